What follows belongs to an exercise in optimizing a design on an open flow for small area; a production flow would make more cautious choices.
At most, simulation tests tie the RTL to the original design; equivalence was not proved.
Order is by start time. A run may have started before the one above it ended, and the first run may already hold edits.
Some runs may be left out. An edit can pass the tests and still lose a function that they never use.
Only the layout flow was run in runs 4, 5, 7 and 8; the RTL was not checked for function there.
The clock cells of runs 10 to 15 come from the design's own scripts or RTL, not from TritonCTS.
No driver is modelled on the clock port, so clock power and skew are understated where the tree is cut down; a real chip needs a root buffer or a tree.
Power is estimated from default activity; no workload was simulated.

--- design.v ---
module shift_reg (
  input        clk, rst_n,
  input  [7:0] pixel_i,
  output [7:0] pixel00, pixel01, pixel02,
  output [7:0] pixel10, pixel11, pixel12,
  output [7:0] pixel20, pixel21, pixel22
);
  reg  [7:0] pixel[0:8];
  genvar j;
  generate for (j = 1; j < 9; j = j + 1) begin : gen_shift
    always @(posedge clk or negedge rst_n) begin
      if (!rst_n)
        pixel[j-1] <= 0;
      else
        pixel[j-1] <= pixel[j];
    end
  end endgenerate
  always @(posedge clk or negedge rst_n) begin
    if (!rst_n)
      pixel[8] <= 0;
    else
      pixel[8] <= pixel_i;
  end
  assign pixel00 = pixel[8];
  assign pixel01 = pixel[7];
  assign pixel02 = pixel[6];
  assign pixel10 = pixel[5];
  assign pixel11 = pixel[4];
  assign pixel12 = pixel[3];
  assign pixel20 = pixel[2];
  assign pixel21 = pixel[1];
  assign pixel22 = pixel[0];
endmodule
module filter_median_3x3 #(
  parameter PixelBit = 8
) (
  input  clk, rst_n,
  input  [PixelBit-1:0] pixel00, pixel01, pixel02,
  input  [PixelBit-1:0] pixel10, pixel11, pixel12,
  input  [PixelBit-1:0] pixel20, pixel21, pixel22,
  output [PixelBit-1:0] median
);
  wire [PixelBit-1:0] max0, max1, max2;
  wire [PixelBit-1:0] med0, med1, med2;
  wire [PixelBit-1:0] min0, min1, min2;
  wire [PixelBit-1:0] min_max, med_med, max_min;
  sort3 #(.Bit(PixelBit))
    u0_sort3 (
      .clk(clk), .rst_n(rst_n),
      .data_x(pixel00), .data_y(pixel01), .data_z(pixel02),
      .max(max0), .med(med0), .min(min0)
    ),
    u1_sort3 (
      .clk(clk), .rst_n(rst_n),
      .data_x(pixel10), .data_y(pixel11), .data_z(pixel12),
      .max(max1), .med(med1), .min(min1)
    ),
    u2_sort3 (
      .clk(clk), .rst_n(rst_n),
      .data_x(pixel20), .data_y(pixel21), .data_z(pixel22),
      .max(max2), .med(med2), .min(min2)
    ),
    u3_min_max (
      .clk(clk), .rst_n(rst_n),
      .data_x(max0), .data_y(max1), .data_z(max2),
      .max(), .med(), .min(min_max)
    ),
    u4_med_med (
      .clk(clk), .rst_n(rst_n),
      .data_x(med0), .data_y(med1), .data_z(med2),
      .max(), .med(med_med), .min()
    ),
    u5_max_min (
      .clk(clk), .rst_n(rst_n),
      .data_x(min0), .data_y(min1), .data_z(min2),
      .max(max_min), .med(), .min()
    ),
    u6_median (
      .clk(clk), .rst_n(rst_n),
      .data_x(min_max), .data_y(med_med), .data_z(max_min),
      .max(), .med(median), .min()
    );
endmodule
module sort3 #(
  parameter Bit = 8
) (
  input  clk, rst_n,
  input  [Bit-1:0] data_x,
  input  [Bit-1:0] data_y,
  input  [Bit-1:0] data_z,
  output reg [Bit-1:0] max,
  output reg [Bit-1:0] med,
  output reg [Bit-1:0] min
);
  wire greater_xy;
  wire greater_yz;
  wire greater_zx;
  assign greater_xy = data_x >= data_y;
  assign greater_yz = data_y >= data_z;
  assign greater_zx = data_z >= data_x;
  always @(posedge clk or negedge rst_n) begin
    if (!rst_n) begin
      max <= 0; med <= 0; min <= 0;
    end else begin
      casez ({greater_xy,greater_yz,greater_zx})
        3'b11?: begin
          max <= data_x; med <= data_y; min <= data_z;
        end
        3'b011: begin
          max <= data_y; med <= data_z; min <= data_x;
        end
        3'b101: begin
          max <= data_z; med <= data_x; min <= data_y;
        end
        3'b001: begin
          max <= data_z; med <= data_y; min <= data_x;
        end
        3'b100: begin
          max <= data_x; med <= data_z; min <= data_y;
        end
        3'b010: begin
          max <= data_y; med <= data_x; min <= data_z;
        end
        default: begin
          max <= data_x; med <= data_y; min <= data_z;
        end
      endcase
    end
  end
endmodule
module filter_median_top (
  input        clk, rst_n,
  input  [7:0] pixel,
  output [7:0] median
);
  wire [7:0] pixel00, pixel01, pixel02;
  wire [7:0] pixel10, pixel11, pixel12;
  wire [7:0] pixel20, pixel21, pixel22;
  shift_reg	u_shift_reg (
    .rst_n ( rst_n ),
    .clk ( clk ),
    .pixel_i ( pixel ),
    .pixel00(pixel00), .pixel01(pixel01), .pixel02(pixel02),
    .pixel10(pixel10), .pixel11(pixel11), .pixel12(pixel12),
    .pixel20(pixel20), .pixel21(pixel21), .pixel22(pixel22)
  );
  filter_median_3x3 #(.PixelBit(8))
    u_filter (.clk(clk), .rst_n(rst_n),
      .pixel00(pixel00), .pixel01(pixel01), .pixel02(pixel02),
      .pixel10(pixel10), .pixel11(pixel11), .pixel12(pixel12),
      .pixel20(pixel20), .pixel21(pixel21), .pixel22(pixel22),
      .median(median)
    );
endmodule
--- run.sh ---
#!/bin/bash
# synth_recipe.tcl (not shown) runs the flow's synth.tcl, then flattens the netlist and writes it again
# the make line also repeats each setting of config.mk as NAME=value (left out here)
make -C /OpenROAD-flow-scripts/flow DESIGN_CONFIG=/design/flow/config.mk WORK_HOME=/design/flow/orfs CLKGATE_MAP_FILE= SYNTH_SCRIPT=/design/flow/synth_recipe.tcl finish
--- config.mk ---
export PLATFORM = sky130hd
export DESIGN_NAME = filter_median_top
export DESIGN_NICKNAME = filter_median_top
export VERILOG_FILES = /design/flow/design.v
export SDC_FILE = /design/flow/constraint.sdc
export NUM_CORES = 4
export LEC_CHECK = 0
export CAP_MARGIN = 20
export CORE_MARGIN = 2
export CORE_UTILIZATION = 40
export SLEW_MARGIN = 20
--- constraint.sdc ---
create_clock -name core_clock -period 6.7 [get_ports {clk}]
set_input_delay 1.3400 -clock core_clock [delete_from_list [all_inputs] [get_ports {clk}]]
set_output_delay 1.3400 -clock core_clock [all_outputs]
set_load 0.01 [all_outputs]
==> flow_metrics.env, run 1 <==
export IMPL_clock_sinks=176
export IMPL_rows=58
export IMPL_cts_setup_buffers=0
export IMPL_whs_path_depth=0
export IMPL_synthesis_nets=1195
export IMPL_final_min_clock_period_ns=3.13
export IMPL_io_pins=18
export IMPL_syn2layout_area_growth_pct=11.4
export IMPL_diodes=0
export IMPL_worstPathArrival_ns=3.48
export IMPL_regToRegSetupSlack_ns=3.57
export IMPL_r2r_end="u_filter.u2_sort3.med[7]"
export IMPL_insertion_delay_ns=0.43
export IMPL_netlist_area_leader_share=0.424
export IMPL_dp_hpwl_um=19700
export IMPL_die_y_um=165
export IMPL_drtIter0Drc=615
export IMPL_holdPathEnd="u_shift_reg.pixel[0][4]"
export IMPL_worstPathMaxFanout=12
export IMPL_fin_nets=1223
export IMPL_top_register="u_shift_reg.pixel"
export IMPL_die_width_um=165
export IMPL_drive_above_1_share=0.0699
export IMPL_power_density_nw_per_um2=363
export IMPL_hp_start="u_shift_reg.pixel[1][4]"
export IMPL_setup_viol=0
export IMPL_syn_inst=1017
export IMPL_grt_first_pass_wirelength_um=40900
export IMPL_cts_inserted_buffers=17
export IMPL_synth_distinct_cells=47
export IMPL_postCtsHoldBufs=0
export IMPL_synth_area_um2=10400
export IMPL_firstDrtPassIters=5
export IMPL_required_ns=7.05
export IMPL_reg2reg_from="u_shift_reg.pixel[1][2]"
export IMPL_gr_usage_all_layers=0.198
export IMPL_cts_tree="done"
export IMPL_cts_reportedPaths_clkPinSlew_ns=0.07
export IMPL_num_vias=7627
export IMPL_p_leak_nw=5.94
export IMPL_endpoint_kind="flop"
export IMPL_root_buffer="clkbuf_16"
export IMPL_slew_viol_final=0
export IMPL_reg2reg_depth=10
export IMPL_fmax_ghz=0.319
export IMPL_overflow=0
export IMPL_largest_register_ffs=72
export IMPL_cts_buffer_depth=2
export IMPL_design_core_area_um2=25300
export IMPL_synth_warnings=3
export IMPL_cap_violations=0
export IMPL_hold_worst_slack_ns=0.409
export IMPL_avgSynthCellArea_um2=10.2
export IMPL_drc=0
export IMPL_ys_seq_elements=176
export IMPL_relSlewSlack=0.357
export IMPL_startpoint_type="flop"
export IMPL_outcome="no timing/DRC/antenna violations"
export IMPL_min_path_type="flop to flop"
export IMPL_worstSetupPathType="flop to flop"
export IMPL_netlist_top_cell_by_area="dfrtp_1"
export IMPL_cts_resized=0
export IMPL_skew_ns=0.0131
export IMPL_start_util=0.410
export IMPL_place_congestion=0.954
export IMPL_avgRoutedWirePerCell_um=18.3
export IMPL_port_buffers=17
export IMPL_tns_ns=0
export IMPL_htree_levels=4
export IMPL_worst_pin_slew_ns=0.938
export IMPL_antenna_found_initial=1
export IMPL_synthTopCellsByArea="dfrtp_1 (42%), ha_1 (20%), inv_1 (6.1%), a21o_1 (3.5%), nor2_1 (3.0%)"
export IMPL_period_share=0.468
export IMPL_ant_nets=0
export IMPL_ir_worst_vdd_uv=167
export IMPL_grt_max_degree=96
export IMPL_rsz0062_at_grt="no"
export IMPL_floorplan_die_area_um2=27300
export IMPL_drt_total_wl_um=25300
export IMPL_detail_route_vias_per_cell=5.49
export IMPL_grt_pass1_vias=7559
export IMPL_synth_edf_count=0
export IMPL_synth_main_ff_cell="dfrtp_1"
export IMPL_ys_seq_area_frac=0.424
export IMPL_hold_viol=0
export IMPL_async_reset_ff_frac=1.00
-- layout by cell type (no fill, tap or decap), types with 8 or more instances in the layout --
master and count:
a21oi_1 43, nand2_1 18, nor2_1 82, o21ai_0 15
a31oi_1 23, dfrtp_1 176, a21o_1 48, clkbuf_16 17
nor2b_1 11, o22ai_1 40, nor3_1 18, clkdlybuf4s50_1 16
nand3_1 25, a221oi_1 35, o221a_2 16, and3_1 8
a22o_1 9, nand2b_1 32, ha_1 168, o221a_1 8
inv_1 168
-- worst max-delay path, stage by stage (launching register included) --
cell and delay [ns]:
dfrtp_1 0.40, inv_1 0.15, ha_1 0.27, a21o_1 0.17, a31oi_1 0.24, o21ai_0 0.32
buf_4 0.27, nor2_1 0.57, nor2_1 0.28, a22o_1 0.25, a21oi_1 0.12
-- synth_stat cells (4+ instances only) --
master,number
nand2_1,18
a31oi_1,23
clkbuf_1,8
a221oi_1,35
inv_1,168
a21o_1,48
o22ai_1,40
buf_2,5
ha_1,168
a21oi_1,43
a22o_1,9
o221a_1,8
o21ai_0,15
nand2b_1,32
a2111o_1,5
and3_1,8
nand3_1,25
nor2_1,82
o221a_2,16
mux2_2,4
nor2b_1,11
dfrtp_1,176
nand3b_1,4
nor3_1,18
o21ai_1,5
-- area by class of cell --
cell class | instances | area (um^2)
fillers | 2326 | 13800
multi-input cells | 658 | 5290
flip-flops and latches | 176 | 4400
inverters | 169 | 634
clock buffers | 17 | 425
well taps | 330 | 413
repair buffers | 23 | 216
clock inverters | 15 | 188
-- per-layer routing --
metal,vias up,track usage,share of wire
li1,3707,-,-
met2,194,0.327,0.47
met1,3686,0.268,0.46
met5,-,0,0
met3,40,0.0327,0.042
met4,0,0.0577,0.022
-- report_power, final --
part           internal (mW)  total (mW)  switching [mW]
clock                  0.540        1.03           0.485
combinational          0.787        1.66           0.878
sequential              1.28        1.51           0.225
total                   2.61        4.19            1.59
-- cells by family after synthesis --
logic type | Yosys count | share of synthesized area
xor+xnor | 3 | 0.00325
flops | 176 | 0.424
compound gates | 271 | 0.198
simple gates | 209 | 0.0976
fa+ha+maj | 168 | 0.202
buf+inv | 183 | 0.0668
mux | 7 | 0.00723
-- per-stage QoR --
step	util	instances	setup WS, ns	total power, mW	instance area (um^2)
finish	0.457	1388	3.57	4.19	11600
global route	0.457	1388	3.33	4.53	11600
CTS	0.456	1385	3.64	4.21	11500
detailed placement	0.432	1353	3.66	3.18	10900
global placement	0.432	1353	3.66	3.14	10900
floorplan	-	1017	4.27	2.68	10400
-- worst max-delay path by stage --
stage / start / to / slack, ns
after global routing: u_shift_reg.pixel[1][7] / u_filter.u2_sort3.med[5] / 3.33
after detailed placement: u_shift_reg.pixel[1][6] / u_filter.u2_sort3.med[2] / 3.66
after CTS: u_shift_reg.pixel[1][6] / u_filter.u2_sort3.med[7] / 3.64
after global placement: u_shift_reg.pixel[1][5] / u_filter.u2_sort3.med[7] / 3.66
final: u_shift_reg.pixel[1][2] / u_filter.u2_sort3.med[7] / 3.57
after floorplan: u_shift_reg.pixel[4][0] / u_filter.u1_sort3.med[0] / 4.27
==> inputs of run 2 (changes only) <==
==> design.v (replaced) <==
module median_delay (
  input            clk, rst_n,
  input      [7:0] d,
  output reg [7:0] q
);
  reg [7:0] d1, d2;
  always @(posedge clk or negedge rst_n) begin
    if (!rst_n) begin
      d1 <= 8'd0; d2 <= 8'd0; q <= 8'd0;
    end else begin
      d1 <= d; d2 <= d1; q <= d2;
    end
  end
endmodule
module median_select (
  input  [7:0] w0, w1, w2, w3, w4, w5, w6, w7, w8,
  input  [3:0] r0, r1, r2, r3, r4, r5, r6, r7, r8,
  output [7:0] med
);
  assign med = ({8{r0 == 4'd4}} & w0) | ({8{r1 == 4'd4}} & w1) |
               ({8{r2 == 4'd4}} & w2) | ({8{r3 == 4'd4}} & w3) |
               ({8{r4 == 4'd4}} & w4) | ({8{r5 == 4'd4}} & w5) |
               ({8{r6 == 4'd4}} & w6) | ({8{r7 == 4'd4}} & w7) |
               ({8{r8 == 4'd4}} & w8);
endmodule
module filter_median_top (
  input        clk, rst_n,
  input  [7:0] pixel,
  output [7:0] median
);
  reg  [7:0] w [0:8];
  reg  [3:0] r [0:8];
  wire [7:0] ge;
  wire [7:0] med_sel;
  wire [7:0] npix = ~pixel;
  genvar i;
  generate for (i = 0; i < 8; i = i + 1) begin : g_cmp
    wire [8:0] c;
    assign c[0] = 1'b0;
    genvar b;
    for (b = 0; b < 8; b = b + 1) begin : g_bit
      assign c[b+1] = (w[i][b] & npix[b]) | (w[i][b] & c[b]) | (npix[b] & c[b]);
    end
    assign ge[i] = ~c[8];
  end endgenerate
  wire [3:0] r_new = ge[0] + ge[1] + ge[2] + ge[3] + ge[4] + ge[5] + ge[6] + ge[7];
  generate for (i = 0; i < 8; i = i + 1) begin : g_upd
    wire       up   = ~ge[i];
    wire       down = r[8] < r[i];
    wire [3:0] r_upd = r[i] + {{3{down & ~up}}, up ^ down};
    always @(posedge clk or negedge rst_n) begin
      if (!rst_n) begin
        w[i+1] <= 8'd0;
        r[i+1] <= 4'd7 - i;
      end else begin
        w[i+1] <= w[i];
        r[i+1] <= r_upd;
      end
    end
  end endgenerate
  always @(posedge clk or negedge rst_n) begin
    if (!rst_n) begin
      w[0] <= 8'd0;
      r[0] <= 4'd8;
    end else begin
      w[0] <= pixel;
      r[0] <= r_new;
    end
  end
  median_select u_sel (
    .w0(w[0]), .w1(w[1]), .w2(w[2]), .w3(w[3]), .w4(w[4]),
    .w5(w[5]), .w6(w[6]), .w7(w[7]), .w8(w[8]),
    .r0(r[0]), .r1(r[1]), .r2(r[2]), .r3(r[3]), .r4(r[4]),
    .r5(r[5]), .r6(r[6]), .r7(r[7]), .r8(r[8]),
    .med(med_sel)
  );
  median_delay u_dly (.clk(clk), .rst_n(rst_n), .d(med_sel), .q(median));
endmodule
--- a/config.mk
+++ b/config.mk
@@ -7,2 +7,3 @@
 export LEC_CHECK = 0
+export ABC_AREA = 1
 export CAP_MARGIN = 20
==> run 2 against run 1 <==
- still clean
- clock skew decreased by 0.0069 ns
- worst hold slack got worse by 0.065 ns
- die area decreased by 34%
- combinational power decreased by 7%
- critical path type is now input pin to flop
- highest routed layer unchanged
==> flow_metrics.env, run 2 <==
export IMPL_rsz0062_at_grt="no"
export IMPL_grt_first_pass_wirelength_um=22500
export IMPL_p_total_mw=3.69
export IMPL_port_buffers=17
export IMPL_worstPathMaxFanout=10
export IMPL_clock_sinks=132
export IMPL_grt_pass1_vias=4708
export IMPL_synth_common_cells="inv_1 (206), dfrtp_1 (119), nand2_1 (117)"
export IMPL_endpoint_kind="flop"
export IMPL_yosysMostFrequentCell="inv_1"
export IMPL_r2r_end="r[0][1]"
export IMPL_postCtsHoldBufs=0
export IMPL_final_min_clock_period_ns=4.80
export IMPL_synthTopCellsByArea="dfrtp_1 (44%), inv_1 (11%), ha_1 (11%), nand2_1 (6.5%), o22ai_1 (5.2%)"
export IMPL_async_reset_ff_frac=1.00
export IMPL_cts_buffer_depth=2
export IMPL_overflow=0
export IMPL_antenna_found_initial=0
export IMPL_power_density_nw_per_um2=475
export IMPL_reg2reg_from="w[0][2]"
export IMPL_layout_commonest_cell="inv_1"
export IMPL_outcome="no timing/DRC/antenna violations"
export IMPL_netlist_top_cell_by_area="dfrtp_1"
export IMPL_avgSynthCellArea_um2=9.08
export IMPL_cts_reportedPaths_clkPinSlew_ns=0.06
export IMPL_nFillCells=1575
export IMPL_cts_setup_buffers=0
export IMPL_netlist_area_leader_share=0.440
export IMPL_synth_warnings=6
export IMPL_cts_resized=0
export IMPL_top_register="w"
export IMPL_die_y_um=134
export IMPL_slew_viol_final=0
export IMPL_root_buffer="clkbuf_16"
export IMPL_htree_levels=4
export IMPL_rows=47
export IMPL_ant_nets=0
export IMPL_drive_above_1_share=0.0659
export IMPL_cts_tree="done"
export IMPL_synthesis_nets=827
export IMPL_final_cell_mix="inv_1 (206), dfrtp_1 (119), nand2_1 (117)"
export IMPL_drtIter0Drc=236
export IMPL_place_area_um2=7170
export IMPL_die_width_um=134
export IMPL_diodes=0
export IMPL_synth_edf_count=0
export IMPL_firstDrtPassIters=4
export IMPL_startpoint_type="input pin"
export IMPL_num_vias=4637
export IMPL_regToRegSetupSlack_ns=3.31
export IMPL_holdPathEnd="u_dly.d2[0]"
export IMPL_reg_top3="w (72), r (36)"
export IMPL_min_path_type="flop to flop"
export IMPL_fin_nets=857
export IMPL_required_ns=7.01
export IMPL_hold_viol=0
export IMPL_insertion_delay_ns=0.42
export IMPL_synth_distinct_cells=22
export IMPL_whs_path_depth=0
export IMPL_ys_seq_elements=132
export IMPL_final_util=0.469
export IMPL_hp_start="u_dly.d1[0]"
export IMPL_worstSetupPathType="input pin to flop"
export IMPL_start_util=0.408
export IMPL_period_share=0.717
export IMPL_fmax_ghz=0.208
export IMPL_skew_ns=0.00624
export IMPL_cts_inserted_buffers=17
export IMPL_relSlewSlack=0.434
export IMPL_worst_pin_slew_ns=0.849
export IMPL_syn_inst=746
export IMPL_synth_main_ff_cell="dfrtp_1"
export IMPL_detail_route_vias_per_cell=4.60
export IMPL_drc=0
export IMPL_grt_max_degree=98
export IMPL_ir_worst_vdd_uv=198
export IMPL_synth_area_um2=6770
export IMPL_multi_input_area_um2=2620
export IMPL_io_pins=18
export IMPL_cap_violations=0
export IMPL_avgRoutedWirePerCell_um=13.0
export IMPL_reg2reg_depth=18
export IMPL_dp_hpwl_um=9590
export IMPL_tns_ns=0
export IMPL_worstPathArrival_ns=5.12
export IMPL_setup_viol=0
export IMPL_p_leak_nw=4.19
export IMPL_floorplan_die_area_um2=18000
export IMPL_design_core_area_um2=16600
export IMPL_ys_seq_area_frac=0.490
export IMPL_largest_register_ffs=72
export IMPL_gr_usage_all_layers=0.162
export IMPL_final_area_um2=7780
export IMPL_drt_total_wl_um=13100
export IMPL_syn2layout_area_growth_pct=14.9
export IMPL_place_congestion=0.793
export IMPL_regArea_um2=3320
[run 2: cells by family after synthesis]
family	share of synthesized area
AO/OA/AOI/OAI	0.0935
XOR/XNOR	0.0323
adder cells (fa/ha/maj)	0.144
buffers and inverters	0.122
flip-flops	0.490
AND/OR/NAND/NOR	0.117
[run 2: power breakdown]
part	switching [mW]	total, mW	internal (mW)
sequential	0.147	1.21	1.06
combinational	0.835	1.54	0.705
clock	0.357	0.946	0.589
total	1.34	3.69	2.35
[run 2: how the worst max path moves through the flow]
| stage | endpoint | start | slack [ns] | depth (start not counted) |
|---|---|---|---|---|
| after global routing | r[0][1] | pixel[4] | 1.69 | 16 |
| after floorplan | r[0][2] | pixel[4] | 2.41 | 16 |
| after detailed placement | r[0][2] | pixel[4] | 1.44 | 16 |
| after CTS | r[0][2] | pixel[4] | 1.90 | 16 |
| after global placement | r[0][2] | pixel[2] | 1.58 | 18 |
| final | r[0][1] | pixel[4] | 1.90 | 16 |
[run 2: per-layer routing]
| layer | vias to the layer above | share of wire | global-route usage |
|---|---|---|---|
| met5 | - | 0 | 0 |
| met4 | 0 | 0.0091 | 0.0620 |
| met3 | 9 | 0.034 | 0.0355 |
| met2 | 60 | 0.46 | 0.252 |
| met1 | 2191 | 0.50 | 0.222 |
| li1 | 2377 | - | - |
[run 2: metrics by stage]
step / instances / hold WS, ns / setup slack, ns
after global routing: 1009 / 0.347 / 1.69
after CTS: 1009 / 0.346 / 1.90
after global placement: 977 / 0.333 / 1.58
final: 1009 / 0.344 / 1.90
after detailed placement: 977 / 0.335 / 1.44
after floorplan: 746 / 0.331 / 2.41
[run 2: layout make-up]
type                       count  share of cell area
multi-input combinational    400               0.337
timing repair buffer          18              0.0230
inverter                     207              0.0999
tap                          220              0.0354
clock buffer                  18              0.0552
sequential                   132               0.427
clock inverter                14              0.0228
[run 2: worst max-delay path, stage by stage]
cell             delay (ns)
clkdlybuf4s50_1        0.71
inv_1                  0.24
o22ai_1                0.20
inv_1                  0.06
nand2_1                0.06
nand2_1                0.05
nand2_1                0.07
a21oi_1                0.09
fa_1                   0.54
inv_1                  0.05
fa_1                   0.45
fa_1                   0.50
ha_1                   0.17
inv_1                  0.06
fa_1                   0.48
inv_1                  0.04
==> inputs of run 3 (changes only) <==
==> design.v (replaced) <==
module filter_median_top (
  input        clk, rst_n,
  input  [7:0] pixel,
  output [7:0] median
);
  reg  [7:0] s [0:9];
  reg  [3:0] s10;           
  reg  [8:0] hi, lo;        
  reg  [3:0] mtop;          
  reg  [7:0] med_q;
  integer k;
  always @(posedge clk or negedge rst_n) begin
    if (!rst_n) begin
      for (k = 0; k < 10; k = k + 1) s[k] <= 8'd0;
      s10 <= 4'd0;
    end else begin
      s[0] <= pixel;
      for (k = 1; k < 10; k = k + 1) s[k] <= s[k-1];
      s10 <= s[9][3:0];
    end
  end
  wire [8:0] hiA [0:4];
  wire [8:0] loA [0:4];
  wire [3:0] mA;
  assign hiA[0] = 9'd0;
  assign loA[0] = 9'd0;
  genvar b, i;
  generate for (b = 0; b < 4; b = b + 1) begin : g_a
    wire [8:0] e;
    for (i = 0; i < 9; i = i + 1) begin : g_e
      assign e[i] = hiA[b][i] | (s[i+1][7-b] & ~loA[b][i]);
    end
    assign mA[3-b] = maj9(e);
    assign hiA[b+1] = hiA[b] | (e & {9{~mA[3-b]}});
    assign loA[b+1] = loA[b] | (~e & {9{mA[3-b]}});
  end endgenerate
  always @(posedge clk or negedge rst_n) begin
    if (!rst_n) begin
      hi <= 9'd0; lo <= 9'd0; mtop <= 4'd0;
    end else begin
      hi <= hiA[4]; lo <= loA[4]; mtop <= mA;
    end
  end
  wire [3:0] low [0:8];
  generate for (i = 0; i < 8; i = i + 1) begin : g_low
    assign low[i] = s[i+2][3:0];
  end endgenerate
  assign low[8] = s10;
  wire [8:0] hiB [0:4];
  wire [8:0] loB [0:4];
  wire [3:0] mB;
  assign hiB[0] = hi;
  assign loB[0] = lo;
  generate for (b = 0; b < 4; b = b + 1) begin : g_b
    wire [8:0] e;
    for (i = 0; i < 9; i = i + 1) begin : g_e
      assign e[i] = hiB[b][i] | (low[i][3-b] & ~loB[b][i]);
    end
    assign mB[3-b] = maj9(e);
    assign hiB[b+1] = hiB[b] | (e & {9{~mB[3-b]}});
    assign loB[b+1] = loB[b] | (~e & {9{mB[3-b]}});
  end endgenerate
  always @(posedge clk or negedge rst_n) begin
    if (!rst_n) med_q <= 8'd0;
    else        med_q <= {mtop, mB};
  end
  assign median = med_q;
  function maj9(input [8:0] v);
    reg [3:0] n;
    begin
      n = v[0] + v[1] + v[2] + v[3] + v[4] + v[5] + v[6] + v[7] + v[8];
      maj9 = n >= 4'd5;
    end
  endfunction
endmodule
--- a/config.mk
+++ b/config.mk
@@ -7,3 +7,2 @@
 export LEC_CHECK = 0
-export ABC_AREA = 1
 export CAP_MARGIN = 20
==> run 3 against run 2 <==
- now fails the layout checks on setup timing
- fmax shrank 66%
- final cell count shrank 2.0%
- flip-flop and latch count shrank 18
- worst hold slack gained 0.0014 ns
- setup slack lost 9.3 ns
- die area shrank 7.9%
- first-iteration DRC count grew 15%
- critical path depth grew 50
- non-clock buffer count grew 203
- clock-buffer cell count grew 4
- critical endpoint is now lo[5]
- highest routed layer unchanged
==> flow_metrics.env, run 3 <==
export IMPL_outcome="complete, but fails checks"
export IMPL_violations="setup timing"
export IMPL_endpoint_kind="flop"
export IMPL_setup_ws_ns=-7.44
export IMPL_worstSetupPathType="flop to flop"
export IMPL_cts_tree="done"
export IMPL_worst_pin_slew_ns=0.896
export IMPL_skew_ns=0.00735
export IMPL_cts_inserted_buffers=17
export IMPL_fin_nets=854
export IMPL_start_util=0.409
export IMPL_slew_viol_final=0
export IMPL_fmax_ghz=0.0707
export IMPL_period_share=2.11
export IMPL_port_buffers=17
export IMPL_cpPeakStageDelay_ns=0.55
export IMPL_largest_register_ffs=80
export IMPL_clock_sinks=114
export IMPL_final_cell_mix="buf_4 (185), dfrtp_1 (114), inv_1 (47)"
export IMPL_crit_path_frequent_cell="buf_4"
export IMPL_place_congestion=0.814
export IMPL_synth_distinct_cells=50
export IMPL_async_reset_ff_frac=1.00
export IMPL_synth_common_cells="dfrtp_1 (114), inv_1 (70), a21oi_1 (66)"
export IMPL_synthTopCellsByArea="dfrtp_1 (46%), fa_1 (13%), a21oi_1 (5.3%), maj3_1 (4.5%), inv_1 (4.2%)"
export IMPL_gr_usage_all_layers=0.215
export IMPL_hold_viol=0
export IMPL_drive_above_1_share=0.423
export IMPL_insertion_delay_ns=0.43
export IMPL_netlist_top_cell_by_area="dfrtp_1"
export IMPL_synth_warnings=2
export IMPL_num_vias=5187
export IMPL_avgRoutedWirePerCell_um=16.6
export IMPL_overflow=0
export IMPL_ant_nets=0
export IMPL_min_path_type="flop to flop"
export IMPL_layout_commonest_cell="buf_4"
export IMPL_worstPathMaxFanout=7
export IMPL_synth_area_um2=6220
export IMPL_htree_levels=4
export IMPL_diodes=0
export IMPL_grt_max_degree=71
export IMPL_dp_hpwl_um=10800
export IMPL_cap_violations=0
export IMPL_syn2layout_area_growth_pct=46.2
export IMPL_firstDrtPassIters=4
export IMPL_grt_pass1_vias=5584
export IMPL_top_register="s"
export IMPL_cts_buffer_depth=2
export IMPL_synthesis_nets=634
export IMPL_cts_reportedPaths_clkPinSlew_ns=0.05
export IMPL_required_ns=7.01
export IMPL_relSlewSlack=0.403
export IMPL_io_pins=18
export IMPL_worstPathArrival_ns=14.45
export IMPL_ys_seq_elements=114
export IMPL_hold_worst_slack_ns=0.346
export IMPL_floorplan_die_area_um2=16600
export IMPL_final_min_clock_period_ns=14.14
export IMPL_antenna_found_initial=0
export IMPL_grt_first_pass_wirelength_um=27200
export IMPL_die_width_um=129
export IMPL_postCtsHoldBufs=0
export IMPL_design_core_area_um2=15200
export IMPL_drc=0
export IMPL_drt_total_wl_um=16400
export IMPL_avgSynthCellArea_um2=10.9
export IMPL_netlist_area_leader_share=0.459
export IMPL_synth_main_ff_cell="dfrtp_1"
export IMPL_reg_top3="s (80), hi (9), lo (9)"
export IMPL_setup_viol=24
export IMPL_crit_path_top_delay_cell="fa_1"
export IMPL_ys_seq_area_frac=0.459
export IMPL_detail_route_vias_per_cell=5.24
export IMPL_drtIter0Drc=271
export IMPL_synth_edf_count=0
export IMPL_yosysMostFrequentCell="dfrtp_1"
export IMPL_rows=45
export IMPL_die_y_um=129
export IMPL_rsz0062_at_grt="yes"
export IMPL_startpoint_type="flop"
export IMPL_syn_inst=568
export IMPL_root_buffer="clkbuf_16"
## run 3: changes by cell type in the layout (fill, tap and decap cells not counted), sizes merged, moves of 43 or more
cell,delta
o22ai,-45
inv,-141
nor2,-43
nand2,-93
a21oi,+48
ha,-43
buf,+203
## run 3: kinds of logic after synthesis
family | count (synthesis) | share of synthesized area
flops | 114 | 0.459
buf+inv | 90 | 0.0622
simple gates | 74 | 0.0594
compound gates | 206 | 0.214
fa+ha+maj | 84 | 0.206
## run 3: area by class of cell
class	instances	area [um^2]
fillers	1228	6110
well taps	188	235
clock buffers	22	464
flip-flops and latches	114	2850
clock inverters	10	156
multi-input cells	364	3310
repair buffers	221	1800
inverters	70	270
## run 3: worst paths after layout
path | start | to | slack (ns) | cells after the start
hold reg to reg | mtop[0] | med_q[4] | 0.35 | 0
setup reg to reg | s[4][7] | lo[5] | -7.44 | 66
hold / removal | mtop[0] | med_q[4] | 0.35 | 0
setup / recovery | s[4][7] | lo[5] | -7.44 | 66
max in group asynchronous | rst_n | hi[7] | 4.56 | 2
min in group asynchronous | rst_n | s[2][6] | 1.02 | 1
## run 3: timing repair
item,4_1_cts,5_1_grt
endpoints found under the setup margin,24,24
buffers inserted,58,9
pin swaps,22,34
resized for setup,59,40
cloned,3,1
## run 3: critical path, delay by kind of cell (launching register included)
family / cells / cell delay (ns)
fa+ha+maj: 16 / 7.16
compound gates: 8 / 1.43
buf+inv: 37 / 4.30
simple gates: 5 / 0.71
flops: 1 / 0.39
## run 3: metal layers
layer	wire, um	GRT usage	up-vias
li1	-	-	2451
met1	7110	0.277	2595
met2	8250	0.356	104
met3	586	0.0403	37
met4	478	0.0953	0
met5	0	0	-
## run 3: through the flow
| step | setup slack [ns] | TNS (ns) | area [um^2] | cells | utilization |
|---|---|---|---|---|---|
| 3_5_place_dp | -7.40 | -156.45 | 7800 | 901 | 0.513 |
| 4_1_cts | -7.29 | -154.31 | 9080 | 994 | 0.598 |
| 3_3_place_gp | -6.97 | -147.26 | 7800 | 901 | 0.513 |
| 5_1_grt | -8.01 | -169.35 | 9090 | 989 | 0.598 |
| 6_report | -7.44 | -156.41 | 9090 | 989 | 0.598 |
| 2_1_floorplan | -7.27 | -151.95 | 6460 | 568 | - |
Power of run 3 is not shown: default switching activity piles up to over one toggle a cycle in this logic, so the estimate is an artifact.
==> inputs of run 4 (changes only) <==
==> design.v (replaced) <==
module filter_median_top (
  input        clk, rst_n,
  input  [7:0] pixel,
  output [7:0] median
);
  reg  [7:0] s0;
  reg  [7:0] s1;
  reg  [7:0] s2;
  reg  [7:0] s3;
  reg  [7:0] s4;
  reg  [7:0] s5;
  reg  [7:0] s6;
  reg  [7:0] s7;
  reg  [7:0] s8;
  reg  [5:0] s9;
  reg  [2:0] s10;
  reg  [3:0] n;             
  always @(posedge clk) begin
    s0 <= pixel[7:0];
    s1 <= s0[7:0];
    s2 <= s1[7:0];
    s3 <= s2[7:0];
    s4 <= s3[7:0];
    s5 <= s4[7:0];
    s6 <= s5[7:0];
    s7 <= s6[7:0];
    s8 <= s7[7:0];
    s9 <= s8[5:0];
    s10 <= s9[2:0];
  end
  always @(posedge clk or negedge rst_n) begin
    if (!rst_n)         n <= 4'd0;
    else if (n != 4'd9) n <= n + 4'd1;
  end
  function [18:0] level(input [8:0] x, input [8:0] hi, input [8:0] lo);
    reg [8:0] e;
    reg       m;
    begin
      e = hi | (x & ~lo);
      m = maj9(e);
      level = {m, hi | (e & {9{~m}}), lo | (~e & {9{m}})};
    end
  endfunction
  function maj9(input [8:0] v);
    reg s1, c1, s2, c2, s3, c3, s4, c4, s5, c5;
    begin
      {c1, s1} = fa(v[0], v[1], v[2]);
      {c2, s2} = fa(v[3], v[4], v[5]);
      {c3, s3} = fa(v[6], v[7], v[8]);
      {c4, s4} = fa(s1, s2, s3);
      {c5, s5} = fa(c1, c2, c3);
      maj9 = (c5 & (s4 | s5 | c4)) | (s4 & s5 & c4);
    end
  endfunction
  function [1:0] fa(input a, input b, input c);
    fa = {(a & b) | (a & c) | (b & c), a ^ b ^ c};
  endfunction
  wire [8:0] valid = {n > 4'd8, n > 4'd7, n > 4'd6, n > 4'd5, n > 4'd4,
                      n > 4'd3, n > 4'd2, n > 4'd1, n > 4'd0};
  wire [8:0] hi0_0 = 9'd0;
  wire [8:0] lo0_0 = ~valid;
  wire [8:0] x0_0 = {s8[7], s7[7], s6[7], s5[7], s4[7], s3[7], s2[7], s1[7], s0[7]};
  wire       m7;
  wire [8:0] hi0_1, lo0_1;
  assign {m7, hi0_1, lo0_1} = level(x0_0, hi0_0, lo0_0);
  wire [8:0] x0_1 = {s8[6], s7[6], s6[6], s5[6], s4[6], s3[6], s2[6], s1[6], s0[6]};
  wire       m6;
  wire [8:0] hi0_2, lo0_2;
  assign {m6, hi0_2, lo0_2} = level(x0_1, hi0_1, lo0_1);
  reg  [8:0] hi_q1, lo_q1;
  reg  [7:6] m_q1;
  always @(posedge clk) begin
    hi_q1 <= hi0_2;
    lo_q1 <= lo0_2;
    m_q1 <= {m7, m6};
  end
  wire [8:0] hi1_0 = hi_q1;
  wire [8:0] lo1_0 = lo_q1;
  wire [8:0] x1_0 = {s9[5], s8[5], s7[5], s6[5], s5[5], s4[5], s3[5], s2[5], s1[5]};
  wire       m5;
  wire [8:0] hi1_1, lo1_1;
  assign {m5, hi1_1, lo1_1} = level(x1_0, hi1_0, lo1_0);
  wire [8:0] x1_1 = {s9[4], s8[4], s7[4], s6[4], s5[4], s4[4], s3[4], s2[4], s1[4]};
  wire       m4;
  wire [8:0] hi1_2, lo1_2;
  assign {m4, hi1_2, lo1_2} = level(x1_1, hi1_1, lo1_1);
  wire [8:0] x1_2 = {s9[3], s8[3], s7[3], s6[3], s5[3], s4[3], s3[3], s2[3], s1[3]};
  wire       m3;
  wire [8:0] hi1_3, lo1_3;
  assign {m3, hi1_3, lo1_3} = level(x1_2, hi1_2, lo1_2);
  reg  [8:0] hi_q2, lo_q2;
  reg  [7:3] m_q2;
  always @(posedge clk) begin
    hi_q2 <= hi1_3;
    lo_q2 <= lo1_3;
    m_q2 <= {m_q1, m5, m4, m3};
  end
  wire [8:0] hi2_0 = hi_q2;
  wire [8:0] lo2_0 = lo_q2;
  wire [8:0] x2_0 = {s10[2], s9[2], s8[2], s7[2], s6[2], s5[2], s4[2], s3[2], s2[2]};
  wire       m2;
  wire [8:0] hi2_1, lo2_1;
  assign {m2, hi2_1, lo2_1} = level(x2_0, hi2_0, lo2_0);
  wire [8:0] x2_1 = {s10[1], s9[1], s8[1], s7[1], s6[1], s5[1], s4[1], s3[1], s2[1]};
  wire       m1;
  wire [8:0] hi2_2, lo2_2;
  assign {m1, hi2_2, lo2_2} = level(x2_1, hi2_1, lo2_1);
  wire [8:0] x2_2 = {s10[0], s9[0], s8[0], s7[0], s6[0], s5[0], s4[0], s3[0], s2[0]};
  wire       m0;
  wire [8:0] hi2_3, lo2_3;
  assign {m0, hi2_3, lo2_3} = level(x2_2, hi2_2, lo2_2);
  reg  [7:0] med_q;
  always @(posedge clk or negedge rst_n) begin
    if (!rst_n) med_q <= 8'd0;
    else        med_q <= (n < 4'd4) ? 8'd0 : {m_q2, m2, m1, m0};
  end
  assign median = med_q;
endmodule
--- a/config.mk
+++ b/config.mk
@@ -7,2 +7,3 @@
 export LEC_CHECK = 0
+export ABC_AREA = 1
 export CAP_MARGIN = 20
==> run 4 against run 3 <==
- the run now finishes clean
- critical path depth fell by 34
- synthesized cell count grew 33%
- core utilization fell by 11 points
- clock skew down 0.0016 ns
- fmax up 120%
- via count is 13% lower
- setup slack improved by 7.8 ns
- critical path type unchanged
- highest routed layer unchanged
==> flow_metrics.env, run 4 <==
export IMPL_cts_inserted_buffers=17
export IMPL_hold_viol=0
export IMPL_htree_levels=4
export IMPL_dp_hpwl_um=9560
export IMPL_ant_nets=0
export IMPL_synth_distinct_cells=43
export IMPL_antenna_found_initial=0
export IMPL_worstPathArrival_ns=6.63
export IMPL_final_min_clock_period_ns=6.33
export IMPL_setup_viol=0
export IMPL_cts_reportedPaths_clkPinSlew_ns=0.06
export IMPL_synth_main_ff_cell="dfxtp_1"
export IMPL_met3_usage=0.0386
export IMPL_die_width_um=131
export IMPL_io_pins=18
export IMPL_syn2layout_area_growth_pct=19.7
export IMPL_avgRoutedWirePerCell_um=11.9
export IMPL_use_met2=0.255
export IMPL_synth_common_cells="nand2_1 (164), inv_1 (156), dfxtp_1 (124)"
export IMPL_fin_nets=855
export IMPL_die_y_um=131
export IMPL_final_cell_mix="nand2_1 (163), inv_1 (156), dfxtp_1 (123)"
export IMPL_busiest_layer="met2"
export IMPL_period_share=0.944
export IMPL_min_path_type="flop to flop"
export IMPL_skew_ns=0.00570
export IMPL_grtUsageMet1=0.187
export IMPL_final_area_um2=7750
export IMPL_synth_top_family_by_area="simple AND/OR/NAND/NOR gates"
export IMPL_drc=0
export IMPL_path_delay_family="adder cells"
export IMPL_firstDrtPassIters=5
export IMPL_start_util=0.408
export IMPL_place_area_um2=6940
export IMPL_slew_viol_final=0
export IMPL_synth_warnings=1
export IMPL_yosysMostFrequentCell="nand2_1"
export IMPL_ys_seq_elements=136
export IMPL_async_reset_ff_frac=0.0882
export IMPL_setup_ws_ns=0.373
export IMPL_rows=46
export IMPL_worst_pin_slew_ns=0.589
export IMPL_synth_xor_area_share=0.00270
export IMPL_layout_commonest_cell="nand2_1"
export IMPL_grt_pass1_vias=4474
export IMPL_root_buffer="clkbuf_16"
export IMPL_design_core_area_um2=15900
export IMPL_netlist_area_leader_share=0.383
export IMPL_syn_inst=753
export IMPL_port_buffers=17
export IMPL_relSlewSlack=0.606
export IMPL_grt_max_degree=20
export IMPL_fmax_ghz=0.158
export IMPL_required_ns=7.01
export IMPL_synthSimpleGateAreaFrac=0.236
export IMPL_synthTopCellsByArea="dfxtp_1 (38%), fa_1 (12%), nand2_1 (9.5%), inv_1 (9.0%), dfrtp_1 (4.6%)"
export IMPL_place_congestion=0.838
export IMPL_muxShareOfSynthArea=0
export IMPL_final_util=0.488
export IMPL_floorplan_die_area_um2=17200
export IMPL_grt_first_pass_wirelength_um=21000
export IMPL_place_ws_ns=-0.0637
export IMPL_outcome="no timing/DRC/antenna violations"
export IMPL_synth_compound_area_frac=0.0946
export IMPL_synthesis_nets=807
export IMPL_synthAdderAreaFrac=0.131
export IMPL_startpoint_type="flop"
export IMPL_tns_ns=0
export IMPL_cpPeakStageDelay_ns=0.58
export IMPL_insertion_delay_ns=0.42
export IMPL_worstSetupPathType="flop to flop"
export IMPL_gr_usage_all_layers=0.152
export IMPL_detail_route_vias_per_cell=4.37
export IMPL_cp_num_buf_inv=8
export IMPL_ys_seq_area_frac=0.430
export IMPL_avgSynthCellArea_um2=8.60
export IMPL_endpoint_kind="flop"
export IMPL_netlist_top_cell_by_area="dfxtp_1"
export IMPL_cap_violations=0
export IMPL_cts_buffer_depth=2
export IMPL_crit_path_top_delay_cell="fa_1"
export IMPL_drt_total_wl_um=12200
export IMPL_drtIter0Drc=149
export IMPL_clock_sinks=136
export IMPL_synth_edf_count=0
export IMPL_overflow=0
export IMPL_crit_path_frequent_cell="fa_1"
export IMPL_drive_above_1_share=0.178
export IMPL_worstPathMaxFanout=16
export IMPL_cts_tree="done"
export IMPL_diodes=0
export IMPL_synth_area_um2=6480
export IMPL_num_vias=4502
## run 4: cell count changes after synthesis, sizes merged, moves of 12 or more
cell	previous run	this run
ha	16	4
inv	70	161
a21oi	67	38
a21o	18	6
o21ai	40	25
maj3	28	0
dfxtp	0	124
nor2	9	53
nand3	4	48
dfrtp	114	12
nand2	26	186
nand4	0	19
## run 4: cell type report
cell class              instances  area [um^2]
flip-flops and latches        136         2780
clock inverters                11          218
well taps                     216          270
repair buffers                 39          335
inverters                     162          608
multi-input cells             445         3070
clock buffers                  21          470
fillers                      1513         8130
## run 4: timing repair
action | in CTS | in global routing
cloned | 0 | 0
setup endpoints to repair | 9 | 19
buffers inserted | 0 | 9
hold buffers | 0 | 0
resized for setup | 1 | 14
pin swaps | 0 | 5
## run 4: stage by stage
stage,hold WS (ns),std cells
finish,0.326,1030
global route,0.329,1030
global placement,0.311,989
CTS,0.327,1021
detailed placement,0.312,989
floorplan,0.310,753
## run 4: worst paths after layout
| kind | slack (ns) | start | depth (start not counted) | endpoint |
|---|---|---|---|---|
| max | 0.37 | lo_q1[2] | 32 | lo_q2[8] |
| min | 0.33 | s0[5] | 0 | s1[5] |
| max reg2reg | 0.37 | lo_q1[2] | 32 | lo_q2[8] |
| min reg2reg | 0.33 | s0[5] | 0 | s1[5] |
| max in group asynchronous | 5.02 | rst_n | 1 | med_q[0] |
| min in group asynchronous | 1.29 | rst_n | 1 | n[3] |
## run 4: worst register-to-register path, delay by kind of cell, from the launching register on
family / cells / cell delay, ns
adders and majority gates: 6 / 2.99
and+or+nand+nor: 16 / 1.67
buffers and inverters: 8 / 0.85
DFF: 1 / 0.38
AOI/OAI and AO/OA: 2 / 0.36
## run 4: layer usage
layer  vias up  part of all wire
li1       2401                 -
met1      2028              0.47
met2        56              0.48
met3        17             0.029
met5         -                 0
met4         0             0.019
## run 4: cells by family (layout without fill, tap and decap cells)
logic type,after synthesis,in the layout
compound gates,83,83
xor+xnor,2,2
fa+ha+maj,44,44
buf+inv,172,233
flops,136,136
simple gates,316,316
Power of run 4 is left out for the same reason.
==> inputs of run 5 (changes only) <==
--- a/design.v
+++ b/design.v
@@ -44,17 +44,14 @@
   function maj9(input [8:0] v);
-    reg s1, c1, s2, c2, s3, c3, s4, c4, s5, c5;
+    reg [2:0] mx, md, mn;
     begin
-      {c1, s1} = fa(v[0], v[1], v[2]);
-      {c2, s2} = fa(v[3], v[4], v[5]);
-      {c3, s3} = fa(v[6], v[7], v[8]);
-      {c4, s4} = fa(s1, s2, s3);
-      {c5, s5} = fa(c1, c2, c3);
-      maj9 = (c5 & (s4 | s5 | c4)) | (s4 & s5 & c4);
+      mx = {v[8] | v[7] | v[6], v[5] | v[4] | v[3], v[2] | v[1] | v[0]};
+      md = {maj3(v[8], v[7], v[6]), maj3(v[5], v[4], v[3]), maj3(v[2], v[1], v[0])};
+      mn = {v[8] & v[7] & v[6], v[5] & v[4] & v[3], v[2] & v[1] & v[0]};
+      maj9 = maj3(&mx, maj3(md[2], md[1], md[0]), |mn);
     end
   endfunction
-  function [1:0] fa(input a, input b, input c);
-    fa = {(a & b) | (a & c) | (b & c), a ^ b ^ c};
+  function maj3(input a, input b, input c);
+    maj3 = (a & b) | (a & c) | (b & c);
   endfunction
-  wire [8:0] valid = {n > 4'd8, n > 4'd7, n > 4'd6, n > 4'd5, n > 4'd4,
-                      n > 4'd3, n > 4'd2, n > 4'd1, n > 4'd0};
+  wire [8:0] valid = {n > 4'd8, n > 4'd7, n > 4'd6, n > 4'd5, n > 4'd4, n > 4'd3, n > 4'd2, n > 4'd1, n > 4'd0};
   wire [8:0] hi0_0 = 9'd0;
==> flow/run.sh (new file) <==
#!/bin/bash
# Layout flow: the standard ORFS flow, except that synthesis maps the
# logic with an area-oriented ABC script (abc_area_map.script) instead of
# ORFS's, which buffers and upsizes for speed. Register inference, naming,
# flattening and everything after synthesis are unchanged.
set -euo pipefail
HERE=$(pwd)
# synth.tcl with ABC's script replaced, right after the preamble sets it
sed "s|^source \$::env(SCRIPTS_DIR)/synth_preamble.tcl\$|&\nset abc_args [lreplace \$abc_args 1 1 $HERE/flow/abc_area_map.script]|" \
  "$FLOW_HOME/scripts/synth.tcl" > "$HERE/synth_area_map.tcl"
grep -q abc_area_map.script "$HERE/synth_area_map.tcl"
# The standard flow's synthesis script, sourcing that synth.tcl
sed "s|\$::env(SCRIPTS_DIR)/synth.tcl|$HERE/synth_area_map.tcl|" synth_recipe.tcl > "$HERE/synth_top.tcl"
grep -q synth_area_map.tcl "$HERE/synth_top.tcl"
bash standard.sh SYNTH_SCRIPT="$HERE/synth_top.tcl" finish > "$HERE/flow_make.log" 2>&1
==> flow/abc_area_map.script (new file) <==
strash
dch
amap
topo
stime -c
==> standard.sh (new file) <==
#!/bin/bash
# synth_recipe.tcl (not shown) runs the flow's synth.tcl, then flattens the netlist and writes it again
# the make line also repeats each setting of config.mk as NAME=value (left out here)
make -C /OpenROAD-flow-scripts/flow DESIGN_CONFIG=/design/flow/config.mk WORK_HOME=/design/flow/orfs CLKGATE_MAP_FILE= SYNTH_SCRIPT=/design/flow/synth_recipe.tcl "${@:-finish}"
--- a/config.mk
+++ b/config.mk
@@ -7,3 +7,2 @@
 export LEC_CHECK = 0
-export ABC_AREA = 1
 export CAP_MARGIN = 20
removed: run.sh
==> run 5 against run 4 <==
- still clean on timing, DRC and antenna
- fmax increased by 6.1%
- register-to-register slack improved by 0.36 ns
- non-clock buffer count decreased by 17
- global-route usage increased by 2.1 points
==> flow_metrics.env, run 5 <==
export IMPL_min_path_type="flop to flop"
export IMPL_grt_first_pass_wirelength_um=17600
export IMPL_root_buffer="clkbuf_16"
export IMPL_cts_tree="done"
export IMPL_rows=40
export IMPL_fmax_ghz=0.168
export IMPL_die_y_um=116
export IMPL_worstPathArrival_ns=6.24
export IMPL_io_pins=18
export IMPL_regArea_um2=2780
export IMPL_synth_warnings=1
export IMPL_skew_ns=0.00596
export IMPL_synth_edf_count=0
export IMPL_place_congestion=0.811
export IMPL_cpPeakStageDelay_ns=0.69
export IMPL_async_reset_ff_frac=0.0882
export IMPL_synth_common_cells="dfxtp_1 (124), nand2_1 (74), o21ai_0 (69)"
export IMPL_period_share=0.890
export IMPL_ys_seq_area_frac=0.554
export IMPL_ant_nets=0
export IMPL_nFillCells=1145
export IMPL_drive_above_1_share=0.0577
export IMPL_floorplan_die_area_um2=13500
export IMPL_insertion_delay_ns=0.41
export IMPL_die_width_um=116
export IMPL_avgSynthCellArea_um2=8.80
export IMPL_dp_hpwl_um=8060
export IMPL_slew_viol_final=0
export IMPL_ys_seq_elements=136
export IMPL_clock_sinks=136
export IMPL_endpoint_kind="flop"
export IMPL_antenna_found_initial=0
export IMPL_firstDrtPassIters=6
export IMPL_worstPathMaxFanout=19
export IMPL_worst_pin_slew_ns=0.755
export IMPL_layout_commonest_cell="dfxtp_1"
export IMPL_cp_num_buf_inv=5
export IMPL_synth_area_um2=5020
export IMPL_startpoint_type="flop"
export IMPL_cts_buffer_depth=2
export IMPL_final_cell_mix="dfxtp_1 (124), nand2_1 (74), o21ai_0 (67)"
export IMPL_crit_path_frequent_cell="o21ai_0"
export IMPL_syn_inst=570
export IMPL_required_ns=6.98
export IMPL_drt_total_wl_um=10700
export IMPL_synthesis_nets=584
export IMPL_synth_main_ff_cell="dfxtp_1"
export IMPL_tns_ns=0
export IMPL_syn2layout_area_growth_pct=19.0
export IMPL_crit_path_top_delay_cell="clkinv_1"
export IMPL_design_core_area_um2=12100
export IMPL_cts_inserted_buffers=17
export IMPL_diodes=0
export IMPL_drtIter0Drc=262
export IMPL_relSlewSlack=0.491
export IMPL_netlist_area_leader_share=0.495
export IMPL_hold_viol=0
export IMPL_drc=0
export IMPL_avgRoutedWirePerCell_um=13.5
export IMPL_synthTopCellsByArea="dfxtp_1 (49%), o21ai_0 (6.9%), dfrtp_1 (6.0%), nand2_1 (5.5%), a21oi_1 (5.1%)"
export IMPL_synth_distinct_cells=24
export IMPL_final_min_clock_period_ns=5.96
export IMPL_path_cells="clkinv_1 -> ha_1 -> clkinv_1 -> o21ai_0 -> clkinv_1 -> o21ai_0 -> nor2b_1 -> nor2_1 -> o21ai_0 -> o221a_1 -> a21oi_1 -> nor2_1 -> o21ai_1 -> clkinv_1 -> o21ai_0 -> a22oi_1 -> nor2_1 -> o21ai_0 -> a221oi_1 -> nor2_1 -> nor2_1 -> o21ai_0 -> clkinv_1 -> o22ai_1"
export IMPL_gr_usage_all_layers=0.172
export IMPL_start_util=0.414
export IMPL_port_buffers=17
export IMPL_overflow=0
export IMPL_fin_nets=625
export IMPL_cap_violations=0
export IMPL_netlist_top_cell_by_area="dfxtp_1"
export IMPL_setup_viol=0
export IMPL_detail_route_vias_per_cell=5.06
export IMPL_yosysMostFrequentCell="dfxtp_1"
export IMPL_cts_reportedPaths_clkPinSlew_ns=0.06
export IMPL_rsz0062_at_grt="no"
export IMPL_path_delay_family="compound AO/OA/AOI/OAI gates"
export IMPL_grt_pass1_vias=3668
export IMPL_htree_levels=4
export IMPL_outcome="no timing/DRC/antenna violations"
export IMPL_multi_input_area_um2=2000
export IMPL_worstSetupPathType="flop to flop"
export IMPL_grt_max_degree=20
export IMPL_num_vias=4004
## run 5: cell count changes after synthesis, sizes merged, moves of 11 or more
cell    delta
inv      -161
nand2    -112
o22ai     +15
o21a      +19
a31oi     +11
fa        -40
nand4     -19
nand3     -47
clkinv    +62
o21ai     +44
a21oi     +13
## run 5: repair_timing
item / 4_1_cts / 5_1_grt
hold buffers: 0 / 0
endpoints found under the setup margin: 0 / 1
buffers inserted: 0 / 0
resized for setup: 0 / 1
## run 5: path summary, 6_finish.rpt
check                           start        to  slack [ns]  depth (start not counted)
worst max register to register   n[0]  hi_q1[7]        0.74                         24
worst min-delay path            s1[1]     s2[1]        0.32                          0
worst min register to register  s1[1]     s2[1]        0.32                          0
max in group asynchronous       rst_n  med_q[3]        5.06                          1
min in group asynchronous       rst_n      n[2]        1.28                          1
worst max-delay path             n[0]  hi_q1[7]        0.74                         24
## run 5: per-layer routing
layer,share of wire,routed length [um],GRT usage
met5,0,0,0
met4,0.0076,82,0.0571
met2,0.42,4460,0.242
met1,0.53,5650,0.249
met3,0.049,528,0.0565
## run 5: final cells by class
cell class | count | area share
multi-input combinational | 371 | 0.335
clock inverter | 12 | 0.0132
sequential | 136 | 0.466
inverter | 63 | 0.0396
tap | 168 | 0.0352
clock buffer | 20 | 0.0765
timing repair buffer | 22 | 0.0348
## run 5: logic make-up (layout without fill, tap and decap cells)
group,Yosys count,in the layout,share of synthesized area
compound gates,225,225,0.278
simple gates,142,142,0.110
flops,136,136,0.554
buf+inv,63,117,0.0471
fa+ha+maj,4,4,0.00997
## run 5: stage by stage
stage	utilization	cells	hold slack, ns	setup WS [ns]	cell area (um^2)
finish	0.493	792	0.324	0.736	5970
global route	0.493	792	0.330	0.143	5970
CTS	0.493	792	0.326	0.441	5970
detailed placement	0.449	760	0.312	0.501	5440
global placement	0.449	760	0.310	0.657	5440
floorplan	-	570	0.310	0.976	5020
## run 5: worst reg2reg max path, cell delays in order, from the launching register on
cell and delay [ns]:
dfrtp_1 0.41, clkinv_1 0.13, ha_1 0.27, clkinv_1 0.12, o21ai_0 0.29, clkinv_1 0.14, o21ai_0 0.13, nor2b_1 0.14
nor2_1 0.16, o21ai_0 0.13, o221a_1 0.24, a21oi_1 0.18, nor2_1 0.07, o21ai_1 0.56, clkinv_1 0.69, o21ai_0 0.44
a22oi_1 0.19, nor2_1 0.20, o21ai_0 0.15, a221oi_1 0.28, nor2_1 0.09, nor2_1 0.08, o21ai_0 0.25, clkinv_1 0.35
o22ai_1 0.14
Power of run 5 is not shown: the default activity estimate is doubtful for this run.
==> inputs of run 6 (changes only) <==
==> design.v (replaced) <==
module filter_median_top (
  input        clk, rst_n,
  input  [7:0] pixel,
  output [7:0] median
);
  reg  [7:0] s0;
  reg  [7:0] s1;
  reg  [7:0] s2;
  reg  [7:0] s3;
  reg  [7:0] s4;
  reg  [7:0] s5;
  reg  [7:0] s6;
  reg  [7:0] s7;
  reg  [7:0] s8;
  reg  [7:0] s9;
  reg  [3:0] s10;
  reg  [3:0] n;             
  always @(posedge clk) begin
    s0 <= pixel[7:0];
    s1 <= s0[7:0];
    s2 <= s1[7:0];
    s3 <= s2[7:0];
    s4 <= s3[7:0];
    s5 <= s4[7:0];
    s6 <= s5[7:0];
    s7 <= s6[7:0];
    s8 <= s7[7:0];
    s9 <= s8[7:0];
    s10 <= s9[3:0];
  end
  always @(posedge clk or negedge rst_n) begin
    if (!rst_n)         n <= 4'd0;
    else if (n != 4'd10) n <= n + 4'd1;
  end
  function [18:0] level(input [8:0] x, input [8:0] hi, input [8:0] lo);
    reg [8:0] e;
    reg       m;
    begin
      e = hi | (x & ~lo);
      m = maj9(e);
      level = {m, hi | (e & {9{~m}}), lo | (~e & {9{m}})};
    end
  endfunction
  function maj9(input [8:0] v);
    reg [2:0] mx, md, mn;
    begin
      mx = {v[8] | v[7] | v[6], v[5] | v[4] | v[3], v[2] | v[1] | v[0]};
      md = {maj3(v[8], v[7], v[6]), maj3(v[5], v[4], v[3]), maj3(v[2], v[1], v[0])};
      mn = {v[8] & v[7] & v[6], v[5] & v[4] & v[3], v[2] & v[1] & v[0]};
      maj9 = maj3(&mx, maj3(md[2], md[1], md[0]), |mn);
    end
  endfunction
  function maj3(input a, input b, input c);
    maj3 = (a & b) | (a & c) | (b & c);
  endfunction
  wire [8:0] valid = {n > 4'd9, n > 4'd8, n > 4'd7, n > 4'd6, n > 4'd5, n > 4'd4, n > 4'd3, n > 4'd2, n > 4'd1};
  wire [8:0] hi0_0 = 9'd0;
  wire [8:0] lo0_0 = ~valid;
  wire [8:0] x0_0 = {s9[7], s8[7], s7[7], s6[7], s5[7], s4[7], s3[7], s2[7], s1[7]};
  wire       m7;
  wire [8:0] hi0_1, lo0_1;
  assign {m7, hi0_1, lo0_1} = level(x0_0, hi0_0, lo0_0);
  wire [8:0] x0_1 = {s9[6], s8[6], s7[6], s6[6], s5[6], s4[6], s3[6], s2[6], s1[6]};
  wire       m6;
  wire [8:0] hi0_2, lo0_2;
  assign {m6, hi0_2, lo0_2} = level(x0_1, hi0_1, lo0_1);
  wire [8:0] x0_2 = {s9[5], s8[5], s7[5], s6[5], s5[5], s4[5], s3[5], s2[5], s1[5]};
  wire       m5;
  wire [8:0] hi0_3, lo0_3;
  assign {m5, hi0_3, lo0_3} = level(x0_2, hi0_2, lo0_2);
  wire [8:0] x0_3 = {s9[4], s8[4], s7[4], s6[4], s5[4], s4[4], s3[4], s2[4], s1[4]};
  wire       m4;
  wire [8:0] hi0_4, lo0_4;
  assign {m4, hi0_4, lo0_4} = level(x0_3, hi0_3, lo0_3);
  reg  [8:0] hi_q1, lo_q1;
  reg  [7:4] m_q1;
  always @(posedge clk) begin
    hi_q1 <= hi0_4;
    lo_q1 <= lo0_4;
    m_q1 <= {m7, m6, m5, m4};
  end
  wire [8:0] hi1_0 = hi_q1;
  wire [8:0] lo1_0 = lo_q1;
  wire [8:0] x1_0 = {s10[3], s9[3], s8[3], s7[3], s6[3], s5[3], s4[3], s3[3], s2[3]};
  wire       m3;
  wire [8:0] hi1_1, lo1_1;
  assign {m3, hi1_1, lo1_1} = level(x1_0, hi1_0, lo1_0);
  wire [8:0] x1_1 = {s10[2], s9[2], s8[2], s7[2], s6[2], s5[2], s4[2], s3[2], s2[2]};
  wire       m2;
  wire [8:0] hi1_2, lo1_2;
  assign {m2, hi1_2, lo1_2} = level(x1_1, hi1_1, lo1_1);
  wire [8:0] x1_2 = {s10[1], s9[1], s8[1], s7[1], s6[1], s5[1], s4[1], s3[1], s2[1]};
  wire       m1;
  wire [8:0] hi1_3, lo1_3;
  assign {m1, hi1_3, lo1_3} = level(x1_2, hi1_2, lo1_2);
  wire [8:0] x1_3 = {s10[0], s9[0], s8[0], s7[0], s6[0], s5[0], s4[0], s3[0], s2[0]};
  wire       m0;
  wire [8:0] hi1_4, lo1_4;
  assign {m0, hi1_4, lo1_4} = level(x1_3, hi1_3, lo1_3);
  reg  [7:0] med_q;
  always @(posedge clk or negedge rst_n) begin
    if (!rst_n) med_q <= 8'd0;
    else        med_q <= (n < 4'd4) ? 8'd0 : {m_q1, m3, m2, m1, m0};
  end
  assign median = med_q;
endmodule
==> run.sh (new file) <==
#!/bin/bash
# synth_recipe.tcl (not shown) runs the flow's synth.tcl, then flattens the netlist and writes it again
# the make line also repeats each setting of config.mk as NAME=value (left out here)
make -C /OpenROAD-flow-scripts/flow DESIGN_CONFIG=/design/flow/config.mk WORK_HOME=/design/flow/orfs CLKGATE_MAP_FILE= SYNTH_SCRIPT=/design/flow/synth_recipe.tcl finish
--- a/config.mk
+++ b/config.mk
@@ -7,2 +7,3 @@
 export LEC_CHECK = 0
+export ABC_AREA = 1
 export CAP_MARGIN = 20
removed: flow/run.sh
removed: flow/abc_area_map.script
removed: standard.sh
==> run 6 against run 5 <==
- still clean on timing, DRC and antenna
- worst hold slack improved by 0.0022 ns
- clock skew rose by 0.00056 ns
- routed wire length rose by 24%
- sequential share of layout area fell by 11 points
- critical path type unchanged
==> flow_metrics.env, run 6 <==
export IMPL_outcome="no timing/DRC/antenna violations"
export IMPL_final_cell_mix="nand2_1 (340), inv_1 (148), nand3_1 (137)"
export IMPL_drt_total_wl_um=13300
export IMPL_synthesis_nets=902
export IMPL_relSlewSlack=0.638
export IMPL_diodes=0
export IMPL_htree_levels=4
export IMPL_crit_path_top_delay_cell="dfrtp_1"
export IMPL_port_buffers=17
export IMPL_required_ns=7.01
export IMPL_cts_resized=0
export IMPL_root_buffer="clkbuf_16"
export IMPL_synth_main_ff_cell="dfxtp_1"
export IMPL_layout_commonest_cell="nand2_1"
export IMPL_netlist_area_leader_share=0.364
export IMPL_clock_sinks=118
export IMPL_grt_first_pass_wirelength_um=22700
export IMPL_skew_ns=0.00652
export IMPL_worstPathArrival_ns=6.06
export IMPL_io_pins=18
export IMPL_die_width_um=125
export IMPL_detail_route_vias_per_cell=4.67
export IMPL_synth_edf_count=0
export IMPL_die_y_um=125
export IMPL_endpoint_kind="flop"
export IMPL_worst_pin_slew_ns=0.541
export IMPL_rsz0062_at_grt="no"
export IMPL_start_util=0.405
export IMPL_drc=0
export IMPL_antenna_found_initial=0
export IMPL_async_reset_ff_frac=0.102
export IMPL_grtUsageMet1=0.241
export IMPL_firstDrtPassIters=5
export IMPL_drtIter0Drc=385
export IMPL_gr_usage_all_layers=0.184
export IMPL_cts_inserted_buffers=17
export IMPL_fin_nets=930
export IMPL_design_core_area_um2=14400
export IMPL_yosysMostFrequentCell="nand2_1"
export IMPL_drive_above_1_share=0.0635
export IMPL_hold_viol=0
export IMPL_synth_common_cells="nand2_1 (340), inv_1 (148), nand3_1 (137)"
export IMPL_reg_top3="hi_q1 (9), lo_q1 (9)"
export IMPL_cap_violations=0
export IMPL_hold_worst_slack_ns=0.326
export IMPL_fmax_ghz=0.174
export IMPL_ys_seq_elements=118
export IMPL_slew_viol_final=0
export IMPL_insertion_delay_ns=0.42
export IMPL_syn_inst=888
export IMPL_cts_reportedPaths_clkPinSlew_ns=0.06
export IMPL_cpPeakStageDelay_ns=0.51
export IMPL_met3_usage=0.0438
export IMPL_floorplan_die_area_um2=15500
export IMPL_synth_distinct_cells=33
export IMPL_avgSynthCellArea_um2=6.56
export IMPL_synth_area_um2=5820
export IMPL_ant_nets=0
export IMPL_ys_seq_area_frac=0.416
export IMPL_synth_warnings=1
export IMPL_rows=44
export IMPL_cts_buffer_depth=2
export IMPL_worstSetupPathType="flop to flop"
export IMPL_netlist_top_cell_by_area="dfxtp_1"
export IMPL_busiest_layer="met2"
export IMPL_postCtsHoldBufs=0
export IMPL_overflow=0
export IMPL_startpoint_type="flop"
export IMPL_tns_ns=0
export IMPL_grt_pass1_vias=4811
export IMPL_period_share=0.858
export IMPL_final_min_clock_period_ns=5.75
export IMPL_setup_viol=0
export IMPL_place_congestion=0.912
export IMPL_crit_path_frequent_cell="nand2_1"
export IMPL_grt_max_degree=21
export IMPL_cts_setup_buffers=0
export IMPL_min_path_type="flop to flop"
export IMPL_avgRoutedWirePerCell_um=12.0
export IMPL_num_vias=5203
export IMPL_syn2layout_area_growth_pct=15.6
export IMPL_worstPathMaxFanout=20
export IMPL_dp_hpwl_um=10600
export IMPL_cts_tree="done"
export IMPL_use_met2=0.289
export IMPL_synthTopCellsByArea="dfxtp_1 (36%), nand2_1 (22%), nand3_1 (12%), inv_1 (9.5%), dfrtp_1 (5.2%)"
==> run 6: layout make-up <==
type / instances / area (um^2)
fill: 1494 / 7640
clock inverter: 14 / 140
timing repair buffer: 18 / 178
inverter: 152 / 571
clock buffer: 18 / 450
sequential: 118 / 2420
tap: 184 / 230
multi-input combinational: 609 / 2740
==> run 6: metrics by stage <==
stage | instance area, um^2 | util | cells | setup slack, ns
floorplan | 5820 | - | 888 | 2.20
global placement | 6140 | 0.427 | 1081 | 0.941
detailed placement | 6140 | 0.427 | 1081 | 1.02
CTS | 6730 | 0.468 | 1113 | 0.988
global route | 6730 | 0.468 | 1113 | 0.355
finish | 6730 | 0.468 | 1113 | 0.948
==> run 6: worst paths after layout <==
| kind | from | to | slack, ns | cells past startpoint |
|---|---|---|---|---|
| hold / removal | s1[2] | s2[2] | 0.33 | 0 |
| min in group asynchronous | rst_n | med_q[7] | 1.27 | 1 |
| setup reg to reg | n[3] | hi_q1[0] | 0.95 | 37 |
| max in group asynchronous | rst_n | med_q[0] | 5.07 | 1 |
| hold reg to reg | s1[2] | s2[2] | 0.33 | 0 |
| setup / recovery | n[3] | hi_q1[0] | 0.95 | 37 |
==> run 6: metal layers <==
layer  vias up  wire, um
li1       2816         -
met1      2255      6560
met2       110      5880
met3        22       626
met4         0       270
met5         -         0
==> run 6: kinds of logic after synthesis <==
logic type | count (synthesis) | synth area share
flip-flops | 118 | 0.416
XOR/XNOR | 3 | 0.00451
AND/OR/NAND/NOR | 538 | 0.397
buffers and inverters | 161 | 0.114
adder cells (fa/ha/maj) | 5 | 0.0103
AO/OA/AOI/OAI | 63 | 0.0591
==> run 6: worst max-delay path, delay by kind of cell, from the launching register on <==
family | cells | cell delay, ns
AND/OR/NAND/NOR | 30 | 4.16
flip-flops | 1 | 0.51
buffers and inverters | 5 | 0.46
AO/OA/AOI/OAI | 2 | 0.50
Power of run 6 is not shown: the default activity estimate is doubtful for this run.
==> inputs of run 7 (changes only) <==
==> design.v: back to that of run 5 <==
==> flow/run.sh (new file) <==
#!/bin/bash
# Layout flow: the standard ORFS flow, except that synthesis maps the
# logic with an area-oriented ABC script (abc_area_map.script) instead of
# ORFS's, which buffers and upsizes for speed. Register inference, naming,
# flattening and everything after synthesis are unchanged.
set -euo pipefail
HERE=$(pwd)
# synth.tcl with ABC's script replaced, right after the preamble sets it
sed "s|^source \$::env(SCRIPTS_DIR)/synth_preamble.tcl\$|&\nset abc_args [lreplace \$abc_args 1 1 $HERE/flow/abc_area_map.script]|" \
  "$FLOW_HOME/scripts/synth.tcl" > "$HERE/synth_area_map.tcl"
grep -q abc_area_map.script "$HERE/synth_area_map.tcl"
# The standard flow's synthesis script, sourcing that synth.tcl
sed "s|\$::env(SCRIPTS_DIR)/synth.tcl|$HERE/synth_area_map.tcl|" synth_recipe.tcl > "$HERE/synth_top.tcl"
grep -q synth_area_map.tcl "$HERE/synth_top.tcl"
bash standard.sh SYNTH_SCRIPT="$HERE/synth_top.tcl" finish > "$HERE/flow_make.log" 2>&1
==> flow/abc_area_map.script (new file) <==
strash
dch
amap
topo
stime -c
==> standard.sh (new file) <==
#!/bin/bash
# synth_recipe.tcl (not shown) runs the flow's synth.tcl, then flattens the netlist and writes it again
# the make line also repeats each setting of config.mk as NAME=value (left out here)
make -C /OpenROAD-flow-scripts/flow DESIGN_CONFIG=/design/flow/config.mk WORK_HOME=/design/flow/orfs CLKGATE_MAP_FILE= SYNTH_SCRIPT=/design/flow/synth_recipe.tcl "${@:-finish}"
--- a/config.mk
+++ b/config.mk
@@ -7,3 +7,2 @@
 export LEC_CHECK = 0
-export ABC_AREA = 1
 export CAP_MARGIN = 20
@@ -11,2 +10,5 @@
 export CORE_UTILIZATION = 40
+export CTS_BUF_LIST = sky130_fd_sc_hd__clkbuf_4 sky130_fd_sc_hd__clkbuf_8
+export CTS_CLUSTER_DIAMETER = 100
+export CTS_CLUSTER_SIZE = 40
 export SLEW_MARGIN = 20
removed: run.sh
==> run 7 against run 6 <==
- register-to-register slack got worse by 0.19 ns
- highest routed layer unchanged
- still clean on timing, DRC and antenna
- core utilization increased by 0.91 points
- final area is 14% lower
- critical path depth down 13
- worst hold slack improved by 0.0017 ns
==> flow_metrics.env, run 7 <==
export IMPL_die_width_um=116
export IMPL_drt_total_wl_um=10600
export IMPL_crit_path_frequent_cell="o21ai_0"
export IMPL_synthSimpleGateAreaFrac=0.110
export IMPL_cap_violations=0
export IMPL_fmax_ghz=0.168
export IMPL_cts_buffer_depth=2
export IMPL_netlist_top_cell_by_area="dfxtp_1"
export IMPL_design_core_area_um2=12100
export IMPL_cts_reportedPaths_clkPinSlew_ns=0.07
export IMPL_reg2reg_from="n[0]"
export IMPL_grt_first_pass_wirelength_um=17400
export IMPL_diodes=0
export IMPL_ys_seq_area_frac=0.554
export IMPL_skew_ns=0.00838
export IMPL_outcome="no timing/DRC/antenna violations"
export IMPL_hp_start="s1[1]"
export IMPL_overflow=0
export IMPL_synthAdderAreaFrac=0.00997
export IMPL_gr_usage_all_layers=0.170
export IMPL_syn2layout_area_growth_pct=15.3
export IMPL_setup_viol=0
export IMPL_root_buffer="clkbuf_8"
export IMPL_worstPathArrival_ns=6.24
export IMPL_port_buffers=17
export IMPL_synth_top_family_by_area="compound AO/OA/AOI/OAI gates"
export IMPL_dp_hpwl_um=8060
export IMPL_htree_levels=4
export IMPL_synth_xor_area_share=0
export IMPL_worst_pin_slew_ns=0.772
export IMPL_path_cells="clkinv_1 -> ha_1 -> clkinv_1 -> o21ai_0 -> clkinv_1 -> o21ai_0 -> nor2b_1 -> nor2_1 -> o21ai_0 -> o221a_1 -> a21oi_1 -> nor2_1 -> o21ai_1 -> clkinv_1 -> o21ai_0 -> a22oi_1 -> nor2_1 -> o21ai_0 -> a221oi_1 -> nor2_1 -> nor2_1 -> o21ai_0 -> clkinv_1 -> o22ai_1"
export IMPL_endpoint_kind="flop"
export IMPL_avgSynthCellArea_um2=8.80
export IMPL_drive_above_1_share=0.0593
export IMPL_hold_viol=0
export IMPL_synth_warnings=1
export IMPL_die_y_um=116
export IMPL_min_path_type="flop to flop"
export IMPL_antenna_found_initial=0
export IMPL_cts_setup_buffers=0
export IMPL_detail_route_vias_per_cell=5.04
export IMPL_ys_seq_elements=136
export IMPL_rows=40
export IMPL_layout_commonest_cell="dfxtp_1"
export IMPL_clock_sinks=136
export IMPL_crit_path_top_delay_cell="clkinv_1"
export IMPL_cts_tree="done"
export IMPL_worstPathMaxFanout=19
export IMPL_ant_nets=0
export IMPL_num_vias=3990
export IMPL_synth_common_cells="dfxtp_1 (124), nand2_1 (74), o21ai_0 (69)"
export IMPL_startpoint="n[0]"
export IMPL_synthesis_nets=584
export IMPL_floorplan_die_area_um2=13500
export IMPL_avgRoutedWirePerCell_um=13.4
export IMPL_final_cell_mix="dfxtp_1 (124), nand2_1 (74), o21ai_0 (67)"
export IMPL_period_share=0.886
export IMPL_path_delay_family="compound AO/OA/AOI/OAI gates"
export IMPL_cpPeakStageDelay_ns=0.65
export IMPL_firstDrtPassIters=6
export IMPL_muxShareOfSynthArea=0
export IMPL_worstSetupPathType="flop to flop"
export IMPL_slew_viol_final=0
export IMPL_yosysMostFrequentCell="dfxtp_1"
export IMPL_grt_pass1_vias=3647
export IMPL_synth_compound_area_frac=0.278
export IMPL_synth_edf_count=0
export IMPL_netlist_area_leader_share=0.495
export IMPL_startpoint_type="flop"
export IMPL_required_ns=7.00
export IMPL_start_util=0.414
export IMPL_cts_inserted_buffers=17
export IMPL_place_congestion=0.811
export IMPL_drtIter0Drc=268
export IMPL_async_reset_ff_frac=0.0882
export IMPL_fin_nets=625
export IMPL_synth_distinct_cells=24
export IMPL_tns_ns=0
export IMPL_io_pins=18
export IMPL_synth_main_ff_cell="dfxtp_1"
export IMPL_drc=0
export IMPL_grt_max_degree=20
export IMPL_syn_inst=570
export IMPL_synth_area_um2=5020
export IMPL_rsz0062_at_grt="no"
export IMPL_final_min_clock_period_ns=5.94
export IMPL_synthTopCellsByArea="dfxtp_1 (49%), o21ai_0 (6.9%), dfrtp_1 (6.0%), nand2_1 (5.5%), a21oi_1 (5.1%)"
export IMPL_insertion_delay_ns=0.43
export IMPL_cp_num_buf_inv=5
export IMPL_relSlewSlack=0.480
## run 7: cell type report
| type | instances | area (um^2) |
|---|---|---|
| tap | 168 | 210 |
| clock buffer | 20 | 269 |
| sequential | 136 | 2780 |
| inverter | 63 | 236 |
| timing repair buffer | 22 | 208 |
| multi-input combinational | 371 | 2000 |
| clock inverter | 12 | 78.8 |
| fill | 1168 | 6330 |
## run 7: path summary, 6_finish.rpt
path	cells past startpoint	end	slack [ns]
worst min-delay path	0	s2[1]	0.33
worst max-delay path	24	hi_q1[7]	0.76
max in group asynchronous	1	med_q[3]	5.09
min in group asynchronous	1	n[2]	1.25
worst max register to register	24	hi_q1[7]	0.76
worst min register to register	0	s2[1]	0.33
## run 7: cell families after synthesis
logic type / Yosys count
AOI/OAI and AO/OA: 225
buffers and inverters: 63
adders and majority gates: 4
DFF: 136
and+or+nand+nor: 142
## run 7: timing repair
item | 4_1_cts | 5_1_grt
endpoints found under the setup margin | 0 | 2
hold buffers | 0 | 0
gates resized for setup | 0 | 1
## run 7: metrics by stage
step	cells	worst slack, ns	hold slack, ns	area, um^2	utilization
after detailed placement	760	0.501	0.312	5440	0.449
final	792	0.763	0.328	5780	0.478
after CTS	792	0.456	0.330	5780	0.478
after global routing	792	0.141	0.336	5780	0.478
after global placement	760	0.657	0.310	5440	0.449
after floorplan	570	0.976	0.310	5020	-
## run 7: worst reg2reg max path, cell delays in order (launching register included)
cell	delay [ns]
dfrtp_1	0.41
clkinv_1	0.13
ha_1	0.27
clkinv_1	0.12
o21ai_0	0.29
clkinv_1	0.14
o21ai_0	0.13
nor2b_1	0.14
nor2_1	0.18
o21ai_0	0.14
o221a_1	0.24
a21oi_1	0.18
nor2_1	0.07
o21ai_1	0.56
clkinv_1	0.65
o21ai_0	0.42
a22oi_1	0.19
nor2_1	0.21
o21ai_0	0.14
a221oi_1	0.28
nor2_1	0.09
nor2_1	0.08
o21ai_0	0.25
clkinv_1	0.34
o22ai_1	0.13
## run 7: per-layer routing
layer | GRT usage | share of wire | vias up
li1 | - | - | 2089
met1 | 0.248 | 0.53 | 1802
met2 | 0.239 | 0.41 | 90
met3 | 0.0565 | 0.049 | 9
met4 | 0.0500 | 0.0098 | 0
met5 | 0 | 0 | -
Power of run 7 is not shown: the default activity estimate is doubtful for this run.
==> inputs of run 8 (changes only) <==
--- a/flow/run.sh
+++ b/flow/run.sh
@@ -1,6 +1,8 @@
 #!/bin/bash
-# Layout flow: the standard ORFS flow, except that synthesis maps the
-# logic with an area-oriented ABC script (abc_area_map.script) instead of
-# ORFS's, which buffers and upsizes for speed. Register inference, naming,
-# flattening and everything after synthesis are unchanged.
+# Layout flow: the standard ORFS flow with these changes:
+#  - synthesis maps the logic with an area-oriented ABC script
+#    (abc_area_map.script) instead of ORFS's, which buffers and upsizes for
+#    speed; register inference, naming and flattening are unchanged;
+#  - the port buffers are the smallest buffer (still one on every port);
+#  - clock tree synthesis without dummy loads and with larger sink clusters.
 set -euo pipefail
@@ -14,2 +16,7 @@
 grep -q synth_area_map.tcl "$HERE/synth_top.tcl"
-bash standard.sh SYNTH_SCRIPT="$HERE/synth_top.tcl" finish > "$HERE/flow_make.log" 2>&1
+CTS="-sink_clustering_enable -repair_clock_nets -dont_use_dummy_load"
+CTS="$CTS -sink_clustering_size ${CTS_SIZE:-30} -sink_clustering_max_diameter ${CTS_DIAM:-100}"
+CTS="$CTS -buf_list {${CTS_BUFS:-sky130_fd_sc_hd__clkbuf_4 sky130_fd_sc_hd__clkbuf_8}}"
+bash standard.sh SYNTH_SCRIPT="$HERE/synth_top.tcl" \
+  BUFFER_PORTS_ARGS="-buffer_cell sky130_fd_sc_hd__buf_1" \
+  CTS_ARGS="$CTS" finish > "$HERE/flow_make.log" 2>&1
--- a/config.mk
+++ b/config.mk
@@ -10,5 +10,2 @@
 export CORE_UTILIZATION = 40
-export CTS_BUF_LIST = sky130_fd_sc_hd__clkbuf_4 sky130_fd_sc_hd__clkbuf_8
-export CTS_CLUSTER_DIAMETER = 100
-export CTS_CLUSTER_SIZE = 40
 export SLEW_MARGIN = 20
==> run 8 against run 7 <==
- sequential share of layout area is 1.9 points higher
- clock-buffer cell count is 3 lower
- routed wire length is 1.7% lower
- via count is 0.85% higher
- setup slack better by 0.0055 ns
- final cell count is 1.9% lower
- critical path depth stayed put
- synthesized cell count stayed put
==> flow_metrics.env, run 8 <==
export IMPL_endpoint_kind="flop"
export IMPL_cts_tree="done"
export IMPL_place_congestion=0.816
export IMPL_ys_seq_area_frac=0.554
export IMPL_reg2reg_from="n[0]"
export IMPL_period_share=0.885
export IMPL_layout_commonest_cell="dfxtp_1"
export IMPL_synth_warnings=1
export IMPL_whs_path_depth=0
export IMPL_insertion_delay_ns=0.43
export IMPL_setup_viol=0
export IMPL_drc=0
export IMPL_gr_usage_all_layers=0.172
export IMPL_synth_edf_count=0
export IMPL_fmax_ghz=0.169
export IMPL_postCtsHoldBufs=0
export IMPL_die_width_um=116
export IMPL_grt_max_degree=20
export IMPL_cts_inserted_buffers=17
export IMPL_tns_ns=0
export IMPL_netlist_area_leader_share=0.495
export IMPL_antenna_found_initial=0
export IMPL_num_vias=4024
export IMPL_rsz0062_at_grt="no"
export IMPL_regToRegSetupSlack_ns=0.77
export IMPL_outcome="no timing/DRC/antenna violations"
export IMPL_dp_hpwl_um=7980
export IMPL_synthesis_nets=584
export IMPL_hold_viol=0
export IMPL_cts_reportedPaths_clkPinSlew_ns=0.06
export IMPL_htree_levels=4
export IMPL_worstPathMaxFanout=19
export IMPL_worst_pin_slew_ns=0.815
export IMPL_slew_viol_final=0
export IMPL_hp_start="s0[3]"
export IMPL_avgSynthCellArea_um2=8.80
export IMPL_final_cell_mix="dfxtp_1 (124), nand2_1 (74), o21ai_0 (68)"
export IMPL_worstSetupPathType="flop to flop"
export IMPL_netlist_top_cell_by_area="dfxtp_1"
export IMPL_drt_total_wl_um=10400
export IMPL_detail_route_vias_per_cell=5.18
export IMPL_required_ns=6.98
export IMPL_firstDrtPassIters=9
export IMPL_async_reset_ff_frac=0.0882
export IMPL_relSlewSlack=0.451
export IMPL_cts_resized=0
export IMPL_rows=40
export IMPL_worstPathArrival_ns=6.22
export IMPL_drive_above_1_share=0.0361
export IMPL_overflow=0
export IMPL_ant_nets=0
export IMPL_holdPathEnd="s1[3]"
export IMPL_clock_sinks=136
export IMPL_root_buffer="clkbuf_8"
export IMPL_grt_pass1_vias=3823
export IMPL_die_y_um=116
export IMPL_avgRoutedWirePerCell_um=13.4
export IMPL_r2r_end="hi_q1[6]"
export IMPL_final_min_clock_period_ns=5.93
export IMPL_start_util=0.414
export IMPL_synthTopCellsByArea="dfxtp_1 (49%), o21ai_0 (6.9%), dfrtp_1 (6.0%), nand2_1 (5.5%), a21oi_1 (5.1%)"
export IMPL_cap_violations=0
export IMPL_synth_main_ff_cell="dfxtp_1"
export IMPL_cts_setup_buffers=0
export IMPL_ys_seq_elements=136
export IMPL_yosysMostFrequentCell="dfxtp_1"
export IMPL_fin_nets=625
export IMPL_min_path_type="flop to flop"
export IMPL_port_buffers=17
export IMPL_drtIter0Drc=282
export IMPL_syn_inst=570
export IMPL_design_core_area_um2=12100
export IMPL_cts_buffer_depth=2
export IMPL_floorplan_die_area_um2=13500
export IMPL_io_pins=18
export IMPL_skew_ns=0.0130
export IMPL_grt_first_pass_wirelength_um=17700
export IMPL_startpoint_type="flop"
export IMPL_synth_area_um2=5020
export IMPL_synth_common_cells="dfxtp_1 (124), nand2_1 (74), o21ai_0 (69)"
export IMPL_reg2reg_depth=24
export IMPL_syn2layout_area_growth_pct=10.9
export IMPL_diodes=0
export IMPL_synth_distinct_cells=24
## run 8: changes by cell type in the layout (fill, tap and decap cells not counted), sizes merged
| cell | previous run | this run |
|---|---|---|
| clkinvlp | 6 | 0 |
| buf | 5 | 22 |
| clkinv | 69 | 63 |
| clkdlybuf4s50 | 17 | 0 |
| clkbuf | 20 | 17 |
## run 8: per-stage QoR
| stage | setup WS, ns | utilization | instances | hold WS, ns | instance area, um^2 |
|---|---|---|---|---|---|
| after detailed placement | 0.521 | 0.440 | 760 | 0.312 | 5330 |
| after floorplan | 0.976 | - | 570 | 0.310 | 5020 |
| after global placement | 0.812 | 0.440 | 760 | 0.310 | 5330 |
| final | 0.768 | 0.459 | 777 | 0.326 | 5560 |
| after global routing | 0.192 | 0.459 | 777 | 0.336 | 5560 |
| after CTS | 0.496 | 0.459 | 777 | 0.326 | 5560 |
## run 8: cell families (layout without fill, tap and decap cells)
| group | after synthesis | in the layout | share of synthesized area |
|---|---|---|---|
| adder cells (fa/ha/maj) | 4 | 4 | 0.00997 |
| flip-flops | 136 | 136 | 0.554 |
| AO/OA/AOI/OAI | 225 | 225 | 0.278 |
| buffers and inverters | 63 | 102 | 0.0471 |
| AND/OR/NAND/NOR | 142 | 142 | 0.110 |
## run 8: per-layer routing
| metal | GRT usage | wire length [um] |
|---|---|---|
| met2 | 0.251 | 4210 |
| met5 | 0 | 0 |
| met1 | 0.234 | 5300 |
| met3 | 0.0596 | 673 |
| met4 | 0.0730 | 216 |
## run 8: critical path: stages (launching register included)
cell	delay, ns
dfrtp_1	0.41
clkinv_1	0.13
ha_1	0.28
clkinv_1	0.12
o21ai_0	0.29
clkinv_1	0.14
o21ai_0	0.12
nor2b_1	0.13
nor2_1	0.17
o21ai_0	0.14
o221a_1	0.25
a21oi_1	0.15
nor2_1	0.06
o21ai_1	0.58
clkinv_1	0.65
o21ai_0	0.44
a22oi_1	0.19
nor2_1	0.20
o21ai_0	0.14
a221oi_1	0.32
nor2_1	0.10
nor2_1	0.10
o21ai_0	0.24
clkinv_1	0.34
o22ai_1	0.10
## run 8: worst max-delay path by stage
stage,startpoint,to,slack (ns),depth (start not counted)
5_1_grt,lo_q1[1],lo_q2[5],0.19,28
3_5_place_dp,n[0],hi_q1[6],0.52,24
3_3_place_gp,n[0],hi_q1[1],0.81,24
2_1_floorplan,lo_q2[4],med_q[0],0.98,23
4_1_cts,n[0],hi_q1[6],0.50,24
6_report,n[0],hi_q1[6],0.77,24
## run 8: area by class of cell
| type | count | area [um^2] |
|---|---|---|
| Sequential cell | 136 | 2780 |
| Clock buffer | 17 | 234 |
| Timing Repair Buffer | 22 | 101 |
| Multi-Input combinational cell | 371 | 2000 |
| Tap cell | 168 | 210 |
| Inverter | 63 | 236 |
| Fill cell | 1253 | 6550 |
Power of run 8 is not shown: the default activity estimate is doubtful for this run.
==> inputs of run 9 (changes only) <==
==> design.v (replaced) <==
module filter_median_top (
  input        clk, rst_n,
  input  [7:0] pixel,
  output [7:0] median
);
  reg  [7:0] s0;
  reg  [7:0] s1;
  reg  [7:0] s2;
  reg  [7:0] s3;
  reg  [7:0] s4;
  reg  [7:0] s5;
  reg  [7:0] s6;
  reg  [7:0] s7;
  reg  [7:0] s8;
  reg  [7:0] s9;
  reg  [3:0] s10;
  reg  [9:0] v;             
  always @(posedge clk) begin
    s0 <= pixel[7:0];
    s1 <= s0[7:0];
    s2 <= s1[7:0];
    s3 <= s2[7:0];
    s4 <= s3[7:0];
    s5 <= s4[7:0];
    s6 <= s5[7:0];
    s7 <= s6[7:0];
    s8 <= s7[7:0];
    s9 <= s8[7:0];
    s10 <= s9[3:0];
  end
  always @(posedge clk or negedge rst_n) begin
    if (!rst_n) v <= 10'd0;
    else        v <= {v[8:0], 1'b1};
  end
  function [18:0] level(input [8:0] x, input [8:0] hi, input [8:0] lo);
    reg [8:0] e;
    reg       m;
    begin
      e = hi | (x & ~lo);
      m = maj9(e);
      level = {m, hi | (e & {9{~m}}), lo | (~e & {9{m}})};
    end
  endfunction
  function maj9(input [8:0] t);
    reg [2:0] mx, md, mn;
    begin
      mx = {t[8] | t[7] | t[6], t[5] | t[4] | t[3], t[2] | t[1] | t[0]};
      md = {maj3(t[8], t[7], t[6]), maj3(t[5], t[4], t[3]), maj3(t[2], t[1], t[0])};
      mn = {t[8] & t[7] & t[6], t[5] & t[4] & t[3], t[2] & t[1] & t[0]};
      maj9 = maj3(&mx, maj3(md[2], md[1], md[0]), |mn);
    end
  endfunction
  function maj3(input a, input b, input c);
    maj3 = (a & b) | (a & c) | (b & c);
  endfunction
  wire [8:0] valid = v[9:1];
  wire [8:0] hi0_0 = 9'd0;
  wire [8:0] lo0_0 = ~valid;
  wire [8:0] x0_0 = {s9[7], s8[7], s7[7], s6[7], s5[7], s4[7], s3[7], s2[7], s1[7]};
  wire       m7;
  wire [8:0] hi0_1, lo0_1;
  assign {m7, hi0_1, lo0_1} = level(x0_0, hi0_0, lo0_0);
  wire [8:0] x0_1 = {s9[6], s8[6], s7[6], s6[6], s5[6], s4[6], s3[6], s2[6], s1[6]};
  wire       m6;
  wire [8:0] hi0_2, lo0_2;
  assign {m6, hi0_2, lo0_2} = level(x0_1, hi0_1, lo0_1);
  wire [8:0] x0_2 = {s9[5], s8[5], s7[5], s6[5], s5[5], s4[5], s3[5], s2[5], s1[5]};
  wire       m5;
  wire [8:0] hi0_3, lo0_3;
  assign {m5, hi0_3, lo0_3} = level(x0_2, hi0_2, lo0_2);
  wire [8:0] x0_3 = {s9[4], s8[4], s7[4], s6[4], s5[4], s4[4], s3[4], s2[4], s1[4]};
  wire       m4;
  wire [8:0] hi0_4, lo0_4;
  assign {m4, hi0_4, lo0_4} = level(x0_3, hi0_3, lo0_3);
  reg  [8:0] hi_q1, lo_q1;
  reg  [7:4] m_q1;
  always @(posedge clk) begin
    hi_q1 <= hi0_4;
    lo_q1 <= lo0_4;
    m_q1 <= {m7, m6, m5, m4};
  end
  wire [8:0] hi1_0 = hi_q1;
  wire [8:0] lo1_0 = lo_q1;
  wire [8:0] x1_0 = {s10[3], s9[3], s8[3], s7[3], s6[3], s5[3], s4[3], s3[3], s2[3]};
  wire       m3;
  wire [8:0] hi1_1, lo1_1;
  assign {m3, hi1_1, lo1_1} = level(x1_0, hi1_0, lo1_0);
  wire [8:0] x1_1 = {s10[2], s9[2], s8[2], s7[2], s6[2], s5[2], s4[2], s3[2], s2[2]};
  wire       m2;
  wire [8:0] hi1_2, lo1_2;
  assign {m2, hi1_2, lo1_2} = level(x1_1, hi1_1, lo1_1);
  wire [8:0] x1_2 = {s10[1], s9[1], s8[1], s7[1], s6[1], s5[1], s4[1], s3[1], s2[1]};
  wire       m1;
  wire [8:0] hi1_3, lo1_3;
  assign {m1, hi1_3, lo1_3} = level(x1_2, hi1_2, lo1_2);
  wire [8:0] x1_3 = {s10[0], s9[0], s8[0], s7[0], s6[0], s5[0], s4[0], s3[0], s2[0]};
  wire       m0;
  wire [8:0] hi1_4, lo1_4;
  assign {m0, hi1_4, lo1_4} = level(x1_3, hi1_3, lo1_3);
  reg  [7:0] med_q;
  always @(posedge clk or negedge rst_n) begin
    if (!rst_n) med_q <= 8'd0;
    else        med_q <= v[3] ? {m_q1, m3, m2, m1, m0} : 8'd0;
  end
  assign median = med_q;
endmodule
==> run 9 against run 8 <==
- die area fell by 7.0%
- flip-flop and latch count decreased by 12
- core utilization up 1.4 points
- critical path type unchanged
==> flow_metrics.env, run 9 <==
export IMPL_setup_viol=0
export IMPL_hold_worst_slack_ns=0.315
export IMPL_cap_violations=0
export IMPL_reg_top3="v (10), hi_q1 (9), lo_q1 (9)"
export IMPL_insertion_delay_ns=0.43
export IMPL_netlist_top_cell_by_area="dfxtp_1"
export IMPL_dp_hpwl_um=7090
export IMPL_avgRoutedWirePerCell_um=12.9
export IMPL_period_share=0.898
export IMPL_layout_commonest_cell="dfxtp_1"
export IMPL_drc=0
export IMPL_clock_sinks=124
export IMPL_syn2layout_area_growth_pct=15.6
export IMPL_synth_common_cells="dfxtp_1 (106), nand2_1 (81), o21ai_0 (73)"
export IMPL_outcome="no timing/DRC/antenna violations"
export IMPL_overflow=0
export IMPL_largest_register_ffs=10
export IMPL_fmax_ghz=0.166
export IMPL_yosysMostFrequentCell="dfxtp_1"
export IMPL_diodes=0
export IMPL_floorplan_die_area_um2=12500
export IMPL_drt_met1_wl_um=4770
export IMPL_regToRegSetupSlack_ns=0.68
export IMPL_cp_num_buf_inv=5
export IMPL_drt_total_wl_um=9370
export IMPL_setup_ws_ns=0.683
export IMPL_ys_seq_elements=124
export IMPL_async_reset_ff_frac=0.145
export IMPL_drtIter0Drc=209
export IMPL_grt_first_pass_wirelength_um=15600
export IMPL_cts_buffer_depth=2
export IMPL_regArea_um2=2570
export IMPL_drive_above_1_share=0.109
export IMPL_fin_nets=598
export IMPL_grt_pass1_vias=3450
export IMPL_die_y_um=112
export IMPL_final_cell_mix="dfxtp_1 (104), nand2_1 (81), nor2_1 (68)"
export IMPL_reg2reg_depth=32
export IMPL_multi_input_area_um2=2010
export IMPL_skew_ns=0.0133
export IMPL_path_depth=32
export IMPL_cts_reportedPaths_clkPinSlew_ns=0.06
export IMPL_synth_edf_count=0
export IMPL_worst_pin_slew_ns=0.549
export IMPL_avgSynthCellArea_um2=8.66
export IMPL_worstPathArrival_ns=6.32
export IMPL_cts_tree="done"
export IMPL_ys_seq_area_frac=0.552
export IMPL_endpoint_kind="flop"
export IMPL_ant_nets=0
export IMPL_path_delay_family="compound AO/OA/AOI/OAI gates"
export IMPL_synthTopCellsByArea="dfxtp_1 (46%), dfrtp_1 (9.7%), o21ai_0 (7.8%), nand2_1 (6.5%), nor2_1 (5.5%)"
export IMPL_startpoint_type="flop"
export IMPL_place_ws_ns=0.270
export IMPL_place_area_um2=5080
export IMPL_root_buffer="clkbuf_8"
export IMPL_htree_levels=4
export IMPL_synth_warnings=1
export IMPL_die_width_um=112
export IMPL_synth_main_ff_cell="dfxtp_1"
export IMPL_design_core_area_um2=11400
export IMPL_place_congestion=0.847
export IMPL_routed_top_layer="met4"
export IMPL_relSlewSlack=0.634
export IMPL_start_util=0.410
export IMPL_rows=39
export IMPL_syn_inst=538
export IMPL_hold_viol=0
export IMPL_wl_met3_um=537
export IMPL_port_buffers=17
export IMPL_io_pins=18
export IMPL_detail_route_vias_per_cell=5.22
export IMPL_synth_distinct_cells=24
export IMPL_min_path_type="flop to flop"
export IMPL_firstDrtPassIters=6
export IMPL_worstPathMaxFanout=19
export IMPL_netlist_area_leader_share=0.456
export IMPL_final_util=0.474
export IMPL_synth_area_um2=4660
export IMPL_wl_met2_um=3910
export IMPL_whs_path_depth=0
export IMPL_worstSetupPathType="flop to flop"
export IMPL_slew_viol_final=0
export IMPL_grt_max_degree=20
export IMPL_crit_path_top_delay_cell="a221oi_1"
export IMPL_required_ns=7.00
export IMPL_final_area_um2=5380
export IMPL_top_register="v"
export IMPL_crit_path_frequent_cell="nor2_1"
export IMPL_cpPeakStageDelay_ns=0.40
export IMPL_gr_usage_all_layers=0.158
export IMPL_synthesis_nets=548
export IMPL_cts_inserted_buffers=17
export IMPL_final_min_clock_period_ns=6.02
export IMPL_nFillCells=1109
export IMPL_antenna_found_initial=0
export IMPL_num_vias=3803
run 9: cell types whose count changed in the layout (fill, tap and decap cells not counted), moves of 11 or more:
cell	delta
a21oi_1	-20
a21oi_2	+11
clkinv_1	-17
dfxtp_1	-20
o21a_1	+12
o21ai_0	-13
o21ai_1	+14
o22ai_1	-13
run 9: per-stage QoR:
step	TNS, ns	std cells
finish	0	729
CTS	0	724
floorplan	-0.117	538
global route	-0.202	729
detailed placement	0	707
global placement	0	707
run 9: worst paths after layout:
check,startpoint,end
setup / recovery,lo_q1[2],med_q[0]
hold / removal,s0[7],s1[7]
setup reg to reg,lo_q1[2],med_q[0]
hold reg to reg,s0[7],s1[7]
max in group asynchronous,rst_n,v[7]
min in group asynchronous,rst_n,v[3]
run 9: what timing repair did:
item | CTS | global route
setup endpoints to repair | 0 | 20
setup buffers | 0 | 4
hold buffers | 0 | 0
gates resized for setup | 0 | 15
run 9: cell families after synthesis:
logic type / share of synthesized area
other: 0.000805
DFF: 0.552
buffers and inverters: 0.0427
AOI/OAI and AO/OA: 0.276
and+or+nand+nor: 0.128
run 9: cell type report:
class	instances	area share
well taps	143	0.0332
repair buffers	30	0.0300
flip-flops and latches	124	0.478
multi-input cells	361	0.374
repair inverters	1	0.000930
inverters	53	0.0400
clock buffers	17	0.0435
run 9: layer usage:
metal	GRT usage	vias up
li1	-	1960
met4	0.0757	0
met3	0.0457	15
met2	0.229	97
met1	0.215	1731
met5	0	-
Power of run 9 is not shown: the default activity estimate is doubtful for this run.
==> inputs of run 10 (changes only) <==
--- a/flow/run.sh
+++ b/flow/run.sh
@@ -6,3 +6,4 @@
 #  - the port buffers are the smallest buffer (still one on every port);
-#  - clock tree synthesis without dummy loads and with larger sink clusters.
+#  - a small balanced clock tree made by hand (cts_manual.tcl) in place of
+#    clock_tree_synthesis.
 set -euo pipefail
@@ -16,7 +17,8 @@
 grep -q synth_area_map.tcl "$HERE/synth_top.tcl"
-CTS="-sink_clustering_enable -repair_clock_nets -dont_use_dummy_load"
-CTS="$CTS -sink_clustering_size ${CTS_SIZE:-30} -sink_clustering_max_diameter ${CTS_DIAM:-100}"
-CTS="$CTS -buf_list {${CTS_BUFS:-sky130_fd_sc_hd__clkbuf_4 sky130_fd_sc_hd__clkbuf_8}}"
+export MANUAL_CTS_LEAF=${MANUAL_CTS_LEAF:-sky130_fd_sc_hd__clkbuf_8}
+export MANUAL_CTS_ROOT=${MANUAL_CTS_ROOT:-sky130_fd_sc_hd__clkbuf_4}
+export MANUAL_CTS_NX=${MANUAL_CTS_NX:-4}
+export MANUAL_CTS_NY=${MANUAL_CTS_NY:-2}
 bash standard.sh SYNTH_SCRIPT="$HERE/synth_top.tcl" \
   BUFFER_PORTS_ARGS="-buffer_cell sky130_fd_sc_hd__buf_1" \
-  CTS_ARGS="$CTS" finish > "$HERE/flow_make.log" 2>&1
+  PRE_CTS_TCL="$HERE/flow/cts_manual.tcl" finish > "$HERE/flow_make.log" 2>&1
==> flow/cts_manual.tcl (new file) <==
# PRE_CTS hook: a hand-made two-level clock tree in place of
# clock_tree_synthesis. The flip-flops are split by position into
# MANUAL_CTS_NX x MANUAL_CTS_NY groups of about equal size (columns by x,
# then each column by y); each group is driven by one clock buffer at its
# centre, and those buffers by one root buffer next to the clock port's pin. clock_tree_synthesis is then
# made to only switch the clock to propagated timing; the rest of cts.tcl
# (legalisation, setup and hold repair) runs as usual.
set ct_db [ord::get_db]
set ct_block [ord::get_db_block]
set ct_leaf_master [$ct_db findMaster $::env(MANUAL_CTS_LEAF)]
set ct_root_master [$ct_db findMaster $::env(MANUAL_CTS_ROOT)]
set ct_clk [$ct_block findNet clk]

set ct_sinks {}
foreach it [$ct_clk getITerms] {
  set inst [$it getInst]
  set loc [$inst getLocation]
  lappend ct_sinks [list $it [lindex $loc 0] [lindex $loc 1]]
}
puts "manual CTS: [llength $ct_sinks] clock sinks"

# split items, sorted by coordinate idx, into n runs of about equal size
proc ct_split { items idx n } {
  set s [lsort -integer -index $idx $items]
  set parts {}
  set len [llength $s]
  for { set k 0 } { $k < $n } { incr k } {
    set a [expr { ($k * $len) / $n }]
    set b [expr { (($k + 1) * $len) / $n - 1 }]
    lappend parts [lrange $s $a $b]
  }
  return $parts
}

set ct_groups {}
foreach col [ct_split $ct_sinks 1 $::env(MANUAL_CTS_NX)] {
  foreach g [ct_split $col 2 $::env(MANUAL_CTS_NY)] {
    lappend ct_groups $g
  }
}

# root buffer next to the clock pin
set ct_bterm [$ct_block findBTerm clk]
set ct_bb [$ct_bterm getBBox]
set ct_px [expr { ([$ct_bb xMin] + [$ct_bb xMax]) / 2 }]
set ct_py [expr { ([$ct_bb yMin] + [$ct_bb yMax]) / 2 }]
set ct_root [odb::dbInst_create $ct_block $ct_root_master clkbuf_root]
set ct_core [$ct_block getCoreArea]
set ct_rx [expr { min(max($ct_px, [$ct_core xMin]), [$ct_core xMax] - 5000) }]
set ct_ry [expr { min(max($ct_py, [$ct_core yMin]), [$ct_core yMax] - 5000) }]
$ct_root setLocation $ct_rx $ct_ry
$ct_root setPlacementStatus PLACED
set ct_rootnet [odb::dbNet_create $ct_block clknet_root]
$ct_rootnet setSigType CLOCK
[$ct_root findITerm A] connect $ct_clk
[$ct_root findITerm X] connect $ct_rootnet

set ct_i 0
foreach g $ct_groups {
  set sx 0
  set sy 0
  foreach s $g {
    set sx [expr { $sx + [lindex $s 1] }]
    set sy [expr { $sy + [lindex $s 2] }]
  }
  set n [llength $g]
  set buf [odb::dbInst_create $ct_block $ct_leaf_master clkbuf_leaf_$ct_i]
  $buf setLocation [expr { $sx / $n }] [expr { $sy / $n }]
  $buf setPlacementStatus PLACED
  set net [odb::dbNet_create $ct_block clknet_leaf_$ct_i]
  $net setSigType CLOCK
  foreach s $g {
    set it [lindex $s 0]
    $it disconnect
    $it connect $net
  }
  [$buf findITerm A] connect $ct_rootnet
  [$buf findITerm X] connect $net
  puts "manual CTS: leaf $ct_i drives $n sinks"
  incr ct_i
}

rename clock_tree_synthesis orig_clock_tree_synthesis
proc clock_tree_synthesis { args } {
  puts "manual CTS: clock tree already built"
  set_propagated_clock [all_clocks]
}
==> run 10 against run 9 <==
- still clean on timing, DRC and antenna
- sequential share of layout area increased by 1.1 points
- setup slack got worse by 0.050 ns
- area after synthesis unchanged
- die area unchanged
- final area decreased by 2.2%
- worst hold slack gained 0.0072 ns
- clock skew is 0.00074 ns higher
- core utilization shrank 1.0 points
- fmax decreased by 0.83%
- global-route usage fell by 1.4 points
- via count down 3.1%
- synthesized cell count did not move
- critical path type unchanged
- highest routed layer unchanged
==> flow_metrics.env, run 10 <==
export IMPL_drtIter0Drc=223
export IMPL_insertion_delay_ns=0.49
export IMPL_period_share=0.906
export IMPL_synth_common_cells="dfxtp_1 (106), nand2_1 (81), o21ai_0 (73)"
export IMPL_setup_viol=0
export IMPL_slew_viol_final=0
export IMPL_diodes=0
export IMPL_hold_viol=0
export IMPL_largest_register_ffs=10
export IMPL_synth_edf_count=0
export IMPL_grt_first_pass_wirelength_um=15500
export IMPL_drive_above_1_share=0.0971
export IMPL_syn2layout_area_growth_pct=13.1
export IMPL_r2r_end="med_q[0]"
export IMPL_syn_inst=538
export IMPL_num_vias=3686
export IMPL_avgSynthCellArea_um2=8.66
export IMPL_min_path_type="flop to flop"
export IMPL_worstPathArrival_ns=6.44
export IMPL_synth_distinct_cells=24
export IMPL_reg_top3="v (10), hi_q1 (9), lo_q1 (9)"
export IMPL_reg2reg_depth=32
export IMPL_ys_seq_elements=124
export IMPL_worst_pin_slew_ns=0.547
export IMPL_layout_commonest_cell="dfxtp_1"
export IMPL_reg2reg_from="lo_q1[1]"
export IMPL_cp_num_buf_inv=5
export IMPL_synth_warnings=1
export IMPL_required_ns=7.07
export IMPL_fmax_ghz=0.165
export IMPL_regToRegSetupSlack_ns=0.63
export IMPL_detail_route_vias_per_cell=5.12
export IMPL_grt_max_degree=20
export IMPL_place_congestion=0.847
export IMPL_skew_ns=0.0140
export IMPL_ant_nets=0
export IMPL_worstPathMaxFanout=19
export IMPL_grt_pass1_vias=3385
export IMPL_die_y_um=112
export IMPL_drt_total_wl_um=9230
export IMPL_ys_seq_area_frac=0.552
export IMPL_outcome="no timing/DRC/antenna violations"
export IMPL_relSlewSlack=0.631
export IMPL_dp_hpwl_um=7090
export IMPL_rows=39
export IMPL_overflow=0
export IMPL_worstSetupPathType="flop to flop"
export IMPL_final_cell_mix="dfxtp_1 (104), nand2_1 (81), nor2_1 (68)"
export IMPL_design_core_area_um2=11400
export IMPL_synth_area_um2=4660
export IMPL_endpoint_kind="flop"
export IMPL_synth_main_ff_cell="dfxtp_1"
export IMPL_crit_path_frequent_cell="nor2_1"
export IMPL_multi_input_area_um2=2020
export IMPL_cts_reportedPaths_clkPinSlew_ns=0.10
export IMPL_holdPathEnd="s1[7]"
export IMPL_place_area_um2=5080
export IMPL_synthTopCellsByArea="dfxtp_1 (46%), dfrtp_1 (9.7%), o21ai_0 (7.8%), nand2_1 (6.5%), nor2_1 (5.5%)"
export IMPL_regArea_um2=2570
export IMPL_cpPeakStageDelay_ns=0.37
export IMPL_dp_cells=707
export IMPL_hp_start="s0[7]"
export IMPL_start_util=0.410
export IMPL_antenna_found_initial=0
export IMPL_fin_nets=589
export IMPL_port_buffers=17
export IMPL_top_register="v"
export IMPL_yosysMostFrequentCell="dfxtp_1"
export IMPL_avgRoutedWirePerCell_um=12.8
export IMPL_die_width_um=112
export IMPL_io_pins=18
export IMPL_firstDrtPassIters=8
export IMPL_gr_usage_all_layers=0.144
export IMPL_drc=0
export IMPL_netlist_top_cell_by_area="dfxtp_1"
export IMPL_netlist_area_leader_share=0.456
export IMPL_crit_path_top_delay_cell="a221oi_1"
export IMPL_whs_path_depth=0
export IMPL_async_reset_ff_frac=0.145
export IMPL_startpoint_type="flop"
export IMPL_tns_ns=0
export IMPL_fin_cells=720
export IMPL_final_area_um2=5270
export IMPL_nFillCells=1121
export IMPL_floorplan_die_area_um2=12500
export IMPL_cap_violations=0
export IMPL_synthesis_nets=548
export IMPL_path_delay_family="compound AO/OA/AOI/OAI gates"
export IMPL_final_min_clock_period_ns=6.07
[run 10: cell counts after synthesis]
Identical to the previous run, type by type.
[run 10: final cells by class]
cell class | instances | area share
multi-input combinational | 361 | 0.384
sequential | 124 | 0.489
buffer | 9 | 0.0223
timing repair inverter | 1 | 0.000950
inverter | 53 | 0.0409
tap | 143 | 0.0340
timing repair buffer | 29 | 0.0292
[run 10: worst max path at each step]
stage | endpoint | cells after the start | startpoint | slack (ns)
5_1_grt | med_q[0] | 30 | lo_q1[1] | -0.03
4_1_cts | med_q[0] | 30 | lo_q1[0] | 0.21
3_3_place_gp | med_q[0] | 31 | lo_q1[0] | 0.37
6_report | med_q[0] | 32 | lo_q1[1] | 0.63
2_1_floorplan | med_q[0] | 29 | lo_q1[4] | -0.12
3_5_place_dp | med_q[0] | 31 | lo_q1[0] | 0.27
[run 10: worst register-to-register path: cells and delay by family, from the launching register on]
| family | cells | cell delay, ns |
|---|---|---|
| compound gates | 19 | 3.82 |
| simple gates | 8 | 0.96 |
| buf+inv | 5 | 0.86 |
| flops | 1 | 0.31 |
[run 10: stage by stage]
step	utilization	worst slack (ns)	hold WS [ns]
3_5_place_dp	0.447	0.270	0.312
6_report	0.463	0.633	0.322
4_1_cts	0.458	0.205	0.329
2_1_floorplan	-	-0.117	0.310
5_1_grt	0.463	-0.0337	0.340
3_3_place_gp	0.447	0.370	0.310
[run 10: repair_timing]
item                       CTS  global route
gates resized for setup      0            20
hold buffers                 0             0
setup endpoints to repair    0            20
buffers inserted             0             3
[run 10: cell families after synthesis]
kind of cell | share of synthesized area
AOI/OAI and AO/OA | 0.276
and+or+nand+nor | 0.128
DFF | 0.552
buffers and inverters | 0.0427
other | 0.000805
[run 10: per-layer routing]
metal	share of wire	up-vias	GRT usage
li1	-	1940	-
met1	0.51	1664	0.214
met2	0.43	74	0.236
met3	0.051	8	0.0103
met4	0.013	0	0.0173
met5	0	-	0
Power of run 10 is not shown: the default activity estimate is doubtful for this run.
==> inputs of run 11 (changes only) <==
--- a/design.v
+++ b/design.v
@@ -16,3 +16,3 @@
   reg  [3:0] s10;
-  reg  [9:0] v;             
+  reg  [3:0] n;             
   always @(posedge clk) begin
@@ -31,4 +31,4 @@
   always @(posedge clk or negedge rst_n) begin
-    if (!rst_n) v <= 10'd0;
-    else        v <= {v[8:0], 1'b1};
+    if (!rst_n)         n <= 4'd0;
+    else if (n != 4'd10) n <= n + 4'd1;
   end
@@ -43,8 +43,8 @@
   endfunction
-  function maj9(input [8:0] t);
+  function maj9(input [8:0] v);
     reg [2:0] mx, md, mn;
     begin
-      mx = {t[8] | t[7] | t[6], t[5] | t[4] | t[3], t[2] | t[1] | t[0]};
-      md = {maj3(t[8], t[7], t[6]), maj3(t[5], t[4], t[3]), maj3(t[2], t[1], t[0])};
-      mn = {t[8] & t[7] & t[6], t[5] & t[4] & t[3], t[2] & t[1] & t[0]};
+      mx = {v[8] | v[7] | v[6], v[5] | v[4] | v[3], v[2] | v[1] | v[0]};
+      md = {maj3(v[8], v[7], v[6]), maj3(v[5], v[4], v[3]), maj3(v[2], v[1], v[0])};
+      mn = {v[8] & v[7] & v[6], v[5] & v[4] & v[3], v[2] & v[1] & v[0]};
       maj9 = maj3(&mx, maj3(md[2], md[1], md[0]), |mn);
@@ -55,3 +55,3 @@
   endfunction
-  wire [8:0] valid = v[9:1];
+  wire [8:0] valid = {n > 4'd9, n > 4'd8, n > 4'd7, n > 4'd6, n > 4'd5, n > 4'd4, n > 4'd3, n > 4'd2, n > 4'd1};
   wire [8:0] hi0_0 = 9'd0;
@@ -102,3 +102,3 @@
     if (!rst_n) med_q <= 8'd0;
-    else        med_q <= v[3] ? {m_q1, m3, m2, m1, m0} : 8'd0;
+    else        med_q <= (n < 4'd4) ? 8'd0 : {m_q1, m3, m2, m1, m0};
   end
==> run 11 against run 10 <==
- now fails the layout checks on setup timing
- highest routed layer unchanged
- critical path depth increased by 7
- fmax is 11% lower
- via count increased by 16%
- critical path type unchanged
==> flow_metrics.env, run 11 <==
export IMPL_overflow=0
export IMPL_synth_xor_area_share=0
export IMPL_drive_above_1_share=0.347
export IMPL_outcome="complete, but fails checks"
export IMPL_cts_reportedPaths_clkPinSlew_ns=0.10
export IMPL_ys_seq_elements=118
export IMPL_synth_distinct_cells=26
export IMPL_fmax_ghz=0.147
export IMPL_synth_top_family_by_area="compound AO/OA/AOI/OAI gates"
export IMPL_period_share=1.02
export IMPL_muxShareOfSynthArea=0
export IMPL_design_core_area_um2=11400
export IMPL_avgSynthCellArea_um2=8.52
export IMPL_postCtsHoldBufs=0
export IMPL_die_width_um=112
export IMPL_grt_max_degree=16
export IMPL_detail_route_vias_per_cell=5.34
export IMPL_worstPathArrival_ns=7.23
export IMPL_min_path_type="flop to flop"
export IMPL_worst_pin_slew_ns=0.663
export IMPL_crit_path_top_delay_cell="dfrtp_2"
export IMPL_final_cell_mix="dfxtp_1 (106), buf_4 (70), nand2_1 (55)"
export IMPL_synthAdderAreaFrac=0.0108
export IMPL_setup_viol=15
export IMPL_yosysMostFrequentCell="dfxtp_1"
export IMPL_grt_pass1_vias=3854
export IMPL_violations="setup timing"
export IMPL_antenna_found_initial=0
export IMPL_slew_viol_final=0
export IMPL_ys_seq_area_frac=0.523
export IMPL_synth_compound_area_frac=0.303
export IMPL_startpoint_type="flop"
export IMPL_place_ws_ns=-0.428
export IMPL_final_min_clock_period_ns=6.81
export IMPL_io_pins=18
export IMPL_num_vias=4261
export IMPL_synth_area_um2=4630
export IMPL_cap_violations=0
export IMPL_netlist_top_cell_by_area="dfxtp_1"
export IMPL_synth_common_cells="dfxtp_1 (106), o21ai_0 (79), nand2_1 (70), nor2_1 (70), clkinv_1 (52)"
export IMPL_grt_first_pass_wirelength_um=18100
export IMPL_tns_ns=-0.925
export IMPL_skew_ns=0.0157
export IMPL_synthesis_nets=558
export IMPL_syn_inst=544
export IMPL_place_congestion=0.976
export IMPL_synth_edf_count=0
export IMPL_async_reset_ff_frac=0.102
export IMPL_rows=39
export IMPL_crit_path_frequent_cell="a222oi_1"
export IMPL_syn2layout_area_growth_pct=39.2
export IMPL_netlist_area_leader_share=0.458
export IMPL_drt_total_wl_um=12500
export IMPL_worstSetupPathType="flop to flop"
export IMPL_die_y_um=112
export IMPL_endpoint_kind="flop"
export IMPL_start_util=0.408
export IMPL_diodes=0
export IMPL_reg_top3="hi_q1 (9), lo_q1 (9)"
export IMPL_drtIter0Drc=262
export IMPL_synthSimpleGateAreaFrac=0.121
export IMPL_insertion_delay_ns=0.49
export IMPL_layout_commonest_cell="dfxtp_1"
export IMPL_rsz0062_at_grt="yes"
export IMPL_synthTopCellsByArea="dfxtp_1 (46%), o21ai_0 (8.5%), dfrtp_1 (6.5%), nand2_1 (5.7%), nor2_1 (5.7%)"
export IMPL_dp_hpwl_um=8040
export IMPL_required_ns=7.12
export IMPL_relSlewSlack=0.558
export IMPL_ant_nets=0
export IMPL_floorplan_die_area_um2=12500
export IMPL_synth_warnings=1
export IMPL_port_buffers=17
export IMPL_avgRoutedWirePerCell_um=15.6
export IMPL_cpPeakStageDelay_ns=0.49
export IMPL_fin_nets=671
export IMPL_setup_ws_ns=-0.109
export IMPL_hold_viol=0
export IMPL_worstPathMaxFanout=7
export IMPL_synth_main_ff_cell="dfxtp_1"
export IMPL_drc=0
export IMPL_gr_usage_all_layers=0.171
export IMPL_firstDrtPassIters=8
==> run 11: changes by cell type in the layout (fill, tap and decap cells not counted), moves of 18 or more <==
cell,change
buf_4,+58
nand2_1,-26
o21ai_2,+20
nor2_1,-18
o21ai_0,-26
==> run 11: timing repair <==
item | CTS | global route
gates resized for setup | 60 | 172
setup endpoints to repair | 19 | 20
pin swaps | 15 | 54
gates cloned | 3 | 1
buffers inserted | 15 | 30
==> run 11: cell type report <==
cell class,count,area [um^2]
repair buffers,100,771
inverters,52,241
multi-input cells,375,2710
plain buffers,9,118
well taps,143,179
flip-flops and latches,118,2430
fillers,991,4920
repair inverters,1,8.76
==> run 11: critical path, delay by kind of cell, from the launching register on <==
kind / cells / cell delay [ns]
compound gates: 19 / 3.55
flops: 1 / 0.49
simple gates: 8 / 0.86
buf+inv: 12 / 1.83
==> run 11: metrics by stage <==
step	util	hold WS [ns]	instances	area (um^2)
6_report	0.567	0.316	798	6450
5_1_grt	0.567	0.335	798	6450
4_1_cts	0.491	0.323	770	5590
3_5_place_dp	0.458	0.313	743	5200
3_3_place_gp	0.458	0.310	743	5200
2_1_floorplan	-	0.310	544	4670
==> run 11: metal layers <==
layer,track usage,part of all wire
met1,0.248,0.46
met2,0.282,0.48
met3,0.0180,0.043
met4,0.0272,0.022
met5,0,0
==> run 11: logic make-up after synthesis <==
group / count (synthesis)
AOI/OAI and AO/OA: 224
DFF: 118
and+or+nand+nor: 146
buffers and inverters: 52
adders and majority gates: 4
==> run 11: final timing paths <==
kind	startpoint	endpoint	slack, ns	depth (start not counted)
setup / recovery	n[2]	hi_q1[7]	-0.11	39
hold / removal	s0[7]	s1[7]	0.32	0
setup reg to reg	n[2]	hi_q1[7]	-0.11	39
hold reg to reg	s0[7]	s1[7]	0.32	0
max in group asynchronous	rst_n	n[3]	5.39	1
min in group asynchronous	rst_n	med_q[4]	0.84	1
Power of run 11 is not shown: the default activity estimate is doubtful for this run.
==> inputs of run 12 (changes only) <==
--- a/design.v
+++ b/design.v
@@ -16,3 +16,3 @@
   reg  [3:0] s10;
-  reg  [3:0] n;             
+  reg  [9:0] v;             
   always @(posedge clk) begin
@@ -31,4 +31,4 @@
   always @(posedge clk or negedge rst_n) begin
-    if (!rst_n)         n <= 4'd0;
-    else if (n != 4'd10) n <= n + 4'd1;
+    if (!rst_n) v <= 10'd0;
+    else        v <= {v[8:0], 1'b1};
   end
@@ -43,8 +43,8 @@
   endfunction
-  function maj9(input [8:0] v);
+  function maj9(input [8:0] t);
     reg [2:0] mx, md, mn;
     begin
-      mx = {v[8] | v[7] | v[6], v[5] | v[4] | v[3], v[2] | v[1] | v[0]};
-      md = {maj3(v[8], v[7], v[6]), maj3(v[5], v[4], v[3]), maj3(v[2], v[1], v[0])};
-      mn = {v[8] & v[7] & v[6], v[5] & v[4] & v[3], v[2] & v[1] & v[0]};
+      mx = {t[8] | t[7] | t[6], t[5] | t[4] | t[3], t[2] | t[1] | t[0]};
+      md = {maj3(t[8], t[7], t[6]), maj3(t[5], t[4], t[3]), maj3(t[2], t[1], t[0])};
+      mn = {t[8] & t[7] & t[6], t[5] & t[4] & t[3], t[2] & t[1] & t[0]};
       maj9 = maj3(&mx, maj3(md[2], md[1], md[0]), |mn);
@@ -55,3 +55,3 @@
   endfunction
-  wire [8:0] valid = {n > 4'd9, n > 4'd8, n > 4'd7, n > 4'd6, n > 4'd5, n > 4'd4, n > 4'd3, n > 4'd2, n > 4'd1};
+  wire [8:0] valid = v[9:1];
   wire [8:0] hi0_0 = 9'd0;
@@ -102,3 +102,3 @@
     if (!rst_n) med_q <= 8'd0;
-    else        med_q <= (n < 4'd4) ? 8'd0 : {m_q1, m3, m2, m1, m0};
+    else        med_q <= v[3] ? {m_q1, m3, m2, m1, m0} : 8'd0;
   end
--- a/config.mk
+++ b/config.mk
@@ -7,5 +7,6 @@
 export LEC_CHECK = 0
-export CAP_MARGIN = 20
+export CAP_MARGIN = 0
 export CORE_MARGIN = 2
 export CORE_UTILIZATION = 40
-export SLEW_MARGIN = 20
+export GPL_TIMING_DRIVEN = 0
+export SLEW_MARGIN = 0
==> run 12 against run 11 <==
- core utilization down 9.7 points
- global-route usage down 2.4 points
- now clean on timing, DRC and antenna
- die area up 0.49%
- via count down 12%
- highest routed layer unchanged
- clock skew down 0.0029 ns
- sequential share of layout area up 11 points
- fmax up 9.4%
- first-iteration DRC count down 19%
- worst hold slack better by 0.016 ns
- synthesized cell count down 1.1%
==> flow_metrics.env, run 12 <==
export IMPL_outcome="no timing/DRC/antenna violations"
export IMPL_num_vias=3762
export IMPL_reg_top3="v (10), hi_q1 (9), lo_q1 (9)"
export IMPL_ant_nets=0
export IMPL_worstPathMaxFanout=12
export IMPL_io_pins=18
export IMPL_synth_main_ff_cell="dfxtp_1"
export IMPL_grt_first_pass_wirelength_um=15800
export IMPL_endpoint_kind="flop"
export IMPL_layout_commonest_cell="dfxtp_1"
export IMPL_place_congestion=0.817
export IMPL_detail_route_vias_per_cell=5.17
export IMPL_fin_nets=597
export IMPL_netlist_top_cell_by_area="dfxtp_1"
export IMPL_gr_usage_all_layers=0.147
export IMPL_endpoint="med_q[0]"
export IMPL_avgSynthCellArea_um2=8.66
export IMPL_syn2layout_area_growth_pct=14.9
export IMPL_dp_hpwl_um=7010
export IMPL_drive_above_1_share=0.116
export IMPL_setup_viol=0
export IMPL_top_register="v"
export IMPL_r2r_end="med_q[0]"
export IMPL_period_share=0.929
export IMPL_design_core_area_um2=11400
export IMPL_hold_viol=0
export IMPL_diodes=0
export IMPL_nFillCells=1139
export IMPL_regToRegSetupSlack_ns=0.47
export IMPL_fmax_ghz=0.161
export IMPL_drtIter0Drc=213
export IMPL_final_cell_mix="dfxtp_1 (104), nand2_1 (81), nor2_1 (67)"
export IMPL_grt_pass1_vias=3538
export IMPL_firstDrtPassIters=6
export IMPL_overflow=0
export IMPL_largest_register_ffs=10
export IMPL_worstPathArrival_ns=6.59
export IMPL_cpPeakStageDelay_ns=0.35
export IMPL_min_path_type="flop to flop"
export IMPL_startpoint_type="flop"
export IMPL_floorplan_die_area_um2=12500
export IMPL_cts_reportedPaths_clkPinSlew_ns=0.10
export IMPL_worstSetupPathType="flop to flop"
export IMPL_reg2reg_depth=32
export IMPL_final_min_clock_period_ns=6.23
export IMPL_reg2reg_from="s3[3]"
export IMPL_synth_warnings=1
export IMPL_startpoint="s3[3]"
export IMPL_synth_common_cells="dfxtp_1 (106), nand2_1 (81), o21ai_0 (73)"
export IMPL_required_ns=7.07
export IMPL_synth_edf_count=0
export IMPL_port_buffers=17
export IMPL_synthTopCellsByArea="dfxtp_1 (46%), dfrtp_1 (9.7%), o21ai_0 (7.8%), nand2_1 (6.5%), nor2_1 (5.5%)"
export IMPL_synthesis_nets=548
export IMPL_rows=39
export IMPL_synth_distinct_cells=24
export IMPL_die_width_um=112
export IMPL_yosysMostFrequentCell="dfxtp_1"
export IMPL_synth_area_um2=4660
export IMPL_die_y_um=112
export IMPL_drt_total_wl_um=9400
export IMPL_ys_seq_area_frac=0.552
export IMPL_crit_path_frequent_cell="nor2_1"
export IMPL_start_util=0.410
export IMPL_slew_viol_final=0
export IMPL_relSlewSlack=0.275
export IMPL_crit_path_top_delay_cell="dfxtp_1"
export IMPL_ys_seq_elements=124
export IMPL_antenna_found_initial=0
export IMPL_netlist_area_leader_share=0.456
export IMPL_insertion_delay_ns=0.48
export IMPL_async_reset_ff_frac=0.145
export IMPL_hold_worst_slack_ns=0.332
export IMPL_avgRoutedWirePerCell_um=12.9
export IMPL_drc=0
export IMPL_skew_ns=0.0129
export IMPL_cap_violations=0
export IMPL_syn_inst=538
export IMPL_worst_pin_slew_ns=1.09
export IMPL_grt_max_degree=19
## run 12: cells by family after synthesis
kind of cell,synth area share
compound gates,0.276
buf+inv,0.0427
flops,0.552
other cells,0.000805
simple gates,0.128
## run 12: critical path: cells and delay by family, from the launching register on
family / cells / cell delay, ns
DFF: 1 / 0.35
buffers and inverters: 6 / 1.04
and+or+nand+nor: 8 / 0.88
AOI/OAI and AO/OA: 18 / 3.84
## run 12: how the worst min path moves through the flow
stage | start | endpoint | slack [ns] | depth (start not counted)
final | s0[5] | s1[5] | 0.33 | 0
after global routing | s0[4] | s1[4] | 0.34 | 0
after CTS | s0[6] | s1[6] | 0.33 | 0
after detailed placement | s0[0] | s1[0] | 0.31 | 0
after global placement | s0[5] | s1[5] | 0.31 | 0
after floorplan | s0[0] | s1[0] | 0.31 | 0
## run 12: final cells by class
class                   count  area (um^2)  area share
plain buffers               9          118      0.0220
inverters                  53          214      0.0400
multi-input cells         362         2060       0.385
flip-flops and latches    124         2570       0.481
well taps                 143          179      0.0334
repair buffers             36          201      0.0376
repair inverters            1         3.75    0.000701
## run 12: through the flow
stage / utilization / instance area (um^2) / std cells / setup TNS, ns / setup slack, ns
floorplan: - / 4770 / 538 / -0.117 / -0.117
global placement: 0.441 / 5020 / 698 / -26.51 / -1.73
detailed placement: 0.443 / 5040 / 702 / -19.67 / -1.24
CTS: 0.459 / 5220 / 717 / 0 / 0.131
global route: 0.471 / 5350 / 728 / -0.171 / -0.0312
finish: 0.471 / 5350 / 728 / 0 / 0.474
## run 12: metal layers
metal / vias up / GRT usage / wire length (um)
li1: 1962 / - / -
met1: 1719 / 0.209 / 4660
met2: 73 / 0.253 / 4190
met3: 8 / 0.0158 / 468
met4: 0 / 0.0115 / 82
met5: - / 0 / 0
## run 12: repair_timing
action,CTS,global route
resized for setup,7,33
setup endpoints to repair,20,20
pin swaps,4,9
hold buffers,0,0
buffers inserted,5,10
hold endpoints to repair,0,0
cloned,1,1
Power of run 12 is not shown: the default activity estimate is doubtful for this run.
==> inputs of run 13 (changes only) <==
--- a/config.mk
+++ b/config.mk
@@ -10,3 +10,2 @@
 export CORE_UTILIZATION = 40
-export GPL_TIMING_DRIVEN = 0
 export SLEW_MARGIN = 0
==> run 13 against run 12 <==
- core utilization down 0.75 points
- worst hold slack worse by 0.010 ns
- global-route usage down 0.33 points
- critical path depth unchanged
- critical path type unchanged
- highest routed layer unchanged
==> flow_metrics.env, run 13 <==
export IMPL_outcome="no timing/DRC/antenna violations"
export IMPL_setup_viol=0
export IMPL_largest_register_ffs=10
export IMPL_wl_met2_um=3930
export IMPL_synth_area_um2=4660
export IMPL_place_ws_ns=0.270
export IMPL_port_buffers=17
export IMPL_fmax_ghz=0.165
export IMPL_grt_pass1_vias=3385
export IMPL_worst_pin_slew_ns=0.547
export IMPL_setup_ws_ns=0.633
export IMPL_crit_path_frequent_cell="nor2_1"
export IMPL_layout_commonest_cell="dfxtp_1"
export IMPL_synth_warnings=1
export IMPL_drt_met1_wl_um=4710
export IMPL_rows=39
export IMPL_reg2reg_from="lo_q1[1]"
export IMPL_relSlewSlack=0.631
export IMPL_ys_seq_elements=124
export IMPL_ys_seq_area_frac=0.552
export IMPL_place_congestion=0.847
export IMPL_fin_cells=720
export IMPL_netlist_top_cell_by_area="dfxtp_1"
export IMPL_startpoint="lo_q1[1]"
export IMPL_overflow=0
export IMPL_synth_distinct_cells=24
export IMPL_skew_ns=0.0140
export IMPL_min_path_type="flop to flop"
export IMPL_slew_viol_final=0
export IMPL_antenna_found_initial=0
export IMPL_io_pins=18
export IMPL_firstDrtPassIters=8
export IMPL_dp_cells=707
export IMPL_fin_nets=589
export IMPL_num_vias=3686
export IMPL_drive_above_1_share=0.0971
export IMPL_gr_usage_all_layers=0.144
export IMPL_reg2reg_depth=32
export IMPL_diodes=0
export IMPL_top_register="v"
export IMPL_routed_top_layer="met4"
export IMPL_async_reset_ff_frac=0.145
export IMPL_final_min_clock_period_ns=6.07
export IMPL_syn2layout_area_growth_pct=13.1
export IMPL_die_width_um=112
export IMPL_r2r_end="med_q[0]"
export IMPL_required_ns=7.07
export IMPL_period_share=0.906
export IMPL_grt_first_pass_wirelength_um=15500
export IMPL_final_util=0.463
export IMPL_detail_route_vias_per_cell=5.12
export IMPL_hold_worst_slack_ns=0.322
export IMPL_floorplan_die_area_um2=12500
export IMPL_synth_common_cells="dfxtp_1 (106), nand2_1 (81), o21ai_0 (73)"
export IMPL_grt_max_degree=20
export IMPL_startpoint_type="flop"
export IMPL_cpPeakStageDelay_ns=0.37
export IMPL_die_y_um=112
export IMPL_start_util=0.410
export IMPL_drtIter0Drc=223
export IMPL_drt_total_wl_um=9230
export IMPL_cts_reportedPaths_clkPinSlew_ns=0.10
export IMPL_syn_inst=538
export IMPL_synth_edf_count=0
export IMPL_netlist_area_leader_share=0.456
export IMPL_final_cell_mix="dfxtp_1 (104), nand2_1 (81), nor2_1 (68)"
export IMPL_avgSynthCellArea_um2=8.66
export IMPL_drc=0
export IMPL_worstPathArrival_ns=6.44
export IMPL_ant_nets=0
export IMPL_endpoint="med_q[0]"
export IMPL_dp_hpwl_um=7090
export IMPL_avgRoutedWirePerCell_um=12.8
export IMPL_synth_main_ff_cell="dfxtp_1"
export IMPL_hold_viol=0
export IMPL_synthTopCellsByArea="dfxtp_1 (46%), dfrtp_1 (9.7%), o21ai_0 (7.8%), nand2_1 (6.5%), nor2_1 (5.5%)"
export IMPL_wl_met3_um=472
export IMPL_design_core_area_um2=11400
export IMPL_cap_violations=0
export IMPL_crit_path_top_delay_cell="a221oi_1"
export IMPL_endpoint_kind="flop"
export IMPL_yosysMostFrequentCell="dfxtp_1"
export IMPL_worstSetupPathType="flop to flop"
export IMPL_regToRegSetupSlack_ns=0.63
export IMPL_reg_top3="v (10), hi_q1 (9), lo_q1 (9)"
export IMPL_worstPathMaxFanout=19
export IMPL_synthesis_nets=548
export IMPL_insertion_delay_ns=0.49
[run 13: cell counts after synthesis]
Identical to the previous run, type by type.
[run 13: how the worst min path moves through the flow]
stage / cells after the start / from / to / slack (ns)
global route: 0 / s0[2] / s1[2] / 0.34
floorplan: 0 / s0[0] / s1[0] / 0.31
detailed placement: 0 / s0[7] / s1[7] / 0.31
global placement: 0 / s0[0] / s1[0] / 0.31
CTS: 0 / s0[7] / s1[7] / 0.33
finish: 0 / s0[7] / s1[7] / 0.32
[run 13: critical path: cells and delay by family (launching register included)]
kind,cells,cell delay [ns]
buffers and inverters,5,0.86
AOI/OAI and AO/OA,19,3.81
DFF,1,0.31
and+or+nand+nor,8,0.95
[run 13: area by class of cell]
cell class | instances | area (um^2)
buffer | 9 | 118
fill | 1121 | 6100
inverter | 53 | 215
multi-input combinational | 361 | 2020
sequential | 124 | 2570
tap | 143 | 179
timing repair buffer | 29 | 154
timing repair inverter | 1 | 5.00
[run 13: metrics by stage]
stage	TNS [ns]	area [um^2]
after floorplan	-0.117	4770
after global placement	0	5080
after detailed placement	0	5080
after CTS	0	5200
after global routing	-0.0337	5270
final	0	5270
[run 13: metal layers]
metal | vias up | track usage
met5 | - | 0
met4 | 0 | 0.0173
met3 | 8 | 0.0103
met2 | 74 | 0.236
met1 | 1664 | 0.214
li1 | 1940 | -
[run 13: logic make-up (layout without fill, tap and decap cells)]
kind of cell / after synthesis / count (layout) / synth area share
AOI/OAI and AO/OA: 205 / 205 / 0.276
and+or+nand+nor: 155 / 155 / 0.128
DFF: 124 / 124 / 0.552
buffers and inverters: 53 / 92 / 0.0427
other: 1 / 1 / 0.000805
[run 13: timing repair]
item,4_1_cts,5_1_grt
setup buffers,0,3
hold buffers,0,0
gates resized for setup,0,20
setup endpoints to repair,0,20
endpoints found under the hold margin,0,0
Power of run 13 is not shown: the default activity estimate is doubtful for this run.
==> inputs of run 14 (changes only) <==
--- a/config.mk
+++ b/config.mk
@@ -7,5 +7,6 @@
 export LEC_CHECK = 0
-export CAP_MARGIN = 0
+export CAP_MARGIN = 20
 export CORE_MARGIN = 2
-export CORE_UTILIZATION = 40
-export SLEW_MARGIN = 0
+export CORE_UTILIZATION = 65
+export PLACE_DENSITY = 0.75
+export SLEW_MARGIN = 20
==> run 14 against run 13 <==
- clock skew grew 0.0025 ns
- worst hold slack got worse by 0.0084 ns
- die area fell by 37%
- routed wire length is 13% higher
- global-route usage up 12 points
- sequential share of layout area fell by 0.35 points
- critical path depth grew 2
- final cell count shrank 5.1%
- area after synthesis unchanged
- fmax fell by 4.8%
- setup slack got worse by 0.30 ns
==> flow_metrics.env, run 14 <==
export IMPL_outcome="no timing/DRC/antenna violations"
export IMPL_start_util=0.678
export IMPL_hold_viol=0
export IMPL_regArea_um2=2570
export IMPL_nFillCells=506
export IMPL_reg2reg_from="lo_q1[1]"
export IMPL_overflow=0
export IMPL_holdPathEnd="s2[3]"
export IMPL_layout_commonest_cell="dfxtp_1"
export IMPL_netlist_top_cell_by_area="dfxtp_1"
export IMPL_worstPathArrival_ns=6.75
export IMPL_syn_inst=538
export IMPL_worstSetupPathType="flop to flop"
export IMPL_multi_input_area_um2=2050
export IMPL_slew_viol_final=0
export IMPL_setup_ws_ns=0.328
export IMPL_async_reset_ff_frac=0.145
export IMPL_tns_ns=0
export IMPL_top_register="v"
export IMPL_io_pins=18
export IMPL_final_min_clock_period_ns=6.37
export IMPL_detail_route_vias_per_cell=5.75
export IMPL_synthesis_nets=548
export IMPL_die_width_um=88.6
export IMPL_relSlewSlack=0.663
export IMPL_place_congestion=0.937
export IMPL_antenna_found_initial=0
export IMPL_avgRoutedWirePerCell_um=15.3
export IMPL_diodes=0
export IMPL_floorplan_die_area_um2=7860
export IMPL_dp_hpwl_um=7870
export IMPL_final_util=0.772
export IMPL_synth_area_um2=4660
export IMPL_avgSynthCellArea_um2=8.66
export IMPL_regToRegSetupSlack_ns=0.33
export IMPL_ant_nets=0
export IMPL_ys_seq_area_frac=0.552
export IMPL_crit_path_frequent_cell="nor2_1"
export IMPL_whs_path_depth=0
export IMPL_place_ws_ns=0.330
export IMPL_worst_pin_slew_ns=0.506
export IMPL_firstDrtPassIters=7
export IMPL_syn2layout_area_growth_pct=13.9
export IMPL_skew_ns=0.0165
export IMPL_insertion_delay_ns=0.47
export IMPL_drt_met1_wl_um=4920
export IMPL_drive_above_1_share=0.126
export IMPL_period_share=0.951
export IMPL_cpPeakStageDelay_ns=0.49
export IMPL_drtIter0Drc=357
export IMPL_gr_usage_all_layers=0.260
export IMPL_endpoint_kind="flop"
export IMPL_drt_total_wl_um=10400
export IMPL_synth_edf_count=0
export IMPL_drc=0
export IMPL_min_path_type="flop to flop"
export IMPL_wl_met2_um=4670
export IMPL_fin_nets=599
export IMPL_rows=30
export IMPL_wl_met3_um=705
export IMPL_synth_distinct_cells=24
export IMPL_startpoint_type="flop"
export IMPL_postCtsHoldBufs=0
export IMPL_synth_common_cells="dfxtp_1 (106), nand2_1 (81), o21ai_0 (73)"
export IMPL_grt_max_degree=20
export IMPL_crit_path_top_delay_cell="a222oi_1"
export IMPL_required_ns=7.08
export IMPL_synth_main_ff_cell="dfxtp_1"
export IMPL_r2r_end="med_q[0]"
export IMPL_port_buffers=17
export IMPL_routed_top_layer="met4"
export IMPL_grt_first_pass_wirelength_um=16300
export IMPL_hp_start="s1[3]"
export IMPL_yosysMostFrequentCell="dfxtp_1"
export IMPL_netlist_area_leader_share=0.456
export IMPL_final_cell_mix="dfxtp_1 (104), nand2_1 (81), nor2_1 (68)"
export IMPL_fmax_ghz=0.157
export IMPL_cts_reportedPaths_clkPinSlew_ns=0.10
export IMPL_setup_viol=0
export IMPL_largest_register_ffs=10
export IMPL_worstPathMaxFanout=12
export IMPL_synth_warnings=1
export IMPL_die_y_um=88.6
export IMPL_grt_pass1_vias=3525
export IMPL_cap_violations=0
export IMPL_reg2reg_depth=34
export IMPL_design_core_area_um2=6870
export IMPL_ys_seq_elements=124
export IMPL_num_vias=3929
export IMPL_reg_top3="v (10), hi_q1 (9), lo_q1 (9)"
export IMPL_synthTopCellsByArea="dfxtp_1 (46%), dfrtp_1 (9.7%), o21ai_0 (7.8%), nand2_1 (6.5%), nor2_1 (5.5%)"
## run 14: cell types whose count changed in the layout (fill, tap and decap cells not counted), sizes merged
cell           previous run  this run
clkdlybuf4s15             0         1
clkinvlp                  1         2
clkbuf                    9        10
bufinv                    1         0
buf                      29        37
## run 14: how the worst max path moves through the flow
stage | depth (start not counted) | start | endpoint | slack [ns]
final | 34 | lo_q1[1] | med_q[0] | 0.33
after global routing | 34 | lo_q1[1] | med_q[0] | -0.13
after CTS | 32 | lo_q1[1] | med_q[0] | 0.27
after detailed placement | 34 | lo_q1[1] | med_q[0] | 0.33
after global placement | 32 | lo_q1[8] | med_q[0] | 0.61
after floorplan | 29 | lo_q1[4] | med_q[0] | -0.12
## run 14: critical path, delay by kind of cell, from the launching register on
family / cells / cell delay (ns)
AOI/OAI and AO/OA: 17 / 3.36
buffers and inverters: 7 / 1.30
and+or+nand+nor: 10 / 1.24
DFF: 1 / 0.34
## run 14: layer usage
| layer | up-vias | global-route usage |
|---|---|---|
| met5 | - | 0 |
| met3 | 16 | 0.0271 |
| li1 | 1967 | - |
| met4 | 0 | 0.0441 |
| met1 | 1790 | 0.385 |
| met2 | 156 | 0.422 |
## run 14: per-stage QoR
step,hold slack [ns],cells,instance area (um^2)
6_report,0.314,683,5300
5_1_grt,0.339,683,5300
4_1_cts,0.318,669,5140
3_5_place_dp,0.312,660,5030
3_3_place_gp,0.310,660,5030
2_1_floorplan,0.310,538,4770
## run 14: timing repair
item                                    CTS  global route
gates resized for setup                   0            35
endpoints found under the setup margin    0            20
setup buffers                             0            11
endpoints found under the hold margin     0             0
## run 14: layout make-up
| class | instances | area share |
|---|---|---|
| Buffer | 9 | 0.0222 |
| Inverter | 53 | 0.0392 |
| Multi-Input combinational cell | 361 | 0.386 |
| Sequential cell | 124 | 0.485 |
| Tap cell | 96 | 0.0226 |
| Timing Repair Buffer | 39 | 0.0436 |
| Timing Repair inverter | 1 | 0.000944 |
## run 14: kinds of logic after synthesis
group	Yosys count	synth area share
compound gates	205	0.276
simple gates	155	0.128
flops	124	0.552
buf+inv	53	0.0427
other cells	1	0.000805
Power of run 14 is not shown: the default activity estimate is doubtful for this run.
==> inputs of run 15 (changes only) <==
--- a/config.mk
+++ b/config.mk
@@ -9,4 +9,3 @@
 export CORE_MARGIN = 2
-export CORE_UTILIZATION = 65
-export PLACE_DENSITY = 0.75
+export CORE_UTILIZATION = 55
 export SLEW_MARGIN = 20
==> run 15 against run 14 <==
- sequential share of layout area shrank 0.45 points
- final cell count grew 1.2%
- routed wire length grew 0.72%
- synthesized cell count is the same
- clock skew is essentially flat
- global-route usage shrank 3.4 points
- final area grew 0.99%
==> flow_metrics.env, run 15 <==
export IMPL_outcome="no timing/DRC/antenna violations"
export IMPL_layout_commonest_cell="dfxtp_1"
export IMPL_avgSynthCellArea_um2=8.66
export IMPL_place_congestion=0.918
export IMPL_drive_above_1_share=0.135
export IMPL_drt_met1_wl_um=5440
export IMPL_relSlewSlack=0.645
export IMPL_port_buffers=17
export IMPL_skew_ns=0.0160
export IMPL_ant_nets=0
export IMPL_tns_ns=0
export IMPL_worstSetupPathType="flop to flop"
export IMPL_die_y_um=96.0
export IMPL_synth_warnings=1
export IMPL_grt_max_degree=20
export IMPL_design_core_area_um2=8220
export IMPL_final_cell_mix="dfxtp_1 (104), nand2_1 (80), nor2_1 (65)"
export IMPL_synth_distinct_cells=24
export IMPL_largest_register_ffs=10
export IMPL_start_util=0.567
export IMPL_hold_viol=0
export IMPL_worst_pin_slew_ns=0.528
export IMPL_rows=33
export IMPL_final_min_clock_period_ns=6.19
export IMPL_synthesis_nets=548
export IMPL_die_width_um=96.0
export IMPL_grt_pass1_vias=3519
export IMPL_synth_main_ff_cell="dfxtp_1"
export IMPL_drtIter0Drc=308
export IMPL_synth_common_cells="dfxtp_1 (106), nand2_1 (81), o21ai_0 (73)"
export IMPL_avgRoutedWirePerCell_um=15.2
export IMPL_yosysMostFrequentCell="dfxtp_1"
export IMPL_antenna_found_initial=0
export IMPL_gr_usage_all_layers=0.226
export IMPL_cts_reportedPaths_clkPinSlew_ns=0.09
export IMPL_endpoint_kind="flop"
export IMPL_slew_viol_final=0
export IMPL_fin_nets=598
export IMPL_wl_met2_um=4420
export IMPL_insertion_delay_ns=0.47
export IMPL_drt_total_wl_um=10500
export IMPL_floorplan_die_area_um2=9220
export IMPL_place_ws_ns=-0.0580
export IMPL_path_delay_family="compound AO/OA/AOI/OAI gates"
export IMPL_ys_seq_elements=124
export IMPL_overflow=0
export IMPL_async_reset_ff_frac=0.145
export IMPL_crit_path_frequent_cell="nor2_1"
export IMPL_setup_viol=0
export IMPL_cp_num_buf_inv=7
export IMPL_fmax_ghz=0.161
export IMPL_startpoint_type="flop"
export IMPL_netlist_area_leader_share=0.456
export IMPL_synth_area_um2=4660
export IMPL_crit_path_top_delay_cell="a222oi_1"
export IMPL_setup_ws_ns=0.506
export IMPL_synth_edf_count=0
export IMPL_required_ns=7.08
export IMPL_num_vias=3890
export IMPL_worstPathArrival_ns=6.57
export IMPL_synthTopCellsByArea="dfxtp_1 (46%), dfrtp_1 (9.7%), o21ai_0 (7.8%), nand2_1 (6.5%), nor2_1 (5.5%)"
export IMPL_reg_top3="v (10), hi_q1 (9), lo_q1 (9)"
export IMPL_firstDrtPassIters=7
export IMPL_grt_first_pass_wirelength_um=16700
export IMPL_ys_seq_area_frac=0.552
export IMPL_cap_violations=0
export IMPL_wl_met3_um=539
export IMPL_io_pins=18
export IMPL_netlist_top_cell_by_area="dfxtp_1"
export IMPL_min_path_type="flop to flop"
export IMPL_period_share=0.924
export IMPL_final_util=0.652
export IMPL_dp_hpwl_um=7990
export IMPL_detail_route_vias_per_cell=5.63
export IMPL_cpPeakStageDelay_ns=0.40
export IMPL_top_register="v"
export IMPL_drc=0
export IMPL_syn2layout_area_growth_pct=15.0
export IMPL_diodes=0
export IMPL_routed_top_layer="met4"
export IMPL_syn_inst=538
export IMPL_worstPathMaxFanout=11
==> run 15: final timing paths <==
kind	depth (start not counted)	slack [ns]	to	from
min in group asynchronous	1	0.80	v[5]	rst_n
min reg2reg	0	0.32	s2[0]	s1[0]
max in group asynchronous	1	5.54	v[1]	rst_n
min	0	0.32	s2[0]	s1[0]
max reg2reg	33	0.51	lo_q1[1]	v[2]
max	33	0.51	lo_q1[1]	v[2]
==> run 15: repair_timing <==
item | in CTS | in global routing
gates resized for setup | 1 | 42
cloned | 0 | 2
hold buffers | 0 | 0
pin swaps | 1 | 8
hold endpoints to repair | 0 | 0
endpoints found under the setup margin | 2 | 20
setup buffers | 1 | 10
==> run 15: routing by layer <==
layer / vias up / GRT usage
met2: 113 / 0.341
met4: 0 / 0.0286
met1: 1805 / 0.352
li1: 1962 / -
met5: - / 0
met3: 10 / 0.0321
==> run 15: area by class of cell <==
type	instances	area, um^2
plain buffers	9	118
multi-input cells	361	2060
inverters	53	233
repair buffers	38	226
well taps	105	131
repair inverters	1	7.51
flip-flops and latches	124	2580
fillers	698	2860
==> run 15: through the flow <==
step,cells,cell area (um^2),hold WS (ns)
floorplan,538,4770,0.310
global placement,669,5040,0.311
detailed placement,669,5040,0.314
CTS,679,5160,0.325
global route,691,5360,0.333
finish,691,5360,0.324
==> run 15: cell families (layout without fill, tap and decap cells) <==
logic type,count (synthesis),in the layout,synth area share
compound gates,205,205,0.276
simple gates,155,155,0.128
flops,124,124,0.552
buf+inv,53,101,0.0427
other cells,1,1,0.000805
Power of run 15 is not shown: the default activity estimate is doubtful for this run.

-- port drivers added, routing unchanged --
The flow's constraints put no driver on any port. The routed layouts listed below were extracted and timed again, unchanged, in two steps.
Step 1 assumes that a clkbuf_16 drives the clock port and a buf_2 every other input.
Step 2 times the ports against the registers' clock, not the clock port: input delays grow and output delays shrink by t, the midpoint of the rising clock arrivals with the driver on.
Three values: ideal ports, drivers, drivers and shift; two values: the first two.
run | t, ns | setup WS [ns] | worst setup path after step 2
run 1 | 0.476 | 3.567 / 3.567 / 3.567 | register to register
run 2 | 0.457 | 1.896 / 1.914 / 1.457 | input to register
run 3 | 0.464 | -7.442 / -7.442 / -7.442 | register to register
run 4 | 0.456 | 0.373 / 0.373 / 0.373 | register to register
run 5 | 0.449 | 0.736 / 0.736 / 0.736 | register to register
run 6 | 0.457 | 0.948 / 0.948 / 0.948 | register to register
run 7 | 0.463 | 0.763 / 0.763 / 0.763 | register to register
run 8 | 0.459 | 0.768 / 0.768 / 0.768 | register to register
run 9 | 0.459 | 0.683 / 0.683 / 0.683 | register to register
run 10 | 0.493 | 0.633 / 0.633 / 0.633 | register to register
run 11 | 0.500 | -0.109 / -0.109 / -0.109 | register to register
run 12 | 0.487 | 0.474 / 0.474 / 0.474 | register to register
run 13 | 0.493 | 0.633 / 0.633 / 0.633 | register to register
run 14 | 0.473 | 0.328 / 0.328 / 0.328 | register to register
run 15 | 0.479 | 0.506 / 0.506 / 0.506 | register to register
The setup slack of run 2, which loses most, moves by +0.018 ns with the drivers and by -0.439 ns with both steps.
